This design comes from an exercise in tuning for a short achievable clock period and few clock cycles on the open sky130 flow, not from production work.
At most, simulation tests tie the RTL to the original design; equivalence was not proved.
Order is by start time. A run may have started before the one above it ended, and the first run may already hold edits.
The series may have gaps, and a smaller design here may also do less where the tests do not look.
Function not checked in runs 1 to 3: the RTL went through the layout flow alone.

===== flow/config.mk =====
export PLATFORM = sky130hd
export DESIGN_NAME = CPU
export DESIGN_NICKNAME = CPU
export VERILOG_FILES = /design/flow/design.v
export SDC_FILE = /design/flow/constraint.sdc
export NUM_CORES = 4
export LEC_CHECK = 0
export CAP_MARGIN = 20
export CELL_PAD_IN_SITES_DETAIL_PLACEMENT = 1
export CELL_PAD_IN_SITES_GLOBAL_PLACEMENT = 2
export CORE_MARGIN = 2
export CORE_UTILIZATION = 30
export PLACE_DENSITY = 0.5
export SLEW_MARGIN = 20

===== flow/constraint.sdc =====
create_clock -name core_clock -period 22.0 [get_ports {clk}]
set_input_delay 4.4000 -clock core_clock [delete_from_list [all_inputs] [get_ports {clk}]]
set_output_delay 4.4000 -clock core_clock [all_outputs]
set_load 0.01 [all_outputs]

===== flow/design.v =====
module Registrador (
    input  wire        Clk,
    input  wire        Reset,
    input  wire        Load,
    input  wire [31:0] Entrada,
    output reg  [31:0] Saida
);
    always @(posedge Clk or posedge Reset) begin
        if (Reset)
            Saida <= 32'd0;
        else if (Load)
            Saida <= Entrada;
    end
endmodule
module Instr_Reg (
    input  wire        Clk,
    input  wire        Reset,
    input  wire        Load_ir,
    input  wire [31:0] Entrada,
    output reg  [5:0]  Instr31_26,
    output reg  [4:0]  Instr25_21,
    output reg  [4:0]  Instr20_16,
    output reg  [15:0] Instr15_0
);
    always @(posedge Clk or posedge Reset) begin
        if (Reset) begin
            Instr31_26 <= 6'd0;
            Instr25_21 <= 5'd0;
            Instr20_16 <= 5'd0;
            Instr15_0  <= 16'd0;
        end else if (Load_ir) begin
            Instr31_26 <= Entrada[31:26];
            Instr25_21 <= Entrada[25:21];
            Instr20_16 <= Entrada[20:16];
            Instr15_0  <= Entrada[15:0];
        end
    end
endmodule
module Banco_reg (
    input  wire        Clk,
    input  wire        Reset,
    input  wire        RegWrite,
    input  wire [4:0]  ReadReg1,
    input  wire [4:0]  ReadReg2,
    input  wire [4:0]  WriteReg,
    input  wire [31:0] WriteData,
    output wire [31:0] ReadData1,
    output wire [31:0] ReadData2
);
    reg [31:0] Cluster [0:31];
    integer i;
    assign ReadData1 = Cluster[ReadReg1];
    assign ReadData2 = Cluster[ReadReg2];
    always @(posedge Clk or posedge Reset) begin
        if (Reset) begin
            for (i = 0; i < 32; i = i + 1)
                Cluster[i] <= 32'd0;
        end else if (RegWrite) begin
            Cluster[WriteReg] <= WriteData;
        end
    end
endmodule
module RegDesloc (
    input  wire        Clk,
    input  wire        Reset,
    input  wire [2:0]  Shift,
    input  wire [4:0]  N,
    input  wire [31:0] Entrada,
    output wire [31:0] Saida
);
    reg [31:0] temp;
    reg [4:0]  n_shift;
    assign Saida = temp;
    always @(posedge Clk or posedge Reset) begin
        if (Reset) begin
            temp <= 32'd0;
        end else begin
            case (Shift)
                3'b001: temp <= Entrada;
                3'b010: temp <= temp << n_shift;
                3'b011: temp <= temp >> n_shift;
                3'b100: temp <= $signed(temp) >>> n_shift;
                3'b101: temp <= (temp >> n_shift) | (temp << (6'd32 - {1'b0, n_shift}));
                3'b110: temp <= (temp << n_shift) | (temp >> (6'd32 - {1'b0, n_shift}));
                default: temp <= temp;
            endcase
        end
    end
    always @(posedge Clk) begin
        if (Shift == 3'b001)
            n_shift <= N;
    end
endmodule
module ula32 (
    input  wire [31:0] A,
    input  wire [31:0] B,
    input  wire [2:0]  Seletor,
    output wire [31:0] S,
    output wire        Overflow,
    output wire        Negativo,
    output wire        z,
    output wire        Igual,
    output wire        Maior,
    output wire        Menor
);
    reg  [31:0] s_temp;
    reg  [31:0] novo_B;
    wire [31:0] soma_temp;
    wire [31:0] carry_temp;
    wire        igual_temp;
    wire        overflow_temp;
    always @(*) begin
        case (Seletor)
            3'b000: s_temp = A;
            3'b001: s_temp = soma_temp;
            3'b010: s_temp = soma_temp;
            3'b011: s_temp = A & B;
            3'b110: s_temp = A ^ B;
            3'b101: s_temp = ~A;
            3'b100: s_temp = soma_temp;
            default: s_temp = 32'd0;
        endcase
    end
    always @(*) begin
        case (Seletor)
            3'b001: novo_B = B;
            3'b100: novo_B = 32'd1;
            default: novo_B = ~B;
        endcase
    end
    assign S        = s_temp;
    assign Negativo = s_temp[31];
    assign z        = (s_temp == 32'd0);
    assign soma_temp[0]  = A[0] ^ novo_B[0] ^ Seletor[1];
    assign carry_temp[0] = (Seletor[1] & (A[0] | novo_B[0])) | (A[0] & novo_B[0]);
    genvar i;
    generate
        for (i = 1; i < 32; i = i + 1) begin : rc
            assign soma_temp[i]  = A[i] ^ novo_B[i] ^ carry_temp[i-1];
            assign carry_temp[i] = (carry_temp[i-1] & (A[i] | novo_B[i])) | (A[i] & novo_B[i]);
        end
    endgenerate
    assign overflow_temp = carry_temp[31] ^ carry_temp[30];
    assign Overflow      = overflow_temp;
    assign igual_temp    = (soma_temp == 32'd0) ? ~overflow_temp : 1'b0;
    assign Igual         = igual_temp;
    assign Maior = ((~soma_temp[31] & ~overflow_temp) | (overflow_temp & ~A[31])) & ~igual_temp;
    assign Menor = (soma_temp[31] & ~overflow_temp) | (overflow_temp & A[31]);
endmodule
module LSize (
    input wire [1:0] sel,
    input wire [31:0] mdr_out,
    output reg [31:0] data_out
);
    always @(*) begin
        case(sel)
            2'b00: data_out = mdr_out;
            2'b01: data_out = {16'b0, mdr_out[15:0]};
            2'b10: data_out = {24'b0, mdr_out[7:0]};
            default: data_out = 32'd0;
        endcase
    end
endmodule
module SSize (
    input wire [1:0] sel,
    input wire [31:0] mem_out,
    input wire [31:0] b_out,
    output reg [31:0] data_out
);
    always @(*) begin
        case(sel)
            2'b00: data_out = {mem_out[31:16], b_out[15:0]};
            2'b01: data_out = {mem_out[31:8], b_out[7:0]};
            2'b10: data_out = b_out;
            default: data_out = 32'd0;
        endcase
    end
endmodule
module mux_A(
    input wire [1:0] selector,
    input wire [31:0] data_0,
    input wire [31:0] data_1,
    input wire [31:0] data_2,
    output reg [31:0] data_out
);
    always @(*) begin
        case(selector)
            2'b00: data_out = data_0;
            2'b01: data_out = data_1;
            2'b10: data_out = data_2;
            default: data_out = 32'd0;
        endcase
    end
endmodule
module mux_ALUOut(
    input wire [2:0] selector,
    input wire [31:0] data_0,
    input wire [31:0] data_1,
    input wire [31:0] ext26_to_28,
    input wire [31:0] EPCOut,
    input wire [31:0] sign_ext_out,
    input wire [31:0] mux_mem_out,
    output reg [31:0] data_out
);
    always @(*) begin
        case(selector)
            3'b000 : data_out = data_0;
            3'b001 : data_out = data_1;
            3'b010 : data_out = ext26_to_28;
            3'b011 : data_out = EPCOut;
            3'b100 : data_out = sign_ext_out;
            3'b101 : data_out = mux_mem_out;
            default : data_out = 32'd0;
        endcase
    end
endmodule
module mux_B(
    input wire [2:0] selector,
    input wire [31:0] data_0,
    input wire [31:0] signExt_out,
    input wire [31:0] ext_shift_out,
    input wire [31:0] men_out,
    output reg [31:0] data_out
);
    wire [31:0] out1, out2;
    always @(*) begin
        case(selector)
            3'b000 : data_out = data_0; 
            3'b001 : data_out = 32'd4; 
            3'b010 : data_out = signExt_out; 
            3'b011 : data_out = ext_shift_out;
            3'b100 : data_out = men_out;
            default : data_out = 32'd0;
        endcase
    end
endmodule
module mux_Mem(
    input wire [2:0] selector,
    input wire [31:0] data_0,
    input wire [31:0] data_1,
    input wire [31:0] reg_A,
    input wire [31:0] reg_B,
    output reg [31:0] data_out
);
    always @(*) begin
        case(selector)
            3'b000 : data_out = data_0;
            3'b001 : data_out = data_1;
            3'b010 : data_out = reg_A;
            3'b011 : data_out = reg_B;
            3'b100 : data_out = 32'd253;
            3'b101 : data_out = 32'd254;
            3'b110 : data_out = 32'd255;
            default : data_out = 32'd0;
        endcase 
    end
endmodule
module mux_ext (
    input wire sel,
    input wire [15:0] imediato,
    input wire [15:0] mdr_out,
    output wire [15:0] data_out 
);
    assign data_out = (sel) ? mdr_out : imediato;  
endmodule
module mux_hi(
    input wire selector,
    input wire [31:0] data_0,
    input wire [31:0] data_1,
    output wire [31:0] data_out
);
    assign data_out = (selector) ? data_1 : data_0;
endmodule
module mux_lo(
    input wire selector,
    input wire [31:0] data_0,
    input wire [31:0] data_1,
    output wire [31:0] data_out
);
    assign data_out = (selector) ? data_1 : data_0;
endmodule
module mux_shamt (
    input wire [1:0] selector,
    input wire [31:0] data_0,
    input wire [15:0] data_1,
    input wire [31:0] data_2,
    output reg [4:0] data_out
);
    always @(*) begin
        case(selector)
            2'b00 : data_out = data_0[4:0];
            2'b01 : data_out = data_1[10:6];
            2'b10 : data_out = data_2[4:0]; 
            default : data_out = 5'd0;
        endcase
    end
endmodule
module mux_shift(
    input wire selector,
    input wire [31:0] data_0,
    input wire [31:0] data_1,
    output wire [31:0] data_out
);
    assign data_out = (selector) ? data_1 : data_0;
endmodule
module mux_wreg(
    input wire [1:0] selector,
    input wire [4:0] data_0,
    input wire [15:0] data_3, 
    output reg [4:0] data_out
);
    always @(*) begin
        case(selector)
            2'b00 : data_out = data_0;
            2'b01 : data_out = 5'd29;
            2'b10 : data_out = 5'd31;
            2'b11 : data_out = data_3[15:11];
        endcase 
    end
endmodule
module mux_writeData(
    input wire [2:0] selector,
    input wire [31:0] data_0,
    input wire [31:0] data_1,
    input wire [31:0] data_2,
    input wire [31:0] data_3,
    input wire [31:0] data_4,
    input wire [31:0] data_5,
    input wire [31:0] data_6,
    output reg [31:0] data_out
);
    always @(*)begin
        case(selector)
            3'b000 : data_out = data_0;
            3'b001 : data_out = data_1;
            3'b010 : data_out = data_2;
            3'b011 : data_out = data_3;
            3'b100 : data_out = data_4;
            3'b101 : data_out = data_5;
            3'b110 : data_out = data_6;
            3'b111 : data_out = 32'd227;
        endcase
    end
endmodule
module shift2_26_to_28_pc (
    input wire [4:0] rs,
    input wire [4:0] rt,
    input wire [15:0] imediato,
    input wire [31:28] pc,
    output wire [31:0] data_out
);
    wire [27:0] data_aux;
    wire [9:0] aux;
    wire [25:0] aux2;
    assign aux = {rs, rt};
    assign aux2 = {aux, imediato};
    assign data_aux = {aux2, 2'b0};
    assign data_out = {pc, data_aux};
endmodule
module shift_16_ext_32 (
    input wire [15:0] imediato,
    output wire [31:0] data_out
);
    assign data_out = {imediato, 16'b0};
endmodule
module shift_lf_2 (
     input  wire [31:0] data_in,
     output wire [31:0] data_out
);
    assign data_out = data_in << 2;
endmodule
module sign_extd(
    input wire [15:0] Data_in,
    output wire [31:0] Data_out
);
    assign Data_out = (Data_in[15]) ? {{16{1'b1}}, Data_in} : {{16{1'b0}}, Data_in};
endmodule
module sign_extd1_to_32 (
    input wire data_0,
    output wire [31:0] data_out
);
    assign data_out = {31'b0, data_0};
endmodule
module Unidade_Controle(
    input wire                  clk,
    input wire                  reset,
    input wire                  Of,
    input wire                  Ng,
    input wire                  Zr,
    input wire                  Eq,
    input wire                  Gt,
    input wire                  Lt,
    input wire [5:0]    OPCODE,
    input wire [15:0]   IMEDIATO,
    output reg       PCWrite,
    output reg [2:0] IorD,
    output reg       MEMWrite,
    output reg       IRWrite,
    output reg [1:0] RegDst,
    output reg [2:0] MemtoReg,
    output reg       RegWrite,
    output reg       AWrite,
    output reg       BWrite,
    output reg [1:0] AluSrcA,
    output reg [2:0] AluSrcB,
    output reg [2:0] ULA_c,
    output reg       ALU_w,
    output reg [2:0] PCSource,
    output reg EPCWrite,
    output reg HiSel,
    output reg HiWrite,
    output reg LoSel,
    output reg LoWrite,
    output reg MDRWrite,
    output reg [1:0] LControl,
    output reg ShiftSrc,
    output reg [1:0] AmountCrtl,
    output reg [2:0] ShiftCtrl,
    output reg ExtdCtrl,
    output reg [1:0] SControl
);
    reg [4:0] CONTADOR;
    reg [5:0] ESTADO;
    parameter fetch             = 6'b000001;
    parameter decoder           = 6'b000010;
    parameter Overflow          = 6'b000011;
    parameter OPCode404         = 6'b000100;
    parameter Div0              = 6'b000101;
    parameter ESTADO_ADD         = 6'b000110;   
    parameter ESTADO_AND         = 6'b000111;   
    parameter ESTADO_DIV         = 6'b001000;   
    parameter ESTADO_MULT        = 6'b001001;   
    parameter ESTADO_JR          = 6'b001010;   
    parameter ESTADO_MFHI        = 6'b001011;   
    parameter ESTADO_MFLO        = 6'b001100;   
    parameter ESTADO_SLL         = 6'b001101;   
    parameter ESTADO_SLLV        = 6'b001110;   
    parameter ESTADO_SLT         = 6'b001111;   
    parameter ESTADO_SRA         = 6'b010000;   
    parameter ESTADO_SRAV        = 6'b010001;   
    parameter ESTADO_SRL         = 6'b010010;   
    parameter ESTADO_SUB         = 6'b010011;   
    parameter ESTADO_BREAK       = 6'b010100;   
    parameter ESTADO_RTE         = 6'b010101;   
    parameter ESTADO_ADDM        = 6'b010110;   
    parameter ESTADO_ADDI        =       6'b010111;  
    parameter ESTADO_ADDIU       =       6'b011000;  
    parameter ESTADO_BEQ         =       6'b011001;  
    parameter ESTADO_BNE         =       6'b011010;  
    parameter ESTADO_BLE         =       6'b011011;  
    parameter ESTADO_BGT         =       6'b011100;  
    parameter ESTADO_SLLM        =       6'b011101;  
    parameter ESTADO_LB          =       6'b011110;  
    parameter ESTADO_LH          =       6'b011111;  
    parameter ESTADO_LUI         =       6'b100000;  
    parameter ESTADO_LW          =       6'b100001;  
    parameter ESTADO_SB          =       6'b100010;  
    parameter ESTADO_SH          =       6'b100011;  
    parameter ESTADO_SLTI        =       6'b100100;  
    parameter ESTADO_SW          =       6'b100101;  
    parameter ESTADO_RESET       =       6'b111111;  
    parameter ESTADO_J           =       6'b100110;  
    parameter ESTADO_JAL         =       6'b100111;  
    parameter OPCODE_TYPE_R      =       6'b000000;  
    parameter FUNCT_ADD         =       6'b100000;  
    parameter FUNCT_AND         =       6'b100100;  
    parameter FUNCT_DIV         =       6'b011010;  
    parameter FUNCT_MULT        =       6'b011000;  
    parameter FUNCT_JR          =       6'b001000;  
    parameter FUNCT_MFHI        =       6'b010000;  
    parameter FUNCT_MFLO        =       6'b010010;  
    parameter FUNCT_SLL         =       6'b000000;  
    parameter FUNCT_SLLV        =       6'b000100;  
    parameter FUNCT_SLT         =       6'b101010;  
    parameter FUNCT_SRA         =       6'b000011;  
    parameter FUNCT_SRAV        =       6'b000111;  
    parameter FUNCT_SRL         =       6'b000010;  
    parameter FUNCT_SUB         =       6'b100010;  
    parameter FUNCT_BREAK       =       6'b001101;  
    parameter FUNCT_RTE         =       6'b010011;  
    parameter FUNCT_ADDM        =       6'b000101;  
    parameter OPCODE_ADDI           =       6'b001000;  
    parameter OPCODE_ADDIU          =       6'b001001;  
    parameter OPCODE_BEQ            =       6'b000100;  
    parameter OPCODE_BNE            =       6'b000101;  
    parameter OPCODE_BLE            =       6'b000110;  
    parameter OPCODE_BGT            =       6'b000111;  
    parameter OPCODE_SLLM           =       6'b000001;  
    parameter OPCODE_LB             =       6'b100000;  
    parameter OPCODE_LH             =       6'b100001;  
    parameter OPCODE_LUI            =       6'b001111;  
    parameter OPCODE_LW             =       6'b100011;  
    parameter OPCODE_SB             =       6'b101000;  
    parameter OPCODE_SH             =       6'b101001;  
    parameter OPCODE_SLTI           =       6'b001010;  
    parameter OPCODE_SW             =       6'b101011;  
    parameter OPCODE_J              =       6'b000010;  
    parameter OPCODE_JAL            =       6'b000011;  
    always @(posedge clk) begin
        if (reset == 1'b1) begin
                RegDst <= 2'b01;       
                MemtoReg <= 3'b111;      
                RegWrite <= 1'b1;      
                PCWrite <= 1'b0;
                MEMWrite <= 1'b0;
                IRWrite <= 1'b0;
                AWrite <= 1'b0;
                BWrite <= 1'b0;
                ALU_w <= 1'b0;
                EPCWrite <= 1'b0;
                HiWrite <= 1'b0;
                LoWrite <= 1'b0;
                MDRWrite <= 1'b0;
                LControl <= 2'b00;
                IorD <= 3'b000;  
                CONTADOR <= 5'b00000;
                ESTADO <= fetch;
        end else begin
            case (ESTADO)
                fetch: begin
                    if (CONTADOR == 5'b00000 || CONTADOR == 5'b00001 || CONTADOR == 5'b00010) begin
                        ESTADO <= fetch;
                        PCWrite <= 1'b0;
                        IorD <= 3'b000;    
                        MEMWrite <= 1'b0;   
                        IRWrite <= 1'b0;
                        RegWrite <= 1'b0;
                        AWrite <= 1'b0;
                        BWrite <= 1'b0;
                        AluSrcA <= 2'b00;  
                        AluSrcB <= 3'b001;   
                        ULA_c <= 3'b001;    
                        ALU_w <= 1'b1;
                        PCSource <= 3'b000;   
                        MDRWrite <= 1'b0;
                        EPCWrite <= 1'b0;
                        HiWrite <= 1'b0;
                        LoWrite <= 1'b0;
                        LControl <= 2'b00;
                        CONTADOR <= CONTADOR + 5'b00001;
                    end else begin
                        ESTADO <= decoder;
                        PCSource <= 3'b000;   
                        PCWrite <= 1'b1;    
                        MEMWrite <= 1'b0;
                        IRWrite <= 1'b1;    
                        RegWrite <= 1'b0;
                        AWrite <= 1'b0;
                        BWrite <= 1'b0;
                        ALU_w <= 1'b0;
                        EPCWrite <= 1'b0;
                        HiWrite <= 1'b0;
                        LoWrite <= 1'b0;
                        MDRWrite <= 1'b0;
                        LControl <= 2'b00;
                        CONTADOR <= 5'b00000;
                    end
                end
                decoder: begin
                    if (CONTADOR == 5'b00000) begin
                        PCWrite <= 1'b0;
                        MEMWrite <= 1'b0;
                        IRWrite <= 1'b0;
                        RegWrite <= 1'b0;
                        AWrite <= 1'b0;  
                        BWrite <= 1'b0;
                        AluSrcA <= 2'b00;   
                        AluSrcB <= 3'b011;  
                        ExtdCtrl <= 1'b0;  
                        ULA_c <= 3'b001;    
                        ALU_w <= 1'b1;  
                        EPCWrite <= 1'b0;
                        HiWrite <= 1'b0;
                        LoWrite <= 1'b0;
                        MDRWrite <= 1'b0;
                        LControl <= 2'b00;
                        CONTADOR <= CONTADOR + 5'b00001;
                    end else if (CONTADOR == 5'b00001) begin
                        PCWrite <= 1'b0;
                        MEMWrite <= 1'b0;
                        IRWrite <= 1'b0;
                        RegWrite <= 1'b0;
                        AWrite <= 1'b1;   
                        BWrite <= 1'b1;  
                        ALU_w <= 1'b0; 
                        EPCWrite <= 1'b0;
                        HiWrite <= 1'b0;
                        LoWrite <= 1'b0;
                        MDRWrite <= 1'b0;  
                        LControl <= 2'b00;                      
                        CONTADOR <= 5'b00000;
                        case (OPCODE)
                            OPCODE_TYPE_R: begin
                                case(IMEDIATO[5:0])  
                                    FUNCT_ADD: begin
                                        ESTADO <= ESTADO_ADD;
                                    end
                                    FUNCT_AND: begin
                                        ESTADO <= ESTADO_AND;
                                    end
                                    FUNCT_DIV: begin
                                        ESTADO <= ESTADO_DIV;
                                    end
                                    FUNCT_MULT: begin
                                        ESTADO <= ESTADO_MULT;
                                    end
                                    FUNCT_JR: begin
                                        ESTADO <= ESTADO_JR;
                                    end
                                    FUNCT_MFHI: begin
                                        ESTADO <= ESTADO_MFHI;
                                    end
                                    FUNCT_MFLO: begin
                                        ESTADO <= ESTADO_MFLO;
                                    end
                                    FUNCT_SLL: begin
                                        ESTADO <= ESTADO_SLL;
                                    end
                                    FUNCT_SLLV: begin
                                        ESTADO <= ESTADO_SLLV;
                                    end
                                    FUNCT_SLT: begin
                                        ESTADO <= ESTADO_SLT;
                                    end
                                    FUNCT_SRA: begin
                                        ESTADO <= ESTADO_SRA;
                                    end
                                    FUNCT_SRAV: begin
                                        ESTADO <= ESTADO_SRAV;
                                    end
                                    FUNCT_SRL: begin
                                        ESTADO <= ESTADO_SRL;
                                    end
                                    FUNCT_SUB: begin
                                        ESTADO <= ESTADO_SUB;
                                    end
                                    FUNCT_BREAK: begin
                                        ESTADO <= ESTADO_BREAK;
                                    end
                                    FUNCT_RTE: begin
                                        ESTADO <= ESTADO_RTE;
                                    end
                                    FUNCT_ADDM: begin
                                        ESTADO <= ESTADO_ADDM;
                                    end
                                endcase
                            end
                            OPCODE_ADDI: begin
                                ESTADO <= ESTADO_ADDI;
                            end
                            OPCODE_ADDIU: begin
                                ESTADO <= ESTADO_ADDIU;
                            end
                            OPCODE_BEQ: begin
                                ESTADO <= ESTADO_BEQ;
                            end
                            OPCODE_BNE: begin
                                ESTADO <= ESTADO_BNE;
                            end
                            OPCODE_BLE: begin
                                ESTADO <= ESTADO_BLE;
                            end
                            OPCODE_BGT: begin
                                ESTADO <= ESTADO_BGT;
                            end
                            OPCODE_SLLM: begin
                                ESTADO <= ESTADO_SLLM;
                            end
                            OPCODE_LB: begin
                                ESTADO <= ESTADO_LB;
                            end
                            OPCODE_LH: begin
                                ESTADO <= ESTADO_LH;
                            end
                            OPCODE_LUI: begin
                                ESTADO <= ESTADO_LUI;
                            end
                            OPCODE_LW: begin
                                ESTADO <= ESTADO_LW;
                            end
                            OPCODE_SB: begin
                                ESTADO <= ESTADO_SB;
                            end
                            OPCODE_SH: begin
                                ESTADO <= ESTADO_SH;
                            end
                            OPCODE_SLTI: begin
                                ESTADO <= ESTADO_SLTI;
                            end
                            OPCODE_SW: begin
                                ESTADO <= ESTADO_SW;
                            end
                            OPCODE_J: begin
                                ESTADO <= ESTADO_J;
                            end
                            OPCODE_JAL: begin
                                ESTADO <= ESTADO_JAL;
                            end
                            default : begin
                                ESTADO <= OPCode404;
                            end
                        endcase
                    end
                end
                ESTADO_ADD: begin
                    if (CONTADOR == 5'b00000) begin
                        ESTADO <= ESTADO_ADD;
                        PCWrite <= 1'b0;
                        MEMWrite <= 1'b0;
                        IRWrite <= 1'b0;
                        RegWrite <= 1'b0;
                        AWrite <= 1'b0;
                        BWrite <= 1'b0;
                        AluSrcA <= 2'b01;  
                        AluSrcB <= 3'b000;  
                        ULA_c <= 3'b001;  
                        ALU_w <= 1'b1;   
                        EPCWrite <= 1'b0;
                        HiWrite <= 1'b0;
                        LoWrite <= 1'b0;
                        MDRWrite <= 1'b0;
                        LControl <= 2'b00;
                        CONTADOR <= CONTADOR + 5'b00001;
                    end
                    else if (CONTADOR == 5'b00001) begin
                        ESTADO <= fetch;
                        PCWrite <= 1'b0;
                        MEMWrite <= 1'b0;
                        IRWrite <= 1'b0;
                        RegDst <= 2'b11;    
                        MemtoReg <= 3'b000;   
                        RegWrite <= 1'b1;    
                        AWrite <= 1'b0;
                        BWrite <= 1'b0;
                        ALU_w <= 1'b0;
                        EPCWrite <= 1'b0;
                        HiWrite <= 1'b0;
                        LoWrite <= 1'b0;
                        MDRWrite <= 1'b0;
                        LControl <= 2'b00;
                        CONTADOR <= 5'b00000;
                    end
                end
                ESTADO_AND: begin
                    if(CONTADOR == 5'b000000)begin
                        AluSrcA <= 2'b01;  
                        AluSrcB <= 3'b000;  
                        ULA_c   <= 3'b011;  
                        ALU_w <= 1'b1;  
                        PCWrite <= 1'b0;
                        RegWrite <= 1'b0;
                        MEMWrite <= 1'b0;
                        IRWrite <= 1'b0;
                        AWrite <= 1'b0;
                        BWrite <= 1'b0;
                        EPCWrite <= 1'b0;
                        HiWrite <= 1'b0;
                        LoWrite <= 1'b0;
                        MDRWrite <= 1'b0;
                        LControl <= 2'b00;
                        ESTADO <= ESTADO_AND;
                        CONTADOR <= CONTADOR + 5'b00001;
                    end else begin
                        ESTADO <= fetch;
                        PCWrite <= 1'b0;
                        MEMWrite <= 1'b0;
                        IRWrite <= 1'b0;
                        RegDst <= 2'b11;    
                        MemtoReg <= 3'b000;   
                        RegWrite <= 1'b1;    
                        AWrite <= 1'b0;
                        BWrite <= 1'b0;
                        ALU_w <= 1'b0;
                        EPCWrite <= 1'b0;
                        HiWrite <= 1'b0;
                        LoWrite <= 1'b0;
                        MDRWrite <= 1'b0;
                        LControl <= 2'b00;
                        CONTADOR <= 5'b00000;
                    end
                end
                ESTADO_ADDI: begin
                    if(CONTADOR == 5'b000000)begin
                        AluSrcA <= 2'b01;  
                        ExtdCtrl <= 1'b0;  
                        AluSrcB <= 3'b010;  
                        ULA_c   <= 3'b001;  
                        ALU_w <= 1'b1;  
                        PCWrite <= 1'b0;
                        RegWrite <= 1'b0;
                        MEMWrite <= 1'b0;
                        IRWrite <= 1'b0;
                        AWrite <= 1'b0;
                        BWrite <= 1'b0;
                        EPCWrite <= 1'b0;
                        HiWrite <= 1'b0;
                        LoWrite <= 1'b0;
                        MDRWrite <= 1'b0;
                        LControl <= 2'b00;
                        ESTADO <= ESTADO_ADDI;
                        CONTADOR <= CONTADOR + 5'b00001;
                    end else begin
                        if(Of == 1'b0) begin
                            ESTADO <= fetch;
                            PCWrite <= 1'b0;
                            MEMWrite <= 1'b0;
                            IRWrite <= 1'b0;
                            RegDst <= 2'b00;    
                            MemtoReg <= 3'b000;   
                            RegWrite <= 1'b1;    
                            AWrite <= 1'b0;
                            BWrite <= 1'b0;
                            ALU_w <= 1'b0;
                            EPCWrite <= 1'b0;
                            HiWrite <= 1'b0;
                            LoWrite <= 1'b0;
                            MDRWrite <= 1'b0;
                            LControl <= 2'b00;
                        end else begin
                            ESTADO <= Overflow;
                        end
                        CONTADOR <= 5'b00000;
                    end
                end
                ESTADO_ADDIU: begin
                    if(CONTADOR == 5'b000000)begin
                        AluSrcA <= 2'b01;  
                        ExtdCtrl <= 1'b0;  
                        AluSrcB <= 3'b010;  
                        ULA_c   <= 3'b001;  
                        ALU_w <= 1'b1;  
                        PCWrite <= 1'b0;
                        RegWrite <= 1'b0;
                        MEMWrite <= 1'b0;
                        IRWrite <= 1'b0;
                        AWrite <= 1'b0;
                        BWrite <= 1'b0;
                        EPCWrite <= 1'b0;
                        HiWrite <= 1'b0;
                        LoWrite <= 1'b0;
                        MDRWrite <= 1'b0;
                        LControl <= 2'b00;
                        ESTADO <= ESTADO_ADDIU;
                        CONTADOR <= CONTADOR + 5'b00001;
                    end else begin
                        ESTADO <= fetch;
                        PCWrite <= 1'b0;
                        MEMWrite <= 1'b0;
                        IRWrite <= 1'b0;
                        RegDst <= 2'b00;    
                        MemtoReg <= 3'b000;   
                        RegWrite <= 1'b1;    
                        AWrite <= 1'b0;
                        BWrite <= 1'b0;
                        ALU_w <= 1'b0;
                        EPCWrite <= 1'b0;
                        HiWrite <= 1'b0;
                        LoWrite <= 1'b0;
                        MDRWrite <= 1'b0;
                        LControl <= 2'b00;
                        CONTADOR <= 5'b00000;
                    end
                end
                ESTADO_JR: begin
                    ESTADO <= fetch;
                    AluSrcA <= 2'b1;  
                    AluSrcB <= 3'b000;  
                    ULA_c   <= 3'b000;  
                    PCSource <= 3'b000;  
                    PCWrite <= 1'b1;  
                    RegWrite <= 1'b0;
                    MEMWrite <= 1'b0;
                    IRWrite <= 1'b0;
                    AWrite <= 1'b0;
                    BWrite <= 1'b0;
                    ALU_w <= 1'b0;
                    EPCWrite <= 1'b0;
                    HiWrite <= 1'b0;
                    LoWrite <= 1'b0;
                    MDRWrite <= 1'b0;
                    LControl <= 2'b00;                    
                    CONTADOR <= 5'b00000;
                end
                ESTADO_MFHI: begin
                    ESTADO <= fetch;
                    PCWrite <= 1'b0;
                    MEMWrite <= 1'b0;
                    IRWrite <= 1'b0;
                    RegDst <= 2'b11;    
                    MemtoReg <= 3'b010;   
                    RegWrite <= 1'b1;    
                    AWrite <= 1'b0;
                    BWrite <= 1'b0;
                    ALU_w <= 1'b0;
                    EPCWrite <= 1'b0;
                    HiWrite <= 1'b0;
                    LoWrite <= 1'b0;
                    MDRWrite <= 1'b0;
                    LControl <= 2'b00;
                    CONTADOR <= 5'b00000;
                end
                ESTADO_MFLO: begin
                    ESTADO <= fetch;
                    PCWrite <= 1'b0;
                    MEMWrite <= 1'b0;
                    IRWrite <= 1'b0;
                    RegDst <= 2'b11;    
                    MemtoReg <= 3'b011;   
                    RegWrite <= 1'b1;    
                    AWrite <= 1'b0;
                    BWrite <= 1'b0;
                    ALU_w <= 1'b0;
                    EPCWrite <= 1'b0;
                    HiWrite <= 1'b0;
                    LoWrite <= 1'b0;
                    MDRWrite <= 1'b0;
                    LControl <= 2'b00;
                    CONTADOR <= 5'b00000;
                end
                ESTADO_SUB: begin
                    if (CONTADOR == 5'b00000) begin
                        ESTADO <= ESTADO_SUB;
                        PCWrite <= 1'b0;
                        MEMWrite <= 1'b0;
                        IRWrite <= 1'b0;
                        RegWrite <= 1'b0;
                        AWrite <= 1'b0;
                        BWrite <= 1'b0;
                        AluSrcA <= 2'b01;  
                        AluSrcB <= 3'b000;  
                        ULA_c <= 3'b010;  
                        ALU_w <= 1'b1;   
                        EPCWrite <= 1'b0;
                        HiWrite <= 1'b0;
                        LoWrite <= 1'b0;
                        MDRWrite <= 1'b0;
                        LControl <= 2'b00;
                        CONTADOR <= CONTADOR + 5'b00001;
                    end
                    else if (CONTADOR == 5'b00001) begin
                        ESTADO <= fetch;
                        PCWrite <= 1'b0;
                        MEMWrite <= 1'b0;
                        IRWrite <= 1'b0;
                        RegDst <= 2'b11;    
                        MemtoReg <= 3'b000;   
                        RegWrite <= 1'b1;    
                        AWrite <= 1'b0;
                        BWrite <= 1'b0;
                        ALU_w <= 1'b0;
                        EPCWrite <= 1'b0;
                        HiWrite <= 1'b0;
                        LoWrite <= 1'b0;
                        MDRWrite <= 1'b0;
                        LControl <= 2'b00;
                        CONTADOR <= 5'b00000;
                    end
                end
                ESTADO_BEQ: begin  
                    if (CONTADOR == 5'b00000) begin
                        ESTADO <= ESTADO_BEQ;
                        AluSrcA <= 2'b01;  
                        AluSrcB <= 3'b000;  
                        ULA_c   <= 3'b111;  
                        PCWrite <= 1'b0;
                        RegWrite <= 1'b0;
                        MEMWrite <= 1'b0;
                        IRWrite <= 1'b0;
                        AWrite <= 1'b0;
                        BWrite <= 1'b0;
                        ALU_w <= 1'b0;
                        EPCWrite <= 1'b0;
                        HiWrite <= 1'b0;
                        LoWrite <= 1'b0;
                        MDRWrite <= 1'b0;
                        LControl <= 2'b00;
                        CONTADOR <= CONTADOR  + 5'b00001;
                    end else if(CONTADOR == 5'b00001) begin
                        if(Eq == 1'b1) begin
                            PCSource <= 3'b001;  
                            PCWrite <= 1'b1;  
                        end
                        ESTADO <= fetch;
                        CONTADOR <= 5'b00000;
                    end
                end
                ESTADO_BNE: begin
                    if (CONTADOR == 5'b00000) begin
                        ESTADO <= ESTADO_BNE;
                        AluSrcA <= 2'b01;  
                        AluSrcB <= 3'b000;  
                        ULA_c   <= 3'b111;  
                        PCWrite <= 1'b0;  
                        RegWrite <= 1'b0;
                        MEMWrite <= 1'b0;
                        IRWrite <= 1'b0;
                        AWrite <= 1'b0;
                        BWrite <= 1'b0;
                        ALU_w <= 1'b0;
                        EPCWrite <= 1'b0;
                        HiWrite <= 1'b0;
                        LoWrite <= 1'b0;
                        MDRWrite <= 1'b0;
                        LControl <= 2'b00;
                        CONTADOR <= CONTADOR  + 5'b00001;
                    end else if(CONTADOR == 5'b00001) begin
                        if(Eq == 1'b0) begin
                            PCSource <= 3'b001;  
                            PCWrite <= 1'b1;  
                        end
                        ESTADO <= fetch;
                        CONTADOR <= 5'b00000;
                    end
                end
                ESTADO_BLE: begin
                    if (CONTADOR == 5'b00000) begin
                        ESTADO <= ESTADO_BLE;
                        AluSrcA <= 2'b01;  
                        AluSrcB <= 3'b000;  
                        ULA_c   <= 3'b111;  
                        PCWrite <= 1'b0;  
                        RegWrite <= 1'b0;
                        MEMWrite <= 1'b0;
                        IRWrite <= 1'b0;
                        AWrite <= 1'b0;
                        BWrite <= 1'b0;
                        ALU_w <= 1'b0;
                        EPCWrite <= 1'b0;
                        HiWrite <= 1'b0;
                        LoWrite <= 1'b0;
                        MDRWrite <= 1'b0;
                        LControl <= 2'b00;
                        CONTADOR <= CONTADOR  + 5'b00001;
                    end else if(CONTADOR == 5'b00001) begin
                        if(Eq == 1'b1 || Lt == 1'b1) begin
                            PCSource <= 3'b001;  
                            PCWrite <= 1'b1;  
                        end
                        ESTADO <= fetch;
                        CONTADOR <= 5'b00000;
                    end
                end
                ESTADO_BGT : begin
                    if (CONTADOR == 5'b00000) begin
                        ESTADO <= ESTADO_BGT;
                        AluSrcA <= 2'b01;       
                        AluSrcB <= 3'b000;      
                        ULA_c   <= 3'b111;     
                        PCWrite <= 1'b0;       
                        RegWrite <= 1'b0;
                        MEMWrite <= 1'b0;
                        IRWrite <= 1'b0;
                        AWrite <= 1'b0;
                        BWrite <= 1'b0;
                        ALU_w <= 1'b0;
                        EPCWrite <= 1'b0;
                        HiWrite <= 1'b0;
                        LoWrite <= 1'b0;
                        MDRWrite <= 1'b0;
                        LControl <= 2'b00;
                        CONTADOR <= CONTADOR  + 5'b00001;
                    end else if(CONTADOR == 5'b00001) begin
                        if(Gt == 1'b1) begin
                            PCSource <= 3'b001;  
                            PCWrite <= 1'b1;  
                        end
                        ESTADO <= fetch;
                        CONTADOR <= 5'b00000;
                    end
                end
                ESTADO_J: begin    
                    if (CONTADOR == 5'b00000) begin
                        PCSource <= 3'b010;  
                        PCWrite <= 1'b1;       
                        RegWrite <= 1'b0;
                        MEMWrite <= 1'b0;
                        IRWrite <= 1'b0;
                        AWrite <= 1'b0;
                        BWrite <= 1'b0;
                        ALU_w <= 1'b0;
                        EPCWrite <= 1'b0;
                        HiWrite <= 1'b0;
                        LoWrite <= 1'b0;
                        MDRWrite <= 1'b0;
                        LControl <= 2'b00;
                        ESTADO <= fetch;
                        CONTADOR <= 5'b00000;
                    end
                end
                ESTADO_JAL: begin    
                    if (CONTADOR == 5'b00000) begin
                        AluSrcA <= 2'b00;  
                        AluSrcB <= 3'b000;  
                        ULA_c <= 3'b000;  
                        PCWrite <= 1'b0; 
                        RegWrite <= 1'b0;
                        MEMWrite <= 1'b0;
                        IRWrite <= 1'b0;
                        AWrite <= 1'b0;
                        BWrite <= 1'b0;
                        ALU_w <= 1'b1;  
                        EPCWrite <= 1'b0;
                        HiWrite <= 1'b0;
                        LoWrite <= 1'b0;
                        MDRWrite <= 1'b0;
                        LControl <= 2'b00;
                        ESTADO <= ESTADO_JAL;
                        CONTADOR <= CONTADOR + 5'b00001;
                    end else begin
                        PCSource <= 3'b010;  
                        PCWrite <= 1'b1;       
                        RegDst <= 2'b10;    
                        MemtoReg <= 3'b000;   
                        RegWrite <= 1'b1;  
                        MEMWrite <= 1'b0;
                        IRWrite <= 1'b0;
                        AWrite <= 1'b0;
                        BWrite <= 1'b0;
                        ALU_w <= 1'b0; 
                        EPCWrite <= 1'b0;
                        HiWrite <= 1'b0;
                        LoWrite <= 1'b0;
                        MDRWrite <= 1'b0;
                        LControl <= 2'b00;
                        ESTADO <= fetch;
                        CONTADOR <= 5'b00000;
                    end
                end
                ESTADO_RTE: begin
                    if (CONTADOR == 5'b00000) begin           
                        PCWrite <= 1'b1;  
                        MEMWrite <= 1'b0;
                        IRWrite <= 1'b0;
                        RegWrite <= 1'b0;
                        AWrite <= 1'b0;
                        BWrite <= 1'b0;
                        ALU_w <= 1'b0;  
                        EPCWrite <= 1'b0;
                        HiWrite <= 1'b0;
                        LoWrite <= 1'b0;
                        EPCWrite <= 1'b0;  
                        PCSource <= 3'b011;  
                        MDRWrite <= 1'b0;
                        LControl <= 2'b00;
                        ESTADO <= fetch;   
                        CONTADOR <= 5'b00000;
                    end
                end
                ESTADO_BREAK: begin
                    if (CONTADOR == 5'b00000) begin
                            AluSrcA <= 2'b00;  
                            AluSrcB <= 3'b001;  
                            ULA_c <= 3'b010;  
                            ALU_w <= 1'b1;  
                            MDRWrite <= 1'b0;
                            PCWrite <= 1'b0; 
                            RegWrite <= 1'b0;
                            MEMWrite <= 1'b0;
                            IRWrite <= 1'b0;
                            AWrite <= 1'b0;
                            BWrite <= 1'b0;
                            EPCWrite <= 1'b0;
                            HiWrite <= 1'b0;
                            LoWrite <= 1'b0;
                            LControl <= 2'b00;
                            ESTADO <= ESTADO_BREAK;
                            CONTADOR <= CONTADOR + 5'b00001;
                    end else begin
                            PCSource <= 3'b001;   
                            PCWrite <= 1'b1;  
                            RegWrite <= 1'b0;
                            MEMWrite <= 1'b0;
                            IRWrite <= 1'b0;
                            AWrite <= 1'b0;
                            BWrite <= 1'b0;
                            ALU_w <= 1'b0;
                            EPCWrite <= 1'b0;
                            HiWrite <= 1'b0;
                            LoWrite <= 1'b0;
                            MDRWrite <= 1'b0;
                            LControl <= 2'b00;
                            ESTADO <= fetch;
                            CONTADOR <=  5'b00000;
                    end
                end
                ESTADO_SLT: begin
                    if (CONTADOR == 5'b00000) begin
                        AluSrcA <= 2'b01;  
                        AluSrcB <= 3'b000;  
                        ULA_c <= 3'b111;   
                        ALU_w <= 1'b0; 
                        PCWrite <= 1'b0;
                        RegWrite <= 1'b0;
                        MEMWrite <= 1'b0;
                        IRWrite <= 1'b0;
                        AWrite <= 1'b0;
                        BWrite <= 1'b0;
                        EPCWrite <= 1'b0;
                        HiWrite <= 1'b0;
                        LoWrite <= 1'b0;
                        MDRWrite <= 1'b0;
                        LControl <= 2'b00;
                        CONTADOR <= CONTADOR + 5'b00001;
                        ESTADO <= ESTADO_SLT;
                    end else begin
                        ALU_w <= 1'b0; 
                        MemtoReg <= 3'b101;  
                        RegDst <= 2'b11;  
                        MDRWrite <= 1'b0;
                        PCWrite <= 1'b0;
                        RegWrite <= 1'b1;  
                        MEMWrite <= 1'b0;
                        IRWrite <= 1'b0;
                        AWrite <= 1'b0;
                        BWrite <= 1'b0;
                        EPCWrite <= 1'b0;
                        HiWrite <= 1'b0;
                        LoWrite <= 1'b0;
                        LControl <= 2'b00;
                        CONTADOR <= 5'b00001;
                        ESTADO <= fetch;
                    end
                end
                ESTADO_ADDM: begin
                    if (CONTADOR == 5'b00000 || CONTADOR == 5'b00001 || CONTADOR == 5'b00010) begin
                        IorD <= 3'b010;  
                        PCWrite <= 1'b0;
                        RegWrite <= 1'b0;
                        MEMWrite <= 1'b0;  
                        IRWrite <= 1'b0;
                        AWrite <= 1'b0;
                        BWrite <= 1'b0;
                        ALU_w <= 1'b0;
                        EPCWrite <= 1'b0;
                        HiWrite <= 1'b0;
                        LoWrite <= 1'b0;
                        MDRWrite <= 1'b0;
                        LControl <= 2'b00;
                        CONTADOR <= CONTADOR + 5'b00001;
                        ESTADO <= ESTADO_ADDM; 
                    end else if (CONTADOR == 5'b00011) begin
                        PCWrite <= 1'b0;
                        RegWrite <= 1'b0;
                        MEMWrite <= 1'b0;
                        IRWrite <= 1'b0;
                        AWrite <= 1'b0;  
                        BWrite <= 1'b0;
                        ALU_w <= 1'b0;
                        EPCWrite <= 1'b0;
                        HiWrite <= 1'b0;
                        LoWrite <= 1'b0;
                        MDRWrite <= 1'b1;  
                        LControl <= 2'b00;
                        CONTADOR <= CONTADOR + 5'b00001;
                        ESTADO <= ESTADO_ADDM; 
                    end else if (CONTADOR == 5'b000100 || CONTADOR == 5'b00101 || CONTADOR == 5'b00110) begin
                        IorD <= 3'b011;  
                        PCWrite <= 1'b0;
                        RegWrite <= 1'b0;
                        MEMWrite <= 1'b0;  
                        IRWrite <= 1'b0;
                        AWrite <= 1'b0;
                        BWrite <= 1'b0;
                        ALU_w <= 1'b0;
                        EPCWrite <= 1'b0;
                        HiWrite <= 1'b0;
                        LoWrite <= 1'b0;
                        MDRWrite <= 1'b0;
                        LControl <= 2'b00;
                        CONTADOR <= CONTADOR + 5'b00001;
                        ESTADO <= ESTADO_ADDM; 
                    end else if(CONTADOR == 5'b00111) begin
                        AluSrcA <= 2'b10;  
                        AluSrcB <= 3'b100;  
                        ULA_c <= 3'b001;  
                        PCWrite <= 1'b0;
                        RegWrite <= 1'b0;
                        MEMWrite <= 1'b0;
                        IRWrite <= 1'b0;
                        AWrite <= 1'b0;
                        BWrite <= 1'b0;
                        ALU_w <= 1'b1;  
                        EPCWrite <= 1'b0;
                        HiWrite <= 1'b0;
                        LoWrite <= 1'b0;
                        MDRWrite <= 1'b0; 
                        LControl <= 2'b00;
                        CONTADOR <= CONTADOR + 5'b00001;
                        ESTADO <= ESTADO_ADDM; 
                    end else begin
                        PCWrite <= 1'b0;
                        MEMWrite <= 1'b0;
                        IRWrite <= 1'b0;
                        RegDst <= 2'b11;    
                        MemtoReg <= 3'b000;   
                        RegWrite <= 1'b1;    
                        AWrite <= 1'b0;
                        BWrite <= 1'b0;
                        ALU_w <= 1'b0;
                        EPCWrite <= 1'b0;
                        HiWrite <= 1'b0;
                        LoWrite <= 1'b0;
                        MDRWrite <= 1'b0;
                        LControl <= 2'b00;
                        ESTADO <= fetch;
                        CONTADOR <= 5'b00000;
                    end
                end
                ESTADO_SLL: begin
                    if(CONTADOR == 5'b00000) begin
                        AmountCrtl <= 2'b01;  
                        ShiftSrc <= 1'b1;  
                        ShiftCtrl <= 3'b001;  
                        PCWrite <= 1'b0;
                        RegWrite <= 1'b0;
                        MEMWrite <= 1'b0;
                        IRWrite <= 1'b0;
                        AWrite <= 1'b0;
                        BWrite <= 1'b0;
                        ALU_w <= 1'b0;
                        EPCWrite <= 1'b0;
                        HiWrite <= 1'b0;
                        LoWrite <= 1'b0;
                        MDRWrite <= 1'b0;
                        LControl <= 2'b00;
                        CONTADOR <= CONTADOR + 5'b00001;
                        ESTADO <= ESTADO_SLL;
                    end else if(CONTADOR == 5'b00001)begin
                        ShiftCtrl <= 3'b010;  
                        PCWrite <= 1'b0;
                        RegWrite <= 1'b0;
                        MEMWrite <= 1'b0;
                        IRWrite <= 1'b0;
                        AWrite <= 1'b0;
                        BWrite <= 1'b0;
                        ALU_w <= 1'b0;
                        EPCWrite <= 1'b0;
                        HiWrite <= 1'b0;
                        LoWrite <= 1'b0;
                        MDRWrite <= 1'b0;
                        LControl <= 2'b00;
                        CONTADOR <= CONTADOR + 5'b00001;
                        ESTADO <= ESTADO_SLL;
                    end else begin
                        RegDst <= 2'b11;  
                        MemtoReg <= 3'b100;  
                        ShiftCtrl <= 3'b000;  
                        PCWrite <= 1'b0;
                        RegWrite <= 1'b1;  
                        MEMWrite <= 1'b0;
                        IRWrite <= 1'b0;
                        AWrite <= 1'b0;
                        BWrite <= 1'b0;
                        ALU_w <= 1'b0;
                        EPCWrite <= 1'b0;
                        HiWrite <= 1'b0;
                        LoWrite <= 1'b0;
                        MDRWrite <= 1'b0;
                        LControl <= 2'b00;
                        CONTADOR <= 5'b00000;
                        ESTADO <= fetch;
                    end   
                end
                ESTADO_SRA: begin
                    if(CONTADOR == 5'b00000) begin
                        AmountCrtl <= 2'b01;  
                        ShiftSrc <= 1'b1;  
                        ShiftCtrl <= 3'b001;  
                        PCWrite <= 1'b0;
                        RegWrite <= 1'b0;
                        MEMWrite <= 1'b0;
                        IRWrite <= 1'b0;
                        AWrite <= 1'b0;
                        BWrite <= 1'b0;
                        ALU_w <= 1'b0;
                        EPCWrite <= 1'b0;
                        HiWrite <= 1'b0;
                        LoWrite <= 1'b0;
                        MDRWrite <= 1'b0;
                        LControl <= 2'b00;
                        CONTADOR <= CONTADOR + 5'b00001;
                        ESTADO <= ESTADO_SRA;
                    end else if(CONTADOR == 5'b00001)begin
                        ShiftCtrl <= 3'b100;  
                        PCWrite <= 1'b0;
                        RegWrite <= 1'b0;
                        MEMWrite <= 1'b0;
                        IRWrite <= 1'b0;
                        AWrite <= 1'b0;
                        BWrite <= 1'b0;
                        ALU_w <= 1'b0;
                        EPCWrite <= 1'b0;
                        HiWrite <= 1'b0;
                        LoWrite <= 1'b0;
                        MDRWrite <= 1'b0;
                        LControl <= 2'b00;
                        CONTADOR <= CONTADOR + 5'b00001;
                        ESTADO <= ESTADO_SRA;
                    end else begin
                        RegDst <= 2'b11;  
                        MemtoReg <= 3'b100;  
                        ShiftCtrl <= 3'b000;  
                        PCWrite <= 1'b0;
                        RegWrite <= 1'b1;  
                        MEMWrite <= 1'b0;
                        IRWrite <= 1'b0;
                        AWrite <= 1'b0;
                        BWrite <= 1'b0;
                        ALU_w <= 1'b0;
                        EPCWrite <= 1'b0;
                        HiWrite <= 1'b0;
                        LoWrite <= 1'b0;
                        MDRWrite <= 1'b0;
                        LControl <= 2'b00;
                        CONTADOR <= 5'b00000;
                        ESTADO <= fetch;
                    end   
                end
                ESTADO_SRL: begin
                    if(CONTADOR == 5'b00000) begin
                        AmountCrtl <= 2'b01;  
                        ShiftSrc <= 1'b1;  
                        ShiftCtrl <= 3'b001;  
                        PCWrite <= 1'b0;
                        RegWrite <= 1'b0;
                        MEMWrite <= 1'b0;
                        IRWrite <= 1'b0;
                        AWrite <= 1'b0;
                        BWrite <= 1'b0;
                        ALU_w <= 1'b0;
                        EPCWrite <= 1'b0;
                        HiWrite <= 1'b0;
                        LoWrite <= 1'b0;
                        MDRWrite <= 1'b0;
                        LControl <= 2'b00;
                        CONTADOR <= CONTADOR + 5'b00001;
                        ESTADO <= ESTADO_SRL;
                    end else if(CONTADOR == 5'b00001)begin
                        ShiftCtrl <= 3'b011;  
                        PCWrite <= 1'b0;
                        RegWrite <= 1'b0;
                        MEMWrite <= 1'b0;
                        IRWrite <= 1'b0;
                        AWrite <= 1'b0;
                        BWrite <= 1'b0;
                        ALU_w <= 1'b0;
                        EPCWrite <= 1'b0;
                        HiWrite <= 1'b0;
                        LoWrite <= 1'b0;
                        MDRWrite <= 1'b0;
                        LControl <= 2'b00;
                        CONTADOR <= CONTADOR + 5'b00001;
                        ESTADO <= ESTADO_SRL;
                    end else begin
                        RegDst <= 2'b11;  
                        MemtoReg <= 3'b100;  
                        ShiftCtrl <= 3'b000;  
                        PCWrite <= 1'b0;
                        RegWrite <= 1'b1;  
                        MEMWrite <= 1'b0;
                        IRWrite <= 1'b0;
                        AWrite <= 1'b0;
                        BWrite <= 1'b0;
                        ALU_w <= 1'b0;
                        EPCWrite <= 1'b0;
                        HiWrite <= 1'b0;
                        LoWrite <= 1'b0;
                        MDRWrite <= 1'b0;
                        LControl <= 2'b00;
                        CONTADOR <= 5'b00000;
                        ESTADO <= fetch;
                    end   
                end
                ESTADO_SLLV: begin
                    if(CONTADOR == 5'b00000) begin
                        AmountCrtl <= 2'b00;  
                        ShiftSrc <= 1'b0;  
                        ShiftCtrl <= 3'b001;  
                        PCWrite <= 1'b0;
                        RegWrite <= 1'b0;
                        MEMWrite <= 1'b0;
                        IRWrite <= 1'b0;
                        AWrite <= 1'b0;
                        BWrite <= 1'b0;
                        ALU_w <= 1'b0;
                        EPCWrite <= 1'b0;
                        HiWrite <= 1'b0;
                        LoWrite <= 1'b0;
                        MDRWrite <= 1'b0;
                        LControl <= 2'b00;
                        CONTADOR <= CONTADOR + 5'b00001;
                        ESTADO <= ESTADO_SLLV;
                    end else if(CONTADOR == 5'b00001)begin
                        ShiftCtrl <= 3'b010;  
                        PCWrite <= 1'b0;
                        RegWrite <= 1'b0;
                        MEMWrite <= 1'b0;
                        IRWrite <= 1'b0;
                        AWrite <= 1'b0;
                        BWrite <= 1'b0;
                        ALU_w <= 1'b0;
                        EPCWrite <= 1'b0;
                        HiWrite <= 1'b0;
                        LoWrite <= 1'b0;
                        MDRWrite <= 1'b0;
                        LControl <= 2'b00;
                        CONTADOR <= CONTADOR + 5'b00001;
                        ESTADO <= ESTADO_SLLV;
                    end else begin
                        RegDst <= 2'b11;  
                        MemtoReg <= 3'b100;  
                        ShiftCtrl <= 3'b000;  
                        PCWrite <= 1'b0;
                        RegWrite <= 1'b1;  
                        MEMWrite <= 1'b0;
                        IRWrite <= 1'b0;
                        AWrite <= 1'b0;
                        BWrite <= 1'b0;
                        ALU_w <= 1'b0;
                        EPCWrite <= 1'b0;
                        HiWrite <= 1'b0;
                        LoWrite <= 1'b0;
                        MDRWrite <= 1'b0;
                        LControl <= 2'b00;
                        CONTADOR <= 5'b00000;
                        ESTADO <= fetch;
                    end   
                end
                ESTADO_SRAV: begin
                    if(CONTADOR == 5'b00000) begin
                        AmountCrtl <= 2'b00;  
                        ShiftSrc <= 1'b0;  
                        ShiftCtrl <= 3'b001;  
                        PCWrite <= 1'b0;
                        RegWrite <= 1'b0;
                        MEMWrite <= 1'b0;
                        IRWrite <= 1'b0;
                        AWrite <= 1'b0;
                        BWrite <= 1'b0;
                        ALU_w <= 1'b0;
                        EPCWrite <= 1'b0;
                        HiWrite <= 1'b0;
                        LoWrite <= 1'b0;
                        MDRWrite <= 1'b0;
                        LControl <= 2'b00;
                        CONTADOR <= CONTADOR + 5'b00001;
                        ESTADO <= ESTADO_SRAV;
                    end else if(CONTADOR == 5'b00001)begin
                        ShiftCtrl <= 3'b100;  
                        PCWrite <= 1'b0;
                        RegWrite <= 1'b0;
                        MEMWrite <= 1'b0;
                        IRWrite <= 1'b0;
                        AWrite <= 1'b0;
                        BWrite <= 1'b0;
                        ALU_w <= 1'b0;
                        EPCWrite <= 1'b0;
                        HiWrite <= 1'b0;
                        LoWrite <= 1'b0;
                        MDRWrite <= 1'b0;
                        LControl <= 2'b00;
                        CONTADOR <= CONTADOR + 5'b00001;
                        ESTADO <= ESTADO_SRAV;
                    end else begin
                        RegDst <= 2'b11;  
                        MemtoReg <= 3'b100;  
                        ShiftCtrl <= 3'b000;  
                        PCWrite <= 1'b0;
                        RegWrite <= 1'b1;  
                        MEMWrite <= 1'b0;
                        IRWrite <= 1'b0;
                        AWrite <= 1'b0;
                        BWrite <= 1'b0;
                        ALU_w <= 1'b0;
                        EPCWrite <= 1'b0;
                        HiWrite <= 1'b0;
                        LoWrite <= 1'b0;
                        MDRWrite <= 1'b0;
                        LControl <= 2'b00;
                        CONTADOR <= 5'b00000;
                        ESTADO <= fetch;
                    end   
                end
                ESTADO_SLLM: begin
                    if(CONTADOR == 5'b00000) begin
                        AluSrcA <= 2'b01;  
                        ExtdCtrl <= 1'b0;  
                        AluSrcB <= 3'b010;  
                        ULA_c <= 3'b001;  
                        PCWrite <= 1'b0;
                        RegWrite <= 1'b0;
                        MEMWrite <= 1'b0;
                        IRWrite <= 1'b0;
                        AWrite <= 1'b0;
                        BWrite <= 1'b0;
                        ALU_w <= 1'b1;  
                        EPCWrite <= 1'b0;
                        HiWrite <= 1'b0;
                        LoWrite <= 1'b0;
                        MDRWrite <= 1'b0;
                        LControl <= 2'b00;
                        ESTADO <= ESTADO_SLLM;
                        CONTADOR <= CONTADOR + 5'b00001;
                    end else if (CONTADOR == 5'b00001 || CONTADOR == 5'b00010 || CONTADOR == 5'b00011) begin
                        IorD <= 3'b001;  
                        PCWrite <= 1'b0;
                        RegWrite <= 1'b0;  
                        MEMWrite <= 1'b0;
                        IRWrite <= 1'b0;
                        AWrite <= 1'b0;
                        BWrite <= 1'b0;
                        ALU_w <= 1'b0;
                        EPCWrite <= 1'b0;
                        HiWrite <= 1'b0;
                        LoWrite <= 1'b0;
                        MDRWrite <= 1'b0;
                        LControl <= 2'b00;
                        ESTADO <= ESTADO_SLLM;
                        CONTADOR <= CONTADOR + 5'b00001;
                    end else if (CONTADOR == 5'b00100) begin
                        PCWrite <= 1'b0;
                        RegWrite <= 1'b0; 
                        MEMWrite <= 1'b0;
                        IRWrite <= 1'b0;
                        AWrite <= 1'b0;
                        BWrite <= 1'b0;
                        ALU_w <= 1'b0;
                        EPCWrite <= 1'b0;
                        HiWrite <= 1'b0;
                        LoWrite <= 1'b0;
                        MDRWrite <= 1'b1;  
                        LControl <= 2'b00;
                        ESTADO <= ESTADO_SLLM;
                        CONTADOR <= CONTADOR + 5'b00001;
                    end else if (CONTADOR == 5'b00101 || CONTADOR == 5'b00110 || CONTADOR == 5'b00111) begin
                        PCWrite <= 1'b0;
                        RegWrite <= 1'b0; 
                        MEMWrite <= 1'b0;
                        IRWrite <= 1'b0;
                        AWrite <= 1'b0;
                        BWrite <= 1'b0;
                        ALU_w <= 1'b0;
                        EPCWrite <= 1'b0;
                        HiWrite <= 1'b0;
                        LoWrite <= 1'b0;
                        MDRWrite <= 1'b0;  
                        LControl <= 2'b00;
                        ESTADO <= ESTADO_SLLM;
                        CONTADOR <= CONTADOR + 5'b00001;
                    end else if (CONTADOR == 5'b01000) begin
                        ShiftCtrl <= 3'b001;  
                        AmountCrtl <= 2'b10;  
                        ShiftSrc <= 1'b1;  
                        PCWrite <= 1'b0;
                        RegWrite <= 1'b0; 
                        MEMWrite <= 1'b0;
                        IRWrite <= 1'b0;
                        AWrite <= 1'b0;
                        BWrite <= 1'b0;
                        ALU_w <= 1'b0;
                        EPCWrite <= 1'b0;
                        HiWrite <= 1'b0;
                        LoWrite <= 1'b0;
                        MDRWrite <= 1'b0;  
                        LControl <= 2'b00;
                        ESTADO <= ESTADO_SLLM;
                        CONTADOR <= CONTADOR + 5'b00001;
                    end else if (CONTADOR ==   5'b01001) begin
                        ShiftCtrl <= 3'b010;  
                        PCWrite <= 1'b0;
                        RegWrite <= 1'b0;  
                        MEMWrite <= 1'b0;
                        IRWrite <= 1'b0;
                        AWrite <= 1'b0;
                        BWrite <= 1'b0;
                        ALU_w <= 1'b0;
                        EPCWrite <= 1'b0;
                        HiWrite <= 1'b0;
                        LoWrite <= 1'b0;
                        MDRWrite <= 1'b0;
                        LControl <= 2'b00;
                        ESTADO <= ESTADO_SLLM;
                        CONTADOR <= CONTADOR + 5'b00001;
                    end else begin
                        MemtoReg <= 3'b100;  
                        RegDst <= 2'b00;  
                        PCWrite <= 1'b0;
                        RegWrite <= 1'b1;  
                        MEMWrite <= 1'b0;
                        IRWrite <= 1'b0;
                        AWrite <= 1'b0;
                        BWrite <= 1'b0;
                        ALU_w <= 1'b0;
                        EPCWrite <= 1'b0;
                        HiWrite <= 1'b0;
                        LoWrite <= 1'b0;
                        MDRWrite <= 1'b0;
                        LControl <= 2'b00;
                        ESTADO <= fetch;
                        CONTADOR <= 5'b00000; 
                    end
                end
                ESTADO_LUI: begin
                    MemtoReg <= 3'b110;  
                    RegDst <= 2'b00;  
                    PCWrite <= 1'b0;
                    RegWrite <= 1'b1;  
                    MEMWrite <= 1'b0;
                    IRWrite <= 1'b0;
                    AWrite <= 1'b0;
                    BWrite <= 1'b0;
                    ALU_w <= 1'b0;
                    EPCWrite <= 1'b0;
                    HiWrite <= 1'b0;
                    LoWrite <= 1'b0;
                    MDRWrite <= 1'b0;
                    LControl <= 2'b00;
                    CONTADOR <= 5'b00000;
                    ESTADO <= fetch;
                end
                ESTADO_LB : begin
                    if (CONTADOR == 5'b00000) begin
                        ESTADO <= ESTADO_LB;
                        AluSrcA <= 1'b1;    
                        AluSrcB <= 3'b010;  
                        ExtdCtrl <= 1'b0;
                        ULA_c <= 3'b001;    
                        PCWrite <= 1'b0;
                        RegWrite <= 1'b0;
                        MEMWrite <= 1'b0;
                        IRWrite <= 1'b0;
                        AWrite <= 1'b0;
                        BWrite <= 1'b0;
                        ALU_w <= 1'b1;  
                        EPCWrite <= 1'b0;
                        HiWrite <= 1'b0;
                        LoWrite <= 1'b0;
                        MDRWrite <= 1'b0;
                        LControl <= 2'b00;
                        CONTADOR <= CONTADOR  + 5'b00001;
                    end 
                    else if(CONTADOR == 5'b00001 || CONTADOR == 5'b00010 || CONTADOR == 5'b00011) begin
                        MEMWrite <= 1'b0;  
                        IorD <= 3'b001;  
                        PCWrite <= 1'b0;
                        RegWrite <= 1'b0;
                        IRWrite <= 1'b0;
                        AWrite <= 1'b0;
                        BWrite <= 1'b0;
                        ALU_w <= 1'b0;
                        EPCWrite <= 1'b0;
                        HiWrite <= 1'b0;
                        LoWrite <= 1'b0;
                        MDRWrite <= 1'b0;
                        LControl <= 2'b00;
                        ESTADO <= ESTADO_LB;
                        CONTADOR <= CONTADOR  + 5'b00001;
                    end
                    else if(CONTADOR == 5'b00100) begin
                        PCWrite <= 1'b0;
                        MEMWrite <= 1'b0;
                        IRWrite <= 1'b0;
                        AWrite <= 1'b0;
                        BWrite <= 1'b0;
                        ALU_w <= 1'b0;
                        EPCWrite <= 1'b0;
                        HiWrite <= 1'b0;
                        LoWrite <= 1'b0;
                        MDRWrite <= 1'b1;  
                        ESTADO <= ESTADO_LB;
                        CONTADOR <= CONTADOR + 5'b00001;
                    end else begin
                        RegDst <= 2'b00;  
                        RegWrite <= 1'b1;  
                        MemtoReg <= 3'b001;  
                        LControl <= 2'b10;  
                        PCWrite <= 1'b0;
                        MEMWrite <= 1'b0;
                        IRWrite <= 1'b0;
                        AWrite <= 1'b0;
                        BWrite <= 1'b0;
                        ALU_w <= 1'b0;
                        EPCWrite <= 1'b0;
                        HiWrite <= 1'b0;
                        LoWrite <= 1'b0;
                        MDRWrite <= 1'b0;  
                        ESTADO <= fetch;
                        CONTADOR <= 5'b00000;
                    end
                end
                ESTADO_LH : begin
                    if (CONTADOR == 5'b00000) begin
                        ESTADO <= ESTADO_LH;
                        AluSrcA <= 1'b1;  
                        AluSrcB <= 3'b010;  
                        ExtdCtrl <= 1'b0;
                        ULA_c <= 3'b001;  
                        PCWrite <= 1'b0;
                        RegWrite <= 1'b0;
                        MEMWrite <= 1'b0;
                        IRWrite <= 1'b0;
                        AWrite <= 1'b0;
                        BWrite <= 1'b0;
                        ALU_w <= 1'b1;  
                        EPCWrite <= 1'b0;
                        HiWrite <= 1'b0;
                        LoWrite <= 1'b0;
                        MDRWrite <= 1'b0;
                        LControl <= 2'b00;
                        ESTADO <= ESTADO_LH;
                        CONTADOR <= CONTADOR  + 5'b00001;
                    end 
                    else if(CONTADOR == 5'b00001 || CONTADOR == 5'b00010 || CONTADOR == 5'b00011) begin
                        MEMWrite <= 1'b0;  
                        IorD <= 3'b001;  
                        PCWrite <= 1'b0;
                        RegWrite <= 1'b0;
                        IRWrite <= 1'b0;
                        AWrite <= 1'b0;
                        BWrite <= 1'b0;
                        ALU_w <= 1'b0;
                        EPCWrite <= 1'b0;
                        HiWrite <= 1'b0;
                        LoWrite <= 1'b0;
                        MDRWrite <= 1'b0;
                        LControl <= 2'b00;
                        CONTADOR <= CONTADOR  + 5'b00001;
                    end
                    else if(CONTADOR == 5'b00100) begin
                        RegWrite <= 1'b0;  
                        PCWrite <= 1'b0;
                        MEMWrite <= 1'b0;
                        IRWrite <= 1'b0;
                        AWrite <= 1'b0;
                        BWrite <= 1'b0;
                        ALU_w <= 1'b0;
                        EPCWrite <= 1'b0;
                        HiWrite <= 1'b0;
                        LoWrite <= 1'b0;
                        MDRWrite <= 1'b1;  
                        ESTADO <= ESTADO_LH;
                        CONTADOR <= CONTADOR + 5'b00001;
                    end else begin
                        RegDst <= 2'b00;  
                        MemtoReg <= 3'b001;  
                        LControl <= 2'b01;  
                        RegWrite <= 1'b1;  
                        PCWrite <= 1'b0;
                        MEMWrite <= 1'b0;
                        IRWrite <= 1'b0;
                        AWrite <= 1'b0;
                        BWrite <= 1'b0;
                        ALU_w <= 1'b0;
                        EPCWrite <= 1'b0;
                        HiWrite <= 1'b0;
                        LoWrite <= 1'b0;
                        MDRWrite <= 1'b0;  
                        ESTADO <= fetch;
                        CONTADOR <= 5'b00000;
                    end
                end
                ESTADO_LW : begin
                    if (CONTADOR == 5'b00000) begin
                        ESTADO <= ESTADO_LW;
                        AluSrcA <= 1'b1;  
                        AluSrcB <= 3'b010;  
                        ExtdCtrl <= 1'b0;
                        ULA_c <= 3'b001;  
                        PCWrite <= 1'b0;
                        RegWrite <= 1'b0;
                        MEMWrite <= 1'b0;
                        IRWrite <= 1'b0;
                        AWrite <= 1'b0;
                        BWrite <= 1'b0;
                        ALU_w <= 1'b1;
                        EPCWrite <= 1'b0;
                        HiWrite <= 1'b0;
                        LoWrite <= 1'b0;
                        MDRWrite <= 1'b0;
                        LControl <= 2'b00;
                        CONTADOR <= CONTADOR  + 5'b00001;
                    end 
                    else if(CONTADOR == 5'b00001 || CONTADOR == 5'b00010 || CONTADOR == 5'b00011) begin
                        MEMWrite <= 1'b0;  
                        IorD <= 3'b001;  
                        PCWrite <= 1'b0;
                        RegWrite <= 1'b0;
                        IRWrite <= 1'b0;
                        AWrite <= 1'b0;
                        BWrite <= 1'b0;
                        ALU_w <= 1'b0;
                        EPCWrite <= 1'b0;
                        HiWrite <= 1'b0;
                        LoWrite <= 1'b0;
                        MDRWrite <= 1'b0;  
                        LControl <= 2'b00;
                        ESTADO <= ESTADO_LW;
                        CONTADOR <= CONTADOR  + 5'b00001;
                    end
                    else if(CONTADOR == 5'b00100) begin
                        RegWrite <= 1'b0;  
                        PCWrite <= 1'b0;
                        MEMWrite <= 1'b0;
                        IRWrite <= 1'b0;
                        AWrite <= 1'b0;
                        BWrite <= 1'b0;
                        ALU_w <= 1'b0;
                        EPCWrite <= 1'b0;
                        HiWrite <= 1'b0;
                        LoWrite <= 1'b0;
                        MDRWrite <= 1'b1;  
                        ESTADO <= ESTADO_LW;
                        CONTADOR <= CONTADOR + 5'b00001;
                    end else begin
                        RegDst <= 2'b00;  
                        MemtoReg <= 3'b001;  
                        LControl <= 2'b00;  
                        RegWrite <= 1'b1;
                        PCWrite <= 1'b0;
                        MEMWrite <= 1'b0;
                        IRWrite <= 1'b0;
                        AWrite <= 1'b0;
                        BWrite <= 1'b0;
                        ALU_w <= 1'b0;
                        EPCWrite <= 1'b0;
                        HiWrite <= 1'b0;
                        LoWrite <= 1'b0;
                        MDRWrite <= 1'b0;  
                        ESTADO <= fetch;
                        CONTADOR <= 5'b00000;
                    end
                end
                ESTADO_SB : begin
                    if (CONTADOR == 5'b00000) begin
                        ESTADO <= ESTADO_SB;
                        AluSrcA <= 2'b01;  
                        AluSrcB <= 3'b010;  
                        ExtdCtrl <= 1'b0;   
                        ULA_c <= 3'b001;  
                        PCWrite <= 1'b0;
                        RegWrite <= 1'b0;
                        MEMWrite <= 1'b0;
                        IRWrite <= 1'b0;
                        AWrite <= 1'b0;
                        BWrite <= 1'b0;
                        ALU_w <= 1'b1;  
                        EPCWrite <= 1'b0;
                        HiWrite <= 1'b0;
                        LoWrite <= 1'b0;
                        MDRWrite <= 1'b0;
                        LControl <= 2'b00;
                        CONTADOR <= CONTADOR + 5'b00001;
                    end
                    else if (CONTADOR == 5'b00001 || CONTADOR == 5'b00010 || CONTADOR == 5'b00011) begin
                        MEMWrite <= 1'b0;  
                        IorD <= 3'b001;  
                        PCWrite <= 1'b0;
                        RegWrite <= 1'b0;
                        IRWrite <= 1'b0;
                        AWrite <= 1'b0;
                        BWrite <= 1'b0;
                        ALU_w <= 1'b0;
                        EPCWrite <= 1'b0;
                        HiWrite <= 1'b0;
                        LoWrite <= 1'b0;
                        MDRWrite <= 1'b0;
                        LControl <= 2'b00;
                        CONTADOR <= CONTADOR + 5'b00001;
                        ESTADO <= ESTADO_SB;
                    end
                    else if (CONTADOR == 5'b00100) begin
                        MEMWrite <= 1'b1;  
                        SControl <= 2'b01;  
                        PCWrite <= 1'b0;
                        RegWrite <= 1'b0;
                        IRWrite <= 1'b0;
                        AWrite <= 1'b0;
                        BWrite <= 1'b0;
                        ALU_w <= 1'b0;
                        EPCWrite <= 1'b0;
                        HiWrite <= 1'b0;
                        LoWrite <= 1'b0;
                        MDRWrite <= 1'b0;
                        LControl <= 2'b00;
                        CONTADOR <= 5'b00000;
                        ESTADO <= fetch;
                    end
                end
                ESTADO_SH : begin
                    if (CONTADOR == 5'b00000) begin
                        ESTADO <= ESTADO_SH;
                        AluSrcA <= 2'b01;  
                        AluSrcB <= 3'b010;  
                        ExtdCtrl <= 1'b0;  
                        ULA_c <= 3'b001;  
                        PCWrite <= 1'b0;
                        RegWrite <= 1'b0;
                        MEMWrite <= 1'b0;
                        IRWrite <= 1'b0;
                        AWrite <= 1'b0;
                        BWrite <= 1'b0;
                        ALU_w <= 1'b1;  
                        EPCWrite <= 1'b0;
                        HiWrite <= 1'b0;
                        LoWrite <= 1'b0;
                        MDRWrite <= 1'b0;
                        LControl <= 2'b00;
                        CONTADOR <= CONTADOR + 5'b00001;
                    end
                    else if (CONTADOR == 5'b00001 || CONTADOR == 5'b00010 || CONTADOR == 5'b00011) begin
                        MEMWrite <= 1'b0;  
                        IorD <= 3'b001;  
                        PCWrite <= 1'b0;
                        RegWrite <= 1'b0;
                        IRWrite <= 1'b0;
                        AWrite <= 1'b0;
                        BWrite <= 1'b0;
                        ALU_w <= 1'b0;
                        EPCWrite <= 1'b0;
                        HiWrite <= 1'b0;
                        LoWrite <= 1'b0;
                        MDRWrite <= 1'b0;
                        LControl <= 2'b00;
                        ESTADO <= ESTADO_SH;
                        CONTADOR <= CONTADOR + 5'b00001;
                    end
                    else if (CONTADOR == 5'b00100) begin
                        MEMWrite <= 1'b1;  
                        SControl <= 2'b00;  
                        PCWrite <= 1'b0;
                        RegWrite <= 1'b0;
                        IRWrite <= 1'b0;
                        AWrite <= 1'b0;
                        BWrite <= 1'b0;
                        ALU_w <= 1'b0;
                        EPCWrite <= 1'b0;
                        HiWrite <= 1'b0;
                        LoWrite <= 1'b0;
                        MDRWrite <= 1'b0;
                        LControl <= 2'b00;
                        CONTADOR <= 5'b00000;
                        ESTADO <= fetch;
                    end
                end
                ESTADO_SW : begin
                    if (CONTADOR == 5'b00000) begin
                        ESTADO <= ESTADO_SW;
                        AluSrcA <= 2'b01;  
                        AluSrcB <= 3'b010;  
                        ExtdCtrl <= 1'b0;  
                        ULA_c <= 3'b001;  
                        PCWrite <= 1'b0;
                        RegWrite <= 1'b0;
                        MEMWrite <= 1'b0;
                        IRWrite <= 1'b0;
                        AWrite <= 1'b0;
                        BWrite <= 1'b0;
                        ALU_w <= 1'b1;  
                        EPCWrite <= 1'b0;
                        HiWrite <= 1'b0;
                        LoWrite <= 1'b0;
                        MDRWrite <= 1'b0;
                        LControl <= 2'b00;
                        CONTADOR <= CONTADOR + 5'b00001;
                    end
                    else if (CONTADOR == 5'b00001 || CONTADOR == 5'b00010 || CONTADOR == 5'b00011) begin
                        MEMWrite <= 1'b0;  
                        IorD <= 3'b001;  
                        PCWrite <= 1'b0;
                        RegWrite <= 1'b0;
                        IRWrite <= 1'b0;
                        AWrite <= 1'b0;
                        BWrite <= 1'b0;
                        ALU_w <= 1'b0;
                        EPCWrite <= 1'b0;
                        HiWrite <= 1'b0;
                        LoWrite <= 1'b0;
                        MDRWrite <= 1'b0;
                        LControl <= 2'b00;
                        ESTADO <= ESTADO_SW;
                        CONTADOR <= CONTADOR + 5'b00001;
                    end
                    else if (CONTADOR == 5'b00100) begin
                        MEMWrite <= 1'b1;  
                        SControl <= 2'b10;  
                        PCWrite <= 1'b0;
                        RegWrite <= 1'b0;
                        IRWrite <= 1'b0;
                        AWrite <= 1'b0;
                        BWrite <= 1'b0;
                        ALU_w <= 1'b0;
                        EPCWrite <= 1'b0;
                        HiWrite <= 1'b0;
                        LoWrite <= 1'b0;
                        MDRWrite <= 1'b0;
                        LControl <= 2'b00;
                        CONTADOR <= 5'b00000;
                        ESTADO <= fetch;
                    end
                end
                ESTADO_SLTI: begin
                    if(CONTADOR == 5'b00000) begin
                        ExtdCtrl <= 1'b0;  
                        AluSrcA <= 2'b01;
                        AluSrcB <= 3'b010;
                        ULA_c <= 3'b111;
                        PCWrite <= 1'b0;
                        RegWrite <= 1'b0;
                        MEMWrite <= 1'b0;
                        IRWrite <= 1'b0;
                        AWrite <= 1'b0;
                        BWrite <= 1'b0;
                        ALU_w <= 1'b0;
                        EPCWrite <= 1'b0;
                        HiWrite <= 1'b0;
                        LoWrite <= 1'b0;
                        MDRWrite <= 1'b0;
                        LControl <= 2'b00;
                        CONTADOR <= CONTADOR + 5'b00001;
                        ESTADO <= ESTADO_SLTI;
                    end else begin
                        RegDst <= 2'b00;
                        MemtoReg <= 3'b101;
                        PCWrite <= 1'b0;
                        RegWrite <= 1'b1;  
                        MEMWrite <= 1'b0;
                        IRWrite <= 1'b0;
                        AWrite <= 1'b0;
                        BWrite <= 1'b0;
                        ALU_w <= 1'b0;
                        EPCWrite <= 1'b0;
                        HiWrite <= 1'b0;
                        LoWrite <= 1'b0;
                        MDRWrite <= 1'b0;
                        LControl <= 2'b00;
                        CONTADOR <= 5'b00000;
                        ESTADO <= fetch;
                    end
                end
                Overflow: begin
                    if (CONTADOR == 5'b00000 || CONTADOR == 5'b00001 || CONTADOR == 5'b00010) begin
                        AluSrcA <= 2'b00;  
                        AluSrcB <= 3'b01;  
                        ULA_c <= 3'b010;  
                        IorD <= 3'b101; 
                        PCWrite <= 1'b0;
                        RegWrite <= 1'b0;
                        MEMWrite <= 1'b0;  
                        IRWrite <= 1'b0;
                        AWrite <= 1'b0;
                        BWrite <= 1'b0;
                        ALU_w <= 1'b0;
                        EPCWrite <= 1'b0;
                        HiWrite <= 1'b0;
                        LoWrite <= 1'b0;
                        MDRWrite <= 1'b0;
                        LControl <= 2'b00;
                        CONTADOR <= CONTADOR + 5'b00001;
                        ESTADO <= Overflow;
                    end else if(CONTADOR == 5'b00011) begin
                        RegWrite <= 1'b0;
                        MEMWrite <= 1'b0; 
                        IRWrite <= 1'b0;
                        AWrite <= 1'b0;
                        BWrite <= 1'b0;
                        ALU_w <= 1'b0;
                        EPCWrite <= 1'b1;  
                        HiWrite <= 1'b0;
                        LoWrite <= 1'b0;
                        MDRWrite <= 1'b1;  
                        LControl <= 2'b00;
                        ESTADO <= Overflow;
                        CONTADOR <= CONTADOR + 5'b00001;
                    end else begin
                        ExtdCtrl <= 1'b1;  
                        PCSource <= 3'b100;  
                        PCWrite <= 1'b1;  
                        RegWrite <= 1'b0;
                        MEMWrite <= 1'b0;
                        IRWrite <= 1'b0;
                        AWrite <= 1'b0;
                        BWrite <= 1'b0;
                        ALU_w <= 1'b0;
                        EPCWrite <= 1'b0;
                        HiWrite <= 1'b0;
                        LoWrite <= 1'b0;
                        MDRWrite <= 1'b0;
                        LControl <= 2'b00;
                    end
                end
                OPCode404 :  begin
                    if (CONTADOR == 5'b00000 || CONTADOR == 5'b00001 || CONTADOR == 5'b00010) begin
                        AluSrcA <= 2'b00;  
                        AluSrcB <= 3'b01;  
                        ULA_c <= 3'b010;  
                        IorD <= 3'b100; 
                        PCWrite <= 1'b0;
                        RegWrite <= 1'b0;
                        MEMWrite <= 1'b0;  
                        IRWrite <= 1'b0;
                        AWrite <= 1'b0;
                        BWrite <= 1'b0;
                        ALU_w <= 1'b0;
                        EPCWrite <= 1'b0;
                        HiWrite <= 1'b0;
                        LoWrite <= 1'b0;
                        MDRWrite <= 1'b0;
                        LControl <= 2'b00;
                        CONTADOR <= CONTADOR + 5'b00001;
                        ESTADO <= OPCode404;
                    end else if(CONTADOR == 5'b00011) begin
                        RegWrite <= 1'b0;
                        MEMWrite <= 1'b0; 
                        IRWrite <= 1'b0;
                        AWrite <= 1'b0;
                        BWrite <= 1'b0;
                        ALU_w <= 1'b0;
                        EPCWrite <= 1'b1;  
                        HiWrite <= 1'b0;
                        LoWrite <= 1'b0;
                        MDRWrite <= 1'b1;  
                        LControl <= 2'b00;
                        ESTADO <= OPCode404;
                        CONTADOR <= CONTADOR + 5'b00001;
                    end else begin
                        ExtdCtrl <= 1'b1;  
                        PCSource <= 3'b100;  
                        PCWrite <= 1'b1;  
                        RegWrite <= 1'b0;
                        MEMWrite <= 1'b0;
                        IRWrite <= 1'b0;
                        AWrite <= 1'b0;
                        BWrite <= 1'b0;
                        ALU_w <= 1'b0;
                        EPCWrite <= 1'b0;
                        HiWrite <= 1'b0;
                        LoWrite <= 1'b0;
                        MDRWrite <= 1'b0;
                        LControl <= 2'b00;
                        ESTADO <= fetch;
                        CONTADOR <= 5'b00000;
                    end
                end 
            endcase
        end
    end
endmodule
module CPU(
    input wire clk,
    input wire reset,
    output wire [31:0] mem_addr,
    output wire        mem_wr,
    output wire [31:0] mem_wdata,
    input  wire [31:0] mem_rdata
);
    wire Of;
    wire Ng;
    wire Zr;
    wire Eq;
    wire Gt;
    wire Lt;
    wire [1:0] RegDst;
    wire [2:0] MentoReg;
    wire [1:0] AluSrcA;
    wire [2:0] AluSrcB;
    wire [2:0] PCSource;
    wire [2:0] IorD;
    wire HiSel;
    wire LoSel;
    wire ShiftSrc;
    wire [1:0] AmountCrtl;
    wire [4:0] M_WRREG_out;
    wire [31:0] mux_to_mem;
    wire [31:0] m_A_out;
    wire [31:0] m_B_out;
    wire [31:0] M_wdata_out;
    wire [31:0] M_ALU_out;
    wire ExtdCtrl;
    wire PCWrite;
    wire ALU_w;
    wire MEMWrite;
    wire IRWrite;
    wire RegWrite;
    wire AWrite;
    wire BWrite;
    wire EPCWrite;
    wire HiWrite;
    wire LoWrite;
    wire MDRWrite;
    wire [2:0] ULA_c;
    wire [1:0] LControl;
    wire [2:0] ShiftCtrl;
    wire [1:0] SControl;
    wire [5:0] OPCODE;
    wire [4:0] RS;
    wire [4:0] RT;
    wire [15:0] IMEDIATO;
    wire [31:0] PC_out;
    wire [31:0] ULA_result;
    wire [31:0] MemOut;
    wire [31:0] RB_to_A;
    wire [31:0] RB_to_B;
    wire [31:0] A_out;
    wire [31:0] B_out;
    wire [31:0] MEM_in;
    wire [31:0] LSize_out;
    wire [31:0] Hi_out;
    wire [31:0] Lo_out;
    wire [31:0] Shift_out;
    wire [31:0] s_ext_1to32_out;
    wire [31:0] shift_ext_out;
    wire [31:0] signExt_out;
    wire [31:0] shift_2_out;
    wire [31:0] ALU_out;
    wire [31:0] EPCOut;
    wire [31:0] DivHi_Out;
    wire [31:0] MultHi_Out;
    wire [31:0] M_Hi_Out;
    wire [31:0] DivLo_Out;
    wire [31:0] MultLo_Out;
    wire [31:0] M_Lo_Out;
    wire [31:0] sign_extd1_32_out;
    wire [31:0] MDR_out;
    wire [31:0] M_shift_out;
    wire [4:0] M_shamt_out;
    wire [31:0] RegDesloc_out;
    wire [31:0] Shift2_26_ext_32_pc_out;
    wire [15:0] M_ext_out;
    wire [31:0] S_out;
    wire [31:0] Shift_16_ext_32_out;
    Registrador          PC_(
        clk,
        reset,
        PCWrite,
        M_ALU_out,
        PC_out
    );
    mux_Mem            Mux_M_(
        IorD,
        PC_out,
        ALU_out,
        A_out,
        B_out,
        mux_to_mem
    );
    assign mem_addr  = mux_to_mem;
    assign mem_wr    = MEMWrite;
    assign mem_wdata = S_out;
    assign MemOut    = mem_rdata;
    assign DivHi_Out  = 32'd0;
    assign MultHi_Out = 32'd0;
    assign DivLo_Out  = 32'd0;
    assign MultLo_Out = 32'd0;
    Instr_Reg          IR_(
        clk,
        reset,
        IRWrite,
        MemOut,
        OPCODE,
        RS,
        RT,
        IMEDIATO
    );
    mux_wreg       M_WRREG_(
        RegDst,
        RT,
        IMEDIATO,
        M_WRREG_out  
    );
    mux_writeData      M_WDATA_(
        MentoReg,
        ALU_out,
        LSize_out,
        Hi_out,
        Lo_out,
        RegDesloc_out,
        sign_extd1_32_out,  
        Shift_16_ext_32_out,
        M_wdata_out
    );
    Banco_reg        REG_BASE_(
        clk,
        reset,
        RegWrite,
        RS,
        RT,
        M_WRREG_out,     
        M_wdata_out,
        RB_to_A,
        RB_to_B
    );
    Registrador      A_(
        clk,
        reset,
        AWrite,       
        RB_to_A,
        A_out
    );
    Registrador      B_(
        clk,
        reset,
        BWrite,       
        RB_to_B,
        B_out
    );
    mux_A            M_A(
        AluSrcA,
        PC_out,
        A_out,
        MDR_out,
        m_A_out
    );
    shift_16_ext_32 Shift_16_ext_32_(
        IMEDIATO,
        Shift_16_ext_32_out
    );
    sign_extd         Sign_ext_(
        M_ext_out,
        signExt_out
    );
    shift_lf_2        Shift_2(
        signExt_out,
        shift_2_out
    );
    shift2_26_to_28_pc Shift2_26_ext_32_pc_(
        RS,
        RT,
        IMEDIATO,
        PC_out[31:28],
        Shift2_26_ext_32_pc_out
    );
    mux_B             M_B(
        AluSrcB,
        B_out,
        signExt_out,
        shift_2_out,
        MemOut,
        m_B_out
    );
    mux_shift M_shift(
        ShiftSrc,
        A_out,
        B_out,
        M_shift_out
    );
    mux_shamt M_shamt(
        AmountCrtl,
        B_out,
        IMEDIATO,
        MDR_out,
        M_shamt_out
    );
    RegDesloc Reg_Desloc_(
        clk,
        reset,
        ShiftCtrl,
        M_shamt_out,
        M_shift_out,
        RegDesloc_out
    );
    Registrador MDR_(
        clk,
        reset,
        MDRWrite,
        MemOut,
        MDR_out
    );
    LSize LSize_(
        LControl,
        MDR_out,
        LSize_out
    );
    ula32           ULA_LA(
        m_A_out,
        m_B_out,
        ULA_c,
        ULA_result,
        Of,  
        Ng,  
        Zr,  
        Eq,
        Gt,
        Lt
    );
    Registrador     REG_ALUOut(
        clk,
        reset,
        ALU_w,
        ULA_result,
        ALU_out
    );
    mux_ALUOut     M_ALUOut(
        PCSource,
        ULA_result,
        ALU_out,
        Shift2_26_ext_32_pc_out,
        EPCOut,
        signExt_out,
        mux_to_mem,
        M_ALU_out
    );
    Registrador EPC_(
        clk,
        reset,
        EPCWrite,
        ULA_result,
        EPCOut
    );
    mux_hi M_Hi(
        HiSel,
        DivHi_Out,
        MultHi_Out,
        M_Hi_Out
    );
    Registrador Hi_(
        clk,
        reset,
        HiWrite,
        M_Hi_Out,
        Hi_out
    );
    mux_lo M_Lo(
        LoSel,
        DivLo_Out,
        MultLo_Out,
        M_Lo_Out
    );
    Registrador Lo(
        clk,
        reset,
        LoWrite,
        M_Lo_Out,
        Lo_out
    );
    sign_extd1_to_32 sign_extd1_32(
        Lt,
        sign_extd1_32_out
    );
    mux_ext M_ext(
        ExtdCtrl,
        IMEDIATO,
        MDR_out[15:0],
        M_ext_out
    );
    SSize SSize_(
        SControl,
        MemOut,
        B_out,
        S_out
    );
    Unidade_Controle       UNI_CTRL(
        clk,
        reset,
        Of,
        Ng,
        Zr,
        Eq,
        Gt,
        Lt,
        OPCODE,
        IMEDIATO,
        PCWrite,
        IorD,
        MEMWrite,
        IRWrite,
        RegDst,
        MentoReg,
        RegWrite,
        AWrite,
        BWrite,
        AluSrcA,
        AluSrcB,
        ULA_c,
        ALU_w,
        PCSource,
        EPCWrite,
        HiSel,
        HiWrite,
        LoSel,
        LoWrite,
        MDRWrite,
        LControl,
        ShiftSrc,
        AmountCrtl,
        ShiftCtrl,
        ExtdCtrl,
        SControl
    );
endmodule

===== flow/run.sh =====
#!/bin/bash
# synth_recipe.tcl (not shown) runs the flow's synth.tcl, then flattens the netlist and writes it again
# the make line also repeats each setting of config.mk as NAME=value (left out here)
make -C /OpenROAD-flow-scripts/flow DESIGN_CONFIG=/design/flow/config.mk WORK_HOME=/design/flow/orfs CLKGATE_MAP_FILE= SYNTH_SCRIPT=/design/flow/synth_recipe.tcl finish

==> results of run 1 <==
## sequential cells by signal, indices dropped and copies added (netlist names), 16 cells and up
register,flops
MDR_.Saida,32
A_.Saida,32
EPC_.Saida,32
IR_.Instr15_0,16
REG_BASE_.Cluster,1024
Reg_Desloc_.temp,32
PC_.Saida,32
REG_ALUOut.Saida,32
B_.Saida,32
## synthesized netlist by cell type, types with 57 or more instances
cell type | instances | area (sq um)
clkbuf_1 | 656 | 2462
buf_2 | 206 | 1031
nand3_1 | 102 | 510.5
nor4_1 | 57 | 356.6
nand4_1 | 115 | 719.4
nor2_1 | 569 | 2136
o211ai_1 | 68 | 510.5
o22ai_1 | 113 | 706.9
o21ai_0 | 1409 | 7052
nand2_1 | 1740 | 6531
nor3_1 | 129 | 645.6
mux2_2 | 133 | 1498
a22oi_1 | 928 | 6967
a21oi_1 | 426 | 2132
dfrtp_1 | 1280 | 32030
nor2b_1 | 62 | 387.9
inv_1 | 146 | 548.0
mux4_2 | 58 | 1306
mux2i_1 | 284 | 2843
nand2b_1 | 64 | 400.4
## area by class of cell
cell class	count	area, sq um
diodes	21	52.55
clock buffers	259	5286
clock inverters	64	965.9
fillers	30556	173300
inverters	152	586.8
multi-input cells	7053	42680
flip-flops and latches	1334	33380
well taps	3533	4420
repair buffers	454	3701
## worst paths after layout
check	endpoint	slack [ns]	cells past startpoint
min in group asynchronous	A_.Saida[27]	3.58	2
setup reg to reg	UNI_CTRL.PCSource[0]	4.55	47
hold reg to reg	REG_BASE_.Cluster[0][24]	0.51	2
setup / recovery	UNI_CTRL.PCSource[2]	2.19	47
hold / removal	REG_BASE_.Cluster[0][24]	0.51	2
max in group asynchronous	REG_BASE_.Cluster[16][13]	15.45	5
## per-layer routing
layer	track usage (%)	routed length (um)
met5	0	137
met4	22.66	37030
met3	7.795	44620
met2	61.92	244500
met1	53.34	233800
## cells in the final DEF (no fill, tap or decap), types with 25 or more instances in the layout
cell type and n:
a22o_1 54, edfxtp_1 25, nor2_4 57, clkbuf_1 35
a22oi_1 928, nand3_1 101, clkdlybuf4s50_1 97, clkbuf_16 184
o22ai_1 113, nand2b_1 60, inv_1 146, a211oi_1 48
o211ai_1 68, clkbuf_8 40, buf_4 351, a31oi_1 39
clkinv_2 27, nand2_1 1726, ha_1 36, nand3b_1 27
nor2b_1 61, o21ai_0 1371, nor2_1 511, a222oi_1 32
mux2_2 133, nand4_1 115, dfrtp_1 1277, nor4_1 56
fa_1 33, a21o_1 40, o21ai_2 27, a21oi_1 422
mux4_2 58, a221oi_1 41, nor3_1 120, mux2i_1 284
## worst min-delay path, delay by kind of cell, from the launching register on
kind            cells  cell delay (ns)
flops               1             0.36
compound gates      1             0.06
simple gates        1             0.05
## metrics by stage
step           cells  hold slack (ns)  setup slack, ns  area (sq um)
3_3_place_gp   12517           0.4802            1.470         84660
4_1_cts        12847           0.5094            2.296         90980
3_5_place_dp   12524           0.4967            1.495         84730
5_1_grt        12853           0.5335            1.745         91030
2_1_floorplan   9469           0.4632            3.810         79570
6_report       12870           0.5067            2.195         91080
## cells by family after synthesis
kind of cell / after synthesis / share of synthesized area [%]
flip-flops: 1334 / 41.93
AND/OR/NAND/NOR: 3051 / 16.69
multiplexers: 476 / 7.111
AO/OA/AOI/OAI: 3440 / 27.05
buffers and inverters: 1082 / 5.581
adder cells (fa/ha/maj): 71 / 1.425
XOR/XNOR: 15 / 0.2076
==> flow_metrics.py, run 1 <==
metrics = {
    "final_layout": {
        "layout.nets": 9282,
        "fin_util_pct": 34.45,
        "drive_gt1_share_pct": 11.39,
        "synthToLayoutAreaGrowth_pct": 14.47,
    },
    "timing": {
        "post-route-period-util_pct": 90.02,
        "final.setup_skew_ns": 0.08531,
        "finalSetupViolCount": 0,
        "hold_violations": 0,
        "timing.setup.tns_ns": 0,
        "max_freq_ghz": 0.05049,
        "tightest_slew_ns": 1.280,
        "slew_viol_final": 0,
        "relSlewSlack_pct": 14.67,
        "rsz0062_at_grt": "false",
        "finalCriticalPeriod_ns": 19.81,
    },
    "yosys": {
        "syn_area_sq_um": 79560,
        "ys_seq_area_share_pct": 41.93,
        "ys_types": 111,
        "syn_avg_cell_area_sq_um": 8.402,
        "postSynthCellCount": 9469,
        "synthesis.nets": 9573,
        "synth_seq_cells": 1334,
        "yosys_warnings": 16,
        "synthFlopType": "dfrtp_1",
        "synth-edff-count": 25,
        "ys_async_sr_fraction_pct": 95.95,
    },
    "die": {
        "fp.dieH_um": 519.0,
        "io_pins": 99,
        "start_util_pct": 30.09,
        "core_region_area_sq_um": 264400,
        "dieArea_sq_um": 269300,
        "die_w_um": 519.0,
        "row_count": 189,
    },
    "worst_setup_path": {
        "max_stage_delay_ns": 0.66,
        "critical_path_arrival_ns": 20.34,
        "cp_slowest_cell": "fa_1",
        "end_kind": "register",
        "rr_startpoint": "UNI_CTRL.ULA_c[2]",
        "path_common_cell": "fa_1",
        "criticalPathCategory": "in2reg",
        "cp_max_fo": 4,
        "crit_family": "adder cells",
        "cp-startpoint": "mem_rdata[0]",
        "required_ns": 22.53,
        "startpoint_type": "input port",
        "cp_num_buf_inv": 4,
    },
    "grt": {
        "grt.total_usage_pct": 40.42,
        "grt_antenna_before_repair": 55,
        "grt_max_degree": 163,
        "overflow": 0,
        "grt_pass1_vias": 81396,
        "grt_first_pass_wirelength_um": 751300,
    },
    "detailed_routing": {
        "wl_per_cell_um": 43.52,
        "dr_total_vias": 83211,
        "route.detailed.drc": 0,
        "drt_iter0_drc": 10089,
        "finalWirelength_um": 560100,
        "viasPerCell": 6.466,
        "drtPass1Iterations": 6,
        "ant_nets": 0,
    },
    "placement": {
        "portBuffers": 98,
        "gp_congestion": 0.9509,
        "place.detailed.hpwl_um": 361400,
    },
    "clock_tree": {
        "postCtsSetupBuffers": 0,
        "cts_buffers": 183,
        "htree_levels": 4,
        "cts-root-buf": "clkbuf_16",
        "clock-sinks": 1334,
        "clkSlewWorstSetupHoldPaths_ns": 0.06,
        "clockBufferDepth": 4,
        "postCtsResizedCells": 0,
        "cts_tree": "done",
        "clk_latency_ns": 0.92,
        "ctsHoldBuffers": 0,
    },
    "status": {
        "status": "complete, no violations",
    },
    "worst_hold_path": {
        "min-delay-start": "REG_BASE_.Cluster[0][24]",
        "hp-class": "reg2reg",
    },
    "run": {
        "maxCapViolCount": 0,
    },
}
Power of run 1 is not shown: the default activity estimate is doubtful for this run.
==> inputs of run 2 (changes only) <==
--- a/flow/design.v
+++ b/flow/design.v
@@ -2247,6 +2247,6 @@
 endmodule
 module CPU(
-    input wire clk,
-    input wire reset,
+    input  wire        clk,
+    input  wire        reset,
     output wire [31:0] mem_addr,
     output wire        mem_wr,
@@ -2254,336 +2254,322 @@
     input  wire [31:0] mem_rdata
 );
-    wire Of;
-    wire Ng;
-    wire Zr;
-    wire Eq;
-    wire Gt;
-    wire Lt;
-    wire [1:0] RegDst;
-    wire [2:0] MentoReg;
-    wire [1:0] AluSrcA;
-    wire [2:0] AluSrcB;
-    wire [2:0] PCSource;
-    wire [2:0] IorD;
-    wire HiSel;
-    wire LoSel;
-    wire ShiftSrc;
-    wire [1:0] AmountCrtl;
-    wire [4:0] M_WRREG_out;
-    wire [31:0] mux_to_mem;
-    wire [31:0] m_A_out;
-    wire [31:0] m_B_out;
-    wire [31:0] M_wdata_out;
-    wire [31:0] M_ALU_out;
-    wire ExtdCtrl;
-    wire PCWrite;
-    wire ALU_w;
-    wire MEMWrite;
-    wire IRWrite;
-    wire RegWrite;
-    wire AWrite;
-    wire BWrite;
-    wire EPCWrite;
-    wire HiWrite;
-    wire LoWrite;
-    wire MDRWrite;
-    wire [2:0] ULA_c;
-    wire [1:0] LControl;
-    wire [2:0] ShiftCtrl;
-    wire [1:0] SControl;
-    wire [5:0] OPCODE;
-    wire [4:0] RS;
-    wire [4:0] RT;
-    wire [15:0] IMEDIATO;
-    wire [31:0] PC_out;
-    wire [31:0] ULA_result;
-    wire [31:0] MemOut;
-    wire [31:0] RB_to_A;
-    wire [31:0] RB_to_B;
-    wire [31:0] A_out;
-    wire [31:0] B_out;
-    wire [31:0] MEM_in;
-    wire [31:0] LSize_out;
-    wire [31:0] Hi_out;
-    wire [31:0] Lo_out;
-    wire [31:0] Shift_out;
-    wire [31:0] s_ext_1to32_out;
-    wire [31:0] shift_ext_out;
-    wire [31:0] signExt_out;
-    wire [31:0] shift_2_out;
-    wire [31:0] ALU_out;
-    wire [31:0] EPCOut;
-    wire [31:0] DivHi_Out;
-    wire [31:0] MultHi_Out;
-    wire [31:0] M_Hi_Out;
-    wire [31:0] DivLo_Out;
-    wire [31:0] MultLo_Out;
-    wire [31:0] M_Lo_Out;
-    wire [31:0] sign_extd1_32_out;
-    wire [31:0] MDR_out;
-    wire [31:0] M_shift_out;
-    wire [4:0] M_shamt_out;
-    wire [31:0] RegDesloc_out;
-    wire [31:0] Shift2_26_ext_32_pc_out;
-    wire [15:0] M_ext_out;
-    wire [31:0] S_out;
-    wire [31:0] Shift_16_ext_32_out;
-    Registrador          PC_(
-        clk,
-        reset,
-        PCWrite,
-        M_ALU_out,
-        PC_out
-    );
-    mux_Mem            Mux_M_(
-        IorD,
-        PC_out,
-        ALU_out,
-        A_out,
-        B_out,
-        mux_to_mem
-    );
-    assign mem_addr  = mux_to_mem;
-    assign mem_wr    = MEMWrite;
-    assign mem_wdata = S_out;
-    assign MemOut    = mem_rdata;
-    assign DivHi_Out  = 32'd0;
-    assign MultHi_Out = 32'd0;
-    assign DivLo_Out  = 32'd0;
-    assign MultLo_Out = 32'd0;
-    Instr_Reg          IR_(
-        clk,
-        reset,
-        IRWrite,
-        MemOut,
-        OPCODE,
-        RS,
-        RT,
-        IMEDIATO
-    );
-    mux_wreg       M_WRREG_(
-        RegDst,
-        RT,
-        IMEDIATO,
-        M_WRREG_out  
-    );
-    mux_writeData      M_WDATA_(
-        MentoReg,
-        ALU_out,
-        LSize_out,
-        Hi_out,
-        Lo_out,
-        RegDesloc_out,
-        sign_extd1_32_out,  
-        Shift_16_ext_32_out,
-        M_wdata_out
-    );
-    Banco_reg        REG_BASE_(
-        clk,
-        reset,
-        RegWrite,
-        RS,
-        RT,
-        M_WRREG_out,     
-        M_wdata_out,
-        RB_to_A,
-        RB_to_B
-    );
-    Registrador      A_(
-        clk,
-        reset,
-        AWrite,       
-        RB_to_A,
-        A_out
-    );
-    Registrador      B_(
-        clk,
-        reset,
-        BWrite,       
-        RB_to_B,
-        B_out
-    );
-    mux_A            M_A(
-        AluSrcA,
-        PC_out,
-        A_out,
-        MDR_out,
-        m_A_out
-    );
-    shift_16_ext_32 Shift_16_ext_32_(
-        IMEDIATO,
-        Shift_16_ext_32_out
-    );
-    sign_extd         Sign_ext_(
-        M_ext_out,
-        signExt_out
-    );
-    shift_lf_2        Shift_2(
-        signExt_out,
-        shift_2_out
-    );
-    shift2_26_to_28_pc Shift2_26_ext_32_pc_(
-        RS,
-        RT,
-        IMEDIATO,
-        PC_out[31:28],
-        Shift2_26_ext_32_pc_out
-    );
-    mux_B             M_B(
-        AluSrcB,
-        B_out,
-        signExt_out,
-        shift_2_out,
-        MemOut,
-        m_B_out
-    );
-    mux_shift M_shift(
-        ShiftSrc,
-        A_out,
-        B_out,
-        M_shift_out
-    );
-    mux_shamt M_shamt(
-        AmountCrtl,
-        B_out,
-        IMEDIATO,
-        MDR_out,
-        M_shamt_out
-    );
-    RegDesloc Reg_Desloc_(
-        clk,
-        reset,
-        ShiftCtrl,
-        M_shamt_out,
-        M_shift_out,
-        RegDesloc_out
-    );
-    Registrador MDR_(
-        clk,
-        reset,
-        MDRWrite,
-        MemOut,
-        MDR_out
-    );
-    LSize LSize_(
-        LControl,
-        MDR_out,
-        LSize_out
-    );
-    ula32           ULA_LA(
-        m_A_out,
-        m_B_out,
-        ULA_c,
-        ULA_result,
-        Of,  
-        Ng,  
-        Zr,  
-        Eq,
-        Gt,
-        Lt
-    );
-    Registrador     REG_ALUOut(
-        clk,
-        reset,
-        ALU_w,
-        ULA_result,
-        ALU_out
-    );
-    mux_ALUOut     M_ALUOut(
-        PCSource,
-        ULA_result,
-        ALU_out,
-        Shift2_26_ext_32_pc_out,
-        EPCOut,
-        signExt_out,
-        mux_to_mem,
-        M_ALU_out
-    );
-    Registrador EPC_(
-        clk,
-        reset,
-        EPCWrite,
-        ULA_result,
-        EPCOut
-    );
-    mux_hi M_Hi(
-        HiSel,
-        DivHi_Out,
-        MultHi_Out,
-        M_Hi_Out
-    );
-    Registrador Hi_(
-        clk,
-        reset,
-        HiWrite,
-        M_Hi_Out,
-        Hi_out
-    );
-    mux_lo M_Lo(
-        LoSel,
-        DivLo_Out,
-        MultLo_Out,
-        M_Lo_Out
-    );
-    Registrador Lo(
-        clk,
-        reset,
-        LoWrite,
-        M_Lo_Out,
-        Lo_out
-    );
-    sign_extd1_to_32 sign_extd1_32(
-        Lt,
-        sign_extd1_32_out
-    );
-    mux_ext M_ext(
-        ExtdCtrl,
-        IMEDIATO,
-        MDR_out[15:0],
-        M_ext_out
-    );
-    SSize SSize_(
-        SControl,
-        MemOut,
-        B_out,
-        S_out
-    );
-    Unidade_Controle       UNI_CTRL(
-        clk,
-        reset,
-        Of,
-        Ng,
-        Zr,
-        Eq,
-        Gt,
-        Lt,
-        OPCODE,
-        IMEDIATO,
-        PCWrite,
-        IorD,
-        MEMWrite,
-        IRWrite,
-        RegDst,
-        MentoReg,
-        RegWrite,
-        AWrite,
-        BWrite,
-        AluSrcA,
-        AluSrcB,
-        ULA_c,
-        ALU_w,
-        PCSource,
-        EPCWrite,
-        HiSel,
-        HiWrite,
-        LoSel,
-        LoWrite,
-        MDRWrite,
-        LControl,
-        ShiftSrc,
-        AmountCrtl,
-        ShiftCtrl,
-        ExtdCtrl,
-        SControl
-    );
+    reg [31:0] ma;
+    reg        mwr;
+    reg [31:0] mwd;
+    assign mem_addr  = ma;
+    assign mem_wr    = mwr;
+    assign mem_wdata = mwd;
+    localparam K_NONE  = 3'd0;
+    localparam K_FETCH = 3'd1;
+    localparam K_LOAD  = 3'd2;
+    localparam K_RMW   = 3'd3;
+    localparam K_SLLM  = 3'd4;
+    localparam K_ADDM1 = 3'd5;
+    localparam K_ADDM2 = 3'd6;
+    reg [2:0]  k1, k2, k3, k4, k5;
+    reg [4:0]  d1, d2, d3, d4;       
+    reg [1:0]  z1, z2, z3, z4;       
+    reg [31:0] p1, p2, p3, p4;       
+    reg [31:0] rdq;
+    reg [1023:0] rf;
+    reg [31:0]   rfv;                
+    localparam QN = 8;
+    reg [255:0] qw;                  
+    reg [255:0] qp;                  
+    reg [2:0]   qh, qt;
+    reg [3:0]   qc;
+    reg [31:0] fa;                   
+    reg [31:0] xpc;               
+    reg        halted;
+    reg [31:0] pend;                 
+    reg        mem_block;            
+    reg        cx_busy;              
+    reg [4:0]  cx_dest;
+    reg [31:0] cx_val;
+    reg [31:0] cx_addr;
+    reg [1:0]  cx_sz;
+    reg        cx_sllm;
+    reg [31:0] cx_tmp;
+    reg        dv;
+    reg [31:0] ir;
+    reg [31:0] dpc;
+    wire [5:0]  op  = ir[31:26];
+    wire [4:0]  rs  = ir[25:21];
+    wire [4:0]  rt  = ir[20:16];
+    wire [4:0]  rdf = ir[15:11];
+    wire [4:0]  sh  = ir[10:6];
+    wire [5:0]  fn  = ir[5:0];
+    wire [15:0] imm = ir[15:0];
+    wire [31:0] sei = {{16{imm[15]}}, imm};
+    wire rtype   = (op == 6'h00);
+    wire i_add   = rtype & (fn == 6'h20);
+    wire i_sub   = rtype & (fn == 6'h22);
+    wire i_and   = rtype & (fn == 6'h24);
+    wire i_slt   = rtype & (fn == 6'h2a);
+    wire i_sll   = rtype & (fn == 6'h00);
+    wire i_srl   = rtype & (fn == 6'h02);
+    wire i_sra   = rtype & (fn == 6'h03);
+    wire i_sllv  = rtype & (fn == 6'h04);
+    wire i_srav  = rtype & (fn == 6'h07);
+    wire i_mfhi  = rtype & (fn == 6'h10);
+    wire i_mflo  = rtype & (fn == 6'h12);
+    wire i_addm  = rtype & (fn == 6'h05);
+    wire i_jr    = rtype & (fn == 6'h08);
+    wire i_rte   = rtype & (fn == 6'h13);
+    wire i_addi  = (op == 6'h08);
+    wire i_addiu = (op == 6'h09);
+    wire i_slti  = (op == 6'h0a);
+    wire i_lui   = (op == 6'h0f);
+    wire i_lb    = (op == 6'h20);
+    wire i_lh    = (op == 6'h21);
+    wire i_lw    = (op == 6'h23);
+    wire i_sllm  = (op == 6'h01);
+    wire i_sb    = (op == 6'h28);
+    wire i_sh    = (op == 6'h29);
+    wire i_sw    = (op == 6'h2b);
+    wire i_beq   = (op == 6'h04);
+    wire i_bne   = (op == 6'h05);
+    wire i_ble   = (op == 6'h06);
+    wire i_bgt   = (op == 6'h07);
+    wire i_j     = (op == 6'h02);
+    wire i_jal   = (op == 6'h03);
+    wire r_alu   = i_add | i_sub | i_and | i_slt | i_sllv | i_srav;
+    wire r_sh    = i_sll | i_srl | i_sra;
+    wire i_load  = i_lb | i_lh | i_lw;
+    wire i_rmw   = i_sb | i_sh;
+    wire i_br    = i_beq | i_bne | i_ble | i_bgt;
+    wire known   = r_alu | r_sh | i_mfhi | i_mflo | i_addm | i_jr | i_rte |
+                   i_addi | i_addiu | i_slti | i_lui | i_load | i_sllm |
+                   i_rmw | i_sw | i_br | i_j | i_jal;
+    wire use_rs  = r_alu | i_addm | i_jr | i_addi | i_addiu | i_slti | i_load |
+                   i_sllm | i_rmw | i_sw | i_br;
+    wire use_rt  = r_alu | r_sh | i_addm | i_sllm | i_rmw | i_sw | i_br;
+    wire wr_now  = r_alu | r_sh | i_mfhi | i_mflo | i_addi | i_addiu | i_slti |
+                   i_lui | i_jal;                  
+    wire wr_late = i_load | i_sllm | i_addm;       
+    wire [4:0] dst = i_jal ? 5'd31 :
+                     ((r_alu | r_sh | i_mfhi | i_mflo | i_addm) ? rdf : rt);
+    wire memop   = i_load | i_rmw | i_sw | i_sllm | i_addm;
+    wire cplx    = i_rmw | i_sllm | i_addm;
+    wire [31:0] dpc4 = dpc + 32'd4;
+    wire [31:0] A_rf = rfv[rs] ? rf[rs*32 +: 32] : ((rs == 5'd29) ? 32'd227 : 32'd0);
+    wire [31:0] B_rf = rfv[rt] ? rf[rt*32 +: 32] : ((rt == 5'd29) ? 32'd227 : 32'd0);
+    reg        ev;
+    reg [31:0] eA, eB, eI, eS;       
+    reg [4:0]  eN;                   
+    reg [4:0]  edst;
+    reg [31:0] epc4, eT;             
+    reg        e_short;              
+    reg        e_sra, e_add, e_sub, e_and, e_slt, e_shl, e_shr, e_lui, e_jal, e_zero;
+    reg        e_wr, e_wrl, e_load, e_sllm, e_rmw, e_sw, e_addm, e_addm_ph;
+    reg        e_beq, e_bne, e_ble, e_bgt, e_j, e_jr, e_rte, e_halt, e_addi;
+    reg [1:0]  e_sz;
+    wire        e_act  = ev & ~halted;
+    wire [31:0] sum_ab = eA + eB;
+    wire [31:0] dif_ab = eA - eB;
+    wire [31:0] addr   = eA + eI;
+    wire        eq_ab  = (eA == eB);
+    wire        lt_ab  = (eA[31] ^ eB[31]) ? eA[31] : dif_ab[31];
+    wire        ovf    = (eA[31] == eB[31]) & (sum_ab[31] != eA[31]);
+    wire [31:0] sh_l   = eS << eN;
+    wire [31:0] sh_r   = $signed({e_sra & eS[31], eS}) >>> eN;
+    reg [31:0] e_res;
+    always @(*) begin
+        e_res = 32'd0;
+        if (e_add)  e_res = sum_ab;
+        if (e_sub)  e_res = dif_ab;
+        if (e_and)  e_res = eA & eB;
+        if (e_slt)  e_res = {31'd0, lt_ab};
+        if (e_shl)  e_res = sh_l;
+        if (e_shr)  e_res = sh_r;
+        if (e_lui)  e_res = eI;
+        if (e_jal)  e_res = epc4;
+    end
+    wire taken   = e_beq & eq_ab | e_bne & ~eq_ab | e_ble & (lt_ab | eq_ab) |
+                   e_bgt & ~(lt_ab | eq_ab) | e_j;
+    wire e_halts = e_halt | (e_addi & ovf);
+    wire e_hold  = e_act & e_addm & ~e_addm_ph;
+    wire e_done  = e_act & ~e_hold;
+    wire e_go    = e_done & ~e_halts;
+    wire redir   = e_go & ((taken & ~e_short) | e_jr | e_rte);
+    wire [31:0] rtgt = e_jr ? eA : (e_rte ? 32'd0 : eT);
+    wire e_dmem  = e_act & ~e_halts & (e_load | e_sllm | e_rmw | e_sw | e_addm);
+    wire e_rfw   = e_go & e_wr;
+    wire e_late  = ev & e_wrl;
+    wire hz = use_rs & (pend[rs] | e_late & (edst == rs)) |
+              use_rt & (pend[rt] | e_late & (edst == rt)) |
+              (wr_now | wr_late) & (pend[dst] | e_late & (edst == dst));
+    wire blk = memop & (mem_block | ev & e_rmw) | cplx & (cx_busy | ev & (e_rmw | e_sllm | e_addm));
+    wire eqT = (dpc == eT);
+    wire eq4 = (dpc == epc4);
+    wire eqX = (dpc == xpc);
+    wire pcm = e_act ? (taken ? eqT : eq4) : eqX;
+    wire d_ok   = dv & ~halted & ~e_hold & ~(e_act & e_halts) & ~redir;
+    wire d_kill = d_ok & ~pcm;
+    wire d_go   = d_ok & pcm & ~hz & ~blk;
+    wire d_free = ~dv | d_kill | d_go;         
+    wire byA = e_rfw & (edst == rs);
+    wire byB = e_rfw & (edst == rt);
+    wire [31:0] A = byA ? e_res : A_rf;
+    wire [31:0] B = byB ? e_res : B_rf;
+    wire        t4f   = (k4 == K_FETCH);
+    wire        qne   = (qc != 4'd0);
+    wire [31:0] qhw   = qw[qh*32 +: 32];
+    wire [31:0] qhp   = qp[qh*32 +: 32];
+    wire        ir_ld = d_free & (qne | t4f);
+    wire        push  = t4f & (qne | ~d_free);
+    wire        pop   = d_free & qne;
+    wire [2:0] nf = (k1 == K_FETCH) + (k2 == K_FETCH) + (k3 == K_FETCH) + (k4 == K_FETCH);
+    wire fetch_ok = ({1'b0, qc} + {2'b0, nf}) < QN;
+    wire t4load = (k4 == K_LOAD);
+    wire t4rmw  = (k4 == K_RMW);
+    wire t5cx   = (k5 == K_SLLM) | (k5 == K_ADDM2);
+    integer i;
+    always @(posedge clk or posedge reset) begin
+        if (reset) begin
+            ma <= 32'd0; mwr <= 1'b0;
+            k1 <= K_FETCH; k2 <= K_NONE; k3 <= K_NONE; k4 <= K_NONE; k5 <= K_NONE;
+            p1 <= 32'd0;
+            rfv <= 32'd0;
+            qh <= 3'd0; qt <= 3'd0; qc <= 4'd0;
+            fa <= 32'd4; xpc <= 32'd0; halted <= 1'b0;
+            pend <= 32'd0; mem_block <= 1'b0; cx_busy <= 1'b0;
+            dv <= 1'b0; ev <= 1'b0; e_addm_ph <= 1'b0;
+        end else begin
+            k2 <= (redir && k1 == K_FETCH) ? K_NONE : k1;
+            k3 <= (redir && k2 == K_FETCH) ? K_NONE : k2;
+            k4 <= (redir && k3 == K_FETCH) ? K_NONE : k3;
+            k5 <= k4;
+            p2 <= p1; p3 <= p2; p4 <= p3;
+            mwr <= 1'b0;
+            k1  <= K_NONE;
+            if (t4rmw) begin
+                ma  <= cx_addr;
+                mwr <= 1'b1;
+                if (redir) fa <= rtgt;
+            end else if (e_dmem) begin
+                if (e_addm) begin
+                    ma <= e_addm_ph ? eB : eA;
+                    k1 <= e_addm_ph ? K_ADDM2 : K_ADDM1;
+                end else begin
+                    ma <= addr;
+                    if (e_sw)        mwr <= 1'b1;
+                    else if (e_load) k1 <= K_LOAD;
+                    else if (e_sllm) k1 <= K_SLLM;
+                    else             k1 <= K_RMW;
+                end
+            end else if (redir) begin
+                ma <= rtgt;
+                p1 <= rtgt;
+                k1 <= K_FETCH;
+                fa <= rtgt + 32'd4;
+            end else if (fetch_ok) begin
+                ma <= fa;
+                p1 <= fa;
+                k1 <= K_FETCH;
+                fa <= fa + 32'd4;
+            end
+            if (redir) begin
+                qc <= 4'd0; qh <= 3'd0; qt <= 3'd0;
+                dv <= 1'b0;
+            end else begin
+                if (push) qt <= qt + 3'd1;
+                if (pop)  qh <= qh + 3'd1;
+                qc <= qc + (push ? 4'd1 : 4'd0) - (pop ? 4'd1 : 4'd0);
+                if (d_free) dv <= qne | t4f;
+            end
+            if (e_act & e_halts) halted <= 1'b1;
+            if (e_act & e_addm) e_addm_ph <= ~e_addm_ph;
+            if (e_done) xpc <= taken ? eT : (e_jr ? eA : (e_rte ? 32'd0 : epc4));
+            if (~e_hold) ev <= d_go;
+            if (e_go & (e_rmw | e_sllm | e_addm)) cx_busy <= 1'b1;
+            if (e_go & e_rmw) mem_block <= 1'b1;
+            if (t4rmw) begin mem_block <= 1'b0; cx_busy <= 1'b0; end
+            if (t5cx) cx_busy <= 1'b0;
+            for (i = 0; i < 32; i = i + 1) begin
+                if ((t4load && d4 == i) || (t5cx && cx_dest == i))
+                    pend[i] <= 1'b0;
+                if (e_go && e_wrl && edst == i)
+                    pend[i] <= 1'b1;
+                if ((t4load && d4 == i) || (t5cx && cx_dest == i) || (e_rfw && edst == i))
+                    rfv[i] <= 1'b1;
+            end
+        end
+    end
+    always @(posedge clk) begin
+        rdq <= mem_rdata;
+        d2 <= d1; d3 <= d2; d4 <= d3;
+        z2 <= z1; z3 <= z2; z4 <= z3;
+        if (e_dmem) begin
+            d1 <= edst;
+            z1 <= e_sz;
+        end
+        if (t4rmw)
+            mwd <= (cx_sz == 2'd2) ? {mem_rdata[31:8], cx_val[7:0]}
+                                   : {mem_rdata[31:16], cx_val[15:0]};
+        else if (e_dmem & e_sw)
+            mwd <= eB;
+        if (push) begin
+            qw[qt*32 +: 32] <= mem_rdata;
+            qp[qt*32 +: 32] <= p4;
+        end
+        if (ir_ld) begin
+            ir  <= qne ? qhw : mem_rdata;
+            dpc <= qne ? qhp : p4;
+        end
+        if (e_go & (e_rmw | e_sllm | e_addm)) begin
+            cx_dest <= edst;
+            cx_val  <= eB;
+            cx_addr <= addr;
+            cx_sz   <= e_sz;
+            cx_sllm <= e_sllm;
+        end
+        if (k4 == K_ADDM1) cx_tmp <= mem_rdata;
+        if (~e_hold) begin
+            eA   <= A;
+            eB   <= (i_addi | i_addiu | i_slti) ? sei : B;
+            eI   <= i_lui ? {imm, 16'd0} : sei;
+            eS   <= (i_sllv | i_srav) ? A : B;
+            eN   <= (i_sllv | i_srav) ? B[4:0] : sh;
+            edst <= dst;
+            epc4 <= dpc4;
+            eT   <= (i_j | i_jal) ? {dpc4[31:28], ir[25:0], 2'b00}
+                                  : (dpc4 + {sei[29:0], 2'b00});
+            e_short <= (i_j | i_jal) ? ((ir[25:0] - dpc[27:2]) <= 26'd5 &&
+                                        (ir[25:0] - dpc[27:2]) != 26'd0)
+                                     : (imm[15:3] == 13'd0 && imm[2:0] <= 3'd4);
+            e_add <= i_add | i_addi | i_addiu;
+            e_sub <= i_sub;
+            e_and <= i_and;
+            e_slt <= i_slt | i_slti;
+            e_shl <= i_sll | i_sllv;
+            e_shr <= i_srl | i_sra | i_srav;
+            e_sra <= i_sra | i_srav;
+            e_lui <= i_lui;
+            e_jal <= i_jal;
+            e_wr  <= wr_now;
+            e_wrl <= wr_late;
+            e_load <= i_load;
+            e_sllm <= i_sllm;
+            e_rmw  <= i_rmw;
+            e_sw   <= i_sw;
+            e_addm <= i_addm;
+            e_beq <= i_beq; e_bne <= i_bne; e_ble <= i_ble; e_bgt <= i_bgt;
+            e_j   <= i_j | i_jal;
+            e_jr  <= i_jr;
+            e_rte <= i_rte;
+            e_halt <= ~known;
+            e_addi <= i_addi;
+            e_sz  <= (i_lw | i_sw) ? 2'd0 : ((i_lh | i_sh) ? 2'd1 : 2'd2);
+        end
+        for (i = 0; i < 32; i = i + 1) begin
+            if (t4load && d4 == i)
+                rf[i*32 +: 32] <= (z4 == 2'd0) ? mem_rdata :
+                                  (z4 == 2'd1) ? {16'd0, mem_rdata[15:0]} : {24'd0, mem_rdata[7:0]};
+            else if (t5cx && cx_dest == i)
+                rf[i*32 +: 32] <= cx_sllm ? (cx_val << rdq[4:0]) : (cx_tmp + rdq);
+            else if (e_rfw && edst == i)
+                rf[i*32 +: 32] <= e_res;
+        end
+    end
 endmodule
==> run 2 against run 1 <==
  * First-iteration DRC count grew 63%
  * Setup slack gained 8.3 ns
  * Routed wire length grew 60%
  * Sequential share of layout area grew 5.0 points
  * Via count grew 52%
  * Non-clock buffer count grew 168
  * Global-route usage shrank 4.9 points
  * Critical path type is now reg2reg
  * Highest routed layer unchanged
==> flow_metrics.py, run 2 <==
metrics = {
    "clock_tree": {
        "postCtsResizedCells": 0,
        "cts_tree": "done",
        "cts_buffers": 314,
        "clockBufferDepth": 4,
        "clk_latency_ns": 1.00,
        "ctsHoldBuffers": 0,
        "postCtsSetupBuffers": 0,
        "clkSlewWorstSetupHoldPaths_ns": 0.06,
        "clock-sinks": 2345,
        "cts-root-buf": "clkbuf_16",
        "htree_levels": 5,
    },
    "detailed_routing": {
        "wl_per_cell_um": 45.09,
        "dr_total_vias": 126381,
        "drtPass1Iterations": 5,
        "ant_nets": 0,
        "viasPerCell": 6.362,
        "drt_iter0_drc": 16426,
        "finalWirelength_um": 895700,
        "route.detailed.drc": 0,
    },
    "yosys": {
        "synth_xor_area_share_pct": 0.8253,
        "ys_seq_area_share_pct": 47.30,
        "ys_async_sr_fraction_pct": 9.510,
        "synth_compound_gate_area_share_pct": 18.42,
        "syn_area_sq_um": 145400,
        "yosys_warnings": 1,
        "yosysMostFrequentCell": "edfxtp_1",
        "synthFlopType": "edfxtp_1",
        "synth_top_family_by_area": "compound AO/OA/AOI/OAI gates",
        "synth_top_cell_by_area": "edfxtp_1",
        "synth-edff-count": 2069,
        "yosys-top-cells-count": "2069 x edfxtp_1, 1525 x nand2_1, 1287 x nor2_1, 1212 x o21ai_0, 1177 x a21oi_1",
        "postSynthCellCount": 13576,
        "synthesis.nets": 13815,
        "synth_mux_area_share_pct": 16.33,
        "synth_seq_cells": 2345,
        "synthAdderAreaFrac_pct": 1.811,
        "synthSimpleGateAreaFrac_pct": 10.92,
        "syn_avg_cell_area_sq_um": 10.71,
        "ys_types": 96,
        "post-synth-top-area-fraction_pct": 42.73,
        "synth_area_leaders": "edfxtp_1 43%, mux4_2 14%, o21ai_0 4.2%",
    },
    "timing": {
        "finalCriticalPeriod_ns": 11.50,
        "final.setup_skew_ns": 0.06710,
        "relSlewSlack_pct": 12.48,
        "finalSetupViolCount": 0,
        "timing.setup.tns_ns": 0,
        "slew_viol_final": 0,
        "tightest_slew_ns": 1.287,
        "post-route-period-util_pct": 52.28,
        "hold_violations": 0,
        "max_freq_ghz": 0.08694,
        "rsz0062_at_grt": "false",
    },
    "final_layout": {
        "layout_commonest_cell": "edfxtp_1",
        "drive_gt1_share_pct": 17.31,
        "final_cell_mix": "2069 x edfxtp_1, 1460 x nand2_1, 1227 x nor2_1",
        "largest_reg_flops": 1024,
        "synthToLayoutAreaGrowth_pct": 13.56,
        "n_fill_cell": 52215,
        "layout.nets": 13370,
    },
    "worst_setup_path": {
        "cp_max_fo": 97,
        "end_kind": "register",
        "reg2reg_setup_slack_ns": 10.50,
        "r2r-end": "qw[145]",
        "required_ns": 22.58,
        "criticalPathCategory": "reg2reg",
        "startpoint_type": "register",
        "critical_path_arrival_ns": 12.08,
        "rr_startpoint": "eA[4]",
        "ff2ff_path_depth": 26,
    },
    "die": {
        "die_w_um": 700.2,
        "io_pins": 99,
        "fp.dieH_um": 700.2,
        "start_util_pct": 30.14,
        "dieArea_sq_um": 490200,
        "core_region_area_sq_um": 482400,
        "row_count": 255,
    },
    "worst_hold_path": {
        "hp-class": "reg2reg",
        "min-delay-start": "d2[2]",
        "hold_end": "d3[2]",
        "worstHoldPathCells": 0,
    },
    "grt": {
        "grt.total_usage_pct": 35.52,
        "grt_pass1_vias": 124658,
        "grt-busiest-layer": "met2",
        "grt_max_degree": 185,
        "use_met2_pct": 57.26,
        "grt_first_pass_wirelength_um": 1184000,
        "grt_use_met1_pct": 45.31,
        "grtUsageMet3_pct": 5.654,
        "overflow": 0,
        "grt_antenna_before_repair": 90,
    },
    "placement": {
        "gp_congestion": 0.9478,
        "portBuffers": 98,
        "place.detailed.hpwl_um": 604900,
    },
    "status": {
        "status": "complete, no violations",
    },
    "run": {
        "maxCapViolCount": 0,
    },
}
[run 2: how the worst max path moves through the flow]
stage / startpoint / end / slack, ns / depth (start not counted)
floorplan: e_addm / qp[0] / 5.42 / 8
detailed placement: eA[4] / qw[145] / 10.57 / 26
CTS: eA[4] / qw[145] / 10.52 / 26
global placement: eA[1] / qw[150] / 10.72 / 27
finish: eA[4] / qw[145] / 10.50 / 26
global route: eA[4] / qw[234] / 10.05 / 26
[run 2: layout make-up]
type	count	area, sq um	area share [%]
inverter	283	1077	0.6525
clock inverter	152	1460	0.8843
sequential	2345	68790	41.66
timing repair buffer	622	5030	3.046
multi-input combinational	9565	71980	43.60
clock buffer	414	8587	5.201
tap	6425	8039	4.869
antenna	58	145.1	0.08790
[run 2: kinds of logic (layout without fill, tap and decap cells)]
logic type / after synthesis / in the layout
DFF: 2345 / 2345
AOI/OAI and AO/OA: 4262 / 4262
buffers and inverters: 1666 / 1471
and+or+nand+nor: 3702 / 3702
other: 0 / 58
xor gates and xnor gates: 137 / 137
adders and majority gates: 205 / 205
muxes: 1259 / 1259
[run 2: worst max-delay path, cell delays in order, from the launching register on]
cell	delay, ns
edfxtp_1	0.51
ha_1	0.51
nand2_1	0.17
a211o_1	0.32
a21o_1	0.30
o31ai_1	0.53
a21o_1	0.35
and3_1	0.21
a2111oi_1	0.11
buf_4	0.21
o31ai_1	0.43
a21o_1	0.22
a21oi_1	0.09
fa_1	0.43
a211oi_1	0.63
nand2_1	0.41
o221ai_1	0.42
a31oi_1	0.15
nor4_1	0.58
nand4_1	0.24
nor4_4	0.59
nand2_1	0.14
o21ai_0	0.52
o21ai_0	0.44
inv_8	0.63
buf_6	0.65
buf_4	0.87
[run 2: through the flow]
| stage | cells | setup slack [ns] | utilization [%] | hold slack (ns) | instance area (sq um) |
|---|---|---|---|---|---|
| after floorplan | 13576 | 5.420 | - | 0.3096 | 145400 |
| after global placement | 19236 | 10.72 | 32.08 | 0.3120 | 154800 |
| after detailed placement | 19238 | 10.57 | 32.10 | 0.3134 | 154800 |
| after CTS | 19804 | 10.52 | 34.18 | 0.3269 | 164900 |
| after global routing | 19821 | 10.05 | 34.20 | 0.3287 | 165000 |
| final | 19864 | 10.50 | 34.23 | 0.3265 | 165100 |
[run 2: metal layers]
metal,share of wire (%),up-vias
met4,6.8,32
met2,46,6408
met3,6.9,1660
met1,40,67259
met5,0.023,-
li1,-,51022
Power of run 2 is not shown: the default activity estimate is doubtful for this run.
==> inputs of run 3 (changes only) <==
--- a/flow/design.v
+++ b/flow/design.v
@@ -2268,17 +2268,28 @@
     localparam K_ADDM2 = 3'd6;
     reg [2:0]  k1, k2, k3, k4, k5;
+    reg        f1, f2, f3, f4;       
+    reg [2:0]  s1, s2, s3, s4;       
     reg [4:0]  d1, d2, d3, d4;       
     reg [1:0]  z1, z2, z3, z4;       
     reg [31:0] p1, p2, p3, p4;       
     reg [31:0] rdq;
+    wire t4f    = (k4 == K_FETCH) & f4;        
+    wire t4load = (k4 == K_LOAD);
+    wire t4rmw  = (k4 == K_RMW);
+    wire t5cx   = (k5 == K_SLLM) | (k5 == K_ADDM2);
     reg [1023:0] rf;
     reg [31:0]   rfv;                
+    localparam CL = 128;             
+    reg [CL*32-1:0] cw;              
+    reg [CL*3-1:0]  ct;              
+    reg [CL-1:0]    cv;              
     localparam QN = 8;
-    reg [255:0] qw;                  
-    reg [255:0] qp;                  
-    reg [2:0]   qh, qt;
-    reg [3:0]   qc;
+    reg [QN*32-1:0] qw;              
+    reg [QN*32-1:0] qp;              
+    reg [QN-1:0]    qv;              
+    reg [2:0]       qh, qt;
+    reg [3:0]       qc;              
     reg [31:0] fa;                   
-    reg [31:0] xpc;               
+    reg [31:0] xpc;                  
     reg        halted;
     reg [31:0] pend;                 
@@ -2316,5 +2327,4 @@
     wire i_addm  = rtype & (fn == 6'h05);
     wire i_jr    = rtype & (fn == 6'h08);
-    wire i_rte   = rtype & (fn == 6'h13);
     wire i_addi  = (op == 6'h08);
     wire i_addiu = (op == 6'h09);
@@ -2339,5 +2349,5 @@
     wire i_rmw   = i_sb | i_sh;
     wire i_br    = i_beq | i_bne | i_ble | i_bgt;
-    wire known   = r_alu | r_sh | i_mfhi | i_mflo | i_addm | i_jr | i_rte |
+    wire known   = r_alu | r_sh | i_mfhi | i_mflo | i_addm | i_jr |
                    i_addi | i_addiu | i_slti | i_lui | i_load | i_sllm |
                    i_rmw | i_sw | i_br | i_j | i_jal;
@@ -2353,4 +2363,5 @@
     wire cplx    = i_rmw | i_sllm | i_addm;
     wire [31:0] dpc4 = dpc + 32'd4;
+    wire [25:0] joff = ir[25:0] - dpc4[27:2];
     wire [31:0] A_rf = rfv[rs] ? rf[rs*32 +: 32] : ((rs == 5'd29) ? 32'd227 : 32'd0);
     wire [31:0] B_rf = rfv[rt] ? rf[rt*32 +: 32] : ((rt == 5'd29) ? 32'd227 : 32'd0);
@@ -2359,11 +2370,12 @@
     reg [4:0]  eN;                   
     reg [4:0]  edst;
-    reg [31:0] epc4, eT;             
+    reg [31:0] epc, epc4, eT;        
     reg        e_short;              
-    reg        e_sra, e_add, e_sub, e_and, e_slt, e_shl, e_shr, e_lui, e_jal, e_zero;
+    reg        e_far1;               
+    reg        e_sra, e_add, e_sub, e_and, e_slt, e_shl, e_shr, e_lui, e_jal;
     reg        e_wr, e_wrl, e_load, e_sllm, e_rmw, e_sw, e_addm, e_addm_ph;
-    reg        e_beq, e_bne, e_ble, e_bgt, e_j, e_jr, e_rte, e_halt, e_addi;
+    reg        e_beq, e_bne, e_ble, e_bgt, e_j, e_jr, e_halt, e_addi;
     reg [1:0]  e_sz;
-    wire        e_act  = ev & ~halted;
+    wire        e_act  = ev & ~halted & (epc == xpc);
     wire [31:0] sum_ab = eA + eB;
     wire [31:0] dif_ab = eA - eB;
@@ -2386,66 +2398,71 @@
         if (e_jal)  e_res = epc4;
     end
+    wire [6:0]  tix   = eT[8:2];
+    wire        t_hit = cv[tix] & (ct[tix*3 +: 3] == eT[11:9]);
+    wire [31:0] t_w   = cw[tix*32 +: 32];
     wire taken   = e_beq & eq_ab | e_bne & ~eq_ab | e_ble & (lt_ab | eq_ab) |
-                   e_bgt & ~(lt_ab | eq_ab) | e_j;
+                   e_bgt & ~(lt_ab | eq_ab) | e_j | e_jr;
     wire e_halts = e_halt | (e_addi & ovf);
     wire e_hold  = e_act & e_addm & ~e_addm_ph;
     wire e_done  = e_act & ~e_hold;
-    wire e_go    = e_done & ~e_halts;
-    wire redir   = e_go & ((taken & ~e_short) | e_jr | e_rte);
-    wire [31:0] rtgt = e_jr ? eA : (e_rte ? 32'd0 : eT);
-    wire e_dmem  = e_act & ~e_halts & (e_load | e_sllm | e_rmw | e_sw | e_addm);
-    wire e_rfw   = e_go & e_wr;
+    wire skip_ok = e_short & ~(t_hit & e_far1) & ~e_jr;
+    wire redir   = e_done & taken & ~skip_ok;
+    wire e_dmem  = e_act & (e_load | e_sllm | e_rmw | e_sw | e_addm);
+    wire e_rfw   = e_done & e_wr;
+    wire [31:0] ld_v = (z4 == 2'd0) ? mem_rdata :
+                       (z4 == 2'd1) ? {16'd0, mem_rdata[15:0]} : {24'd0, mem_rdata[7:0]};
+    wire ldA = t4load & (d4 == rs);
+    wire ldB = t4load & (d4 == rt);
+    wire ldD = t4load & (d4 == dst);
     wire e_late  = ev & e_wrl;
-    wire hz = use_rs & (pend[rs] | e_late & (edst == rs)) |
-              use_rt & (pend[rt] | e_late & (edst == rt)) |
-              (wr_now | wr_late) & (pend[dst] | e_late & (edst == dst));
-    wire blk = memop & (mem_block | ev & e_rmw) | cplx & (cx_busy | ev & (e_rmw | e_sllm | e_addm));
-    wire eqT = (dpc == eT);
-    wire eq4 = (dpc == epc4);
-    wire eqX = (dpc == xpc);
-    wire pcm = e_act ? (taken ? eqT : eq4) : eqX;
-    wire d_ok   = dv & ~halted & ~e_hold & ~(e_act & e_halts) & ~redir;
-    wire d_kill = d_ok & ~pcm;
-    wire d_go   = d_ok & pcm & ~hz & ~blk;
-    wire d_free = ~dv | d_kill | d_go;         
+    wire hz = use_rs & (pend[rs] & ~ldA | e_late & (edst == rs)) |
+              use_rt & (pend[rt] & ~ldB | e_late & (edst == rt)) |
+              (wr_now | wr_late) & (pend[dst] & ~ldD | e_late & (edst == dst));
+    wire blk = memop & (mem_block | ev & e_rmw) |
+               cplx & (cx_busy | ev & (e_rmw | e_sllm | e_addm));
+    wire d_go   = dv & ~halted & ~e_hold & ~hz & ~blk;
+    wire d_free = ~dv | d_go;                  
     wire byA = e_rfw & (edst == rs);
     wire byB = e_rfw & (edst == rt);
-    wire [31:0] A = byA ? e_res : A_rf;
-    wire [31:0] B = byB ? e_res : B_rf;
-    wire        t4f   = (k4 == K_FETCH);
-    wire        qne   = (qc != 4'd0);
-    wire [31:0] qhw   = qw[qh*32 +: 32];
-    wire [31:0] qhp   = qp[qh*32 +: 32];
-    wire        ir_ld = d_free & (qne | t4f);
-    wire        push  = t4f & (qne | ~d_free);
-    wire        pop   = d_free & qne;
-    wire [2:0] nf = (k1 == K_FETCH) + (k2 == K_FETCH) + (k3 == K_FETCH) + (k4 == K_FETCH);
-    wire fetch_ok = ({1'b0, qc} + {2'b0, nf}) < QN;
-    wire t4load = (k4 == K_LOAD);
-    wire t4rmw  = (k4 == K_RMW);
-    wire t5cx   = (k5 == K_SLLM) | (k5 == K_ADDM2);
+    wire [31:0] A = byA ? e_res : (ldA ? ld_v : A_rf);
+    wire [31:0] B = byB ? e_res : (ldB ? ld_v : B_rf);
+    wire [6:0]  fix   = fa[8:2];
+    wire        f_hit = cv[fix] & (ct[fix*3 +: 3] == fa[11:9]);
+    wire [31:0] f_w   = cw[fix*32 +: 32];
+    wire        space = (qc < QN);
+    wire        bus_free = ~t4rmw & ~e_dmem;
+    wire        f_get_hit  = ~redir & space & f_hit;
+    wire        f_get_miss = ~redir & space & ~f_hit & bus_free;
+    wire        f_alloc    = f_get_hit | f_get_miss;
+    wire        r_miss_go  = redir & ~t_hit & ~t4rmw;
+    wire        qne    = (qc != 4'd0);
+    wire        h_fill = t4f & (s4 == qh) & qne;   
+    wire        h_new  = ~qne & f_get_hit;         
+    wire        h_ok   = (qne & qv[qh]) | h_fill | h_new;
+    wire [31:0] h_w    = (qne & qv[qh]) ? qw[qh*32 +: 32] : (h_fill ? mem_rdata : f_w);
+    wire [31:0] h_p    = qne ? qp[qh*32 +: 32] : fa;
+    wire        pop    = ~redir & d_free & h_ok;
     integer i;
     always @(posedge clk or posedge reset) begin
         if (reset) begin
             ma <= 32'd0; mwr <= 1'b0;
-            k1 <= K_FETCH; k2 <= K_NONE; k3 <= K_NONE; k4 <= K_NONE; k5 <= K_NONE;
-            p1 <= 32'd0;
+            k1 <= K_NONE; k2 <= K_NONE; k3 <= K_NONE; k4 <= K_NONE; k5 <= K_NONE;
+            f1 <= 1'b0; f2 <= 1'b0; f3 <= 1'b0; f4 <= 1'b0;
             rfv <= 32'd0;
+            cv <= {CL{1'b0}};
+            qv <= {QN{1'b0}};
             qh <= 3'd0; qt <= 3'd0; qc <= 4'd0;
-            fa <= 32'd4; xpc <= 32'd0; halted <= 1'b0;
+            fa <= 32'd0; xpc <= 32'd0; halted <= 1'b0;
             pend <= 32'd0; mem_block <= 1'b0; cx_busy <= 1'b0;
             dv <= 1'b0; ev <= 1'b0; e_addm_ph <= 1'b0;
         end else begin
-            k2 <= (redir && k1 == K_FETCH) ? K_NONE : k1;
-            k3 <= (redir && k2 == K_FETCH) ? K_NONE : k2;
-            k4 <= (redir && k3 == K_FETCH) ? K_NONE : k3;
-            k5 <= k4;
-            p2 <= p1; p3 <= p2; p4 <= p3;
+            k2 <= k1; k3 <= k2; k4 <= k3; k5 <= k4;
+            f2 <= f1 & ~redir; f3 <= f2 & ~redir; f4 <= f3 & ~redir;
             mwr <= 1'b0;
             k1  <= K_NONE;
+            f1  <= 1'b0;
             if (t4rmw) begin
                 ma  <= cx_addr;
                 mwr <= 1'b1;
-                if (redir) fa <= rtgt;
             end else if (e_dmem) begin
                 if (e_addm) begin
@@ -2459,30 +2476,37 @@
                     else             k1 <= K_RMW;
                 end
-            end else if (redir) begin
-                ma <= rtgt;
-                p1 <= rtgt;
-                k1 <= K_FETCH;
-                fa <= rtgt + 32'd4;
-            end else if (fetch_ok) begin
+            end else if (r_miss_go) begin
+                ma <= eT;
+                k1 <= K_FETCH; f1 <= 1'b1;
+            end else if (f_get_miss) begin
                 ma <= fa;
-                p1 <= fa;
-                k1 <= K_FETCH;
-                fa <= fa + 32'd4;
+                k1 <= K_FETCH; f1 <= 1'b1;
             end
+            if (redir)        fa <= (t_hit | ~t4rmw) ? eT + 32'd4 : eT;
+            else if (f_alloc) fa <= fa + 32'd4;
             if (redir) begin
-                qc <= 4'd0; qh <= 3'd0; qt <= 3'd0;
-                dv <= 1'b0;
+                qh <= 3'd0;
+                qt <= r_miss_go ? 3'd1 : 3'd0;
+                qc <= r_miss_go ? 4'd1 : 4'd0;
+                qv <= {QN{1'b0}};
+                dv <= t_hit;
             end else begin
-                if (push) qt <= qt + 3'd1;
-                if (pop)  qh <= qh + 3'd1;
-                qc <= qc + (push ? 4'd1 : 4'd0) - (pop ? 4'd1 : 4'd0);
-                if (d_free) dv <= qne | t4f;
+                if (f_alloc) qt <= qt + 3'd1;
+                if (pop)     qh <= qh + 3'd1;
+                qc <= qc + (f_alloc ? 4'd1 : 4'd0) - (pop ? 4'd1 : 4'd0);
+                for (i = 0; i < QN; i = i + 1) begin
+                    if (f_alloc && qt == i) qv[i] <= f_get_hit;
+                    if (t4f && s4 == i)     qv[i] <= 1'b1;
+                    if (pop && qh == i)     qv[i] <= 1'b0;
+                end
+                if (d_free) dv <= h_ok;
             end
+            if (k4 == K_FETCH) cv[p4[8:2]] <= 1'b1;
             if (e_act & e_halts) halted <= 1'b1;
             if (e_act & e_addm) e_addm_ph <= ~e_addm_ph;
-            if (e_done) xpc <= taken ? eT : (e_jr ? eA : (e_rte ? 32'd0 : epc4));
+            if (e_done) xpc <= taken ? eT : epc4;
             if (~e_hold) ev <= d_go;
-            if (e_go & (e_rmw | e_sllm | e_addm)) cx_busy <= 1'b1;
-            if (e_go & e_rmw) mem_block <= 1'b1;
+            if (e_done & (e_rmw | e_sllm | e_addm)) cx_busy <= 1'b1;
+            if (e_done & e_rmw) mem_block <= 1'b1;
             if (t4rmw) begin mem_block <= 1'b0; cx_busy <= 1'b0; end
             if (t5cx) cx_busy <= 1'b0;
@@ -2490,5 +2514,5 @@
                 if ((t4load && d4 == i) || (t5cx && cx_dest == i))
                     pend[i] <= 1'b0;
-                if (e_go && e_wrl && edst == i)
+                if (e_done && e_wrl && edst == i)
                     pend[i] <= 1'b1;
                 if ((t4load && d4 == i) || (t5cx && cx_dest == i) || (e_rfw && edst == i))
@@ -2501,8 +2525,15 @@
         d2 <= d1; d3 <= d2; d4 <= d3;
         z2 <= z1; z3 <= z2; z4 <= z3;
+        p2 <= p1; p3 <= p2; p4 <= p3;
+        s2 <= s1; s3 <= s2; s4 <= s3;
         if (e_dmem) begin
             d1 <= edst;
             z1 <= e_sz;
         end
+        if (r_miss_go) begin
+            p1 <= eT; s1 <= 3'd0;
+        end else begin
+            p1 <= fa; s1 <= qt;
+        end
         if (t4rmw)
             mwd <= (cx_sz == 2'd2) ? {mem_rdata[31:8], cx_val[7:0]}
@@ -2510,13 +2541,26 @@
         else if (e_dmem & e_sw)
             mwd <= eB;
-        if (push) begin
-            qw[qt*32 +: 32] <= mem_rdata;
-            qp[qt*32 +: 32] <= p4;
+        if (k4 == K_FETCH) begin
+            cw[p4[8:2]*32 +: 32] <= mem_rdata;
+            ct[p4[8:2]*3 +: 3]   <= p4[11:9];
+        end
+        for (i = 0; i < QN; i = i + 1) begin
+            if (t4f && s4 == i)
+                qw[i*32 +: 32] <= mem_rdata;
+            else if (f_get_hit && qt == i)
+                qw[i*32 +: 32] <= f_w;
+            if (r_miss_go && i == 0)
+                qp[i*32 +: 32] <= eT;
+            else if (f_alloc && qt == i)
+                qp[i*32 +: 32] <= fa;
         end
-        if (ir_ld) begin
-            ir  <= qne ? qhw : mem_rdata;
-            dpc <= qne ? qhp : p4;
+        if (redir) begin
+            ir  <= t_w;
+            dpc <= eT;
+        end else if (d_free) begin
+            ir  <= h_w;
+            dpc <= h_p;
         end
-        if (e_go & (e_rmw | e_sllm | e_addm)) begin
+        if (e_done & (e_rmw | e_sllm | e_addm)) begin
             cx_dest <= edst;
             cx_val  <= eB;
@@ -2533,10 +2577,12 @@
             eN   <= (i_sllv | i_srav) ? B[4:0] : sh;
             edst <= dst;
+            epc  <= dpc;
             epc4 <= dpc4;
-            eT   <= (i_j | i_jal) ? {dpc4[31:28], ir[25:0], 2'b00}
-                                  : (dpc4 + {sei[29:0], 2'b00});
-            e_short <= (i_j | i_jal) ? ((ir[25:0] - dpc[27:2]) <= 26'd5 &&
-                                        (ir[25:0] - dpc[27:2]) != 26'd0)
+            eT   <= i_jr ? A :
+                    ((i_j | i_jal) ? {dpc4[31:28], ir[25:0], 2'b00}
+                                   : (dpc4 + {sei[29:0], 2'b00}));
+            e_short <= (i_j | i_jal) ? (joff[25:3] == 23'd0 && joff[2:0] <= 3'd4)
                                      : (imm[15:3] == 13'd0 && imm[2:0] <= 3'd4);
+            e_far1  <= (i_j | i_jal) ? (joff[2:0] >= 3'd2) : (imm[2:0] >= 3'd2);
             e_add <= i_add | i_addi | i_addiu;
             e_sub <= i_sub;
@@ -2558,5 +2604,4 @@
             e_j   <= i_j | i_jal;
             e_jr  <= i_jr;
-            e_rte <= i_rte;
             e_halt <= ~known;
             e_addi <= i_addi;
@@ -2565,6 +2610,5 @@
         for (i = 0; i < 32; i = i + 1) begin
             if (t4load && d4 == i)
-                rf[i*32 +: 32] <= (z4 == 2'd0) ? mem_rdata :
-                                  (z4 == 2'd1) ? {16'd0, mem_rdata[15:0]} : {24'd0, mem_rdata[7:0]};
+                rf[i*32 +: 32] <= ld_v;
             else if (t5cx && cx_dest == i)
                 rf[i*32 +: 32] <= cx_sllm ? (cx_val << rdq[4:0]) : (cx_tmp + rdq);
==> flow/flow/run.sh (new file) <==
#!/bin/bash
# The standard layout (standard.sh: standard synthesis, floorplan,
# placement, CTS, routing), with the post-CTS and post-global-route timing
# repair asked to leave a setup margin, so that it sizes and buffers the
# critical paths for a shorter achieved period. The clock period and I/O
# constraints are the standard flow's, unchanged. Output goes to flow_standard.log.
set -euo pipefail
bash standard.sh SETUP_SLACK_MARGIN=15 TNS_END_PERCENT=5 finish > flow_standard.log 2>&1
==> flow/standard.sh (new file) <==
#!/bin/bash
# synth_recipe.tcl (not shown) runs the flow's synth.tcl, then flattens the netlist and writes it again
# the make line also repeats each setting of config.mk as NAME=value (left out here)
make -C /OpenROAD-flow-scripts/flow DESIGN_CONFIG=/design/flow/config.mk WORK_HOME=/design/flow/orfs CLKGATE_MAP_FILE= SYNTH_SCRIPT=/design/flow/synth_recipe.tcl "${@:-finish}"
removed: flow/run.sh
==> run 3 against run 2 <==
  * Still clean
  * First-iteration DRC count increased by 110%
  * Area after synthesis rose to 2.8 times the previous value
  * Critical path depth is 12 lower
  * Synthesized cell count rose by 110%
  * Flip-flop and latch count is 4574 higher
  * Sequential share of layout area is 2.8 points higher
  * Non-clock buffer count is 589 higher
  * Count of clock-buffer cells in the layout grew 752
  * Global-route usage fell by 7.3 points
==> flow_metrics.py, run 3 <==
metrics = {
    "die": {
        "fp.dieH_um": 1170,
        "core_region_area_sq_um": 1357000,
        "start_util_pct": 30.06,
        "die_w_um": 1170,
        "io_pins": 99,
        "dieArea_sq_um": 1369000,
        "row_count": 428,
    },
    "status": {
        "status": "complete, no violations",
    },
    "placement": {
        "dp_cells": 44254,
        "place.detailed.hpwl_um": 1262000,
        "place_ws_ns": 13.06,
        "portBuffers": 98,
        "gp_congestion": 0.8887,
    },
    "clock_tree": {
        "clkSlewWorstSetupHoldPaths_ns": 0.06,
        "clockBufferDepth": 5,
        "ctsHoldBuffers": 0,
        "htree_levels": 6,
        "clock-sinks": 6919,
        "cts_tree": "done",
        "clk_latency_ns": 1.31,
        "cts-root-buf": "clkbuf_16",
        "cts_buffers": 875,
    },
    "yosys": {
        "synthFlopType": "edfxtp_1",
        "synth_top_cell_by_area": "edfxtp_1",
        "synth_area_leaders": "edfxtp_1 48%, mux4_2 21%, mux2_2 13%",
        "yosys_warnings": 1,
        "ys_async_sr_fraction_pct": 4.784,
        "syn_avg_cell_area_sq_um": 14.61,
        "syn_area_sq_um": 407900,
        "synth_seq_cells": 6919,
        "post-synth-top-area-fraction_pct": 47.73,
        "synth-edff-count": 6483,
        "ys_seq_area_share_pct": 50.28,
        "yosys-top-cells-count": "6483 x edfxtp_1, 4610 x mux2_2, 3802 x mux4_2, 2219 x clkbuf_1, 1962 x nand2_1",
        "ys_types": 104,
        "yosysMostFrequentCell": "edfxtp_1",
        "postSynthCellCount": 27907,
        "synthesis.nets": 28152,
    },
    "timing": {
        "rsz0062_at_grt": "true",
        "finalCriticalPeriod_ns": 7.296,
        "setup_ws_ns": 14.70,
        "timing.setup.tns_ns": 0,
        "max_freq_ghz": 0.1371,
        "slew_viol_final": 0,
        "relSlewSlack_pct": 8.052,
        "tightest_slew_ns": 1.379,
        "hold_violations": 0,
        "final.setup_skew_ns": 0.1107,
        "finalSetupViolCount": 0,
        "holdWs_ns": 0.3155,
        "post-route-period-util_pct": 33.17,
    },
    "detailed_routing": {
        "wl_per_cell_um": 43.16,
        "drtPass1Iterations": 6,
        "viasPerCell": 6.104,
        "ant_nets": 0,
        "route.detailed.drc": 0,
        "drt_iter0_drc": 35101,
        "finalWirelength_um": 1985000,
        "dr_total_vias": 280745,
    },
    "run": {
        "maxCapViolCount": 0,
    },
    "grt": {
        "grt.total_usage_pct": 28.18,
        "overflow": 0,
        "grt_antenna_before_repair": 281,
        "grt_pass1_vias": 280149,
        "grt_first_pass_wirelength_um": 2652000,
        "grt_max_degree": 169,
    },
    "final_layout": {
        "final-seq-area_sq_um": 205100,
        "largest_reg_flops": 4096,
        "layout.nets": 27331,
        "final_cell_mix": "6483 x edfxtp_1, 4610 x mux2_2, 3802 x mux4_2",
        "instances_no_fill": 45994,
        "drive_gt1_share_pct": 40.85,
        "layout_commonest_cell": "edfxtp_1",
        "multi_input_area_sq_um": 193800,
        "n_fill_cell": 138409,
        "synthToLayoutAreaGrowth_pct": 13.02,
    },
    "worst_setup_path": {
        "end_kind": "register",
        "max_stage_delay_ns": 0.74,
        "criticalPathCategory": "reg2reg",
        "ff2ff_path_depth": 14,
        "r2r-end": "eS[8]",
        "critical_path_arrival_ns": 8.13,
        "cp_slowest_cell": "or2_2",
        "required_ns": 22.84,
        "cp_max_fo": 50,
        "reg2reg_setup_slack_ns": 14.70,
        "rr_startpoint": "ir[17]",
        "startpoint_type": "register",
        "crit_path_cell_trace": "buf_4 -> buf_12 -> buf_4 -> buf_4 -> mux4_2 -> mux4_2 -> mux2i_2 -> buf_4 -> or2_2 -> nor2_1 -> a21oi_1 -> nand2_1 -> o21ai_0 -> mux2i_1",
        "path_common_cell": "buf_4",
    },
    "worst_hold_path": {
        "hold_end": "p3[9]",
        "min-delay-start": "p2[9]",
        "worstHoldPathCells": 0,
        "hp-class": "reg2reg",
    },
}
-- run 3: cell count changes after synthesis, moves of 322 or more --
cell	before	now
clkbuf_1	1093	2219
a22o_1	464	40
mux4_2	885	3802
buf_1	196	518
edfxtp_1	2069	6483
nand2_1	1525	1962
mux2_2	51	4610
-- run 3: how the worst max path moves through the flow --
stage | depth (start not counted) | slack [ns] | startpoint | end
final | 14 | 14.70 | ir[17] | eS[8]
after global routing | 30 | 14.76 | eB[4] | qc[3]
after CTS | 12 | 14.86 | ir[17] | eB[22]
after detailed placement | 6 | 13.06 | reset | cv[113]
after global placement | 23 | 13.04 | eT[2] | qc[3]
after floorplan | 7 | 10.19 | k4[0] | qv[2]
-- run 3: metrics by stage --
| step | instance area [sq um] | util (%) |
|---|---|---|
| floorplan | 407900 | - |
| global placement | 431900 | 31.83 |
| detailed placement | 432100 | 31.84 |
| CTS | 460500 | 33.93 |
| global route | 460700 | 33.95 |
| finish | 460900 | 33.97 |
-- run 3: final cells by class --
class	instances	share of cell area, %
antenna	108	0.05863
clock buffer	1166	5.227
clock inverter	451	0.8230
inverter	257	0.2207
multi-input combinational	17822	42.04
sequential	6919	44.50
tap	18060	4.902
timing repair buffer	1211	2.231
-- run 3: worst max-delay path: cells and delay by family, from the launching register on --
kind                   cells  cell delay [ns]
multiplexers               4             1.73
flip-flops                 1             0.55
AO/OA/AOI/OAI              2             0.68
buffers and inverters      5             2.55
AND/OR/NAND/NOR            3             1.06
-- run 3: kinds of logic (layout without fill, tap and decap cells) --
group | count (synthesis) | after routing | share of synthesized area [%]
XOR/XNOR | 270 | 270 | 0.5798
AND/OR/NAND/NOR | 4270 | 4270 | 4.406
buffers and inverters | 3167 | 3085 | 3.009
other | 0 | 108 | 0
flip-flops | 6919 | 6919 | 50.28
multiplexers | 9001 | 9001 | 35.17
AO/OA/AOI/OAI | 4069 | 4070 | 5.894
adder cells (fa/ha/maj) | 211 | 211 | 0.6620
-- run 3: what timing repair did --
| item | 4_1_cts | 5_1_grt |
|---|---|---|
| endpoints found under the setup margin | 1075 | 695 |
| pin swaps | 6 | 3 |
| resized for setup | 78 | 20 |
| cloned | 1 | 1 |
| buffers inserted | 10 | 0 |
-- run 3: per-layer routing --
| metal | track usage (%) | routed length (um) | vias to the layer above |
|---|---|---|---|
| li1 | - | - | 110267 |
| met1 | 39.93 | 867100 | 155966 |
| met2 | 43.13 | 885500 | 11739 |
| met3 | 5.209 | 148100 | 2703 |
| met4 | 10.22 | 84140 | 70 |
| met5 | 0 | 518 | - |
Power of run 3 is not shown: the default activity estimate is doubtful for this run.
==> inputs of run 4 (changes only) <==
--- a/flow/design.v
+++ b/flow/design.v
@@ -2267,15 +2267,19 @@
     localparam K_ADDM1 = 3'd5;
     localparam K_ADDM2 = 3'd6;
+    localparam K_PF    = 3'd7;       
     reg [2:0]  k1, k2, k3, k4, k5;
     reg        f1, f2, f3, f4;       
     reg [2:0]  s1, s2, s3, s4;       
     reg [4:0]  d1, d2, d3, d4;       
+    reg        w1, w2, w3, w4, w5;   
+    wire       e_kill;
     reg [1:0]  z1, z2, z3, z4;       
     reg [31:0] p1, p2, p3, p4;       
+    reg [127:0] p4_oh;               
     reg [31:0] rdq;
     wire t4f    = (k4 == K_FETCH) & f4;        
-    wire t4load = (k4 == K_LOAD);
+    wire t4load = (k4 == K_LOAD) & w4 & ~(e_kill & (d4 == edst));
     wire t4rmw  = (k4 == K_RMW);
-    wire t5cx   = (k5 == K_SLLM) | (k5 == K_ADDM2);
+    wire t5cx   = ((k5 == K_SLLM) | (k5 == K_ADDM2)) & w5 & ~(e_kill & (d5 == edst));
     reg [1023:0] rf;
     reg [31:0]   rfv;                
@@ -2288,21 +2292,35 @@
     reg [QN*32-1:0] qp;              
     reg [QN-1:0]    qv;              
+    reg [QN-1:0]    qpt;             
+    reg [QN*32-1:0] qtg;             
     reg [2:0]       qh, qt;
     reg [3:0]       qc;              
     reg [31:0] fa;                   
+    reg [127:0] fa_oh;               
+    reg [31:0] pf;                   
+    reg [127:0] pf_oh;               
+    localparam NB = 8;
+    reg [NB-1:0]    bv;
+    reg [NB*10-1:0] btag;            
+    reg [NB*32-1:0] btgt;
+    reg [NB-1:0]    bret, bcall;
+    reg [2:0]       bptr;            
+    reg [31:0]      ras;
     reg [31:0] xpc;                  
     reg        halted;
     reg [31:0] pend;                 
     reg        mem_block;            
-    reg        cx_busy;              
-    reg [4:0]  cx_dest;
-    reg [31:0] cx_val;
+    reg [31:0] cx_val;               
     reg [31:0] cx_addr;
     reg [1:0]  cx_sz;
-    reg        cx_sllm;
-    reg [31:0] cx_tmp;
+    reg [9:0]  cx_w0, cx_wp, cx_wm;  
+    reg [31:0] cx_tmp;               
+    reg [31:0] v1, v2, v3, v4, v5;   
+    reg [4:0]  d5;
     reg        dv;
     reg [31:0] ir;
     reg [31:0] dpc;
+    reg        dpt;
+    reg [31:0] dtg;
     wire [5:0]  op  = ir[31:26];
     wire [4:0]  rs  = ir[25:21];
@@ -2364,4 +2382,5 @@
     wire [31:0] dpc4 = dpc + 32'd4;
     wire [25:0] joff = ir[25:0] - dpc4[27:2];
+    wire [31:0] d_T;                 
     wire [31:0] A_rf = rfv[rs] ? rf[rs*32 +: 32] : ((rs == 5'd29) ? 32'd227 : 32'd0);
     wire [31:0] B_rf = rfv[rt] ? rf[rt*32 +: 32] : ((rt == 5'd29) ? 32'd227 : 32'd0);
@@ -2371,5 +2390,8 @@
     reg [4:0]  edst;
     reg [31:0] epc, epc4, eT;        
+    reg [127:0] eT_oh;               
     reg        e_short;              
+    reg        e_pt;                 
+    reg [31:0] e_ptg;
     reg        e_far1;               
     reg        e_sra, e_add, e_sub, e_and, e_slt, e_shl, e_shr, e_lui, e_jal;
@@ -2398,16 +2420,45 @@
         if (e_jal)  e_res = epc4;
     end
-    wire [6:0]  tix   = eT[8:2];
-    wire        t_hit = cv[tix] & (ct[tix*3 +: 3] == eT[11:9]);
-    wire [31:0] t_w   = cw[tix*32 +: 32];
+    reg [31:0]  t_w;
+    reg [2:0]   t_tag;
+    reg         t_v;
+    reg [31:0]  f_w;
+    reg [2:0]   f_tag;
+    reg         f_v;
+    integer m;
+    always @(*) begin
+        t_w = 32'd0; t_tag = 3'd0; t_v = 1'b0;
+        f_w = 32'd0; f_tag = 3'd0; f_v = 1'b0;
+        for (m = 0; m < CL; m = m + 1) begin
+            if (eT_oh[m]) begin
+                t_w   = t_w   | cw[m*32 +: 32];
+                t_tag = t_tag | ct[m*3 +: 3];
+                t_v   = t_v   | cv[m];
+            end
+            if (fa_oh[m]) begin
+                f_w   = f_w   | cw[m*32 +: 32];
+                f_tag = f_tag | ct[m*3 +: 3];
+                f_v   = f_v   | cv[m];
+            end
+        end
+    end
+    wire        t_hit = t_v & (t_tag == eT[11:9]);
     wire taken   = e_beq & eq_ab | e_bne & ~eq_ab | e_ble & (lt_ab | eq_ab) |
                    e_bgt & ~(lt_ab | eq_ab) | e_j | e_jr;
     wire e_halts = e_halt | (e_addi & ovf);
-    wire e_hold  = e_act & e_addm & ~e_addm_ph;
+    wire        e_mem  = e_load | e_sllm | e_rmw | e_sw | e_addm;
+    wire [11:0] ra12   = e_addm ? (e_addm_ph ? eB[11:0] : eA[11:0]) : (eA[11:0] + eI[11:0]);
+    wire        ovl    = (ra12[11:2] == cx_w0) | (ra12[11:2] == cx_wp) | (ra12[11:2] == cx_wm);
+    wire        mwait  = e_mem & (t4rmw | mem_block & ovl);
+    wire e_dmem  = e_act & e_mem & ~mwait;
+    wire e_hold  = e_act & (mwait | e_addm & ~e_addm_ph);
     wire e_done  = e_act & ~e_hold;
     wire skip_ok = e_short & ~(t_hit & e_far1) & ~e_jr;
-    wire redir   = e_done & taken & ~skip_ok;
-    wire e_dmem  = e_act & (e_load | e_sllm | e_rmw | e_sw | e_addm);
-    wire e_rfw   = e_done & e_wr;
+    wire p_eqT   = (eT == e_ptg);
+    wire redir_T = e_done & taken & (e_pt ? ~p_eqT : ~skip_ok);
+    wire redir_4 = e_done & ~taken & e_pt;
+    wire redir   = redir_T | redir_4;
+    wire e_rfw   = e_act & e_wr;             
+    assign e_kill = e_done & (e_wr | e_wrl);
     wire [31:0] ld_v = (z4 == 2'd0) ? mem_rdata :
                        (z4 == 2'd1) ? {16'd0, mem_rdata[15:0]} : {24'd0, mem_rdata[7:0]};
@@ -2416,9 +2467,7 @@
     wire ldD = t4load & (d4 == dst);
     wire e_late  = ev & e_wrl;
-    wire hz = use_rs & (pend[rs] & ~ldA | e_late & (edst == rs)) |
-              use_rt & (pend[rt] & ~ldB | e_late & (edst == rt)) |
-              (wr_now | wr_late) & (pend[dst] & ~ldD | e_late & (edst == dst));
-    wire blk = memop & (mem_block | ev & e_rmw) |
-               cplx & (cx_busy | ev & (e_rmw | e_sllm | e_addm));
+    wire hz = use_rs & (pend[rs] & ~ldA & ~byA | e_late & (edst == rs)) |
+              use_rt & (pend[rt] & ~ldB & ~byB | e_late & (edst == rt));
+    wire blk = (i_sw | i_rmw) & (mem_block | ev & e_rmw);
     wire d_go   = dv & ~halted & ~e_hold & ~hz & ~blk;
     wire d_free = ~dv | d_go;                  
@@ -2427,13 +2476,51 @@
     wire [31:0] A = byA ? e_res : (ldA ? ld_v : A_rf);
     wire [31:0] B = byB ? e_res : (ldB ? ld_v : B_rf);
-    wire [6:0]  fix   = fa[8:2];
-    wire        f_hit = cv[fix] & (ct[fix*3 +: 3] == fa[11:9]);
-    wire [31:0] f_w   = cw[fix*32 +: 32];
+    assign d_T = i_jr ? A :
+                 ((i_j | i_jal) ? {dpc4[31:28], ir[25:0], 2'b00}
+                                : (dpc4 + {sei[29:0], 2'b00}));
+    wire        f_hit = f_v & (f_tag == fa[11:9]);
     wire        space = (qc < QN);
+    reg  [NB-1:0] bhit;
+    reg  [31:0]   b_t;
+    reg           b_call;
+    integer j;
+    always @(*) begin
+        b_t = 32'd0; b_call = 1'b0;
+        for (j = 0; j < NB; j = j + 1) begin
+            bhit[j] = bv[j] & (btag[j*10 +: 10] == fa[11:2]);
+            if (bhit[j]) begin
+                b_t    = b_t | (bret[j] ? ras : btgt[j*32 +: 32]);
+                b_call = b_call | bcall[j];
+            end
+        end
+    end
+    wire          b_any = |bhit;
+    wire [31:0]   fa_n  = redir_4 ? epc4 :
+                          redir   ? ((t_hit | ~t4rmw) ? eT + 32'd4 : eT) :
+                          f_alloc ? (b_any ? b_t : fa + 32'd4) : fa;
+    reg  [NB-1:0] ehit;
+    always @(*)
+        for (j = 0; j < NB; j = j + 1)
+            ehit[j] = bv[j] & (btag[j*10 +: 10] == epc[11:2]);
     wire        bus_free = ~t4rmw & ~e_dmem;
     wire        f_get_hit  = ~redir & space & f_hit;
     wire        f_get_miss = ~redir & space & ~f_hit & bus_free;
     wire        f_alloc    = f_get_hit | f_get_miss;
-    wire        r_miss_go  = redir & ~t_hit & ~t4rmw;
+    wire        r_miss_go  = redir_T & ~t_hit & ~t4rmw;
+    reg  [2:0]  p_tag;
+    reg         p_v;
+    always @(*) begin
+        p_tag = 3'd0; p_v = 1'b0;
+        for (m = 0; m < CL; m = m + 1)
+            if (pf_oh[m]) begin
+                p_tag = p_tag | ct[m*3 +: 3];
+                p_v   = p_v   | cv[m];
+            end
+    end
+    wire        p_hit  = p_v & (p_tag == pf[11:9]);
+    wire [31:0] p_dist = pf - fa;
+    wire        p_near = (p_dist[31:8] == 24'd0);
+    wire        p_go   = p_near & ~p_hit & bus_free & ~r_miss_go & ~f_get_miss;
+    wire [31:0] pf_n   = ~p_near ? fa + 32'd4 : ((p_hit | p_go) ? pf + 32'd4 : pf);
     wire        qne    = (qc != 4'd0);
     wire        h_fill = t4f & (s4 == qh) & qne;   
@@ -2448,14 +2535,21 @@
             ma <= 32'd0; mwr <= 1'b0;
             k1 <= K_NONE; k2 <= K_NONE; k3 <= K_NONE; k4 <= K_NONE; k5 <= K_NONE;
+            w1 <= 1'b0; w2 <= 1'b0; w3 <= 1'b0; w4 <= 1'b0; w5 <= 1'b0;
             f1 <= 1'b0; f2 <= 1'b0; f3 <= 1'b0; f4 <= 1'b0;
             rfv <= 32'd0;
             cv <= {CL{1'b0}};
+            bv <= {NB{1'b0}}; bptr <= 3'd0;
             qv <= {QN{1'b0}};
             qh <= 3'd0; qt <= 3'd0; qc <= 4'd0;
-            fa <= 32'd0; xpc <= 32'd0; halted <= 1'b0;
-            pend <= 32'd0; mem_block <= 1'b0; cx_busy <= 1'b0;
+            fa <= 32'd0; fa_oh <= 128'd1; pf <= 32'd4; pf_oh <= 128'd2; xpc <= 32'd0; halted <= 1'b0;
+            pend <= 32'd0; mem_block <= 1'b0;
             dv <= 1'b0; ev <= 1'b0; e_addm_ph <= 1'b0;
         end else begin
             k2 <= k1; k3 <= k2; k4 <= k3; k5 <= k4;
+            w1 <= e_dmem;
+            w2 <= w1 & ~(e_kill & d1 == edst);
+            w3 <= w2 & ~(e_kill & d2 == edst);
+            w4 <= w3 & ~(e_kill & d3 == edst);
+            w5 <= w4 & ~(e_kill & d4 == edst);
             f2 <= f1 & ~redir; f3 <= f2 & ~redir; f4 <= f3 & ~redir;
             mwr <= 1'b0;
@@ -2482,7 +2576,12 @@
                 ma <= fa;
                 k1 <= K_FETCH; f1 <= 1'b1;
+            end else if (p_go) begin
+                ma <= pf;
+                k1 <= K_PF;
             end
-            if (redir)        fa <= (t_hit | ~t4rmw) ? eT + 32'd4 : eT;
-            else if (f_alloc) fa <= fa + 32'd4;
+            pf    <= pf_n;
+            pf_oh <= 128'd1 << pf_n[8:2];
+            fa    <= fa_n;
+            fa_oh <= 128'd1 << fa_n[8:2];
             if (redir) begin
                 qh <= 3'd0;
@@ -2490,5 +2589,5 @@
                 qc <= r_miss_go ? 4'd1 : 4'd0;
                 qv <= {QN{1'b0}};
-                dv <= t_hit;
+                dv <= redir_T & t_hit;
             end else begin
                 if (f_alloc) qt <= qt + 3'd1;
@@ -2502,19 +2601,35 @@
                 if (d_free) dv <= h_ok;
             end
-            if (k4 == K_FETCH) cv[p4[8:2]] <= 1'b1;
+            if (k4 == K_FETCH || k4 == K_PF) cv <= cv | p4_oh;
             if (e_act & e_halts) halted <= 1'b1;
-            if (e_act & e_addm) e_addm_ph <= ~e_addm_ph;
+            if (e_dmem & e_addm) e_addm_ph <= ~e_addm_ph;
             if (e_done) xpc <= taken ? eT : epc4;
+            if (f_alloc & b_any & b_call) ras <= fa + 32'd4;
+            if (e_done & e_jal & ~e_pt)   ras <= epc4;
+            if (e_done & taken & ~(e_pt & p_eqT)) begin
+                if (|ehit) begin
+                    for (i = 0; i < NB; i = i + 1)
+                        if (ehit[i]) begin
+                            bret[i]  <= e_jr;
+                            bcall[i] <= e_jal;
+                        end
+                end else begin
+                    bv[bptr]    <= 1'b1;
+                    bret[bptr]  <= e_jr;
+                    bcall[bptr] <= e_jal;
+                    bptr        <= bptr + 3'd1;
+                end
+            end
             if (~e_hold) ev <= d_go;
-            if (e_done & (e_rmw | e_sllm | e_addm)) cx_busy <= 1'b1;
-            if (e_done & e_rmw) mem_block <= 1'b1;
-            if (t4rmw) begin mem_block <= 1'b0; cx_busy <= 1'b0; end
-            if (t5cx) cx_busy <= 1'b0;
+            if (e_dmem & e_rmw) mem_block <= 1'b1;
+            if (t4rmw) mem_block <= 1'b0;
             for (i = 0; i < 32; i = i + 1) begin
-                if ((t4load && d4 == i) || (t5cx && cx_dest == i))
+                if ((t4load && d4 == i) || (t5cx && d5 == i))
+                    pend[i] <= 1'b0;
+                if (e_rfw && edst == i)
                     pend[i] <= 1'b0;
                 if (e_done && e_wrl && edst == i)
                     pend[i] <= 1'b1;
-                if ((t4load && d4 == i) || (t5cx && cx_dest == i) || (e_rfw && edst == i))
+                if ((t4load && d4 == i) || (t5cx && d5 == i) || (e_rfw && edst == i))
                     rfv[i] <= 1'b1;
             end
@@ -2523,16 +2638,30 @@
     always @(posedge clk) begin
         rdq <= mem_rdata;
-        d2 <= d1; d3 <= d2; d4 <= d3;
+        d2 <= d1; d3 <= d2; d4 <= d3; d5 <= d4;
+        v2 <= v1; v3 <= v2; v4 <= v3; v5 <= v4;
         z2 <= z1; z3 <= z2; z4 <= z3;
         p2 <= p1; p3 <= p2; p4 <= p3;
+        p4_oh <= 128'd1 << p3[8:2];
         s2 <= s1; s3 <= s2; s4 <= s3;
         if (e_dmem) begin
             d1 <= edst;
             z1 <= e_sz;
+            v1 <= eB;
+        end
+        if (e_done & taken & ~(e_pt & p_eqT)) begin
+            if (|ehit) begin
+                for (i = 0; i < NB; i = i + 1)
+                    if (ehit[i]) btgt[i*32 +: 32] <= eT;
+            end else begin
+                btag[bptr*10 +: 10] <= epc[11:2];
+                btgt[bptr*32 +: 32] <= eT;
+            end
         end
         if (r_miss_go) begin
             p1 <= eT; s1 <= 3'd0;
-        end else begin
+        end else if (f_get_miss) begin
             p1 <= fa; s1 <= qt;
+        end else begin
+            p1 <= pf; s1 <= qt;
         end
         if (t4rmw)
@@ -2541,7 +2670,10 @@
         else if (e_dmem & e_sw)
             mwd <= eB;
-        if (k4 == K_FETCH) begin
-            cw[p4[8:2]*32 +: 32] <= mem_rdata;
-            ct[p4[8:2]*3 +: 3]   <= p4[11:9];
+        if (k4 == K_FETCH || k4 == K_PF) begin
+            for (i = 0; i < CL; i = i + 1)
+                if (p4_oh[i]) begin
+                    cw[i*32 +: 32] <= mem_rdata;
+                    ct[i*3 +: 3]   <= p4[11:9];
+                end
         end
         for (i = 0; i < QN; i = i + 1) begin
@@ -2550,22 +2682,30 @@
             else if (f_get_hit && qt == i)
                 qw[i*32 +: 32] <= f_w;
-            if (r_miss_go && i == 0)
+            if (r_miss_go && i == 0) begin
                 qp[i*32 +: 32] <= eT;
-            else if (f_alloc && qt == i)
+                qpt[i] <= 1'b0;
+            end else if (f_alloc && qt == i) begin
                 qp[i*32 +: 32] <= fa;
+                qpt[i] <= b_any;
+                qtg[i*32 +: 32] <= b_t;
+            end
         end
         if (redir) begin
             ir  <= t_w;
             dpc <= eT;
+            dpt <= 1'b0;
         end else if (d_free) begin
             ir  <= h_w;
             dpc <= h_p;
+            dpt <= qne ? qpt[qh] : b_any;
+            dtg <= qne ? qtg[qh*32 +: 32] : b_t;
         end
-        if (e_done & (e_rmw | e_sllm | e_addm)) begin
-            cx_dest <= edst;
+        if (e_dmem & e_rmw) begin
             cx_val  <= eB;
             cx_addr <= addr;
             cx_sz   <= e_sz;
-            cx_sllm <= e_sllm;
+            cx_w0   <= addr[11:2];
+            cx_wp   <= addr[11:2] + 10'd1;
+            cx_wm   <= addr[11:2] - 10'd1;
         end
         if (k4 == K_ADDM1) cx_tmp <= mem_rdata;
@@ -2578,8 +2718,9 @@
             edst <= dst;
             epc  <= dpc;
+            e_pt <= dpt;
+            e_ptg <= dtg;
             epc4 <= dpc4;
-            eT   <= i_jr ? A :
-                    ((i_j | i_jal) ? {dpc4[31:28], ir[25:0], 2'b00}
-                                   : (dpc4 + {sei[29:0], 2'b00}));
+            eT   <= d_T;
+            eT_oh <= 128'd1 << d_T[8:2];
             e_short <= (i_j | i_jal) ? (joff[25:3] == 23'd0 && joff[2:0] <= 3'd4)
                                      : (imm[15:3] == 13'd0 && imm[2:0] <= 3'd4);
@@ -2611,6 +2752,6 @@
             if (t4load && d4 == i)
                 rf[i*32 +: 32] <= ld_v;
-            else if (t5cx && cx_dest == i)
-                rf[i*32 +: 32] <= cx_sllm ? (cx_val << rdq[4:0]) : (cx_tmp + rdq);
+            else if (t5cx && d5 == i)
+                rf[i*32 +: 32] <= (k5 == K_SLLM) ? (v5 << rdq[4:0]) : (cx_tmp + rdq);
             else if (e_rfw && edst == i)
                 rf[i*32 +: 32] <= e_res;
--- a/flow/config.mk
+++ b/flow/config.mk
@@ -10,5 +10,5 @@
 export CELL_PAD_IN_SITES_GLOBAL_PLACEMENT = 2
 export CORE_MARGIN = 2
-export CORE_UTILIZATION = 30
-export PLACE_DENSITY = 0.5
+export CORE_UTILIZATION = 50
+export PLACE_DENSITY = 0.65
 export SLEW_MARGIN = 20
==> run 4 against run 3 <==
  * The run now fails in 5_1_grt
  * Area after synthesis shrank 3.7%
  * Synthesized cell count up 8.1%
==> flow_metrics.py, run 4 <==
metrics = {
    "yosys": {
        "synthesis.nets": 30444,
        "synthSimpleGateAreaFrac_pct": 7.524,
        "synth_seq_cells": 8348,
        "synthFlopType": "edfxtp_1",
        "postSynthCellCount": 30158,
        "yosys_warnings": 1,
        "ys_types": 120,
        "yosys-top-cells-count": "7352 x edfxtp_1, 2200 x clkbuf_1, 2003 x nor2_1, 1948 x a22o_1, 1686 x a221oi_1",
        "yosysMostFrequentCell": "edfxtp_1",
        "synth-edff-count": 7352,
        "synth_top_family_by_area": "compound AO/OA/AOI/OAI gates",
        "synth_compound_gate_area_share_pct": 18.15,
        "syn_avg_cell_area_sq_um": 13.02,
        "post-synth-top-area-fraction_pct": 56.22,
        "syn_area_sq_um": 392700,
        "synth_mux_area_share_pct": 7.024,
        "synth_area_leaders": "edfxtp_1 56%, mux4_2 4.6%, a22o_1 4.3%",
        "ys_seq_area_share_pct": 62.11,
        "ys_async_sr_fraction_pct": 7.607,
        "synth_xor_area_share_pct": 1.288,
        "synth_top_cell_by_area": "edfxtp_1",
        "synthAdderAreaFrac_pct": 0.8182,
    },
    "clock_tree": {
        "ctsHoldBuffers": 0,
        "cts_buffers": 877,
        "clockBufferDepth": 4,
        "cts-root-buf": "clkbuf_16",
        "htree_levels": 6,
        "clock-sinks": 8348,
    },
    "grt": {
        "grt_max_degree": 177,
        "grt.total_usage_pct": 83.43,
        "overflow": 3010,
        "grt_first_pass_wirelength_um": 4406000,
        "grt_pass1_vias": 399440,
    },
    "placement": {
        "gp_congestion": 1.215,
        "place.detailed.hpwl_um": 1912000,
        "place_ws_ns": 12.18,
        "portBuffers": 98,
    },
    "die": {
        "die_w_um": 890.2,
        "start_util_pct": 50.17,
        "io_pins": 99,
        "fp.dieH_um": 890.2,
        "row_count": 325,
    },
    "status": {
        "stop_stage": "5_1_grt",
        "status": "aborted with a tool error",
        "firstError": "[ERROR GRT-0116] Global routing finished with congestion. Check the congestion regions in the DRC Viewer.",
    },
}
## run 4: cell count changes after synthesis, sizes merged, moves of 284 or more
cell / before / now
a211oi: 94 / 378
a221oi: 47 / 1686
a22o: 40 / 1948
a22oi: 133 / 1658
dfrtp: 331 / 632
edfxtp: 6483 / 7352
mux2: 4617 / 146
mux4: 3802 / 802
nand2: 1963 / 1641
nand4: 54 / 808
nor2: 1474 / 2013
o211ai: 126 / 411
## run 4: timing repair
action / CTS
gates resized for setup: 135
endpoints found under the setup margin: 4336
cloned: 8
pin swaps: 26
buffers inserted: 43
## run 4: worst max path at each step
stage / slack, ns / to / start
global placement: 12.21 / pf_oh[89] / eA[1]
detailed placement: 12.18 / fa_oh[90] / reset
CTS: 14.81 / pf_oh[66] / eB[1]
floorplan: 7.08 / bcall[0] / reset
## run 4: metrics by stage
step	utilization [%]	area, sq um	cells
after detailed placement	52.67	412300	39561
after floorplan	-	392800	30158
after CTS	56.63	443300	41259
after global placement	52.64	412000	39552
## run 4: logic make-up after synthesis
family | after synthesis
flip-flops | 8348
adder cells (fa/ha/maj) | 252
AND/OR/NAND/NOR | 6253
XOR/XNOR | 576
buffers and inverters | 3191
multiplexers | 1730
AO/OA/AOI/OAI | 9808
## run 4: per-layer routing
metal	GRT usage (%)	overflow
met2	92.40	1051
met5	61.74	93
met1	85.54	523
met3	75.40	569
met4	77.10	774
Testbench counts for the RTL of run 4, summed over its fixed seeds: cycles 47,000.
==> inputs of run 5 (changes only) <==
--- a/flow/design.v
+++ b/flow/design.v
@@ -2257,4 +2257,5 @@
     reg        mwr;
     reg [31:0] mwd;
+    reg        rst_q;
     assign mem_addr  = ma;
     assign mem_wr    = mwr;
@@ -2276,5 +2277,6 @@
     reg [1:0]  z1, z2, z3, z4;       
     reg [31:0] p1, p2, p3, p4;       
-    reg [127:0] p4_oh;               
+    reg [31:0] p5;                   
+    reg [63:0] p5_oh;               
     reg [31:0] rdq;
     wire t4f    = (k4 == K_FETCH) & f4;        
@@ -2284,7 +2286,7 @@
     reg [1023:0] rf;
     reg [31:0]   rfv;                
-    localparam CL = 128;             
+    localparam CL = 64;              
     reg [CL*32-1:0] cw;              
-    reg [CL*3-1:0]  ct;              
+    reg [CL*6-1:0]  ct;              
     reg [CL-1:0]    cv;              
     localparam QN = 8;
@@ -2297,7 +2299,7 @@
     reg [3:0]       qc;              
     reg [31:0] fa;                   
-    reg [127:0] fa_oh;               
+    reg [63:0] fa_oh;               
     reg [31:0] pf;                   
-    reg [127:0] pf_oh;               
+    reg [63:0] pf_oh;               
     localparam NB = 8;
     reg [NB-1:0]    bv;
@@ -2310,10 +2312,11 @@
     reg        halted;
     reg [31:0] pend;                 
-    reg        mem_block;            
-    reg [31:0] cx_val;               
-    reg [31:0] cx_addr;
-    reg [1:0]  cx_sz;
-    reg [9:0]  cx_w0, cx_wp, cx_wm;  
+    reg [31:0] a1, a2, a3, a4;
+    reg [9:0]  x1, x2, x3, x4, xp1, xp2, xp3, xp4, xm1, xm2, xm3, xm4;
     reg [31:0] cx_tmp;               
+    reg        a2_pend;              
+    reg        a2_w;                 
+    reg [31:0] a2_addr;
+    reg [4:0]  a2_dst;
     reg [31:0] v1, v2, v3, v4, v5;   
     reg [4:0]  d5;
@@ -2383,6 +2386,16 @@
     wire [25:0] joff = ir[25:0] - dpc4[27:2];
     wire [31:0] d_T;                 
-    wire [31:0] A_rf = rfv[rs] ? rf[rs*32 +: 32] : ((rs == 5'd29) ? 32'd227 : 32'd0);
-    wire [31:0] B_rf = rfv[rt] ? rf[rt*32 +: 32] : ((rt == 5'd29) ? 32'd227 : 32'd0);
+    wire [31:0] rs_oh = 32'd1 << rs;
+    wire [31:0] rt_oh = 32'd1 << rt;
+    reg  [31:0] A_rf, B_rf;
+    integer n;
+    always @(*) begin
+        A_rf = (rs_oh[29] & ~rfv[29]) ? 32'd227 : 32'd0;
+        B_rf = (rt_oh[29] & ~rfv[29]) ? 32'd227 : 32'd0;
+        for (n = 0; n < 32; n = n + 1) begin
+            if (rs_oh[n] & rfv[n]) A_rf = A_rf | rf[n*32 +: 32];
+            if (rt_oh[n] & rfv[n]) B_rf = B_rf | rf[n*32 +: 32];
+        end
+    end
     reg        ev;
     reg [31:0] eA, eB, eI, eS;       
@@ -2390,5 +2403,5 @@
     reg [4:0]  edst;
     reg [31:0] epc, epc4, eT;        
-    reg [127:0] eT_oh;               
+    reg [63:0] eT_oh;               
     reg        e_short;              
     reg        e_pt;                 
@@ -2396,13 +2409,28 @@
     reg        e_far1;               
     reg        e_sra, e_add, e_sub, e_and, e_slt, e_shl, e_shr, e_lui, e_jal;
-    reg        e_wr, e_wrl, e_load, e_sllm, e_rmw, e_sw, e_addm, e_addm_ph;
+    reg        e_wr, e_wrl, e_load, e_sllm, e_rmw, e_sw, e_addm;
     reg        e_beq, e_bne, e_ble, e_bgt, e_j, e_jr, e_halt, e_addi;
     reg [1:0]  e_sz;
-    wire        e_act  = ev & ~halted & (epc == xpc);
+    wire        e_ok   = (epc == xpc);
+    wire        e_act  = ev & ~halted & e_ok;
     wire [31:0] sum_ab = eA + eB;
     wire [31:0] dif_ab = eA - eB;
     wire [31:0] addr   = eA + eI;
-    wire        eq_ab  = (eA == eB);
-    wire        lt_ab  = (eA[31] ^ eB[31]) ? eA[31] : dif_ab[31];
+    reg  [31:0] cg, ce;
+    integer q, r;
+    always @(*) begin
+        for (q = 0; q < 32; q = q + 1) begin
+            cg[q] = (q == 31) ? (~eA[q] & eB[q]) : (eA[q] & ~eB[q]);
+            ce[q] = ~(eA[q] ^ eB[q]);
+        end
+        for (r = 1; r < 32; r = r * 2)
+            for (q = 0; q < 32; q = q + 2 * r) begin
+                cg[q] = cg[q + r] | (ce[q + r] & cg[q]);
+                ce[q] = ce[q + r] & ce[q];
+            end
+    end
+    wire        eq_ab  = ce[0];
+    wire        gt_ab  = cg[0];
+    wire        lt_ab  = ~gt_ab & ~eq_ab;
     wire        ovf    = (eA[31] == eB[31]) & (sum_ab[31] != eA[31]);
     wire [31:0] sh_l   = eS << eN;
@@ -2421,36 +2449,46 @@
     end
     reg [31:0]  t_w;
-    reg [2:0]   t_tag;
+    reg [5:0]   t_tag;
     reg         t_v;
     reg [31:0]  f_w;
-    reg [2:0]   f_tag;
+    reg [5:0]   f_tag;
     reg         f_v;
     integer m;
     always @(*) begin
-        t_w = 32'd0; t_tag = 3'd0; t_v = 1'b0;
-        f_w = 32'd0; f_tag = 3'd0; f_v = 1'b0;
+        t_w = 32'd0; t_tag = 6'd0; t_v = 1'b0;
+        f_w = 32'd0; f_tag = 6'd0; f_v = 1'b0;
         for (m = 0; m < CL; m = m + 1) begin
             if (eT_oh[m]) begin
                 t_w   = t_w   | cw[m*32 +: 32];
-                t_tag = t_tag | ct[m*3 +: 3];
+                t_tag = t_tag | ct[m*6 +: 6];
                 t_v   = t_v   | cv[m];
             end
             if (fa_oh[m]) begin
                 f_w   = f_w   | cw[m*32 +: 32];
-                f_tag = f_tag | ct[m*3 +: 3];
+                f_tag = f_tag | ct[m*6 +: 6];
                 f_v   = f_v   | cv[m];
             end
         end
     end
-    wire        t_hit = t_v & (t_tag == eT[11:9]);
-    wire taken   = e_beq & eq_ab | e_bne & ~eq_ab | e_ble & (lt_ab | eq_ab) |
-                   e_bgt & ~(lt_ab | eq_ab) | e_j | e_jr;
+    wire        t_hit = t_v & (t_tag == {eT[11:8], eT[1:0]});
+    wire taken   = e_beq & eq_ab | e_bne & ~eq_ab | e_ble & ~gt_ab |
+                   e_bgt & gt_ab | e_j | e_jr;
     wire e_halts = e_halt | (e_addi & ovf);
     wire        e_mem  = e_load | e_sllm | e_rmw | e_sw | e_addm;
-    wire [11:0] ra12   = e_addm ? (e_addm_ph ? eB[11:0] : eA[11:0]) : (eA[11:0] + eI[11:0]);
-    wire        ovl    = (ra12[11:2] == cx_w0) | (ra12[11:2] == cx_wp) | (ra12[11:2] == cx_wm);
-    wire        mwait  = e_mem & (t4rmw | mem_block & ovl);
+    wire [11:0] ra12   = e_addm ? eA[11:0] : (eA[11:0] + eI[11:0]);
+    wire r1 = (k1 == K_RMW), r2 = (k2 == K_RMW), r3 = (k3 == K_RMW);
+    wire mem_block = r1 | r2 | r3 | t4rmw;       
+    wire [9:0]  rwA = ra12[11:2];
+    wire [9:0]  rwB = eB[11:2];
+    wire        ovl = r1 & ((rwA == x1) | (rwA == xp1) | (rwA == xm1)) |
+                      r2 & ((rwA == x2) | (rwA == xp2) | (rwA == xm2)) |
+                      r3 & ((rwA == x3) | (rwA == xp3) | (rwA == xm3)) |
+                      e_addm & (r1 & ((rwB == x1) | (rwB == xp1) | (rwB == xm1)) |
+                                r2 & ((rwB == x2) | (rwB == xp2) | (rwB == xm2)) |
+                                r3 & ((rwB == x3) | (rwB == xp3) | (rwB == xm3)));
+    wire        busy_x = t4rmw | a2_pend;        
+    wire        mwait  = e_mem & (busy_x | ovl);
     wire e_dmem  = e_act & e_mem & ~mwait;
-    wire e_hold  = e_act & (mwait | e_addm & ~e_addm_ph);
+    wire e_hold  = e_act & mwait;
     wire e_done  = e_act & ~e_hold;
     wire skip_ok = e_short & ~(t_hit & e_far1) & ~e_jr;
@@ -2458,5 +2496,6 @@
     wire redir_T = e_done & taken & (e_pt ? ~p_eqT : ~skip_ok);
     wire redir_4 = e_done & ~taken & e_pt;
-    wire redir   = redir_T | redir_4;
+    wire redir_x = ev & ~halted & ~e_ok & e_pt;
+    wire redir   = redir_T | redir_4 | redir_x;
     wire e_rfw   = e_act & e_wr;             
     assign e_kill = e_done & (e_wr | e_wrl);
@@ -2467,7 +2506,7 @@
     wire ldD = t4load & (d4 == dst);
     wire e_late  = ev & e_wrl;
-    wire hz = use_rs & (pend[rs] & ~ldA & ~byA | e_late & (edst == rs)) |
-              use_rt & (pend[rt] & ~ldB & ~byB | e_late & (edst == rt));
-    wire blk = (i_sw | i_rmw) & (mem_block | ev & e_rmw);
+    wire hz = use_rs & ((|(pend & rs_oh)) & ~ldA & ~byA | e_late & (edst == rs)) |
+              use_rt & ((|(pend & rt_oh)) & ~ldB & ~byB | e_late & (edst == rt));
+    wire blk = i_sw & (mem_block | ev & e_rmw);
     wire d_go   = dv & ~halted & ~e_hold & ~hz & ~blk;
     wire d_free = ~dv | d_go;                  
@@ -2476,8 +2515,9 @@
     wire [31:0] A = byA ? e_res : (ldA ? ld_v : A_rf);
     wire [31:0] B = byB ? e_res : (ldB ? ld_v : B_rf);
+    wire [7:2] d_Tl = i_jr ? A_rf[7:2] : d_T[7:2];
     assign d_T = i_jr ? A :
                  ((i_j | i_jal) ? {dpc4[31:28], ir[25:0], 2'b00}
                                 : (dpc4 + {sei[29:0], 2'b00}));
-    wire        f_hit = f_v & (f_tag == fa[11:9]);
+    wire        f_hit = f_v & (f_tag == {fa[11:8], fa[1:0]});
     wire        space = (qc < QN);
     reg  [NB-1:0] bhit;
@@ -2496,56 +2536,55 @@
     end
     wire          b_any = |bhit;
-    wire [31:0]   fa_n  = redir_4 ? epc4 :
-                          redir   ? ((t_hit | ~t4rmw) ? eT + 32'd4 : eT) :
-                          f_alloc ? (b_any ? b_t : fa + 32'd4) : fa;
+    wire [31:0]   fa_n  = redir_x ? xpc :
+                          redir_4 ? epc4 :
+                          redir   ? ((t_hit | ~busy_x) ? eT + 32'd4 : eT) :
+                          f_alloc0 ? (b_any ? b_t : fa + 32'd4) : fa;
     reg  [NB-1:0] ehit;
     always @(*)
         for (j = 0; j < NB; j = j + 1)
             ehit[j] = bv[j] & (btag[j*10 +: 10] == epc[11:2]);
-    wire        bus_free = ~t4rmw & ~e_dmem;
-    wire        f_get_hit  = ~redir & space & f_hit;
-    wire        f_get_miss = ~redir & space & ~f_hit & bus_free;
-    wire        f_alloc    = f_get_hit | f_get_miss;
-    wire        r_miss_go  = redir_T & ~t_hit & ~t4rmw;
-    reg  [2:0]  p_tag;
+    wire        bus_free = ~busy_x & ~e_dmem;
+    wire        f_hit_go   = ~rst_q & space & f_hit;
+    wire        f_miss_go  = ~rst_q & space & ~f_hit & bus_free;
+    wire        f_alloc0   = f_hit_go | f_miss_go;
+    wire        f_get_miss = ~redir & f_miss_go;
+    wire        f_alloc    = ~redir & f_alloc0;
+    wire        r_miss_go  = redir_T & ~t_hit & ~busy_x;
+    reg  [5:0]  p_tag;
     reg         p_v;
     always @(*) begin
-        p_tag = 3'd0; p_v = 1'b0;
+        p_tag = 6'd0; p_v = 1'b0;
         for (m = 0; m < CL; m = m + 1)
             if (pf_oh[m]) begin
-                p_tag = p_tag | ct[m*3 +: 3];
+                p_tag = p_tag | ct[m*6 +: 6];
                 p_v   = p_v   | cv[m];
             end
     end
-    wire        p_hit  = p_v & (p_tag == pf[11:9]);
+    wire        p_hit  = p_v & (p_tag == {pf[11:8], pf[1:0]});
     wire [31:0] p_dist = pf - fa;
     wire        p_near = (p_dist[31:8] == 24'd0);
-    wire        p_go   = p_near & ~p_hit & bus_free & ~r_miss_go & ~f_get_miss;
-    wire [31:0] pf_n   = ~p_near ? fa + 32'd4 : ((p_hit | p_go) ? pf + 32'd4 : pf);
+    wire        p_go   = ~rst_q & p_near & ~p_hit & bus_free & ~(space & ~f_hit);
+    wire [31:0] pf_n   = rst_q ? pf : (~p_near ? fa + 32'd4 : ((p_hit | p_go) ? pf + 32'd4 : pf));
     wire        qne    = (qc != 4'd0);
     wire        h_fill = t4f & (s4 == qh) & qne;   
-    wire        h_new  = ~qne & f_get_hit;         
+    wire        h_new  = ~qne & f_hit_go;          
     wire        h_ok   = (qne & qv[qh]) | h_fill | h_new;
     wire [31:0] h_w    = (qne & qv[qh]) ? qw[qh*32 +: 32] : (h_fill ? mem_rdata : f_w);
     wire [31:0] h_p    = qne ? qp[qh*32 +: 32] : fa;
-    wire        pop    = ~redir & d_free & h_ok;
+    wire        pop    = d_free & h_ok;            
     integer i;
-    always @(posedge clk or posedge reset) begin
-        if (reset) begin
+    always @(posedge clk) begin
+        if (rst_q) begin
             ma <= 32'd0; mwr <= 1'b0;
             k1 <= K_NONE; k2 <= K_NONE; k3 <= K_NONE; k4 <= K_NONE; k5 <= K_NONE;
             w1 <= 1'b0; w2 <= 1'b0; w3 <= 1'b0; w4 <= 1'b0; w5 <= 1'b0;
             f1 <= 1'b0; f2 <= 1'b0; f3 <= 1'b0; f4 <= 1'b0;
-            rfv <= 32'd0;
-            cv <= {CL{1'b0}};
-            bv <= {NB{1'b0}}; bptr <= 3'd0;
             qv <= {QN{1'b0}};
             qh <= 3'd0; qt <= 3'd0; qc <= 4'd0;
-            fa <= 32'd0; fa_oh <= 128'd1; pf <= 32'd4; pf_oh <= 128'd2; xpc <= 32'd0; halted <= 1'b0;
-            pend <= 32'd0; mem_block <= 1'b0;
-            dv <= 1'b0; ev <= 1'b0; e_addm_ph <= 1'b0;
+            fa <= 32'd0; pf <= 32'd4; xpc <= 32'd0; halted <= 1'b0;
+            dv <= 1'b0; ev <= 1'b0; a2_pend <= 1'b0;
         end else begin
             k2 <= k1; k3 <= k2; k4 <= k3; k5 <= k4;
-            w1 <= e_dmem;
+            w1 <= (a2_pend & ~t4rmw) ? (a2_w & ~(e_kill & (edst == a2_dst))) : e_dmem;
             w2 <= w1 & ~(e_kill & d1 == edst);
             w3 <= w2 & ~(e_kill & d2 == edst);
@@ -2557,10 +2596,13 @@
             f1  <= 1'b0;
             if (t4rmw) begin
-                ma  <= cx_addr;
+                ma  <= a4;
                 mwr <= 1'b1;
+            end else if (a2_pend) begin
+                ma  <= a2_addr;
+                k1  <= K_ADDM2;
             end else if (e_dmem) begin
                 if (e_addm) begin
-                    ma <= e_addm_ph ? eB : eA;
-                    k1 <= e_addm_ph ? K_ADDM2 : K_ADDM1;
+                    ma <= eA;
+                    k1 <= K_ADDM1;
                 end else begin
                     ma <= addr;
@@ -2581,7 +2623,5 @@
             end
             pf    <= pf_n;
-            pf_oh <= 128'd1 << pf_n[8:2];
             fa    <= fa_n;
-            fa_oh <= 128'd1 << fa_n[8:2];
             if (redir) begin
                 qh <= 3'd0;
@@ -2591,9 +2631,9 @@
                 dv <= redir_T & t_hit;
             end else begin
-                if (f_alloc) qt <= qt + 3'd1;
+                if (f_alloc0) qt <= qt + 3'd1;
                 if (pop)     qh <= qh + 3'd1;
-                qc <= qc + (f_alloc ? 4'd1 : 4'd0) - (pop ? 4'd1 : 4'd0);
+                qc <= qc + (f_alloc0 ? 4'd1 : 4'd0) - (pop ? 4'd1 : 4'd0);
                 for (i = 0; i < QN; i = i + 1) begin
-                    if (f_alloc && qt == i) qv[i] <= f_get_hit;
+                    if (f_alloc0 && qt == i) qv[i] <= f_hit_go;
                     if (t4f && s4 == i)     qv[i] <= 1'b1;
                     if (pop && qh == i)     qv[i] <= 1'b0;
@@ -2601,27 +2641,34 @@
                 if (d_free) dv <= h_ok;
             end
-            if (k4 == K_FETCH || k4 == K_PF) cv <= cv | p4_oh;
             if (e_act & e_halts) halted <= 1'b1;
-            if (e_dmem & e_addm) e_addm_ph <= ~e_addm_ph;
+            if (e_dmem & e_addm)     a2_pend <= 1'b1;
+            else if (~t4rmw)         a2_pend <= 1'b0;
+            if (e_dmem & e_addm)                        a2_w <= 1'b1;
+            else if (a2_pend & e_kill & (edst == a2_dst)) a2_w <= 1'b0;
             if (e_done) xpc <= taken ? eT : epc4;
-            if (f_alloc & b_any & b_call) ras <= fa + 32'd4;
-            if (e_done & e_jal & ~e_pt)   ras <= epc4;
-            if (e_done & taken & ~(e_pt & p_eqT)) begin
-                if (|ehit) begin
-                    for (i = 0; i < NB; i = i + 1)
-                        if (ehit[i]) begin
-                            bret[i]  <= e_jr;
-                            bcall[i] <= e_jal;
-                        end
-                end else begin
-                    bv[bptr]    <= 1'b1;
-                    bret[bptr]  <= e_jr;
-                    bcall[bptr] <= e_jal;
-                    bptr        <= bptr + 3'd1;
-                end
-            end
             if (~e_hold) ev <= d_go;
-            if (e_dmem & e_rmw) mem_block <= 1'b1;
-            if (t4rmw) mem_block <= 1'b0;
+        end
+    end
+    always @(posedge clk or posedge reset) begin
+        if (reset) rst_q <= 1'b1;
+        else       rst_q <= 1'b0;
+    end
+    always @(posedge clk) begin
+        if (rst_q) begin
+            fa_oh <= 64'd1;
+            pf_oh <= 64'd2;
+            cv    <= {CL{1'b0}};
+            bv    <= {NB{1'b0}};
+            bptr  <= 3'd0;
+            rfv   <= 32'd0;
+            pend  <= 32'd0;
+        end else begin
+            fa_oh <= 64'd1 << fa_n[7:2];
+            pf_oh <= 64'd1 << pf_n[7:2];
+            if (k5 == K_FETCH || k5 == K_PF) cv <= cv | p5_oh;
+            if (e_done & taken & ~(e_pt & p_eqT) & ~(|ehit)) begin
+                bv[bptr] <= 1'b1;
+                bptr     <= bptr + 3'd1;
+            end
             for (i = 0; i < 32; i = i + 1) begin
                 if ((t4load && d4 == i) || (t5cx && d5 == i))
@@ -2635,4 +2682,18 @@
             end
         end
+        if (f_alloc & b_any & b_call) ras <= fa + 32'd4;
+        if (e_done & e_jal & ~e_pt)   ras <= epc4;
+        if (e_done & taken & ~(e_pt & p_eqT)) begin
+            if (|ehit) begin
+                for (i = 0; i < NB; i = i + 1)
+                    if (ehit[i]) begin
+                        bret[i]  <= e_jr;
+                        bcall[i] <= e_jal;
+                    end
+            end else begin
+                bret[bptr]  <= e_jr;
+                bcall[bptr] <= e_jal;
+            end
+        end
     end
     always @(posedge clk) begin
@@ -2642,11 +2703,18 @@
         z2 <= z1; z3 <= z2; z4 <= z3;
         p2 <= p1; p3 <= p2; p4 <= p3;
-        p4_oh <= 128'd1 << p3[8:2];
+        p5 <= p4;
+        p5_oh <= 64'd1 << p4[7:2];
         s2 <= s1; s3 <= s2; s4 <= s3;
-        if (e_dmem) begin
+        if (a2_pend & ~t4rmw) begin
+            d1 <= a2_dst;
+        end else if (e_dmem) begin
             d1 <= edst;
             z1 <= e_sz;
             v1 <= eB;
         end
+        if (e_dmem & e_addm) begin
+            a2_addr <= eB;
+            a2_dst  <= edst;
+        end
         if (e_done & taken & ~(e_pt & p_eqT)) begin
             if (|ehit) begin
@@ -2666,13 +2734,13 @@
         end
         if (t4rmw)
-            mwd <= (cx_sz == 2'd2) ? {mem_rdata[31:8], cx_val[7:0]}
-                                   : {mem_rdata[31:16], cx_val[15:0]};
+            mwd <= (z4 == 2'd2) ? {mem_rdata[31:8], v4[7:0]}
+                                : {mem_rdata[31:16], v4[15:0]};
         else if (e_dmem & e_sw)
             mwd <= eB;
-        if (k4 == K_FETCH || k4 == K_PF) begin
+        if (k5 == K_FETCH || k5 == K_PF) begin
             for (i = 0; i < CL; i = i + 1)
-                if (p4_oh[i]) begin
-                    cw[i*32 +: 32] <= mem_rdata;
-                    ct[i*3 +: 3]   <= p4[11:9];
+                if (p5_oh[i]) begin
+                    cw[i*32 +: 32] <= rdq;
+                    ct[i*6 +: 6]   <= {p5[11:8], p5[1:0]};
                 end
         end
@@ -2680,10 +2748,10 @@
             if (t4f && s4 == i)
                 qw[i*32 +: 32] <= mem_rdata;
-            else if (f_get_hit && qt == i)
+            else if (f_hit_go && qt == i)
                 qw[i*32 +: 32] <= f_w;
             if (r_miss_go && i == 0) begin
                 qp[i*32 +: 32] <= eT;
                 qpt[i] <= 1'b0;
-            end else if (f_alloc && qt == i) begin
+            end else if (f_alloc0 && qt == i) begin
                 qp[i*32 +: 32] <= fa;
                 qpt[i] <= b_any;
@@ -2701,12 +2769,8 @@
             dtg <= qne ? qtg[qh*32 +: 32] : b_t;
         end
-        if (e_dmem & e_rmw) begin
-            cx_val  <= eB;
-            cx_addr <= addr;
-            cx_sz   <= e_sz;
-            cx_w0   <= addr[11:2];
-            cx_wp   <= addr[11:2] + 10'd1;
-            cx_wm   <= addr[11:2] - 10'd1;
-        end
+        a1 <= addr; x1 <= addr[11:2]; xp1 <= addr[11:2] + 10'd1; xm1 <= addr[11:2] - 10'd1;
+        a2 <= a1; x2 <= x1; xp2 <= xp1; xm2 <= xm1;
+        a3 <= a2; x3 <= x2; xp3 <= xp2; xm3 <= xm2;
+        a4 <= a3;
         if (k4 == K_ADDM1) cx_tmp <= mem_rdata;
         if (~e_hold) begin
@@ -2722,5 +2786,5 @@
             epc4 <= dpc4;
             eT   <= d_T;
-            eT_oh <= 128'd1 << d_T[8:2];
+            eT_oh <= (i_jr & (byA | ldA)) ? 64'd0 : (64'd1 << d_Tl[7:2]);
             e_short <= (i_j | i_jal) ? (joff[25:3] == 23'd0 && joff[2:0] <= 3'd4)
                                      : (imm[15:3] == 13'd0 && imm[2:0] <= 3'd4);
--- a/flow/flow/run.sh
+++ b/flow/flow/run.sh
@@ -6,3 +6,3 @@
 # constraints are the standard flow's, unchanged. Output goes to flow_standard.log.
 set -euo pipefail
-bash standard.sh SETUP_SLACK_MARGIN=15 TNS_END_PERCENT=5 finish > flow_standard.log 2>&1
+bash standard.sh SETUP_SLACK_MARGIN=16 TNS_END_PERCENT=5 finish > flow_standard.log 2>&1
--- a/flow/config.mk
+++ b/flow/config.mk
@@ -10,5 +10,5 @@
 export CELL_PAD_IN_SITES_GLOBAL_PLACEMENT = 2
 export CORE_MARGIN = 2
-export CORE_UTILIZATION = 50
-export PLACE_DENSITY = 0.65
+export CORE_UTILIZATION = 27
+export PLACE_DENSITY = 0.45
 export SLEW_MARGIN = 20
==> run 5 against run 4 <==
  * The layout now fails its checks (antenna violations)
  * Synthesized cell count decreased by 16%
  * Area after synthesis down 24%
==> flow_metrics.py, run 5 <==
metrics = {
    "detailed_routing": {
        "viasPerCell": 6.855,
        "finalWirelength_um": 2409000,
        "drt_iter0_drc": 52194,
        "ant_nets": 1,
        "wl_per_cell_um": 58.21,
        "drtPass1Iterations": 7,
        "route.detailed.drc": 0,
        "dr_total_vias": 283668,
    },
    "worst_hold_path": {
        "hp-class": "reg2reg",
        "hold_end": "v3[28]",
        "worstHoldPathCells": 0,
        "min-delay-start": "v2[28]",
    },
    "grt": {
        "grt_first_pass_wirelength_um": 2989000,
        "grt_antenna_before_repair": 406,
        "grt_pass1_vias": 257906,
        "grt.total_usage_pct": 41.38,
        "overflow": 0,
        "grt_max_degree": 131,
    },
    "timing": {
        "relSlewSlack_pct": 8.011,
        "slew_viol_final": 0,
        "post-route-period-util_pct": 30.90,
        "finalSetupViolCount": 0,
        "rsz0062_at_grt": "true",
        "hold_violations": 0,
        "tightest_slew_ns": 1.380,
        "max_freq_ghz": 0.1471,
        "final.setup_skew_ns": 0.1171,
        "finalCriticalPeriod_ns": 6.798,
        "timing.setup.tns_ns": 0,
    },
    "placement": {
        "place.detailed.hpwl_um": 1532000,
        "placed_area_sq_um": 323900,
        "portBuffers": 98,
        "gp_congestion": 0.9638,
        "dp_cells": 39207,
    },
    "final_layout": {
        "layout_commonest_cell": "edfxtp_1",
        "layout.nets": 25896,
        "synthToLayoutAreaGrowth_pct": 20.09,
        "n_fill_cell": 117071,
        "largest_reg_flops": 2048,
        "drive_gt1_share_pct": 17.46,
        "instances_no_fill": 41383,
        "final_cell_mix": "5209 x edfxtp_1, 1743 x nor2_1, 1715 x nand2_1",
        "design_area_sq_um": 358000,
    },
    "clock_tree": {
        "cts-root-buf": "clkbuf_16",
        "clkSlewWorstSetupHoldPaths_ns": 0.07,
        "clk_latency_ns": 1.23,
        "clock-sinks": 6155,
        "htree_levels": 6,
        "ctsHoldBuffers": 0,
        "cts_buffers": 772,
        "clockBufferDepth": 5,
        "cts_tree": "done",
    },
    "yosys": {
        "yosys-top-cells-count": "5209 x edfxtp_1, 1929 x clkbuf_1, 1821 x nor2_1, 1763 x nand2_1, 1704 x a22oi_1",
        "ys_seq_area_share_pct": 58.82,
        "synthesis.nets": 25580,
        "synth-edff-count": 5209,
        "syn_area_sq_um": 298100,
        "post-synth-top-area-fraction_pct": 52.47,
        "yosys_warnings": 1,
        "ys_types": 113,
        "postSynthCellCount": 25290,
        "synth_seq_cells": 6155,
        "yosysMostFrequentCell": "edfxtp_1",
        "syn_avg_cell_area_sq_um": 11.79,
        "synth_area_leaders": "edfxtp_1 52%, dfxtp_1 6.3%, a22oi_1 4.3%",
        "synthFlopType": "edfxtp_1",
        "ys_async_sr_fraction_pct": 0.01625,
        "synth_top_cell_by_area": "edfxtp_1",
    },
    "die": {
        "fp.dieH_um": 1055,
        "dieArea_sq_um": 1113000,
        "start_util_pct": 27.04,
        "io_pins": 99,
        "core_region_area_sq_um": 1103000,
        "row_count": 386,
        "die_w_um": 1055,
    },
    "worst_setup_path": {
        "required_ns": 22.88,
        "criticalPathCategory": "reg2reg",
        "cp_num_buf_inv": 6,
        "max_stage_delay_ns": 0.99,
        "path_common_cell": "buf_4",
        "cp_slowest_cell": "nor4_4",
        "crit_family": "simple AND/OR/NAND/NOR gates",
        "critical_path_arrival_ns": 7.68,
        "reg2reg_setup_slack_ns": 15.20,
        "path_depth": 15,
        "r2r-end": "qp[11]",
        "cp_max_fo": 40,
        "end_kind": "register",
        "rr_startpoint": "eT_oh[30]",
        "crit_path_cell_trace": "buf_12 -> a221oi_1 -> nand4_1 -> nor4_4 -> xnor2_1 -> or4_4 -> nor4_2 -> buf_4 -> inv_1 -> and3_1 -> nand3_2 -> buf_6 -> inv_2 -> buf_4 -> o21ai_0",
        "ff2ff_path_depth": 15,
        "startpoint_type": "register",
    },
    "status": {
        "violatedChecks": "antenna violations",
        "status": "failed layout checks",
    },
    "run": {
        "maxCapViolCount": 0,
    },
}
run 5: cell count changes after synthesis, moves of 149 or more:
cell,change
edfxtp_1,-2143
mux4_2,-564
dfxtp_1,+584
clkbuf_1,-271
a211oi_1,-156
dfrtp_1,-632
a22o_1,-679
buf_1,-149
nor2_1,-182
a221oi_1,-665
nand4_1,-192
or2_2,-153
nand3_1,+153
a21oi_1,-491
run 5: how the worst max path moves through the flow:
stage,from,end,slack [ns]
6_report,eT_oh[30],qp[11],15.20
5_1_grt,eI[0],eS[27],15.42
4_1_cts,eI[0],eS[27],15.59
3_5_place_dp,eA[5],eT_oh[23],13.03
3_3_place_gp,eA[5],rf[973],12.76
2_1_floorplan,eA[0],qc[1],14.17
run 5: cell type report:
cell class,count,area (sq um),area share [%]
antenna,379,948.4,0.2649
clock buffer,996,20930,5.845
clock inverter,432,4506,1.259
inverter,295,1197,0.3345
multi-input combinational,16466,118800,33.18
sequential,6155,175800,49.10
tap,14744,18450,5.153
timing repair buffer,1916,17430,4.868
run 5: cells by family (layout without fill, tap and decap cells):
kind of cell,after synthesis,count (layout),synth area share [%]
simple gates,5919,5941,9.153
mux,1373,1373,5.731
other cells,1,380,0.001258
fa+ha+maj,256,256,1.092
flops,6155,6155,58.82
compound gates,8182,8183,19.67
buf+inv,2692,3639,3.433
xor+xnor,712,712,2.092
run 5: metal layers:
layer | global-route usage [%] | part of all wire (%) | vias up
li1 | - | - | 101179
met1 | 53.25 | 40 | 149829
met2 | 60.43 | 42 | 24875
met3 | 11.54 | 10 | 7671
met4 | 28.00 | 8.0 | 114
met5 | 0.08915 | 0.035 | -
run 5: worst reg2reg max path, stage by stage (launching register included):
cell and delay, ns:
edfxtp_1 0.41, buf_12 0.20, a221oi_1 0.97, nand4_1 0.28
nor4_4 0.99, xnor2_1 0.14, or4_4 0.50, nor4_2 0.16
buf_4 0.27, inv_1 0.10, and3_1 0.26, nand3_2 0.11
buf_6 0.48, inv_2 0.35, buf_4 0.38, o21ai_0 0.86
run 5: what timing repair did:
item,CTS,global route
buffers inserted,166,133
setup endpoints to repair,4240,3584
pin swaps,98,84
gates cloned,37,26
resized for setup,532,415
run 5: through the flow:
| stage | worst slack, ns | hold slack (ns) | util (%) |
|---|---|---|---|
| after floorplan | 14.17 | 0.3096 | - |
| after global placement | 12.76 | 0.3097 | 29.36 |
| after detailed placement | 13.03 | 0.3132 | 29.38 |
| after CTS | 15.59 | 0.3125 | 32.06 |
| after global routing | 15.42 | 0.3128 | 32.40 |
| final | 15.20 | 0.2744 | 32.47 |
Testbench counts for the RTL of run 5, summed over its fixed seeds: cycles 47,155.
Power of run 5 is not shown: the default activity estimate is doubtful for this run.
==> inputs of run 6 (changes only) <==
--- a/flow/design.v
+++ b/flow/design.v
@@ -2257,5 +2257,4 @@
     reg        mwr;
     reg [31:0] mwd;
-    reg        rst_q;
     assign mem_addr  = ma;
     assign mem_wr    = mwr;
@@ -2268,62 +2267,31 @@
     localparam K_ADDM1 = 3'd5;
     localparam K_ADDM2 = 3'd6;
-    localparam K_PF    = 3'd7;       
     reg [2:0]  k1, k2, k3, k4, k5;
-    reg        f1, f2, f3, f4;       
-    reg [2:0]  s1, s2, s3, s4;       
     reg [4:0]  d1, d2, d3, d4;       
-    reg        w1, w2, w3, w4, w5;   
-    wire       e_kill;
     reg [1:0]  z1, z2, z3, z4;       
     reg [31:0] p1, p2, p3, p4;       
-    reg [31:0] p5;                   
-    reg [63:0] p5_oh;               
     reg [31:0] rdq;
-    wire t4f    = (k4 == K_FETCH) & f4;        
-    wire t4load = (k4 == K_LOAD) & w4 & ~(e_kill & (d4 == edst));
-    wire t4rmw  = (k4 == K_RMW);
-    wire t5cx   = ((k5 == K_SLLM) | (k5 == K_ADDM2)) & w5 & ~(e_kill & (d5 == edst));
     reg [1023:0] rf;
     reg [31:0]   rfv;                
-    localparam CL = 64;              
-    reg [CL*32-1:0] cw;              
-    reg [CL*6-1:0]  ct;              
-    reg [CL-1:0]    cv;              
     localparam QN = 8;
-    reg [QN*32-1:0] qw;              
-    reg [QN*32-1:0] qp;              
-    reg [QN-1:0]    qv;              
-    reg [QN-1:0]    qpt;             
-    reg [QN*32-1:0] qtg;             
-    reg [2:0]       qh, qt;
-    reg [3:0]       qc;              
+    reg [255:0] qw;                  
+    reg [255:0] qp;                  
+    reg [2:0]   qh, qt;
+    reg [3:0]   qc;
     reg [31:0] fa;                   
-    reg [63:0] fa_oh;               
-    reg [31:0] pf;                   
-    reg [63:0] pf_oh;               
-    localparam NB = 8;
-    reg [NB-1:0]    bv;
-    reg [NB*10-1:0] btag;            
-    reg [NB*32-1:0] btgt;
-    reg [NB-1:0]    bret, bcall;
-    reg [2:0]       bptr;            
-    reg [31:0]      ras;
-    reg [31:0] xpc;                  
+    reg [31:0] xpc;               
     reg        halted;
     reg [31:0] pend;                 
-    reg [31:0] a1, a2, a3, a4;
-    reg [9:0]  x1, x2, x3, x4, xp1, xp2, xp3, xp4, xm1, xm2, xm3, xm4;
-    reg [31:0] cx_tmp;               
-    reg        a2_pend;              
-    reg        a2_w;                 
-    reg [31:0] a2_addr;
-    reg [4:0]  a2_dst;
-    reg [31:0] v1, v2, v3, v4, v5;   
-    reg [4:0]  d5;
+    reg        mem_block;            
+    reg        cx_busy;              
+    reg [4:0]  cx_dest;
+    reg [31:0] cx_val;
+    reg [31:0] cx_addr;
+    reg [1:0]  cx_sz;
+    reg        cx_sllm;
+    reg [31:0] cx_tmp;
     reg        dv;
     reg [31:0] ir;
     reg [31:0] dpc;
-    reg        dpt;
-    reg [31:0] dtg;
     wire [5:0]  op  = ir[31:26];
     wire [4:0]  rs  = ir[25:21];
@@ -2348,4 +2316,5 @@
     wire i_addm  = rtype & (fn == 6'h05);
     wire i_jr    = rtype & (fn == 6'h08);
+    wire i_rte   = rtype & (fn == 6'h13);
     wire i_addi  = (op == 6'h08);
     wire i_addiu = (op == 6'h09);
@@ -2370,5 +2339,5 @@
     wire i_rmw   = i_sb | i_sh;
     wire i_br    = i_beq | i_bne | i_ble | i_bgt;
-    wire known   = r_alu | r_sh | i_mfhi | i_mflo | i_addm | i_jr |
+    wire known   = r_alu | r_sh | i_mfhi | i_mflo | i_addm | i_jr | i_rte |
                    i_addi | i_addiu | i_slti | i_lui | i_load | i_sllm |
                    i_rmw | i_sw | i_br | i_j | i_jal;
@@ -2384,18 +2353,6 @@
     wire cplx    = i_rmw | i_sllm | i_addm;
     wire [31:0] dpc4 = dpc + 32'd4;
-    wire [25:0] joff = ir[25:0] - dpc4[27:2];
-    wire [31:0] d_T;                 
-    wire [31:0] rs_oh = 32'd1 << rs;
-    wire [31:0] rt_oh = 32'd1 << rt;
-    reg  [31:0] A_rf, B_rf;
-    integer n;
-    always @(*) begin
-        A_rf = (rs_oh[29] & ~rfv[29]) ? 32'd227 : 32'd0;
-        B_rf = (rt_oh[29] & ~rfv[29]) ? 32'd227 : 32'd0;
-        for (n = 0; n < 32; n = n + 1) begin
-            if (rs_oh[n] & rfv[n]) A_rf = A_rf | rf[n*32 +: 32];
-            if (rt_oh[n] & rfv[n]) B_rf = B_rf | rf[n*32 +: 32];
-        end
-    end
+    wire [31:0] A_rf = rfv[rs] ? rf[rs*32 +: 32] : ((rs == 5'd29) ? 32'd227 : 32'd0);
+    wire [31:0] B_rf = rfv[rt] ? rf[rt*32 +: 32] : ((rt == 5'd29) ? 32'd227 : 32'd0);
     reg        ev;
     reg [31:0] eA, eB, eI, eS;       
@@ -2403,34 +2360,15 @@
     reg [4:0]  edst;
     reg [31:0] epc, epc4, eT;        
-    reg [63:0] eT_oh;               
     reg        e_short;              
-    reg        e_pt;                 
-    reg [31:0] e_ptg;
-    reg        e_far1;               
-    reg        e_sra, e_add, e_sub, e_and, e_slt, e_shl, e_shr, e_lui, e_jal;
-    reg        e_wr, e_wrl, e_load, e_sllm, e_rmw, e_sw, e_addm;
-    reg        e_beq, e_bne, e_ble, e_bgt, e_j, e_jr, e_halt, e_addi;
+    reg        e_sra, e_add, e_sub, e_and, e_slt, e_shl, e_shr, e_lui, e_jal, e_zero;
+    reg        e_wr, e_wrl, e_load, e_sllm, e_rmw, e_sw, e_addm, e_addm_ph;
+    reg        e_beq, e_bne, e_ble, e_bgt, e_j, e_jr, e_rte, e_halt, e_addi;
     reg [1:0]  e_sz;
-    wire        e_ok   = (epc == xpc);
-    wire        e_act  = ev & ~halted & e_ok;
+    wire        e_act  = ev & ~halted & (epc == xpc);
     wire [31:0] sum_ab = eA + eB;
     wire [31:0] dif_ab = eA - eB;
     wire [31:0] addr   = eA + eI;
-    reg  [31:0] cg, ce;
-    integer q, r;
-    always @(*) begin
-        for (q = 0; q < 32; q = q + 1) begin
-            cg[q] = (q == 31) ? (~eA[q] & eB[q]) : (eA[q] & ~eB[q]);
-            ce[q] = ~(eA[q] ^ eB[q]);
-        end
-        for (r = 1; r < 32; r = r * 2)
-            for (q = 0; q < 32; q = q + 2 * r) begin
-                cg[q] = cg[q + r] | (ce[q + r] & cg[q]);
-                ce[q] = ce[q + r] & ce[q];
-            end
-    end
-    wire        eq_ab  = ce[0];
-    wire        gt_ab  = cg[0];
-    wire        lt_ab  = ~gt_ab & ~eq_ab;
+    wire        eq_ab  = (eA == eB);
+    wire        lt_ab  = (eA[31] ^ eB[31]) ? eA[31] : dif_ab[31];
     wire        ovf    = (eA[31] == eB[31]) & (sum_ab[31] != eA[31]);
     wire [31:0] sh_l   = eS << eN;
@@ -2448,161 +2386,64 @@
         if (e_jal)  e_res = epc4;
     end
-    reg [31:0]  t_w;
-    reg [5:0]   t_tag;
-    reg         t_v;
-    reg [31:0]  f_w;
-    reg [5:0]   f_tag;
-    reg         f_v;
-    integer m;
-    always @(*) begin
-        t_w = 32'd0; t_tag = 6'd0; t_v = 1'b0;
-        f_w = 32'd0; f_tag = 6'd0; f_v = 1'b0;
-        for (m = 0; m < CL; m = m + 1) begin
-            if (eT_oh[m]) begin
-                t_w   = t_w   | cw[m*32 +: 32];
-                t_tag = t_tag | ct[m*6 +: 6];
-                t_v   = t_v   | cv[m];
-            end
-            if (fa_oh[m]) begin
-                f_w   = f_w   | cw[m*32 +: 32];
-                f_tag = f_tag | ct[m*6 +: 6];
-                f_v   = f_v   | cv[m];
-            end
-        end
-    end
-    wire        t_hit = t_v & (t_tag == {eT[11:8], eT[1:0]});
-    wire taken   = e_beq & eq_ab | e_bne & ~eq_ab | e_ble & ~gt_ab |
-                   e_bgt & gt_ab | e_j | e_jr;
+    wire taken   = e_beq & eq_ab | e_bne & ~eq_ab | e_ble & (lt_ab | eq_ab) |
+                   e_bgt & ~(lt_ab | eq_ab) | e_j;
     wire e_halts = e_halt | (e_addi & ovf);
-    wire        e_mem  = e_load | e_sllm | e_rmw | e_sw | e_addm;
-    wire [11:0] ra12   = e_addm ? eA[11:0] : (eA[11:0] + eI[11:0]);
-    wire r1 = (k1 == K_RMW), r2 = (k2 == K_RMW), r3 = (k3 == K_RMW);
-    wire mem_block = r1 | r2 | r3 | t4rmw;       
-    wire [9:0]  rwA = ra12[11:2];
-    wire [9:0]  rwB = eB[11:2];
-    wire        ovl = r1 & ((rwA == x1) | (rwA == xp1) | (rwA == xm1)) |
-                      r2 & ((rwA == x2) | (rwA == xp2) | (rwA == xm2)) |
-                      r3 & ((rwA == x3) | (rwA == xp3) | (rwA == xm3)) |
-                      e_addm & (r1 & ((rwB == x1) | (rwB == xp1) | (rwB == xm1)) |
-                                r2 & ((rwB == x2) | (rwB == xp2) | (rwB == xm2)) |
-                                r3 & ((rwB == x3) | (rwB == xp3) | (rwB == xm3)));
-    wire        busy_x = t4rmw | a2_pend;        
-    wire        mwait  = e_mem & (busy_x | ovl);
-    wire e_dmem  = e_act & e_mem & ~mwait;
-    wire e_hold  = e_act & mwait;
+    wire e_hold  = e_act & e_addm & ~e_addm_ph;
     wire e_done  = e_act & ~e_hold;
-    wire skip_ok = e_short & ~(t_hit & e_far1) & ~e_jr;
-    wire p_eqT   = (eT == e_ptg);
-    wire redir_T = e_done & taken & (e_pt ? ~p_eqT : ~skip_ok);
-    wire redir_4 = e_done & ~taken & e_pt;
-    wire redir_x = ev & ~halted & ~e_ok & e_pt;
-    wire redir   = redir_T | redir_4 | redir_x;
-    wire e_rfw   = e_act & e_wr;             
-    assign e_kill = e_done & (e_wr | e_wrl);
-    wire [31:0] ld_v = (z4 == 2'd0) ? mem_rdata :
-                       (z4 == 2'd1) ? {16'd0, mem_rdata[15:0]} : {24'd0, mem_rdata[7:0]};
-    wire ldA = t4load & (d4 == rs);
-    wire ldB = t4load & (d4 == rt);
-    wire ldD = t4load & (d4 == dst);
+    wire e_go    = e_done;
+    wire redir   = e_go & ((taken & ~e_short) | e_jr | e_rte);
+    wire [31:0] rtgt = e_jr ? eA : (e_rte ? 32'd0 : eT);
+    wire e_dmem  = e_act & ~e_halt & (e_load | e_sllm | e_rmw | e_sw | e_addm);
+    wire e_rfw   = e_go & e_wr;
     wire e_late  = ev & e_wrl;
-    wire hz = use_rs & ((|(pend & rs_oh)) & ~ldA & ~byA | e_late & (edst == rs)) |
-              use_rt & ((|(pend & rt_oh)) & ~ldB & ~byB | e_late & (edst == rt));
-    wire blk = i_sw & (mem_block | ev & e_rmw);
+    wire hz = use_rs & (pend[rs] | e_late & (edst == rs)) |
+              use_rt & (pend[rt] | e_late & (edst == rt)) |
+              (wr_now | wr_late) & (pend[dst] | e_late & (edst == dst));
+    wire blk = memop & (mem_block | ev & e_rmw) | cplx & (cx_busy | ev & (e_rmw | e_sllm | e_addm));
     wire d_go   = dv & ~halted & ~e_hold & ~hz & ~blk;
     wire d_free = ~dv | d_go;                  
     wire byA = e_rfw & (edst == rs);
     wire byB = e_rfw & (edst == rt);
-    wire [31:0] A = byA ? e_res : (ldA ? ld_v : A_rf);
-    wire [31:0] B = byB ? e_res : (ldB ? ld_v : B_rf);
-    wire [7:2] d_Tl = i_jr ? A_rf[7:2] : d_T[7:2];
-    assign d_T = i_jr ? A :
-                 ((i_j | i_jal) ? {dpc4[31:28], ir[25:0], 2'b00}
-                                : (dpc4 + {sei[29:0], 2'b00}));
-    wire        f_hit = f_v & (f_tag == {fa[11:8], fa[1:0]});
-    wire        space = (qc < QN);
-    reg  [NB-1:0] bhit;
-    reg  [31:0]   b_t;
-    reg           b_call;
-    integer j;
-    always @(*) begin
-        b_t = 32'd0; b_call = 1'b0;
-        for (j = 0; j < NB; j = j + 1) begin
-            bhit[j] = bv[j] & (btag[j*10 +: 10] == fa[11:2]);
-            if (bhit[j]) begin
-                b_t    = b_t | (bret[j] ? ras : btgt[j*32 +: 32]);
-                b_call = b_call | bcall[j];
-            end
-        end
-    end
-    wire          b_any = |bhit;
-    wire [31:0]   fa_n  = redir_x ? xpc :
-                          redir_4 ? epc4 :
-                          redir   ? ((t_hit | ~busy_x) ? eT + 32'd4 : eT) :
-                          f_alloc0 ? (b_any ? b_t : fa + 32'd4) : fa;
-    reg  [NB-1:0] ehit;
-    always @(*)
-        for (j = 0; j < NB; j = j + 1)
-            ehit[j] = bv[j] & (btag[j*10 +: 10] == epc[11:2]);
-    wire        bus_free = ~busy_x & ~e_dmem;
-    wire        f_hit_go   = ~rst_q & space & f_hit;
-    wire        f_miss_go  = ~rst_q & space & ~f_hit & bus_free;
-    wire        f_alloc0   = f_hit_go | f_miss_go;
-    wire        f_get_miss = ~redir & f_miss_go;
-    wire        f_alloc    = ~redir & f_alloc0;
-    wire        r_miss_go  = redir_T & ~t_hit & ~busy_x;
-    reg  [5:0]  p_tag;
-    reg         p_v;
-    always @(*) begin
-        p_tag = 6'd0; p_v = 1'b0;
-        for (m = 0; m < CL; m = m + 1)
-            if (pf_oh[m]) begin
-                p_tag = p_tag | ct[m*6 +: 6];
-                p_v   = p_v   | cv[m];
-            end
-    end
-    wire        p_hit  = p_v & (p_tag == {pf[11:8], pf[1:0]});
-    wire [31:0] p_dist = pf - fa;
-    wire        p_near = (p_dist[31:8] == 24'd0);
-    wire        p_go   = ~rst_q & p_near & ~p_hit & bus_free & ~(space & ~f_hit);
-    wire [31:0] pf_n   = rst_q ? pf : (~p_near ? fa + 32'd4 : ((p_hit | p_go) ? pf + 32'd4 : pf));
-    wire        qne    = (qc != 4'd0);
-    wire        h_fill = t4f & (s4 == qh) & qne;   
-    wire        h_new  = ~qne & f_hit_go;          
-    wire        h_ok   = (qne & qv[qh]) | h_fill | h_new;
-    wire [31:0] h_w    = (qne & qv[qh]) ? qw[qh*32 +: 32] : (h_fill ? mem_rdata : f_w);
-    wire [31:0] h_p    = qne ? qp[qh*32 +: 32] : fa;
-    wire        pop    = d_free & h_ok;            
+    wire [31:0] A = byA ? e_res : A_rf;
+    wire [31:0] B = byB ? e_res : B_rf;
+    wire        t4f   = (k4 == K_FETCH);
+    wire        qne   = (qc != 4'd0);
+    wire [31:0] qhw   = qw[qh*32 +: 32];
+    wire [31:0] qhp   = qp[qh*32 +: 32];
+    wire        ir_ld = d_free & (qne | t4f);
+    wire        push  = t4f;
+    wire        pop   = ir_ld;
+    wire [2:0] nf = (k1 == K_FETCH) + (k2 == K_FETCH) + (k3 == K_FETCH) + (k4 == K_FETCH);
+    wire fetch_ok = ({1'b0, qc} + {2'b0, nf}) < QN;
+    wire t4load = (k4 == K_LOAD);
+    wire t4rmw  = (k4 == K_RMW);
+    wire t5cx   = (k5 == K_SLLM) | (k5 == K_ADDM2);
     integer i;
-    always @(posedge clk) begin
-        if (rst_q) begin
+    always @(posedge clk or posedge reset) begin
+        if (reset) begin
             ma <= 32'd0; mwr <= 1'b0;
-            k1 <= K_NONE; k2 <= K_NONE; k3 <= K_NONE; k4 <= K_NONE; k5 <= K_NONE;
-            w1 <= 1'b0; w2 <= 1'b0; w3 <= 1'b0; w4 <= 1'b0; w5 <= 1'b0;
-            f1 <= 1'b0; f2 <= 1'b0; f3 <= 1'b0; f4 <= 1'b0;
-            qv <= {QN{1'b0}};
+            k1 <= K_FETCH; k2 <= K_NONE; k3 <= K_NONE; k4 <= K_NONE; k5 <= K_NONE;
+            p1 <= 32'd0;
+            rfv <= 32'd0;
             qh <= 3'd0; qt <= 3'd0; qc <= 4'd0;
-            fa <= 32'd0; pf <= 32'd4; xpc <= 32'd0; halted <= 1'b0;
-            dv <= 1'b0; ev <= 1'b0; a2_pend <= 1'b0;
+            fa <= 32'd4; xpc <= 32'd0; halted <= 1'b0;
+            pend <= 32'd0; mem_block <= 1'b0; cx_busy <= 1'b0;
+            dv <= 1'b0; ev <= 1'b0; e_addm_ph <= 1'b0;
         end else begin
-            k2 <= k1; k3 <= k2; k4 <= k3; k5 <= k4;
-            w1 <= (a2_pend & ~t4rmw) ? (a2_w & ~(e_kill & (edst == a2_dst))) : e_dmem;
-            w2 <= w1 & ~(e_kill & d1 == edst);
-            w3 <= w2 & ~(e_kill & d2 == edst);
-            w4 <= w3 & ~(e_kill & d3 == edst);
-            w5 <= w4 & ~(e_kill & d4 == edst);
-            f2 <= f1 & ~redir; f3 <= f2 & ~redir; f4 <= f3 & ~redir;
+            k2 <= (redir && k1 == K_FETCH) ? K_NONE : k1;
+            k3 <= (redir && k2 == K_FETCH) ? K_NONE : k2;
+            k4 <= (redir && k3 == K_FETCH) ? K_NONE : k3;
+            k5 <= k4;
+            p2 <= p1; p3 <= p2; p4 <= p3;
             mwr <= 1'b0;
             k1  <= K_NONE;
-            f1  <= 1'b0;
             if (t4rmw) begin
-                ma  <= a4;
+                ma  <= cx_addr;
                 mwr <= 1'b1;
-            end else if (a2_pend) begin
-                ma  <= a2_addr;
-                k1  <= K_ADDM2;
+                if (redir) fa <= rtgt;
             end else if (e_dmem) begin
                 if (e_addm) begin
-                    ma <= eA;
-                    k1 <= K_ADDM1;
+                    ma <= e_addm_ph ? eB : eA;
+                    k1 <= e_addm_ph ? K_ADDM2 : K_ADDM1;
                 end else begin
                     ma <= addr;
@@ -2612,165 +2453,70 @@
                     else             k1 <= K_RMW;
                 end
-            end else if (r_miss_go) begin
-                ma <= eT;
-                k1 <= K_FETCH; f1 <= 1'b1;
-            end else if (f_get_miss) begin
+            end else if (redir) begin
+                ma <= rtgt;
+                p1 <= rtgt;
+                k1 <= K_FETCH;
+                fa <= rtgt + 32'd4;
+            end else if (fetch_ok) begin
                 ma <= fa;
-                k1 <= K_FETCH; f1 <= 1'b1;
-            end else if (p_go) begin
-                ma <= pf;
-                k1 <= K_PF;
+                p1 <= fa;
+                k1 <= K_FETCH;
+                fa <= fa + 32'd4;
             end
-            pf    <= pf_n;
-            fa    <= fa_n;
             if (redir) begin
-                qh <= 3'd0;
-                qt <= r_miss_go ? 3'd1 : 3'd0;
-                qc <= r_miss_go ? 4'd1 : 4'd0;
-                qv <= {QN{1'b0}};
-                dv <= redir_T & t_hit;
+                qc <= 4'd0; qh <= 3'd0; qt <= 3'd0;
+                dv <= 1'b0;
             end else begin
-                if (f_alloc0) qt <= qt + 3'd1;
-                if (pop)     qh <= qh + 3'd1;
-                qc <= qc + (f_alloc0 ? 4'd1 : 4'd0) - (pop ? 4'd1 : 4'd0);
-                for (i = 0; i < QN; i = i + 1) begin
-                    if (f_alloc0 && qt == i) qv[i] <= f_hit_go;
-                    if (t4f && s4 == i)     qv[i] <= 1'b1;
-                    if (pop && qh == i)     qv[i] <= 1'b0;
-                end
-                if (d_free) dv <= h_ok;
+                if (push) qt <= qt + 3'd1;
+                if (pop)  qh <= qh + 3'd1;
+                qc <= qc + (push ? 4'd1 : 4'd0) - (pop ? 4'd1 : 4'd0);
+                if (d_free) dv <= qne | t4f;
             end
             if (e_act & e_halts) halted <= 1'b1;
-            if (e_dmem & e_addm)     a2_pend <= 1'b1;
-            else if (~t4rmw)         a2_pend <= 1'b0;
-            if (e_dmem & e_addm)                        a2_w <= 1'b1;
-            else if (a2_pend & e_kill & (edst == a2_dst)) a2_w <= 1'b0;
-            if (e_done) xpc <= taken ? eT : epc4;
+            if (e_act & e_addm) e_addm_ph <= ~e_addm_ph;
+            if (e_done) xpc <= e_jr ? eA : (e_rte ? 32'd0 : (taken ? eT : epc4));
             if (~e_hold) ev <= d_go;
-        end
-    end
-    always @(posedge clk or posedge reset) begin
-        if (reset) rst_q <= 1'b1;
-        else       rst_q <= 1'b0;
-    end
-    always @(posedge clk) begin
-        if (rst_q) begin
-            fa_oh <= 64'd1;
-            pf_oh <= 64'd2;
-            cv    <= {CL{1'b0}};
-            bv    <= {NB{1'b0}};
-            bptr  <= 3'd0;
-            rfv   <= 32'd0;
-            pend  <= 32'd0;
-        end else begin
-            fa_oh <= 64'd1 << fa_n[7:2];
-            pf_oh <= 64'd1 << pf_n[7:2];
-            if (k5 == K_FETCH || k5 == K_PF) cv <= cv | p5_oh;
-            if (e_done & taken & ~(e_pt & p_eqT) & ~(|ehit)) begin
-                bv[bptr] <= 1'b1;
-                bptr     <= bptr + 3'd1;
-            end
+            if (e_go & (e_rmw | e_sllm | e_addm)) cx_busy <= 1'b1;
+            if (e_go & e_rmw) mem_block <= 1'b1;
+            if (t4rmw) begin mem_block <= 1'b0; cx_busy <= 1'b0; end
+            if (t5cx) cx_busy <= 1'b0;
             for (i = 0; i < 32; i = i + 1) begin
-                if ((t4load && d4 == i) || (t5cx && d5 == i))
-                    pend[i] <= 1'b0;
-                if (e_rfw && edst == i)
+                if ((t4load && d4 == i) || (t5cx && cx_dest == i))
                     pend[i] <= 1'b0;
-                if (e_done && e_wrl && edst == i)
+                if (e_go && e_wrl && edst == i)
                     pend[i] <= 1'b1;
-                if ((t4load && d4 == i) || (t5cx && d5 == i) || (e_rfw && edst == i))
+                if ((t4load && d4 == i) || (t5cx && cx_dest == i) || (e_rfw && edst == i))
                     rfv[i] <= 1'b1;
             end
         end
-        if (f_alloc & b_any & b_call) ras <= fa + 32'd4;
-        if (e_done & e_jal & ~e_pt)   ras <= epc4;
-        if (e_done & taken & ~(e_pt & p_eqT)) begin
-            if (|ehit) begin
-                for (i = 0; i < NB; i = i + 1)
-                    if (ehit[i]) begin
-                        bret[i]  <= e_jr;
-                        bcall[i] <= e_jal;
-                    end
-            end else begin
-                bret[bptr]  <= e_jr;
-                bcall[bptr] <= e_jal;
-            end
-        end
     end
     always @(posedge clk) begin
         rdq <= mem_rdata;
-        d2 <= d1; d3 <= d2; d4 <= d3; d5 <= d4;
-        v2 <= v1; v3 <= v2; v4 <= v3; v5 <= v4;
+        d2 <= d1; d3 <= d2; d4 <= d3;
         z2 <= z1; z3 <= z2; z4 <= z3;
-        p2 <= p1; p3 <= p2; p4 <= p3;
-        p5 <= p4;
-        p5_oh <= 64'd1 << p4[7:2];
-        s2 <= s1; s3 <= s2; s4 <= s3;
-        if (a2_pend & ~t4rmw) begin
-            d1 <= a2_dst;
-        end else if (e_dmem) begin
+        if (e_dmem) begin
             d1 <= edst;
             z1 <= e_sz;
-            v1 <= eB;
-        end
-        if (e_dmem & e_addm) begin
-            a2_addr <= eB;
-            a2_dst  <= edst;
-        end
-        if (e_done & taken & ~(e_pt & p_eqT)) begin
-            if (|ehit) begin
-                for (i = 0; i < NB; i = i + 1)
-                    if (ehit[i]) btgt[i*32 +: 32] <= eT;
-            end else begin
-                btag[bptr*10 +: 10] <= epc[11:2];
-                btgt[bptr*32 +: 32] <= eT;
-            end
-        end
-        if (r_miss_go) begin
-            p1 <= eT; s1 <= 3'd0;
-        end else if (f_get_miss) begin
-            p1 <= fa; s1 <= qt;
-        end else begin
-            p1 <= pf; s1 <= qt;
         end
         if (t4rmw)
-            mwd <= (z4 == 2'd2) ? {mem_rdata[31:8], v4[7:0]}
-                                : {mem_rdata[31:16], v4[15:0]};
+            mwd <= (cx_sz == 2'd2) ? {mem_rdata[31:8], cx_val[7:0]}
+                                   : {mem_rdata[31:16], cx_val[15:0]};
         else if (e_dmem & e_sw)
             mwd <= eB;
-        if (k5 == K_FETCH || k5 == K_PF) begin
-            for (i = 0; i < CL; i = i + 1)
-                if (p5_oh[i]) begin
-                    cw[i*32 +: 32] <= rdq;
-                    ct[i*6 +: 6]   <= {p5[11:8], p5[1:0]};
-                end
-        end
-        for (i = 0; i < QN; i = i + 1) begin
-            if (t4f && s4 == i)
-                qw[i*32 +: 32] <= mem_rdata;
-            else if (f_hit_go && qt == i)
-                qw[i*32 +: 32] <= f_w;
-            if (r_miss_go && i == 0) begin
-                qp[i*32 +: 32] <= eT;
-                qpt[i] <= 1'b0;
-            end else if (f_alloc0 && qt == i) begin
-                qp[i*32 +: 32] <= fa;
-                qpt[i] <= b_any;
-                qtg[i*32 +: 32] <= b_t;
-            end
-        end
-        if (redir) begin
-            ir  <= t_w;
-            dpc <= eT;
-            dpt <= 1'b0;
-        end else if (d_free) begin
-            ir  <= h_w;
-            dpc <= h_p;
-            dpt <= qne ? qpt[qh] : b_any;
-            dtg <= qne ? qtg[qh*32 +: 32] : b_t;
+        if (push) begin
+            qw[qt*32 +: 32] <= mem_rdata;
+            qp[qt*32 +: 32] <= p4;
+        end
+        if (ir_ld) begin
+            ir  <= qne ? qhw : mem_rdata;
+            dpc <= qne ? qhp : p4;
+        end
+        if (e_go & (e_rmw | e_sllm | e_addm)) begin
+            cx_dest <= edst;
+            cx_val  <= eB;
+            cx_addr <= addr;
+            cx_sz   <= e_sz;
+            cx_sllm <= e_sllm;
         end
-        a1 <= addr; x1 <= addr[11:2]; xp1 <= addr[11:2] + 10'd1; xm1 <= addr[11:2] - 10'd1;
-        a2 <= a1; x2 <= x1; xp2 <= xp1; xm2 <= xm1;
-        a3 <= a2; x3 <= x2; xp3 <= xp2; xm3 <= xm2;
-        a4 <= a3;
         if (k4 == K_ADDM1) cx_tmp <= mem_rdata;
         if (~e_hold) begin
@@ -2782,12 +2528,10 @@
             edst <= dst;
             epc  <= dpc;
-            e_pt <= dpt;
-            e_ptg <= dtg;
             epc4 <= dpc4;
-            eT   <= d_T;
-            eT_oh <= (i_jr & (byA | ldA)) ? 64'd0 : (64'd1 << d_Tl[7:2]);
-            e_short <= (i_j | i_jal) ? (joff[25:3] == 23'd0 && joff[2:0] <= 3'd4)
+            eT   <= (i_j | i_jal) ? {dpc4[31:28], ir[25:0], 2'b00}
+                                  : (dpc4 + {sei[29:0], 2'b00});
+            e_short <= (i_j | i_jal) ? ((ir[25:0] - dpc[27:2]) <= 26'd5 &&
+                                        (ir[25:0] - dpc[27:2]) != 26'd0)
                                      : (imm[15:3] == 13'd0 && imm[2:0] <= 3'd4);
-            e_far1  <= (i_j | i_jal) ? (joff[2:0] >= 3'd2) : (imm[2:0] >= 3'd2);
             e_add <= i_add | i_addi | i_addiu;
             e_sub <= i_sub;
@@ -2809,4 +2553,5 @@
             e_j   <= i_j | i_jal;
             e_jr  <= i_jr;
+            e_rte <= i_rte;
             e_halt <= ~known;
             e_addi <= i_addi;
@@ -2815,7 +2560,8 @@
         for (i = 0; i < 32; i = i + 1) begin
             if (t4load && d4 == i)
-                rf[i*32 +: 32] <= ld_v;
-            else if (t5cx && d5 == i)
-                rf[i*32 +: 32] <= (k5 == K_SLLM) ? (v5 << rdq[4:0]) : (cx_tmp + rdq);
+                rf[i*32 +: 32] <= (z4 == 2'd0) ? mem_rdata :
+                                  (z4 == 2'd1) ? {16'd0, mem_rdata[15:0]} : {24'd0, mem_rdata[7:0]};
+            else if (t5cx && cx_dest == i)
+                rf[i*32 +: 32] <= cx_sllm ? (cx_val << rdq[4:0]) : (cx_tmp + rdq);
             else if (e_rfw && edst == i)
                 rf[i*32 +: 32] <= e_res;
--- a/flow/config.mk
+++ b/flow/config.mk
@@ -10,5 +10,5 @@
 export CELL_PAD_IN_SITES_GLOBAL_PLACEMENT = 2
 export CORE_MARGIN = 2
-export CORE_UTILIZATION = 27
-export PLACE_DENSITY = 0.45
+export CORE_UTILIZATION = 30
+export PLACE_DENSITY = 0.5
 export SLEW_MARGIN = 20
==> run 6 against run 5 <==
  * Now clean on timing, DRC and antenna
  * Area after synthesis is 51% lower
  * Register-to-register slack better by 0.32 ns
  * First-iteration DRC count is 71% lower
  * Hold slack better by 0.050 ns
  * Maximum frequency is 4.9% higher
  * Global-route usage is 7.3 points lower
  * Via count is 56% lower
==> flow_metrics.py, run 6 <==
metrics = {
    "clock_tree": {
        "cts_tree": "done",
        "htree_levels": 5,
        "clock-sinks": 2375,
        "cts-root-buf": "clkbuf_16",
        "clk_latency_ns": 1.02,
        "clockBufferDepth": 4,
        "cts_buffers": 317,
        "clkSlewWorstSetupHoldPaths_ns": 0.06,
    },
    "worst_setup_path": {
        "cp_max_fo": 82,
        "critical_path_arrival_ns": 7.18,
        "startpoint_type": "register",
        "cp-endpoint": "eB[7]",
        "end_kind": "register",
        "rr_startpoint": "ir[17]",
        "criticalPathCategory": "reg2reg",
        "required_ns": 22.70,
        "r2r-end": "eB[7]",
        "ff2ff_path_depth": 11,
        "reg2reg_setup_slack_ns": 15.52,
        "cp-startpoint": "ir[17]",
    },
    "detailed_routing": {
        "ant_nets": 0,
        "drtPass1Iterations": 6,
        "drt_iter0_drc": 15197,
        "finalWirelength_um": 857100,
        "viasPerCell": 6.248,
        "dr_total_vias": 125133,
        "route.detailed.drc": 0,
        "wl_per_cell_um": 42.79,
    },
    "placement": {
        "place_ws_ns": 13.86,
        "portBuffers": 98,
        "place.detailed.hpwl_um": 589000,
        "gp_congestion": 0.9606,
    },
    "yosys": {
        "syn_avg_cell_area_sq_um": 10.74,
        "synth_top_cell_by_area": "edfxtp_1",
        "yosys_warnings": 1,
        "ys_async_sr_fraction_pct": 9.389,
        "post-synth-top-area-fraction_pct": 43.56,
        "yosysMostFrequentCell": "edfxtp_1",
        "synth_area_leaders": "edfxtp_1 44%, mux4_2 13%, o21ai_0 5.1%",
        "synth_seq_cells": 2375,
        "synth-edff-count": 2099,
        "yosys-top-cells-count": "2099 x edfxtp_1, 1853 x nand2_1, 1469 x o21ai_0, 1224 x nor2_1, 1005 x clkbuf_1",
        "ys_seq_area_share_pct": 48.15,
        "ys_types": 109,
        "synthesis.nets": 13714,
        "postSynthCellCount": 13474,
        "syn_area_sq_um": 144700,
        "synthFlopType": "edfxtp_1",
    },
    "die": {
        "row_count": 255,
        "core_region_area_sq_um": 481500,
        "die_w_um": 698.5,
        "fp.dieH_um": 698.5,
        "start_util_pct": 30.06,
        "dieArea_sq_um": 487900,
        "io_pins": 99,
    },
    "final_layout": {
        "drive_gt1_share_pct": 18.13,
        "layout_commonest_cell": "edfxtp_1",
        "final_cell_mix": "2099 x edfxtp_1, 1804 x nand2_1, 1397 x o21ai_0",
        "synthToLayoutAreaGrowth_pct": 14.77,
        "layout.nets": 13483,
        "fin_util_pct": 34.50,
        "largest_reg_flops": 1024,
    },
    "run": {
        "maxCapViolCount": 0,
    },
    "grt": {
        "overflow": 0,
        "grt_max_degree": 145,
        "grt.total_usage_pct": 34.06,
        "grt_pass1_vias": 123428,
        "grt_antenna_before_repair": 106,
        "grt_first_pass_wirelength_um": 1143000,
    },
    "timing": {
        "hold_violations": 0,
        "max_freq_ghz": 0.1544,
        "rsz0062_at_grt": "true",
        "finalSetupViolCount": 0,
        "setup_ws_ns": 15.52,
        "post-route-period-util_pct": 29.44,
        "final.setup_skew_ns": 0.08260,
        "tightest_slew_ns": 1.314,
        "relSlewSlack_pct": 11.47,
        "timing.setup.tns_ns": 0,
        "slew_viol_final": 0,
        "finalCriticalPeriod_ns": 6.478,
    },
    "status": {
        "status": "complete, no violations",
    },
    "worst_hold_path": {
        "hp-class": "reg2reg",
    },
}
run 6: routing by layer:
layer / global-route usage (%) / part of all wire [%] / up-vias
met5: 0 / 0.011 / -
met4: 17.73 / 6.0 / 16
met3: 5.824 / 7.0 / 1482
met2: 54.97 / 47 / 6188
met1: 43.86 / 40 / 66437
li1: - / - / 51010
run 6: timing repair:
action,in CTS,in global routing
setup endpoints to repair,441,207
gates resized for setup,172,22
gates cloned,2,2
pin swaps,14,15
setup buffers,26,23
hold buffers,0,0
run 6: worst min path at each step:
stage | start | cells after the start | to
2_1_floorplan | d2[0] | 0 | d3[0]
3_3_place_gp | d3[3] | 0 | d4[3]
3_5_place_dp | d2[0] | 0 | d3[0]
4_1_cts | d2[4] | 0 | d3[4]
5_1_grt | d2[2] | 0 | d3[2]
6_report | z2[1] | 0 | z3[1]
run 6: kinds of logic (layout without fill, tap and decap cells):
kind of cell	after synthesis	in the layout	synth area share, %
other	0	109	0
buffers and inverters	1462	1481	3.993
xor gates and xnor gates	177	177	1.071
and+or+nand+nor	3915	3917	11.44
muxes	1365	1365	16.59
adders and majority gates	206	206	1.828
AOI/OAI and AO/OA	3974	3974	16.93
DFF	2375	2375	48.15
run 6: through the flow:
step | hold WS, ns | cell area (sq um) | cells
detailed placement | 0.3135 | 154600 | 19295
global route | 0.3339 | 166000 | 19983
floorplan | 0.3096 | 145000 | 13474
CTS | 0.3266 | 165500 | 19894
global placement | 0.3119 | 154500 | 19290
finish | 0.3244 | 166100 | 20029
run 6: critical path: stages (launching register included):
cell and delay, ns:
edfxtp_1 0.45, buf_4 0.68, buf_4 0.68, buf_12 0.55, buf_6 0.52, mux4_2 0.34
mux2i_1 0.07, o21ai_0 0.72, nand3_1 0.53, o21ai_0 0.21, o21ai_0 0.20, o21ai_0 0.72
run 6: layout make-up:
type,count,area [sq um]
tap,6425,8039
multi-input combinational,9639,71330
antenna,109,272.8
clock inverter,154,1563
timing repair buffer,706,5684
fill,52069,315400
sequential,2375,69710
inverter,204,804.5
clock buffer,417,8685
Testbench counts for the RTL of run 6, summed over its fixed seeds: cycles 64,715.
Power of run 6 is not shown: the default activity estimate is doubtful for this run.

## port drivers added, routing unchanged
Ports are ideal in the flow. The routed layouts listed here were re-timed in OpenROAD. Step 1 assumes that a clkbuf_16 drives the clock port and a buf_2 every other input. Step 2 also shifts input and output timing later by t, the mid clock arrival at the registers, as if the neighbouring blocks saw the same clock. Three values: ideal ports, drivers, drivers and shift; two values: the first two.
| run | t, ns | setup slack, ns | worst register clock-pin slew, ns |
|---|---|---|---|
| run 1 | 0.972 | 2.195 / 2.222 / 1.250 | 0.07 / 0.07 |
| run 2 | 1.096 | 10.498 / 10.498 / 10.498 | 0.07 / 0.07 |
| run 3 | 1.386 | 14.704 / 14.704 / 13.925 | 0.07 / 0.07 |
| run 5 | 1.358 | 15.202 / 15.202 / 14.629 | 0.08 / 0.08 |
| run 6 | 1.114 | 15.522 / 15.522 / 15.005 | 0.07 / 0.07 |
The setup slack of run 1, which loses most, moves by +0.027 ns with the drivers and by -0.945 ns with both steps. Setup slack includes reset recovery checks.
